This is an optimization exercise on Yosys and OpenROAD, whose aim is small area, not a production implementation.
Where RTL was checked, it was by simulation tests only, not by an equivalence proof against the original.
Order is by start time. A run may have started before the one above it ended, and the first run may already hold edits.
The series may have gaps, and a smaller design here may also do less where the tests do not look.
The RTL of runs 1 and 5 to 7 was laid out without a check of its function.
Power figures rest on the tool's default switching activity, not on a simulated workload.

<file path="design/flow/run.sh">
#!/bin/bash
# synth_recipe.tcl (not shown) runs the flow's synth.tcl, then flattens the netlist and writes it again
# the make line also repeats each setting of config.mk as NAME=value (left out here)
make -C /OpenROAD-flow-scripts/flow DESIGN_CONFIG=/design/flow/config.mk WORK_HOME=/design/flow/orfs CLKGATE_MAP_FILE= SYNTH_SCRIPT=/design/flow/synth_recipe.tcl finish
</file>
<file path="design/flow/config.mk">
export PLATFORM = sky130hd
export DESIGN_NAME = snake_game
export DESIGN_NICKNAME = snake_game
export VERILOG_FILES = /design/flow/design.v
export SDC_FILE = /design/flow/constraint.sdc
export NUM_CORES = 4
export LEC_CHECK = 0
export CAP_MARGIN = 20
export CORE_MARGIN = 2
export CORE_UTILIZATION = 40
export SLEW_MARGIN = 20
</file>
<file path="design/flow/constraint.sdc">
create_clock -name core_clock -period 25.0 [get_ports {clk}]
set_input_delay 5.0000 -clock core_clock [delete_from_list [all_inputs] [get_ports {clk}]]
set_output_delay 5.0000 -clock core_clock [all_outputs]
set_load 0.01 [all_outputs]
</file>
<file path="design/flow/design.v">
module CLK_1HZ(clk_ht, rst, clk_1hz, tick);
parameter HALF = 27'd559;
input clk_ht;
input rst;
output clk_1hz;
output tick;
reg clk_1hz;
reg [26:0] counter;
assign tick = (counter == HALF) && !clk_1hz;
always @ (posedge clk_ht)
    begin
    if (!rst)
        begin
            counter <= 0;
            clk_1hz <= 0;
        end
    else
        begin
        counter <= counter + 1;
        if (counter == HALF)
            begin
                    counter <= 0;
                    clk_1hz <= ~clk_1hz;
            end
        else
            clk_1hz <= clk_1hz;
        end
    end
endmodule
module CLK_100HZ(clk_ht, rst, clk_1hz, tick);
parameter HALF = 27'd7;
input clk_ht;
input rst;
output clk_1hz;
output tick;
reg clk_1hz;
reg [26:0] counter;
assign tick = (counter == HALF) && !clk_1hz;
always @ (posedge clk_ht)
    begin
    if (!rst)
        begin
            counter <= 0;
            clk_1hz <= 0;
        end
    else
        begin
        counter <= counter + 1;
        if (counter == HALF)
            begin
                    counter <= 0;
                    clk_1hz <= ~clk_1hz;
            end
        else
            clk_1hz <= clk_1hz;
        end
    end
endmodule
module RNG (
    input clock,
    input rst,
    input step,
    output reg [7:0] rnd
);
reg [6:0] random;
wire feedback = random[6] ^ random[5];
always @(posedge clock) begin
    if (!rst) begin
        random <= 7'b1010101;
        rnd <= 8'd40;
    end else if (step) begin
        random <= {random[5:0], feedback};
        rnd <= {1'b0, random} % 80;
    end
end
endmodule
module DISPLAY_7SEG (
    input clk,
    input rst,
    input [13:0] so,
    output reg [6:0] seg,
    output reg [3:0] an
);
reg [7:0] clk_div;
reg [1:0] scan;
reg [3:0] digit;
always @(posedge clk) begin
    if (!rst) clk_div <= 0;
    else clk_div <= clk_div + 1;
end
wire slow_tick = (clk_div == 8'h7f);
wire [3:0] nghin, tram, chuc, dvi;
assign dvi   = so % 10;
assign chuc  = (so / 10) ;
assign tram  = (so / 100) ;
assign nghin = (so / 1000) ;
function [6:0] seg_decode;
    input [3:0] num;
    case (num)
        4'h0: seg_decode = 7'b1000000;
        4'h1: seg_decode = 7'b1001111;
        4'h2: seg_decode = 7'b0100100;
        4'h3: seg_decode = 7'b0000110;
        4'h4: seg_decode = 7'b0001011;
        4'h5: seg_decode = 7'b0010010;
        4'h6: seg_decode = 7'b0010000;
        4'h7: seg_decode = 7'b1000111;
        4'h8: seg_decode = 7'b0000000;
        4'h9: seg_decode = 7'b0000010;
        default: seg_decode = 7'b1111111;
    endcase
endfunction
always @(posedge clk) begin
    if (!rst) begin
        scan <= 0;
        an <= 0;
        digit <= 0;
        seg <= 0;
    end else if (slow_tick) begin
        scan <= scan + 1;
        case (scan)
            2'b00: begin an <= 4'b1110; digit <= chuc; end
            2'b01: begin an <= 4'b1101; digit <= dvi; end
            2'b10: begin an <= 4'b1011; digit <= tram; end
            2'b11: begin an <= 4'b0111; digit <= nghin; end
        endcase
        seg <= seg_decode(digit);
    end
end
endmodule
module sound(
    input clk,
    input rst,
    output beep
);
    reg beep_r;
    reg [7:0] state;
    reg [15:0] count, count_end;
    reg [23:0] count1;
    reg [7:0] state_nx;
    parameter   C4 = 16'd96,
                D4 = 16'd85,
                E4 = 16'd76,
                F4 = 16'd72,
                G4 = 16'd64,
                A4 = 16'd57,
                A4s = 16'd54,
                C5 = 16'd48;
    parameter   TIME = 10000;
    assign beep = beep_r;
    always @(posedge clk) begin
        if (!rst) begin
            count <= 16'h0;
            beep_r <= 1'b0;
        end else begin
            count <= count + 1'b1;
            if (count == count_end) begin
                count <= 16'h0;
                beep_r <= !beep_r;
            end
        end
    end
    always @(*) begin
        if (state == 8'd24)
            state_nx = 8'd0;
        else
            state_nx = state + 1'b1;
    end
    always @(posedge clk) begin
        if (!rst) begin
            count1 <= 24'd0;
            state <= 8'd0;
            count_end <= 16'd0;
        end else if (count1 < TIME) begin
            count1 <= count1 + 1'b1;
        end else begin
            count1 <= 24'd0;
            state <= state_nx;
            case (state_nx)
                8'd0, 8'd1: count_end <= C4;
                8'd2, 8'd3: count_end <= D4;
                8'd4, 8'd5: count_end <= C4;
                8'd6, 8'd7: count_end <= F4;
                8'd8, 8'd9: count_end <= E4;
                8'd10, 8'd11: count_end <= C4;
                8'd12, 8'd13: count_end <= D4;
                8'd14, 8'd15: count_end <= C4;
                8'd16, 8'd17: count_end <= G4;
                8'd18, 8'd19: count_end <= F4;
                8'd20, 8'd21: count_end <= C4;
                8'd22, 8'd23: count_end <= C5;
                8'd24, 8'd25: count_end <= A4;
                8'd26, 8'd27: count_end <= F4;
                8'd28, 8'd29: count_end <= E4;
                8'd30, 8'd31: count_end <= D4;
                8'd32, 8'd33: count_end <= A4s;
                8'd34, 8'd35: count_end <= A4;
                8'd36, 8'd37: count_end <= F4;
                8'd38, 8'd39: count_end <= G4;
                8'd40, 8'd41: count_end <= F4;
                default: count_end <= 16'd0;
            endcase
        end
    end
endmodule
module snake_game(clk, rs, rw, en, dat, rst, up, dwn, lef, rig, led, seg, buz);
    input up, dwn, lef, rig, rst, clk;
    output [7:0] dat;
    output rs, rw, en;
    output [3:0] led;
    output [6:0] seg;
    output buz;
    reg [1:0] dir;
    reg [3:0] wall;
    reg [7:0] pos;
    reg [7:0] x;
    reg [7:0] food;
    wire clk_1hz, tick_1hz;
    reg [7:0] dat;
    reg rs;
    wire clk_100hz, tick_100hz;
    reg [4:0] next;
    wire [7:0] rnd;
    reg [14:0] score;
    reg clk_food;
    reg food_toggle;
    wire food_step;
    reg [7:0] arr1[0:79];
    integer y;
    reg [31:0] n;
    reg [31:0] m;
    integer o;
    reg game_over;
    CLK_1HZ U1 (clk, rst, clk_1hz, tick_1hz);
    DISPLAY_7SEG U2 (clk, rst, score[13:0], seg, led);
    CLK_100HZ U3 (clk, rst, clk_100hz, tick_100hz);
    sound U4 (clk, rst, buz);
    RNG U5 (clk, rst, food_step, rnd);
    function [7:0] arr;
        input [7:0] i;
        begin
            if (i < 20) arr = 8'h80 + i;
            else if (i < 40) arr = 8'hC0 + (i - 20);
            else if (i < 60) arr = 8'h94 + (i - 40);
            else arr = 8'hD4 + (i - 60);
        end
    endfunction
    always @(*) begin
        food_toggle = (pos == food);
        if (!game_over && score > 3) begin
            for (o = 1; o < 79; o = o + 1) begin
                if (arr(o) == food && o < score) food_toggle = 1'b1;
            end
        end
    end
    assign food_step = food_toggle && !clk_food;
    always @(posedge clk) begin
        if (!rst) begin
            food <= 8'd0;
            score <= 15'd0;
        end else if (food_step) begin
            food <= arr(rnd);
            score <= score + 1;
        end
    end
    always @(posedge clk) begin
    if (!rst) begin
        dir <= 0;
        wall <= 0;
        clk_food <= 0;
        game_over <= 0;
    end else begin
    if (rig == 0 && dir != 1) dir <= 0;
    else if (lef == 0 && dir != 0) dir <= 1;
    else if (up == 0 && dir != 3) dir <= 2;
    else if (dwn == 0 && dir != 2) dir <= 3;
        if (x > 0 && x < 19)
            wall <= 0;
        else if (x == 39 || x == 59)
            wall <= 1;
        else if (x > 60 && x < 79)
            wall <= 2;
        else if (x == 20 || x == 40)
            wall <= 3;
        else if (x == 0)
            wall <= 4;
        else if (x == 19)
            wall <= 5;
        else if (x == 60)
            wall <= 6;
        else if (x == 79)
            wall <= 7;
        else
            wall <= 8;
        if (food_toggle)
            clk_food <= ~clk_food;
        if (!game_over && score > 3) begin
            for (o = 1; o < 79; o = o + 1) begin
                if (arr1[o] == pos && o < score) game_over <= 1;
            end
        end
    end
    end
    always @(posedge clk) begin
    if (!rst) begin
        x <= 0;
        pos <= 0;
        for (y = 0; y < 80; y = y + 1)
            arr1[y] <= 8'hff;
    end else if (tick_1hz) begin
        case (wall)
            0: begin
                case (dir)
                    2'd0: x <= x + 1;
                    2'd1: x <= x - 1;
                    2'd2: x <= x + 60;
                    2'd3: x <= x + 20;
                endcase
            end
            1: begin
                case (dir)
                    2'd0: x <= x - 19;
                    2'd1: x <= x - 1;
                    2'd2: x <= x - 20;
                    2'd3: x <= x + 20;
                endcase
            end
            2: begin
                case (dir)
                    2'd0: x <= x + 1;
                    2'd1: x <= x - 1;
                    2'd2: x <= x - 20;
                    2'd3: x <= x - 60;
                endcase
            end
            3: begin
                case (dir)
                    2'd0: x <= x + 1;
                    2'd1: x <= x + 19;
                    2'd2: x <= x - 20;
                    2'd3: x <= x + 20;
                endcase
            end
            4: begin
                case (dir)
                    2'd0: x <= x + 1;
                    2'd1: x <= x + 19;
                    2'd2: x <= x + 60;
                    2'd3: x <= x + 20;
                endcase
            end
            5: begin
                case (dir)
                    2'd0: x <= x - 19;
                    2'd1: x <= x - 1;
                    2'd2: x <= x + 60;
                    2'd3: x <= x + 20;
                endcase
            end
            6: begin
                case (dir)
                    2'd0: x <= x + 1;
                    2'd1: x <= x + 19;
                    2'd2: x <= x - 20;
                    2'd3: x <= x - 60;
                endcase
            end
            7: begin
                case (dir)
                    2'd0: x <= x - 19;
                    2'd1: x <= x - 1;
                    2'd2: x <= x - 20;
                    2'd3: x <= x - 60;
                endcase
            end
            default: begin
                case (dir)
                    2'd0: x <= x + 7'd1;
                    2'd1: x <= x - 7'd1;
                    2'd2: x <= x - 7'd20;
                    2'd3: x <= x + 7'd20;
                endcase
            end
        endcase
        pos <= arr(x);
        arr1[0] <= pos;
        for (y = 79; y > 0; y = y - 1) begin
            arr1[y] <= arr1[y-1];
        end
    end
    end
    always @(posedge clk) begin
    if (!rst) begin
        rs <= 0;
        dat <= 0;
        next <= 0;
        n <= 0;
        m <= 0;
    end else if (tick_100hz) begin
        case (next)
            5'd0:  begin rs <= 0; dat <= 8'h38; next <= 5'd1; end
            5'd1:  begin rs <= 0; dat <= 8'h0C; next <= 5'd2; end
            5'd2:  begin rs <= 0; dat <= 8'h6; next <= 5'd3; end
            5'd3:  begin rs <= 0; dat <= 8'h1; next <= 5'd4; end
            5'd4:  begin rs <= 0; dat <= food; next <= 5'd8; end
            5'd8:  begin rs <= 1; dat <= 8'h6F; next <= 5'd5; end
            5'd5:  begin rs <= 0; dat <= pos; next <= 5'd9; end
            5'd9:  begin rs <= 1; dat <= 8'h4F;
                        if (score != 0) next <= 5'd10;
                        else next <= 5'd0;
                   end
            5'd6:  begin
                        if (n < score) begin
                            n <= n + 1;
                            rs <= 0;
                            dat <= (n < 80) ? arr1[n] : 8'hff;
                            next <= 5'd7;
                        end else begin
                            n <= 0;
                            m <= 0;
                            next <= 5'd13;
                        end
                   end
            5'd7:  begin
                        if (m < score) begin
                            m <= m + 1;
                            rs <= 1;
                            dat <= 8'b11011011;
                            next <= 5'd10;
                        end else begin
                            next <= 5'd13;
                        end
                   end
            5'd10: begin rs <= 1; dat <= 8'h20; next <= 5'd6; end
            5'd13: begin
                        if (game_over) next <= 5'd12;
                        else next <= 5'd0;
                   end
            5'd12: begin rs <= 0; dat <= 8'h1; next <= 5'd14;  end
            5'd14: begin rs <= 0; dat <= arr(5); next <= 5'd15; end
            5'd15: begin rs <= 1; dat <= "G"; next <= 5'd16;  end
            5'd16: begin rs <= 1; dat <= "a"; next <= 5'd17;  end
            5'd17: begin rs <= 1; dat <= "m"; next <= 5'd18;  end
            5'd18: begin rs <= 1; dat <= "e"; next <= 5'd19; end
            5'd19: begin rs <= 1; dat <= " "; next <= 5'd20; end
            5'd20: begin rs <= 1; dat <= "O"; next <= 5'd21; end
            5'd21: begin rs <= 1; dat <= "v"; next <= 5'd22; end
            5'd22: begin rs <= 1; dat <= "e"; next <= 5'd23; end
            5'd23: begin rs <= 1; dat <= "r"; next <= 5'd24; end
            5'd24: begin rs <= 0; end
            default: begin end
        endcase
    end
    end
    assign en = clk_100hz;
    assign rw = 0;
endmodule
</file>
==> results of run 1 <==
-- synth_stat cells, types with 18 or more instances --
cell | instances | area, µm²
a211oi_1 | 46 | 345.3
a21o_1 | 34 | 255.2
a21oi_1 | 253 | 1266
a221oi_1 | 50 | 437.9
a22o_1 | 55 | 481.7
a22oi_1 | 221 | 1659
a31oi_1 | 52 | 325.3
and2_1 | 27 | 168.9
and3_1 | 58 | 362.9
buf_1 | 54 | 202.7
clkbuf_1 | 401 | 1505
dfxtp_1 | 914 | 18300
ha_1 | 149 | 1864
inv_1 | 93 | 349.1
mux2i_1 | 40 | 400.4
nand2_1 | 1609 | 6040
nand2b_1 | 42 | 262.8
nand3_1 | 793 | 3969
nand4_1 | 170 | 1064
nor2_1 | 573 | 2151
nor2b_1 | 32 | 200.2
nor3_1 | 95 | 475.5
nor4_1 | 167 | 1045
o211ai_1 | 41 | 307.8
o21a_1 | 29 | 217.7
o21ai_0 | 185 | 925.9
o22ai_1 | 33 | 206.5
o31ai_1 | 21 | 157.7
or2_2 | 18 | 112.6
or3_1 | 33 | 206.5
xnor2_1 | 407 | 3565
xor2_1 | 456 | 3994
-- worst paths after layout --
kind | cells after the start | endpoint | slack [ns] | from
min reg2reg | 1 | U3.counter[0] | 0.44 | U3.counter[0]
min | 1 | U3.counter[0] | 0.44 | U3.counter[0]
max | 101 | U2.digit[0] | 1.87 | U2.scan[0]
max reg2reg | 101 | U2.digit[0] | 1.87 | U2.scan[0]
-- layout make-up --
class / instances / area, µm² / area share
Multi-Input combinational cell: 6027 / 35790 / 0.5767
Sequential cell: 914 / 18330 / 0.2953
Clock buffer: 157 / 3072 / 0.04950
Tap cell: 1876 / 2347 / 0.03782
Timing Repair Buffer: 208 / 1688 / 0.02720
Clock inverter: 30 / 424.2 / 0.006835
Inverter: 101 / 381.6 / 0.006149
Antenna cell: 11 / 27.53 / 0.0004435
-- per-layer routing --
metal | vias up | share of wire | wire length (µm) | global-route usage
li1 | 26060 | - | - | -
met1 | 28900 | 0.41 | 124900 | 0.5579
met2 | 3950 | 0.38 | 114000 | 0.5392
met3 | 884 | 0.14 | 41360 | 0.1579
met4 | 42 | 0.069 | 20830 | 0.2275
met5 | - | 0.0011 | 341 | 0
-- cells by family (layout without fill, tap and decap cells) --
kind of cell,count (synthesis),after routing,synth area share
and+or+nand+nor,3706,3706,0.2996
AOI/OAI and AO/OA,1241,1241,0.1555
DFF,914,914,0.3260
xor gates and xnor gates,864,864,0.1350
buffers and inverters,578,496,0.03986
adders and majority gates,154,154,0.03415
muxes,51,51,0.009809
other,1,22,0.00006682
-- cells in the final DEF, fill, tap and decap left out, drive strengths merged, types with 20 or more instances in the layout --
cell and instances:
nand2 1610, dfxtp 914, nand3 794, nor2 575, xor2 456, xnor2 408
a21oi 257, a22oi 221, o21ai 197, buf 182, nand4 172, nor4 168
clkbuf 157, ha 149, inv 102, nor3 98, and3 58, a22o 55
a31oi 54, a221oi 52, a211oi 49, nand2b 42, o211ai 42, mux2i 42
a21o 34, o22ai 33, or3 33, nor2b 32, and2 31, o21a 29
clkdlybuf4s50 26, o31ai 23, or2 21, clkinv 20
-- worst max-delay path: cells and delay by family (launching register included) --
family / cells / cell delay [ns]
xor+xnor: 1 / 0.28
compound gates: 41 / 8.56
mux: 3 / 0.96
simple gates: 32 / 6.82
buf+inv: 10 / 1.36
fa+ha+maj: 14 / 4.54
flops: 1 / 0.45
-- sequential cells by signal (all words and copies together), names as in the netlist, 4 cells and up --
signal        flops
U4.state          8
m                32
U2.digit          4
U5.random         5
U2.seg            7
U2.clk_div        8
next              5
score            15
U4.count1        24
pos               8
U1.counter       27
dat               8
n                32
U2.an             4
U4.count         16
food              8
arr1            640
U4.count_end      7
U3.counter       27
wall              4
x                 8
U5.rnd            7
-- stage by stage --
stage               utilization  setup slack (ns)  instance area [µm²]  total power, mW  setup TNS, ns
global placement         0.4194             1.182                58440            1.838              0
finish                   0.4453             1.870                62060            3.425              0
CTS                      0.4445            0.9999                61950            3.423              0
floorplan                     -             3.168                56160            1.739              0
detailed placement       0.4195             1.097                58450            1.840              0
global route             0.4451         -0.008729                62030            3.517      -0.008729
-- where the power goes --
| group | switching, mW | leakage (nW) | internal [mW] |
|---|---|---|---|
| logic | 0.204 | 15.6 | 0.101 |
| clock network | 0.703 | 1.70 | 0.904 |
| registers | 0.0373 | 7.41 | 1.48 |
| total | 0.944 | 24.7 | 2.48 |
-- repair_timing --
item | in CTS | in global routing
gates resized for setup | 0 | 11
setup endpoints to repair | 0 | 1
buffers inserted | 0 | 2
hold buffers | 0 | 0
==> results.yml, run 1 <==
clock_tree:
  cts_made_buffers: 104
  path_clk_slew_ns: 0.07
  htreeDepth: 3
  cts_buffer_depth: 3
  cts.sinks: 914
  cts.root.buffer_cell: "clkbuf_16"
  worstSkewPairLatency_ns: 0.80
  cts_tree: "done"
floorplan:
  io_pins: 29
  fp.dieW_um: 378.6
  die_area_um2: 143300
  core_area_um2: 139400
  rows: 137
  start_util: 0.4027
  die_h_um: 378.6
power_and_ir_drop:
  p_leak_nw: 24.67
  power_density_nw_per_um2: 55.19
  ir_drop_mv: 0.05526
routing:
  routed_wl_um: 301500
  drc_errors: 0
  vias: 59840
  firstDrtPassIters: 8
  postRouteAntennaNets: 0
  drt_iter0_markers: 9428
  vias_per_cell: 6.417
  wl_per_cell_um: 32.33
setup_path:
  critical_path.max_fanout: 9
  cpPeakStageDelay_ns: 0.55
  crit_top_cell: "ha_1"
  critPathKind: "reg -> reg"
  slowest_stage: "or4b_1"
  worst_setup_path_start_kind: "flip-flop"
  critPathArrivalTime_ns: 23.81
  worstPathRequired_ns: 25.68
  worstSetupEndpointType: "flip-flop"
cells_and_area:
  layoutNonFillerInstCount: 9324
  final_net_count: 7511
  syn2layout_area_growth_pct: 10.58
  fill_cells: 14210
  drive_gt1_frac: 0.06683
synth:
  synth_seq_cells: 914
  yosys_warnings: 7
  synth-edff-count: 0
  syn_area_um2: 56120
  synth.distinct_cells: 127
  ys_async_sr_fraction: 0
  ys_seq_area_frac: 0.3260
  synthCells: 7509
  synth_ff_type: "dfxtp_1"
  syn_area_per_cell_um2: 7.474
timing:
  fin_skew_ns: 0.06366
  setup_viol: 0
  period_needed_ns: 23.13
  timing.fmax_mhz: 43.23
  relSlewSlack: 0.08649
  hold_slack_ns: 0.4438
  min_period_over_period: 0.9252
  hold_viol: 0
  worst_pin_slew_ns: 1.370
  slew_violations: 0
grt:
  groute.usage.overall: 0.4083
  overflow: 0
  grt_max_degree: 217
  antenna_found_initial: 41
  grt_pass1_wl_um: 418000
  grt_pass1_vias: 53180
place:
  portBuffers: 27
  place_inst: 9123
  gp_congestion: 1.156
  hpwlAfterDp_um: 225500
flow_run:
  drv_cap: 0
hold_path:
  worstHoldPathType: "reg -> reg"
outcome:
  status: "finished clean"
==> run 2, diff against run 1 <==
==> design/flow/design.v (replaced) <==
module CLK_1HZ(clk, rst, q15, h, tick);
input clk;
input rst;
input q15;
output reg [6:0] h;
output tick;
assign tick = q15 && (h == 7'd69);
always @(posedge clk)
    if (!rst) h <= 7'd35;
    else if (q15) h <= (h == 7'd69) ? 7'd0 : h + 7'd1;
endmodule
module CLK_100HZ(clk, rst, q);
input clk;
input rst;
output reg [3:0] q;
always @(posedge clk)
    if (!rst) q <= 4'd0;
    else q <= q + 4'd1;
endmodule
module RNG (
    input clock,
    input rst,
    input step,
    output reg [6:0] rc
);
reg [6:0] random;
wire feedback = random[6] ^ random[5];
wire [6:0] r80 = (random >= 7'd80) ? random - 7'd80 : random;
wire [1:0] row = (r80 >= 7'd60) ? 2'd3 : (r80 >= 7'd40) ? 2'd2 : (r80 >= 7'd20) ? 2'd1 : 2'd0;
wire [6:0] col = r80 - {row, 4'b0} - {row, 2'b0};
always @(posedge clock) begin
    if (!rst) begin
        random <= 7'b1010101;
        rc <= {2'd2, 5'd0};    
    end else if (step) begin
        random <= {random[5:0], feedback};
        rc <= {row, col[4:0]};
    end
end
endmodule
module DISPLAY_7SEG (
    input clk,
    input rst,
    input q15,
    input inc,
    input wrap,
    output reg [6:0] seg,
    output reg [3:0] an
);
reg [3:0] g;
reg [1:0] scan;
reg [3:0] digit;
reg [3:0] d0, d1, d2, d3;
reg d4;
always @(posedge clk) begin
    if (!rst) g <= 0;
    else if (q15) g <= g + 1;
end
wire slow_tick = q15 && (g == 4'd7);
always @(posedge clk) begin
    if (!rst || (inc && wrap)) begin
        d0 <= 0; d1 <= 0; d2 <= 0; d3 <= 0; d4 <= 0;
    end else if (inc) begin
        if (d0 != 9) d0 <= d0 + 1;
        else begin
            d0 <= 0;
            if (d1 != 9) d1 <= d1 + 1;
            else begin
                d1 <= 0;
                if (d2 != 9) d2 <= d2 + 1;
                else begin
                    d2 <= 0;
                    if (d3 != 9) d3 <= d3 + 1;
                    else begin
                        d3 <= 0;
                        d4 <= 1;
                    end
                end
            end
        end
    end
end
wire [3:0] dvi   = d0;
wire [3:0] e4    = {3'b0, d4};
wire [3:0] chuc  = d1 + 4'd10 * d2 + 4'd4 * d3 + 4'd8 * e4;
wire [3:0] tram  = d2 + 4'd10 * d3 + 4'd4 * e4;
wire [3:0] nghin = d3 + 4'd10 * e4;
function [6:0] seg_decode;
    input [3:0] num;
    case (num)
        4'h0: seg_decode = 7'b1000000;
        4'h1: seg_decode = 7'b1001111;
        4'h2: seg_decode = 7'b0100100;
        4'h3: seg_decode = 7'b0000110;
        4'h4: seg_decode = 7'b0001011;
        4'h5: seg_decode = 7'b0010010;
        4'h6: seg_decode = 7'b0010000;
        4'h7: seg_decode = 7'b1000111;
        4'h8: seg_decode = 7'b0000000;
        4'h9: seg_decode = 7'b0000010;
        default: seg_decode = 7'b1111111;
    endcase
endfunction
always @(posedge clk) begin
    if (!rst) begin
        scan <= 0;
        an <= 0;
        digit <= 0;
        seg <= 0;
    end else if (slow_tick) begin
        scan <= scan + 1;
        case (scan)
            2'b00: begin an <= 4'b1110; digit <= chuc; end
            2'b01: begin an <= 4'b1101; digit <= dvi; end
            2'b10: begin an <= 4'b1011; digit <= tram; end
            2'b11: begin an <= 4'b0111; digit <= nghin; end
        endcase
        seg <= seg_decode(digit);
    end
end
endmodule
module sound(
    input clk,
    input rst,
    output beep
);
    reg beep_r;
    reg [4:0] st;
    reg [15:0] count;
    reg [13:0] count1;
    reg [6:0] count_end;
    parameter   C4 = 7'd96,
                D4 = 7'd85,
                E4 = 7'd76,
                F4 = 7'd72,
                G4 = 7'd64,
                A4 = 7'd57,
                A4s = 7'd54,
                C5 = 7'd48;
    parameter   TIME = 10000;
    assign beep = beep_r;
    always @(*) begin
        case (st)
            5'd0, 5'd1: count_end = C4;
            5'd2, 5'd3: count_end = D4;
            5'd4, 5'd5: count_end = C4;
            5'd6, 5'd7: count_end = F4;
            5'd8, 5'd9: count_end = E4;
            5'd10, 5'd11: count_end = C4;
            5'd12, 5'd13: count_end = D4;
            5'd14, 5'd15: count_end = C4;
            5'd16, 5'd17: count_end = G4;
            5'd18, 5'd19: count_end = F4;
            5'd20, 5'd21: count_end = C4;
            5'd22, 5'd23: count_end = C5;
            5'd24: count_end = A4;
            default: count_end = 7'd0;
        endcase
    end
    always @(posedge clk) begin
        if (!rst) begin
            count <= 16'h0;
            beep_r <= 1'b0;
        end else begin
            count <= count + 1'b1;
            if (count == {9'd0, count_end}) begin
                count <= 16'h0;
                beep_r <= !beep_r;
            end
        end
    end
    always @(posedge clk) begin
        if (!rst) begin
            count1 <= 14'd0;
            st <= 5'd25;
        end else if (count1 != TIME) begin
            count1 <= count1 + 1'b1;
        end else begin
            count1 <= 14'd0;
            st <= (st == 5'd24) ? 5'd0 : (st == 5'd25) ? 5'd1 : st + 5'd1;
        end
    end
endmodule
module snake_game(clk, rs, rw, en, dat, rst, up, dwn, lef, rig, led, seg, buz);
    input up, dwn, lef, rig, rst, clk;
    output [7:0] dat;
    output rs, rw, en;
    output [3:0] led;
    output [6:0] seg;
    output buz;
    localparam [6:0] CELL_Z  = 7'b0011111;   
    localparam [6:0] CELL_19 = 7'b0010011;   
    reg [7:0] dat;
    reg rs;
    reg [4:0] next;
    reg [14:0] n;
    reg [14:0] m;
    reg [14:0] score;
    reg [1:0] dir;
    reg [1:0] ld;           
    reg [6:0] x;            
    reg [6:0] pos;          
    reg [6:0] food;
    reg clk_food;
    reg game_over;
    reg [6:0] cnt;
    reg [1:0] D [0:79];
    reg [6:0] W;            
    reg [6:0] S;            
    reg [6:0] cj;           
    reg fnd;
    reg [6:0] ci;           
    reg cif;
    integer k;
    wire [3:0] q;
    wire [6:0] h;
    wire tick;
    wire q15 = (q == 4'd15);
    wire lcd_step = (q == 4'd7);
    wire [6:0] rc;
    wire food_step;
    CLK_100HZ U3 (clk, rst, q);
    CLK_1HZ U1 (clk, rst, q15, h, tick);
    DISPLAY_7SEG U2 (clk, rst, q15, food_step, score[13:0] == 14'h3fff, seg, led);
    sound U4 (clk, rst, buz);
    RNG U5 (clk, rst, food_step, rc);
    function [6:0] mv;
        input [6:0] c;
        input [1:0] d;
        begin
            mv = c;
            case (d)
                2'd0: mv[4:0] = (c[4:0] == 5'd19) ? 5'd0 : c[4:0] + 5'd1;
                2'd1: mv[4:0] = (c[4:0] == 5'd0) ? 5'd19 : c[4:0] - 5'd1;
                2'd2: begin mv[5] = ~c[5]; mv[6] = c[6] ^ ~c[5]; end
                2'd3: begin mv[5] = ~c[5]; mv[6] = c[6] ^ c[5]; end
            endcase
        end
    endfunction
    function [7:0] conv;
        input [6:0] c;
        reg [5:0] lo;
        begin
            lo = {1'b0, c[4:0]} + (c[6] ? 6'd20 : 6'd0);
            conv = {1'b1, c[5], lo};
        end
    endfunction
    function [6:0] idx;
        input [6:0] c;
        begin
            idx = (c[6] ? 7'd40 : 7'd0) + (c[5] ? 7'd20 : 7'd0) + {2'b0, c[4:0]};
        end
    endfunction
    wire cnt0 = (cnt == 7'd0);
    wire food_z = food[4] & food[3];
    wire eq = cnt0 ? food_z : (food == pos);
    wire [6:0] fi = idx(food);
    wire live = !game_over && (score > 15'd3);
    wire forb = live && (fi != 7'd0) && (fi <= 7'd78) && ({8'd0, fi} < score);
    wire food_toggle = eq | forb;
    assign food_step = food_toggle && !clk_food;
    wire hit = live && cif && ({8'd0, ci} + 15'd1 < score);
    always @(posedge clk) begin
        if (!rst) begin
            food <= CELL_Z;
            score <= 15'd0;
        end else if (food_step) begin
            food <= rc;
            score <= score + 15'd1;
        end
    end
    always @(posedge clk) begin
        if (!rst) begin
            dir <= 0;
            clk_food <= 0;
            game_over <= 0;
        end else begin
            if (rig == 0 && dir != 1) dir <= 0;
            else if (lef == 0 && dir != 0) dir <= 1;
            else if (up == 0 && dir != 3) dir <= 2;
            else if (dwn == 0 && dir != 2) dir <= 3;
            if (food_toggle)
                clk_food <= ~clk_food;
            if (hit)
                game_over <= 1;
        end
    end
    wire [6:0] di = q[2] ? n[6:0] : {h[5:0], q[3]};
    wire [1:0] dv = D[di];
    always @(posedge clk) begin
        if (tick) begin
            D[0] <= ld;
            for (k = 79; k > 0; k = k - 1)
                D[k] <= D[k-1];
        end
    end
    wire [6:0] sj = {h[5:0], q[3]};
    wire scan_step = (q[2:0] == 3'b001) && (h <= 7'd38);
    wire [6:0] sn = mv(S, dv ^ 2'd1);
    wire sv = ({1'b0, sj} + 8'd1 < {1'b0, cnt});
    always @(posedge clk) begin
        if (!rst) begin
            x <= 7'd0;
            pos <= CELL_19;
            ld <= 2'd0;
            cnt <= 7'd0;
            fnd <= 1'b0;
            cif <= 1'b0;
        end else if (tick) begin
            x <= mv(x, dir);
            pos <= x;
            ld <= dir;
            if (cnt != 7'd81) cnt <= cnt + 7'd1;
            ci <= cj;
            cif <= fnd;
            fnd <= 1'b0;
            S <= x;
        end else if (scan_step) begin
            S <= sn;
            if (!fnd && sv && sn == x) begin
                fnd <= 1'b1;
                cj <= sj;
            end
        end
    end
    wire [6:0] base = (n == 15'd0) ? pos : W;
    wire [6:0] wv = mv(base, dv ^ {1'b0, q[0]});
    wire lcd_read = lcd_step && (next == 5'd6) && (n < score);
    wire adjust = (q == 4'd6) && (h == 7'd0) && (n != 15'd0);
    always @(posedge clk) begin
        if (lcd_read || adjust)
            W <= wv;
    end
    wire [7:0] body = (n >= 15'd80) ? 8'hff :
                      ({1'b0, n[6:0]} + 8'd1 < {1'b0, cnt}) ? conv(wv) :
                      ({1'b0, n[6:0]} + 8'd1 == {1'b0, cnt}) ? 8'h00 : 8'hff;
    always @(posedge clk) begin
    if (!rst) begin
        rs <= 0;
        dat <= 0;
        next <= 0;
        n <= 0;
        m <= 0;
    end else if (lcd_step) begin
        case (next)
            5'd0:  begin rs <= 0; dat <= 8'h38; next <= 5'd1; end
            5'd1:  begin rs <= 0; dat <= 8'h0C; next <= 5'd2; end
            5'd2:  begin rs <= 0; dat <= 8'h6; next <= 5'd3; end
            5'd3:  begin rs <= 0; dat <= 8'h1; next <= 5'd4; end
            5'd4:  begin rs <= 0; dat <= conv(food); next <= 5'd8; end
            5'd8:  begin rs <= 1; dat <= 8'h6F; next <= 5'd5; end
            5'd5:  begin rs <= 0; dat <= cnt0 ? 8'h00 : conv(pos); next <= 5'd9; end
            5'd9:  begin rs <= 1; dat <= 8'h4F;
                        if (score != 0) next <= 5'd10;
                        else next <= 5'd0;
                   end
            5'd6:  begin
                        if (n < score) begin
                            n <= n + 1;
                            rs <= 0;
                            dat <= body;
                            next <= 5'd7;
                        end else begin
                            n <= 0;
                            m <= 0;
                            next <= 5'd13;
                        end
                   end
            5'd7:  begin
                        if (m < score) begin
                            m <= m + 1;
                            rs <= 1;
                            dat <= 8'b11011011;
                            next <= 5'd10;
                        end else begin
                            next <= 5'd13;
                        end
                   end
            5'd10: begin rs <= 1; dat <= 8'h20; next <= 5'd6; end
            5'd13: begin
                        if (game_over) next <= 5'd12;
                        else next <= 5'd0;
                   end
            5'd12: begin rs <= 0; dat <= 8'h1; next <= 5'd14;  end
            5'd14: begin rs <= 0; dat <= 8'h85; next <= 5'd15; end
            5'd15: begin rs <= 1; dat <= "G"; next <= 5'd16;  end
            5'd16: begin rs <= 1; dat <= "a"; next <= 5'd17;  end
            5'd17: begin rs <= 1; dat <= "m"; next <= 5'd18;  end
            5'd18: begin rs <= 1; dat <= "e"; next <= 5'd19; end
            5'd19: begin rs <= 1; dat <= " "; next <= 5'd20; end
            5'd20: begin rs <= 1; dat <= "O"; next <= 5'd21; end
            5'd21: begin rs <= 1; dat <= "v"; next <= 5'd22; end
            5'd22: begin rs <= 1; dat <= "e"; next <= 5'd23; end
            5'd23: begin rs <= 1; dat <= "r"; next <= 5'd24; end
            5'd24: begin rs <= 0; end
            default: begin end
        endcase
    end
    end
    assign en = q[3];
    assign rw = 0;
endmodule
==> run 2 against run 1 <==
Compared with the run above: still clean on timing, DRC and antenna; cell area fell by 62%; worst hold slack got worse by 0.028 ns; register-to-register slack improved by 17 ns; clock power fell by 57%; first-iteration DRC count fell by 82%; wire length fell by 82%; via count fell by 72%; global-route usage fell by 21 points; combinational power fell by 8.5%; power fell by 51%; non-clock buffer count fell by 159; fmax rose to 3.3 times the previous value; largest cell class unchanged.
==> results.yml, run 2 <==
cells_and_area:
  syn2layout_area_growth_pct: 10.76
  fill_cells: 4982
  layout_common_cells: "222 x nor2_1, 200 x dfxtp_1, 193 x nand2_1"
  final_area_um2: 23640
  drive_gt1_frac: 0.06219
  final_common_cell: "nor2_1"
  final_net_count: 2332
  layoutNonFillerInstCount: 2923
  top_register: "D"
  largest_register_ffs: 160
  antenna_cells: 0
  fin_util: 0.4490
  biggestRegsByFlops: "D (160), U4.count (16)"
place:
  place_inst: 2843
  gp_congestion: 0.9115
  portBuffers: 27
  hpwlAfterDp_um: 38710
  place_ws_ns: 17.63
  place_area_um2: 22090
setup_path:
  worstSetupEndpointType: "output pin"
  critPathKind: "reg -> out"
  critPathArrivalTime_ns: 2.05
  crit_chain: "clkdlybuf4s50_1"
  worst_setup_path_start_kind: "flip-flop"
  critical_path.max_fanout: 20
  worst-path-buf-inv: 1
  slowest_stage: "dfxtp_1"
  cpPeakStageDelay_ns: 0.77
  worstPathRequired_ns: 20.00
  cpLargestDelayFamily: "flip-flops"
synth:
  synth-xor-area-share: 0.05909
  synth.most_common_cell: "nor2_1"
  ys_async_sr_fraction: 0
  ys_seq_area_frac: 0.4521
  synth_top_family_by_area: "simple AND/OR/NAND/NOR gates"
  synth-simple-area-share: 0.1957
  netlist_top_cells_area: "edfxtp_1 26%, dfxtp_1 19%, ha_1 7.2%"
  syn_area_um2: 21340
  yosys_warnings: 7
  synth_ff_type: "dfxtp_1"
  synth_top_area_frac: 0.2645
  synth_top_cell_by_area: "edfxtp_1"
  synthTopCellsByCount: "222 x nor2_1, 200 x dfxtp_1, 193 x nand2_1, 188 x edfxtp_1, 130 x a21oi_1"
  syn_area_per_cell_um2: 9.579
  synth_adder_area_share: 0.07480
  synthCells: 2228
  synth.distinct_cells: 102
  synth_compound_area_frac: 0.1545
  synth_seq_cells: 388
  synth-edff-count: 188
  synth.area.mux_share: 0.02374
routing:
  drc_errors: 0
  drt_iter0_markers: 1669
  vias: 16920
  firstDrtPassIters: 8
  vias_per_cell: 5.789
  wl_per_cell_um: 18.98
  routed_wl_um: 55480
  postRouteAntennaNets: 0
timing:
  tns_ns: 0
  fin_ws_ns: 17.95
  timing.fmax_mhz: 141.8
  hold_viol: 0
  hold_slack_ns: 0.4161
  slew_violations: 0
  worst_pin_slew_ns: 1.100
  fin_skew_ns: 0.05546
  rsz0062_at_grt: "false"
  relSlewSlack: 0.2652
  period_needed_ns: 7.052
  min_period_over_period: 0.2821
  setup_viol: 0
power_and_ir_drop:
  pwr-share-clk: 0.410
  sw_frac_of_total: 0.2770
  power.switching_mw: 0.4658
  pwr-share-comb: 0.166
  p_leak_nw: 8.051
  p_int_mw: 1.216
  power_mw: 1.682
  seqPwrFrac: 0.423
  ir_drop_mv: 0.05052
  power_density_nw_per_um2: 71.14
floorplan:
  core_area_um2: 52660
  rows: 84
  start_util: 0.4053
  die_h_um: 235.0
  fp.dieW_um: 235.0
  die_area_um2: 55220
  io_pins: 29
clock_tree:
  cts_setup_buffers: 0
  cts_hold_buf: 0
  worstSkewPairLatency_ns: 0.60
  cts_tree: "done"
  cts_resized: 0
  cts.root.buffer_cell: "clkbuf_16"
  htreeDepth: 2
  path_clk_slew_ns: 0.07
  cts.sinks: 388
  cts_made_buffers: 44
  cts_buffer_depth: 3
grt:
  grt_pass1_vias: 16060
  groute.usage.overall: 0.1949
  overflow: 0
  antenna_found_initial: 0
  grt_pass1_wl_um: 88060
  grt_max_degree: 120
flow_run:
  drv_cap: 0
outcome:
  status: "finished clean"
hold_path:
  worstHoldPathType: "reg -> reg"
## run 2: cell types whose count changed in the layout (fill, tap and decap cells not counted), sizes merged, moves of 316 or more
| cell | before | now |
|---|---|---|
| nand3 | 794 | 82 |
| xnor2 | 408 | 92 |
| dfxtp | 914 | 200 |
| nor2 | 575 | 223 |
| nand2 | 1610 | 193 |
| xor2 | 456 | 49 |
## run 2: logic make-up after synthesis
kind of cell / Yosys count
AO/OA/AOI/OAI: 504
AND/OR/NAND/NOR: 821
multiplexers: 49
adder cells (fa/ha/maj): 126
buffers and inverters: 198
XOR/XNOR: 141
other: 1
flip-flops: 388
## run 2: final timing paths
kind | startpoint | endpoint | slack (ns) | depth (start not counted)
max reg2reg | U3.q[2] | dat[4] | 18.47 | 21
max | U3.q[3] | en | 17.95 | 1
min | cj[2] | ci[2] | 0.42 | 0
min reg2reg | cj[2] | ci[2] | 0.42 | 0
## run 2: routing by layer
layer | track usage | vias to the layer above | routed length [µm]
met5 | 0 | - | 0
met3 | 0.04112 | 80 | 3580
met2 | 0.3008 | 509 | 24620
met4 | 0.05811 | 0 | 1241
li1 | - | 8147 | -
met1 | 0.2742 | 8186 | 26030
## run 2: final cells by class
class                           instances  area (µm²)  area share
Clock buffer                           52        1162     0.04917
Clock inverter                         28       377.9     0.01598
Inverter                               76       291.5     0.01233
Multi-Input combinational cell       1642       10870      0.4597
Sequential cell                       388        9649      0.4082
Tap cell                              688       860.8     0.03641
Timing Repair Buffer                   49       430.4     0.01821
## run 2: power groups by stage
| stage | sequential [mW] | clock [mW] | combinational [mW] |
|---|---|---|---|
| 2_1_floorplan | 0.713 | 0 | 0.226 |
| 6_report | 0.711 | 0.690 | 0.280 |
| 5_1_grt | 0.715 | 0.729 | 0.314 |
| 4_1_cts | 0.711 | 0.705 | 0.280 |
| 3_3_place_gp | 0.724 | 0 | 0.272 |
| 3_5_place_dp | 0.725 | 0 | 0.278 |
==> run 3, diff against run 2 <==
--- a/design/flow/design.v
+++ b/design/flow/design.v
@@ -195,5 +195,5 @@
     reg [4:0] next;
     reg [14:0] n;
-    reg [14:0] m;
+    reg dl;                 
     reg [14:0] score;
     reg [1:0] dir;
@@ -204,8 +204,12 @@
     reg clk_food;
     reg game_over;
-    reg [6:0] cnt;
-    reg [1:0] D [0:79];
-    reg [6:0] W;            
+    reg z;                  
+    reg [6:0] cr;           
+    reg [1:0] R [0:79];
+    reg [6:0] p;
     reg [6:0] S;            
+    reg [6:0] P, A, B;      
+    reg sa;
+    reg [1:0] d0r;
     reg [6:0] cj;           
     reg fnd;
@@ -252,13 +256,13 @@
         end
     endfunction
-    wire cnt0 = (cnt == 7'd0);
     wire food_z = food[4] & food[3];
-    wire eq = cnt0 ? food_z : (food == pos);
+    wire eq = z ? food_z : (food == pos);
     wire [6:0] fi = idx(food);
-    wire live = !game_over && (score > 15'd3);
-    wire forb = live && (fi != 7'd0) && (fi <= 7'd78) && ({8'd0, fi} < score);
+    wire shi = |score[14:7];
+    wire live = !game_over && (shi || score[6:2] != 5'd0);
+    wire forb = live && (fi != 7'd0) && (fi <= 7'd78) && (shi || fi < score[6:0]);
     wire food_toggle = eq | forb;
     assign food_step = food_toggle && !clk_food;
-    wire hit = live && cif && ({8'd0, ci} + 15'd1 < score);
+    wire hit = live && cif && (shi || ci < score[6:0]);
     always @(posedge clk) begin
         if (!rst) begin
@@ -286,17 +290,19 @@
         end
     end
-    wire [6:0] di = q[2] ? n[6:0] : {h[5:0], q[3]};
-    wire [1:0] dv = D[di];
+    wire [1:0] tv = (p == 7'd0) ? d0r : R[79];
     always @(posedge clk) begin
-        if (tick) begin
-            D[0] <= ld;
-            for (k = 79; k > 0; k = k - 1)
-                D[k] <= D[k-1];
-        end
+        R[0] <= tv;
+        for (k = 1; k < 80; k = k + 1)
+            R[k] <= R[k-1];
+    end
+    always @(posedge clk) begin
+        if (!rst) p <= 7'd0;
+        else if (tick) p <= (p == 7'd78) ? 7'd0 : (p == 7'd79) ? 7'd1 : p + 7'd2;
+        else p <= (p == 7'd79) ? 7'd0 : p + 7'd1;
     end
-    wire [6:0] sj = {h[5:0], q[3]};
-    wire scan_step = (q[2:0] == 3'b001) && (h <= 7'd38);
-    wire [6:0] sn = mv(S, dv ^ 2'd1);
-    wire sv = ({1'b0, sj} + 8'd1 < {1'b0, cnt});
+    wire [6:0] sb = (p == 7'd0) ? pos : S;
+    wire [6:0] sn = mv(sb, tv ^ 2'd1);
+    always @(posedge clk) S <= (tick && p == 7'd79) ? pos : sn;
+    wire sreal = (p <= cr) && !z;
     always @(posedge clk) begin
         if (!rst) begin
@@ -304,6 +310,8 @@
             pos <= CELL_19;
             ld <= 2'd0;
-            cnt <= 7'd0;
+            z <= 1'b1;
+            cr <= 7'd0;
             fnd <= 1'b0;
+            sa <= 1'b0;
             cif <= 1'b0;
         end else if (tick) begin
@@ -311,28 +319,39 @@
             pos <= x;
             ld <= dir;
-            if (cnt != 7'd81) cnt <= cnt + 7'd1;
+            d0r <= ld;
+            z <= 1'b0;
+            if (!z && cr != 7'd80) cr <= cr + 7'd1;
             ci <= cj;
             cif <= fnd;
             fnd <= 1'b0;
-            S <= x;
-        end else if (scan_step) begin
-            S <= sn;
-            if (!fnd && sv && sn == x) begin
+            sa <= 1'b0;
+        end else begin
+            if (p == 7'd0) sa <= 1'b1;
+            if (sa && !fnd && sreal && p != 7'd0 && p <= 7'd78 && S == x) begin
                 fnd <= 1'b1;
-                cj <= sj;
+                cj <= p;
             end
         end
     end
-    wire [6:0] base = (n == 15'd0) ? pos : W;
-    wire [6:0] wv = mv(base, dv ^ {1'b0, q[0]});
-    wire lcd_read = lcd_step && (next == 5'd6) && (n < score);
-    wire adjust = (q == 4'd6) && (h == 7'd0) && (n != 15'd0);
-    always @(posedge clk) begin
-        if (lcd_read || adjust)
-            W <= wv;
-    end
-    wire [7:0] body = (n >= 15'd80) ? 8'hff :
-                      ({1'b0, n[6:0]} + 8'd1 < {1'b0, cnt}) ? conv(wv) :
-                      ({1'b0, n[6:0]} + 8'd1 == {1'b0, cnt}) ? 8'h00 : 8'hff;
+    wire st7 = (next == 5'd7);
+    wire [15:0] cs = {1'b0, n} + {1'b0, ~score} + {15'd0, !(st7 && dl)};
+    wire lt = !cs[15];
+    wire lcd_read = lcd_step && (next == 5'd6) && lt;
+    wire [6:0] b = n[6:0] + (st7 ? 7'd0 : 7'h7f) + (lcd_read ? 7'd1 : 7'd0) + (tick ? 7'h7f : 7'd0);
+    wire [6:0] pd = p - b;
+    wire n0 = (n == 15'd0) && !st7;
+    always @(posedge clk) begin
+        if (pd == 7'd0) P <= sn;
+        else if (n0 && !lcd_read) P <= pos;
+        else if (lcd_read) P <= A;
+        if (pd == 7'd1) A <= sn;
+        else if (lcd_read) A <= B;
+        else if (tick) A <= P;
+        if (pd == 7'd2) B <= sn;
+        else if (tick) B <= A;
+    end
+    wire [7:0] body = (n[14:7] != 8'd0 || n[6:0] >= 7'd80) ? 8'hff :
+                      (n[6:0] < cr) ? conv(A) :
+                      (n[6:0] == cr && !z) ? 8'h00 : 8'hff;
     always @(posedge clk) begin
     if (!rst) begin
@@ -341,5 +360,5 @@
         next <= 0;
         n <= 0;
-        m <= 0;
+        dl <= 0;
     end else if (lcd_step) begin
         case (next)
@@ -350,5 +369,5 @@
             5'd4:  begin rs <= 0; dat <= conv(food); next <= 5'd8; end
             5'd8:  begin rs <= 1; dat <= 8'h6F; next <= 5'd5; end
-            5'd5:  begin rs <= 0; dat <= cnt0 ? 8'h00 : conv(pos); next <= 5'd9; end
+            5'd5:  begin rs <= 0; dat <= z ? 8'h00 : conv(pos); next <= 5'd9; end
             5'd9:  begin rs <= 1; dat <= 8'h4F;
                         if (score != 0) next <= 5'd10;
@@ -356,6 +375,5 @@
                    end
             5'd6:  begin
-                        if (n < score) begin
-                            n <= n + 1;
+                        if (lt) begin
                             rs <= 0;
                             dat <= body;
@@ -363,15 +381,16 @@
                         end else begin
                             n <= 0;
-                            m <= 0;
+                            dl <= 0;
                             next <= 5'd13;
                         end
                    end
             5'd7:  begin
-                        if (m < score) begin
-                            m <= m + 1;
+                        n <= n + 1;
+                        if (lt) begin
                             rs <= 1;
                             dat <= 8'b11011011;
                             next <= 5'd10;
                         end else begin
+                            dl <= 1;
                             next <= 5'd13;
                         end
==> run 3 against run 2 <==
Compared with the run above: wire length fell by 31%; register-to-register slack worse by 0.65 ns; flip-flop and latch count is 11 higher; synthesized cell count decreased by 17%; fmax decreased by 1.8%; cell count fell by 15%; power fell by 0.40%; clock power is 9.4% lower; cell area fell by 16%; die area is 17% lower; clock skew decreased by 0.011 ns; critical path type is now reg -> reg; critical endpoint is now A[3]; largest power group unchanged.
==> results.yml, run 3 <==
hold_path:
  worstHoldPathType: "reg -> reg"
  hold_depth: 0
floorplan:
  die_h_um: 214.7
  start_util: 0.4033
  io_pins: 29
  rows: 77
  fp.dieW_um: 214.7
  core_area_um2: 44030
  die_area_um2: 46100
synth:
  syn_area_per_cell_um2: 9.620
  synth_ff_type: "dfxtp_1"
  synth_top_area_frac: 0.4081
  synth_top_family_by_area: "simple AND/OR/NAND/NOR gates"
  synth-xor-area-share: 0.05651
  synth.area.mux_share: 0.02952
  synth_adder_area_share: 0.09723
  ys_async_sr_fraction: 0
  yosys_warnings: 7
  synth-edff-count: 37
  synth.most_common_cell: "dfxtp_1"
  ys_seq_area_frac: 0.4707
  synth_compound_area_frac: 0.1467
  synth_top_cell_by_area: "dfxtp_1"
  synth.distinct_cells: 88
  syn_area_um2: 17760
  synth-simple-area-share: 0.1620
  netlist_top_cells_area: "dfxtp_1 41%, ha_1 8.3%, edfxtp_1 6.3%"
  synthCells: 1846
  synth_seq_cells: 399
  synthTopCellsByCount: "362 x dfxtp_1, 178 x nor2_1, 159 x nand2_1, 130 x a21oi_1, 118 x ha_1"
clock_tree:
  cts_hold_buf: 0
  htreeDepth: 2
  cts_buffer_depth: 3
  cts_setup_buffers: 0
  cts.root.buffer_cell: "clkbuf_16"
  cts_made_buffers: 43
  worstSkewPairLatency_ns: 0.59
  path_clk_slew_ns: 0.06
  cts_tree: "done"
  cts.sinks: 399
  cts_resized: 0
cells_and_area:
  syn2layout_area_growth_pct: 12.38
  layoutNonFillerInstCount: 2479
  layout_common_cells: "362 x dfxtp_1, 178 x nor2_1, 159 x nand2_1"
  final_common_cell: "dfxtp_1"
  fin_util: 0.4533
  drive_gt1_frac: 0.06677
  top_register: "R"
  largest_register_ffs: 160
  fill_cells: 4161
  final_area_um2: 19960
  antenna_cells: 0
  final_net_count: 1991
  biggestRegsByFlops: "R (160), U4.count (16)"
timing:
  rsz0062_at_grt: "false"
  timing.fmax_mhz: 139.2
  hold_viol: 0
  slew_violations: 0
  setup_viol: 0
  tns_ns: 0
  min_period_over_period: 0.2873
  fin_ws_ns: 17.82
  worst_pin_slew_ns: 1.023
  period_needed_ns: 7.184
  fin_skew_ns: 0.04413
  hold_slack_ns: 0.3238
  relSlewSlack: 0.3131
routing:
  vias_per_cell: 5.282
  drt_iter0_markers: 766
  drc_errors: 0
  wl_per_cell_um: 15.49
  routed_wl_um: 38390
  firstDrtPassIters: 5
  vias: 13100
  postRouteAntennaNets: 0
setup_path:
  reg2regPathDepth: 20
  worstSetupEndpointType: "flip-flop"
  crit_end: "A[3]"
  worstPathRequired_ns: 25.27
  critPathArrivalTime_ns: 7.45
  critPathKind: "reg -> reg"
  r2r_slack_ns: 17.82
  crit_chain: "nor2b_1 -> nand2_1 -> nor2_1 -> o2111ai_1 -> nor2_1 -> buf_4 -> fa_1 -> inv_1 -> fa_1 -> inv_1 -> fa_1 -> ha_1 -> or2_2 -> fa_1 -> o21ai_0 -> o21ai_0 -> a311oi_1 -> o211ai_1 -> nor3_2 -> or3_1"
  cpLargestDelayFamily: "simple AND/OR/NAND/NOR gates"
  worstReg2RegStart: "next[2]"
  cp.depth: 20
  r2r-end: "A[3]"
  cp-startpoint: "next[2]"
  critical_path.max_fanout: 26
  crit_top_cell: "fa_1"
  worst-path-buf-inv: 3
  worst_setup_path_start_kind: "flip-flop"
  slowest_stage: "dfxtp_1"
  cpPeakStageDelay_ns: 0.89
place:
  place_ws_ns: 17.74
  portBuffers: 27
  place_area_um2: 18540
  place_inst: 2402
  hpwlAfterDp_um: 25990
  gp_congestion: 0.8580
grt:
  overflow: 0
  grt_max_degree: 75
  grt_pass1_wl_um: 64370
  groute.usage.overall: 0.1678
  antenna_found_initial: 0
  grt_pass1_vias: 12760
power_and_ir_drop:
  ir_drop_mv: 0.05158
  p_leak_nw: 7.717
  power_mw: 1.675
  power_density_nw_per_um2: 83.93
flow_run:
  drv_cap: 0
outcome:
  status: "finished clean"
[run 3: changes by cell type in the layout (fill, tap and decap cells not counted), sizes merged, moves of 16 or more]
cell / previous run / this run
dfxtp: 200 / 362
edfxtp: 188 / 37
o21ai: 129 / 77
nor2: 223 / 178
nand2: 193 / 160
nand4: 55 / 23
xnor2: 92 / 66
nand3: 82 / 58
inv: 76 / 99
nor3: 44 / 24
a22oi: 24 / 8
[run 3: worst min path at each step]
stage	startpoint	to	slack [ns]
6_report	R[12][0]	R[13][0]	0.32
5_1_grt	R[20][0]	R[21][0]	0.33
4_1_cts	R[13][1]	R[14][1]	0.33
3_5_place_dp	R[31][1]	R[32][1]	0.31
3_3_place_gp	R[32][1]	R[33][1]	0.31
2_1_floorplan	R[9][0]	R[10][0]	0.31
[run 3: metal layers]
layer	wire, µm	vias to the layer above	GRT usage
li1	-	6553	-
met1	17990	6202	0.2228
met2	17350	268	0.2732
met3	1950	72	0.02703
met4	1095	0	0.06667
met5	0	-	0
[run 3: report_power, final]
part,internal [mW],total (mW),switching [mW]
clock network,0.360,0.625,0.265
registers,0.693,0.740,0.0475
logic,0.131,0.310,0.179
total,1.18,1.67,0.491
[run 3: cells by family (layout without fill, tap and decap cells)]
logic type | count (synthesis) | in the layout
and+or+nand+nor | 594 | 594
AOI/OAI and AO/OA | 388 | 388
xor gates and xnor gates | 113 | 113
other | 1 | 1
buffers and inverters | 168 | 209
adders and majority gates | 131 | 131
DFF | 399 | 399
muxes | 52 | 52
[run 3: layout make-up]
class	count	area [µm²]	area share
repair buffers	36	332.8	0.01668
clock buffers	57	1229	0.06157
clock inverters	20	188.9	0.009467
flip-flops and latches	399	8358	0.4188
inverters	96	360.3	0.01806
multi-input cells	1279	8747	0.4383
well taps	592	740.7	0.03712
[run 3: worst register-to-register path, stage by stage, from the launching register on]
cell	delay, ns
dfxtp_1	0.89
nor2b_1	0.38
nand2_1	0.14
nor2_1	0.43
o2111ai_1	0.29
nor2_1	0.15
buf_4	0.24
fa_1	0.44
inv_1	0.08
fa_1	0.41
inv_1	0.08
fa_1	0.52
ha_1	0.24
or2_2	0.28
fa_1	0.41
o21ai_0	0.21
o21ai_0	0.10
a311oi_1	0.26
o211ai_1	0.26
nor3_2	0.66
or3_1	0.38
==> run 4, diff against run 3 <==
--- a/design/flow/config.mk
+++ b/design/flow/config.mk
@@ -9,3 +9,5 @@
 export CORE_MARGIN = 2
 export CORE_UTILIZATION = 40
+export CTS_BUF_LIST = sky130_fd_sc_hd__clkbuf_4
+export CTS_CLUSTER_SIZE = 30
 export SLEW_MARGIN = 20
==> run 4 against run 3 <==
Compared with the run above: still clean on timing, DRC and antenna; area after synthesis is the same; register-to-register slack is essentially flat; fmax down 0.12%; non-clock buffer count is the same; worst hold slack got worse by 0.0097 ns; power down 4.5%; via count grew 2.9%; combinational power is essentially flat; critical endpoint unchanged.
==> results.yml, run 4 <==
outcome:
  status: "finished clean"
power_and_ir_drop:
  power_mw: 1.600
  p_leak_nw: 7.795
  power.switching_mw: 0.4947
  pwr-share-clk: 0.343
  p_int_mw: 1.106
  power_density_nw_per_um2: 80.63
  pwr-share-comb: 0.194
  seqPwrFrac: 0.463
  ir_drop_mv: 0.04630
  sw_frac_of_total: 0.3091
setup_path:
  crit_top_cell: "fa_1"
  worst-path-buf-inv: 4
  critPathKind: "reg -> reg"
  worstPathRequired_ns: 25.49
  slowest_stage: "dfxtp_1"
  crit_chain: "nor3b_1 -> a31oi_1 -> o211ai_1 -> a211oi_2 -> nor2_1 -> buf_4 -> fa_1 -> inv_1 -> fa_1 -> inv_1 -> fa_1 -> inv_1 -> ha_1 -> or2_2 -> fa_1 -> o21ai_0 -> o21ai_0 -> a311oi_1 -> o211ai_1 -> nor3_2 -> or3_1"
  cp.depth: 21
  cpPeakStageDelay_ns: 0.89
  cpLargestDelayFamily: "adder cells"
  worstReg2RegStart: "next[4]"
  cp-startpoint: "next[4]"
  critical_path.max_fanout: 27
  worstSetupEndpointType: "flip-flop"
  worst_setup_path_start_kind: "flip-flop"
  reg2regPathDepth: 21
  critPathArrivalTime_ns: 7.69
hold_path:
  worstHoldPathType: "reg -> reg"
  holdCritStartpoint: "R[48][1]"
  hold_depth: 0
synth:
  synth.most_common_cell: "dfxtp_1"
  netlist_top_cells_area: "dfxtp_1 41%, ha_1 8.3%, edfxtp_1 6.3%"
  synthCells: 1846
  synth_top_cell_by_area: "dfxtp_1"
  synth-edff-count: 37
  syn_area_um2: 17760
  ys_async_sr_fraction: 0
  synth_seq_cells: 399
  synth.distinct_cells: 88
  yosys_warnings: 7
  synth_ff_type: "dfxtp_1"
  ys_seq_area_frac: 0.4707
  synthTopCellsByCount: "362 x dfxtp_1, 178 x nor2_1, 159 x nand2_1, 130 x a21oi_1, 118 x ha_1"
  synth_top_area_frac: 0.4081
  syn_area_per_cell_um2: 9.620
floorplan:
  io_pins: 29
  start_util: 0.4033
  die_h_um: 214.7
  rows: 77
  die_area_um2: 46100
  core_area_um2: 44030
  fp.dieW_um: 214.7
timing:
  rsz0062_at_grt: "false"
  setup_viol: 0
  tns_ns: 0
  min_period_over_period: 0.2877
  relSlewSlack: 0.3202
  timing.fmax_mhz: 139.0
  worst_pin_slew_ns: 1.015
  fin_skew_ns: 0.07215
  fin_ws_ns: 17.81
  hold_viol: 0
  period_needed_ns: 7.193
  hold_slack_ns: 0.3141
  slew_violations: 0
flow_run:
  drv_cap: 0
cells_and_area:
  layoutNonFillerInstCount: 2588
  fin_util: 0.4508
  top_register: "R"
  final_net_count: 2050
  regArea_um2: 8358
  multi_input_area_um2: 8747
  final_area_um2: 19850
  drive_gt1_frac: 0.1104
  final_common_cell: "dfxtp_1"
  fill_cells: 4246
  largest_register_ffs: 160
  biggestRegsByFlops: "R (160), U4.count (16)"
  syn2layout_area_growth_pct: 11.77
  layout_common_cells: "362 x dfxtp_1, 178 x nor2_1, 159 x nand2_1"
grt:
  grt_pass1_vias: 13240
  overflow: 0
  grt_pass1_wl_um: 65610
  groute.usage.overall: 0.1714
  grt_max_degree: 75
  antenna_found_initial: 2
routing:
  vias: 13480
  routed_wl_um: 39040
  postRouteAntennaNets: 0
  firstDrtPassIters: 5
  drc_errors: 0
  drt_iter0_markers: 713
  wl_per_cell_um: 15.08
  vias_per_cell: 5.209
clock_tree:
  cts_tree: "done"
  cts_resized: 0
  cts_made_buffers: 102
  worstSkewPairLatency_ns: 0.87
  cts.sinks: 399
  cts_setup_buffers: 0
  htreeDepth: 3
  cts.root.buffer_cell: "clkbuf_4"
  path_clk_slew_ns: 0.07
  cts_buffer_depth: 3
  cts_hold_buf: 0
place:
  portBuffers: 27
  hpwlAfterDp_um: 25990
  place_inst: 2402
  gp_congestion: 0.8580
  place_ws_ns: 17.74
  place_area_um2: 18540
run 4: cell counts after synthesis:
No cell type changed its count.
run 4: kinds of logic after synthesis:
group,after synthesis,share of synthesized area
simple gates,594,0.1620
flops,399,0.4707
compound gates,388,0.1467
buf+inv,168,0.03720
fa+ha+maj,131,0.09723
xor+xnor,113,0.05651
mux,52,0.02952
other cells,1,0.0002112
run 4: area by class of cell:
class	count	area share
multi-input combinational	1279	0.4407
sequential	399	0.4211
clock buffer	153	0.05787
tap	592	0.03732
inverter	96	0.01816
timing repair buffer	36	0.01677
clock inverter	29	0.007565
antenna	4	0.0005043
run 4: worst reg2reg max path: stages, from the launching register on:
cell and delay (ns):
dfxtp_1 0.89, nor3b_1 0.17, a31oi_1 0.23, o211ai_1 0.11
a211oi_2 0.53, nor2_1 0.11, buf_4 0.23, fa_1 0.49
inv_1 0.05, fa_1 0.48, inv_1 0.05, fa_1 0.62
inv_1 0.08, ha_1 0.19, or2_2 0.30, fa_1 0.41
o21ai_0 0.21, o21ai_0 0.10, a311oi_1 0.25, o211ai_1 0.26
nor3_2 0.68, or3_1 0.38
run 4: metal layers:
| metal | GRT usage | part of all wire | vias to the layer above |
|---|---|---|---|
| li1 | - | - | 6732 |
| met1 | 0.2221 | 0.47 | 6360 |
| met2 | 0.2748 | 0.45 | 300 |
| met3 | 0.04147 | 0.053 | 88 |
| met4 | 0.06921 | 0.028 | 0 |
| met5 | 0 | 0 | - |
run 4: worst paths after layout:
| kind | endpoint | slack, ns |
|---|---|---|
| setup / recovery | A[3] | 17.81 |
| hold / removal | R[49][1] | 0.31 |
| setup reg to reg | A[3] | 17.81 |
| hold reg to reg | R[49][1] | 0.31 |
run 4: power groups by stage:
| stage | Sequential [mW] | Combinational, mW | Clock (mW) |
|---|---|---|---|
| final | 0.740 | 0.311 | 0.549 |
| after global routing | 0.747 | 0.354 | 0.604 |
| after CTS | 0.740 | 0.313 | 0.570 |
| after detailed placement | 0.754 | 0.310 | 0 |
| after floorplan | 0.732 | 0.261 | 0 |
| after global placement | 0.753 | 0.302 | 0 |
==> run 5, diff against run 4 <==
--- a/design/flow/design.v
+++ b/design/flow/design.v
@@ -22,18 +22,24 @@
     input rst,
     input step,
-    output reg [6:0] rc
+    output f0,
+    output [6:0] fi
 );
 reg [6:0] random;
+reg f0r, f1r;
 wire feedback = random[6] ^ random[5];
-wire [6:0] r80 = (random >= 7'd80) ? random - 7'd80 : random;
-wire [1:0] row = (r80 >= 7'd60) ? 2'd3 : (r80 >= 7'd40) ? 2'd2 : (r80 >= 7'd20) ? 2'd1 : 2'd0;
-wire [6:0] col = r80 - {row, 4'b0} - {row, 2'b0};
+wire [6:0] r1 = {random[0] ^ random[6], random[6:1]};
+wire [6:0] r2 = {r1[0] ^ r1[6], r1[6:1]};
+wire [6:0] r80 = (r2 >= 7'd80) ? r2 - 7'd80 : r2;
+assign f0 = f0r;
+assign fi = f1r ? 7'd40 : r80;
 always @(posedge clock) begin
     if (!rst) begin
         random <= 7'b1010101;
-        rc <= {2'd2, 5'd0};    
+        f0r <= 1'b1;
+        f1r <= 1'b0;
     end else if (step) begin
         random <= {random[5:0], feedback};
-        rc <= {row, col[4:0]};
+        f0r <= 1'b0;
+        f1r <= f0r;
     end
 end
@@ -45,10 +51,12 @@
     input inc,
     input wrap,
-    output reg [6:0] seg,
-    output reg [3:0] an
+    output [6:0] seg,
+    output [3:0] an
 );
 reg [3:0] g;
 reg [1:0] scan;
 reg [3:0] digit;
+reg [3:0] dp;           
+reg on;                 
 reg [3:0] d0, d1, d2, d3;
 reg d4;
@@ -102,19 +110,25 @@
     endcase
 endfunction
+assign seg = seg_decode(dp);
+assign an = !on ? 4'b0000 :
+            (scan == 2'b01) ? 4'b1110 :
+            (scan == 2'b10) ? 4'b1101 :
+            (scan == 2'b11) ? 4'b1011 : 4'b0111;
 always @(posedge clk) begin
     if (!rst) begin
         scan <= 0;
-        an <= 0;
+        on <= 0;
         digit <= 0;
-        seg <= 0;
+        dp <= 4'd8;
     end else if (slow_tick) begin
         scan <= scan + 1;
+        on <= 1;
         case (scan)
-            2'b00: begin an <= 4'b1110; digit <= chuc; end
-            2'b01: begin an <= 4'b1101; digit <= dvi; end
-            2'b10: begin an <= 4'b1011; digit <= tram; end
-            2'b11: begin an <= 4'b0111; digit <= nghin; end
+            2'b00: digit <= chuc;
+            2'b01: digit <= dvi;
+            2'b10: digit <= tram;
+            2'b11: digit <= nghin;
         endcase
-        seg <= seg_decode(digit);
+        dp <= digit;
     end
 end
@@ -129,4 +143,5 @@
     reg [15:0] count;
     reg [13:0] count1;
+    wire [13:0] count1_nx = {count1[12:0], count1[13] ^ count1[12] ^ count1[11] ^ count1[1]};
     reg [6:0] count_end;
     parameter   C4 = 7'd96,
@@ -172,10 +187,10 @@
     always @(posedge clk) begin
         if (!rst) begin
-            count1 <= 14'd0;
+            count1 <= 14'd1;
             st <= 5'd25;
-        end else if (count1 != TIME) begin
-            count1 <= count1 + 1'b1;
+        end else if (count1 != 14'd1470) begin
+            count1 <= count1_nx;
         end else begin
-            count1 <= 14'd0;
+            count1 <= 14'd1;
             st <= (st == 5'd24) ? 5'd0 : (st == 5'd25) ? 5'd1 : st + 5'd1;
         end
@@ -199,7 +214,5 @@
     reg [1:0] dir;
     reg [1:0] ld;           
-    reg [6:0] x;            
     reg [6:0] pos;          
-    reg [6:0] food;
     reg clk_food;
     reg game_over;
@@ -222,5 +235,6 @@
     wire q15 = (q == 4'd15);
     wire lcd_step = (q == 4'd7);
-    wire [6:0] rc;
+    wire f0;
+    wire [6:0] fi;
     wire food_step;
     CLK_100HZ U3 (clk, rst, q);
@@ -228,5 +242,5 @@
     DISPLAY_7SEG U2 (clk, rst, q15, food_step, score[13:0] == 14'h3fff, seg, led);
     sound U4 (clk, rst, buz);
-    RNG U5 (clk, rst, food_step, rc);
+    RNG U5 (clk, rst, food_step, f0, fi);
     function [6:0] mv;
         input [6:0] c;
@@ -256,7 +270,9 @@
         end
     endfunction
-    wire food_z = food[4] & food[3];
-    wire eq = z ? food_z : (food == pos);
-    wire [6:0] fi = idx(food);
+    wire [1:0] frow = (fi >= 7'd60) ? 2'd3 : (fi >= 7'd40) ? 2'd2 : (fi >= 7'd20) ? 2'd1 : 2'd0;
+    wire [6:0] fcol = fi - {frow, 4'b0} - {frow, 2'b0};
+    wire [6:0] food = {frow, fcol[4:0]};
+    wire [6:0] x = mv(pos, ld);    
+    wire eq = f0 ? z : (!z && food == pos);
     wire shi = |score[14:7];
     wire live = !game_over && (shi || score[6:2] != 5'd0);
@@ -266,11 +282,8 @@
     wire hit = live && cif && (shi || ci < score[6:0]);
     always @(posedge clk) begin
-        if (!rst) begin
-            food <= CELL_Z;
+        if (!rst)
             score <= 15'd0;
-        end else if (food_step) begin
-            food <= rc;
+        else if (food_step)
             score <= score + 15'd1;
-        end
     end
     always @(posedge clk) begin
@@ -307,5 +320,4 @@
     always @(posedge clk) begin
         if (!rst) begin
-            x <= 7'd0;
             pos <= CELL_19;
             ld <= 2'd0;
@@ -316,5 +328,4 @@
             cif <= 1'b0;
         end else if (tick) begin
-            x <= mv(x, dir);
             pos <= x;
             ld <= dir;
@@ -351,6 +362,7 @@
         else if (tick) B <= A;
     end
+    wire [6:0] cv = (next == 5'd4) ? food : (next == 5'd5) ? pos : A;
     wire [7:0] body = (n[14:7] != 8'd0 || n[6:0] >= 7'd80) ? 8'hff :
-                      (n[6:0] < cr) ? conv(A) :
+                      (n[6:0] < cr) ? conv(cv) :
                       (n[6:0] == cr && !z) ? 8'h00 : 8'hff;
     always @(posedge clk) begin
@@ -367,7 +379,7 @@
             5'd2:  begin rs <= 0; dat <= 8'h6; next <= 5'd3; end
             5'd3:  begin rs <= 0; dat <= 8'h1; next <= 5'd4; end
-            5'd4:  begin rs <= 0; dat <= conv(food); next <= 5'd8; end
+            5'd4:  begin rs <= 0; dat <= conv(cv); next <= 5'd8; end
             5'd8:  begin rs <= 1; dat <= 8'h6F; next <= 5'd5; end
-            5'd5:  begin rs <= 0; dat <= z ? 8'h00 : conv(pos); next <= 5'd9; end
+            5'd5:  begin rs <= 0; dat <= z ? 8'h00 : conv(cv); next <= 5'd9; end
             5'd9:  begin rs <= 1; dat <= 8'h4F;
                         if (score != 0) next <= 5'd10;
--- a/design/flow/config.mk
+++ b/design/flow/config.mk
@@ -10,4 +10,5 @@
 export CORE_UTILIZATION = 40
 export CTS_BUF_LIST = sky130_fd_sc_hd__clkbuf_4
-export CTS_CLUSTER_SIZE = 30
+export CTS_CLUSTER_DIAMETER = 40
+export CTS_CLUSTER_SIZE = 10
 export SLEW_MARGIN = 20
==> run 5 against run 4 <==
Compared with the run above: critical path type unchanged; flip-flop and latch count shrank 18; non-clock buffer count is 1 lower; clock-buffer cell count fell by 77; register-to-register slack lost 1.3 ns.
==> results.yml, run 5 <==
synth:
  synth.distinct_cells: 83
  synth_top_cell_by_area: "dfxtp_1"
  ys_seq_area_frac: 0.4755
  synthCells: 1769
  synth_ff_type: "dfxtp_1"
  ys_async_sr_fraction: 0
  syn_area_per_cell_um2: 9.509
  synth_top_area_frac: 0.4094
  yosys_warnings: 7
  syn_area_um2: 16820
  synth.most_common_cell: "dfxtp_1"
  netlist_top_cells_area: "dfxtp_1 41%, ha_1 7.8%, edfxtp_1 6.6%"
  synth_seq_cells: 381
  synthTopCellsByCount: "344 x dfxtp_1, 161 x nor2_1, 142 x nand2_1, 129 x a21oi_1, 105 x ha_1"
  synth-edff-count: 37
clock_tree:
  cts_hold_buf: 0
  cts_resized: 0
  htreeDepth: 3
  cts.root.buffer_cell: "clkbuf_4"
  cts_tree: "done"
  cts_buffer_depth: 3
  cts.sinks: 381
  worstSkewPairLatency_ns: 0.78
  cts_made_buffers: 68
  path_clk_slew_ns: 0.09
  cts_setup_buffers: 0
routing:
  vias: 12740
  wl_per_cell_um: 16.06
  firstDrtPassIters: 5
  drc_errors: 0
  routed_wl_um: 38420
  vias_per_cell: 5.327
  drt_iter0_markers: 847
  postRouteAntennaNets: 0
floorplan:
  io_pins: 29
  die_h_um: 209.1
  fp.dieW_um: 209.1
  start_util: 0.4028
  core_area_um2: 41760
  die_area_um2: 43710
  rows: 75
grt:
  antenna_found_initial: 3
  grt_pass1_wl_um: 63090
  overflow: 0
  grt_max_degree: 55
  groute.usage.overall: 0.1777
  grt_pass1_vias: 12440
timing:
  relSlewSlack: 0.2519
  fin_skew_ns: 0.03937
  worst_pin_slew_ns: 1.122
  rsz0062_at_grt: "false"
  hold_viol: 0
  timing.fmax_mhz: 117.7
  period_needed_ns: 8.496
  setup_viol: 0
  slew_violations: 0
  tns_ns: 0
  min_period_over_period: 0.3398
  fin_ws_ns: 16.50
setup_path:
  worst-path-buf-inv: 2
  crit_chain: "nor3b_2 -> a31oi_1 -> o21ai_0 -> a211o_1 -> a21oi_1 -> o31ai_1 -> nand2_1 -> inv_1 -> fa_1 -> fa_1 -> fa_1 -> inv_1 -> ha_1 -> or2_2 -> fa_1 -> o21a_1 -> nor3_1 -> a21oi_1 -> o32a_1 -> o21ai_0 -> nand4_1 -> nor3_2 -> or3_1"
  cpLargestDelayFamily: "simple AND/OR/NAND/NOR gates"
  worst_setup_path_start_kind: "flip-flop"
  worstSetupEndpointType: "flip-flop"
  worstReg2RegStart: "next[2]"
  reg2regPathDepth: 23
  r2r_slack_ns: 16.50
  critPathArrivalTime_ns: 8.93
  critPathKind: "reg -> reg"
  worstPathRequired_ns: 25.44
  cp.depth: 23
  crit_top_cell: "fa_1"
  slowest_stage: "dfxtp_1"
  r2r-end: "A[6]"
  cpPeakStageDelay_ns: 0.78
  critical_path.max_fanout: 21
cells_and_area:
  final_net_count: 1921
  syn2layout_area_growth_pct: 10.58
  biggestRegsByFlops: "R (160), U4.count (16)"
  final_common_cell: "dfxtp_1"
  largest_register_ffs: 160
  top_register: "R"
  drive_gt1_frac: 0.08004
  layout_common_cells: "344 x dfxtp_1, 161 x nor2_1, 142 x nand2_1"
place:
  portBuffers: 27
  gp_congestion: 0.8710
  place_ws_ns: 16.29
  hpwlAfterDp_um: 25860
power_and_ir_drop:
  power_density_nw_per_um2: 74.12
  p_leak_nw: 7.427
  ir_drop_mv: 0.06213
flow_run:
  drv_cap: 0
hold_path:
  holdCritStartpoint: "R[19][0]"
  worstHoldPathType: "reg -> reg"
  hold_depth: 0
  hold_end: "R[20][0]"
outcome:
  status: "finished clean"
## run 5: through the flow
step           power (mW)  cell area (µm²)  hold slack [ns]  cells  utilization
2_1_floorplan      0.8257            16820           0.3096   1769            -
3_3_place_gp       0.8788            17530           0.3116   2268       0.4197
3_5_place_dp       0.8849            17530           0.3121   2268       0.4198
4_1_cts             1.398            18590           0.3186   2388       0.4451
5_1_grt             1.452            18600           0.3321   2392       0.4455
6_report            1.379            18600           0.3263   2392       0.4455
## run 5: final cells by class
cell class	instances	area [µm²]
antenna	4	10.01
clock buffer	76	570.5
clock inverter	44	485.5
fill	3912	23160
inverter	97	364.1
multi-input combinational	1216	8174
sequential	381	7998
tap	539	674.4
timing repair buffer	35	325.3
## run 5: routing by layer
metal	vias to the layer above	routed length (µm)	global-route usage
met1	6003	17550	0.2304
met5	-	0	0
li1	6340	-	-
met3	76	2223	0.04388
met4	0	1137	0.07094
met2	323	17520	0.2846
## run 5: how the worst max path moves through the flow
stage	start	endpoint	slack, ns
floorplan	next[3]	A[0]	17.83
global placement	next[2]	A[1]	16.50
detailed placement	next[2]	A[4]	16.29
CTS	next[2]	A[6]	16.26
global route	next[2]	A[5]	16.01
finish	next[2]	A[6]	16.50
## run 5: cell families (layout without fill, tap and decap cells)
family	Yosys count	count (layout)	synth area share
AOI/OAI and AO/OA	385	385	0.1441
adders and majority gates	116	116	0.09119
DFF	381	381	0.4755
buffers and inverters	172	252	0.03913
muxes	63	63	0.03801
and+or+nand+nor	554	554	0.1606
other	1	5	0.0002229
xor gates and xnor gates	97	97	0.05132
## run 5: report_power, final
part           switching (mW)  total [mW]  internal (mW)
logic                   0.124       0.203         0.0788
clock network           0.247       0.505          0.258
registers              0.0215       0.671          0.649
total                   0.392        1.38          0.986
## run 5: worst reg2reg max path, delay by kind of cell (launching register included)
family | cells | cell delay (ns)
AOI/OAI and AO/OA | 9 | 1.97
buffers and inverters | 2 | 0.34
adders and majority gates | 5 | 2.08
DFF | 1 | 0.78
and+or+nand+nor | 7 | 3.00
==> run 6, diff against run 5 <==
--- a/design/flow/config.mk
+++ b/design/flow/config.mk
@@ -9,6 +9,6 @@
 export CORE_MARGIN = 2
 export CORE_UTILIZATION = 40
-export CTS_BUF_LIST = sky130_fd_sc_hd__clkbuf_4
-export CTS_CLUSTER_DIAMETER = 40
-export CTS_CLUSTER_SIZE = 10
+export CTS_BUF_LIST = sky130_fd_sc_hd__clkbuf_8
+export CTS_CLUSTER_DIAMETER = 50
+export CTS_CLUSTER_SIZE = 20
 export SLEW_MARGIN = 20
==> run 6 against run 5 <==
Compared with the run above: setup slack got worse by 0.055 ns; sequential share of layout area increased by 0.41 points; sequential power about the same; combinational power about the same; synthesized cell count unchanged; non-clock buffer count unchanged; cell count decreased by 2.3%; power decreased by 4.6%; critical endpoint is now A[5]; largest cell class unchanged; largest power group unchanged.
==> results.yml, run 6 <==
place:
  gp_congestion: 0.8710
  hpwlAfterDp_um: 25860
  place_area_um2: 17530
  place_ws_ns: 16.29
  portBuffers: 27
synth:
  yosys_warnings: 7
  synth.most_common_cell: "dfxtp_1"
  netlist_top_cells_area: "dfxtp_1 41%, ha_1 7.8%, edfxtp_1 6.6%"
  syn_area_um2: 16820
  synth-edff-count: 37
  synthTopCellsByCount: "344 x dfxtp_1, 161 x nor2_1, 142 x nand2_1, 129 x a21oi_1, 105 x ha_1"
  synth_top_cell_by_area: "dfxtp_1"
  ys_seq_area_frac: 0.4755
  synth_ff_type: "dfxtp_1"
  synth_top_area_frac: 0.4094
  ys_async_sr_fraction: 0
  synth.distinct_cells: 83
  syn_area_per_cell_um2: 9.509
  synth_seq_cells: 381
  synthCells: 1769
cells_and_area:
  top_register: "R"
  antenna_cells: 0
  final_common_cell: "dfxtp_1"
  fin_util: 0.4413
  syn2layout_area_growth_pct: 9.543
  final_area_um2: 18430
  final_net_count: 1894
  biggestRegsByFlops: "R (160), U4.count (16)"
  layout_common_cells: "344 x dfxtp_1, 161 x nor2_1, 142 x nand2_1"
  largest_register_ffs: 160
  drive_gt1_frac: 0.05670
timing:
  tns_ns: 0
  rsz0062_at_grt: "false"
  hold_viol: 0
  fin_ws_ns: 16.45
  period_needed_ns: 8.551
  fin_skew_ns: 0.03472
  relSlewSlack: 0.2132
  worst_pin_slew_ns: 1.180
  setup_viol: 0
  timing.fmax_mhz: 116.9
  slew_violations: 0
  min_period_over_period: 0.3420
clock_tree:
  cts_tree: "done"
  path_clk_slew_ns: 0.10
  worstSkewPairLatency_ns: 0.62
  cts_buffer_depth: 3
  htreeDepth: 2
  cts_setup_buffers: 0
  cts_made_buffers: 41
  cts.sinks: 381
  cts_hold_buf: 0
  cts.root.buffer_cell: "clkbuf_8"
  cts_resized: 0
routing:
  vias_per_cell: 5.388
  firstDrtPassIters: 5
  vias: 12600
  postRouteAntennaNets: 0
  drt_iter0_markers: 976
  drc_errors: 0
  routed_wl_um: 38000
  wl_per_cell_um: 16.25
setup_path:
  worstReg2RegStart: "next[2]"
  worstPathRequired_ns: 25.26
  worst-path-buf-inv: 2
  worstSetupEndpointType: "flip-flop"
  cp-startpoint: "next[2]"
  critical_path.max_fanout: 21
  crit_chain: "nor3b_2 -> a31oi_1 -> o21ai_0 -> a211o_1 -> a21oi_1 -> o31ai_1 -> nand2_1 -> inv_1 -> fa_1 -> fa_1 -> fa_1 -> inv_1 -> ha_1 -> or2_2 -> fa_1 -> o21a_1 -> nor3_1 -> a21oi_1 -> o32a_1 -> o21ai_0 -> nand4_1 -> nor3_2 -> or3_1"
  critPathArrivalTime_ns: 8.82
  slowest_stage: "dfxtp_1"
  cpPeakStageDelay_ns: 0.78
  crit_top_cell: "fa_1"
  critPathKind: "reg -> reg"
  worst_setup_path_start_kind: "flip-flop"
  cpLargestDelayFamily: "simple AND/OR/NAND/NOR gates"
power_and_ir_drop:
  ir_drop_mv: 0.03546
  power_mw: 1.316
  power_density_nw_per_um2: 71.40
  p_leak_nw: 7.288
floorplan:
  rows: 75
  io_pins: 29
  die_area_um2: 43710
  die_h_um: 209.1
  start_util: 0.4028
  core_area_um2: 41760
  fp.dieW_um: 209.1
hold_path:
  holdCritStartpoint: "R[47][1]"
  worstHoldPathType: "reg -> reg"
flow_run:
  drv_cap: 0
grt:
  grt_pass1_wl_um: 61950
  overflow: 0
  groute.usage.overall: 0.1741
  grt_pass1_vias: 12090
  grt_max_degree: 55
  antenna_found_initial: 0
outcome:
  status: "finished clean"
-- run 6: layer usage --
| metal | GRT usage | wire length (µm) | part of all wire |
|---|---|---|---|
| met3 | 0.04028 | 2277 | 0.060 |
| met5 | 0 | 0 | 0 |
| met2 | 0.2799 | 17210 | 0.45 |
| met1 | 0.2304 | 17420 | 0.46 |
| met4 | 0.05985 | 1091 | 0.029 |
-- run 6: cell families after synthesis --
family	Yosys count	synth area share
AOI/OAI and AO/OA	385	0.1441
xor gates and xnor gates	97	0.05132
adders and majority gates	116	0.09119
buffers and inverters	172	0.03913
DFF	381	0.4755
muxes	63	0.03801
other	1	0.0002229
and+or+nand+nor	554	0.1606
-- run 6: per-stage QoR --
| stage | instances | hold WS, ns |
|---|---|---|
| 2_1_floorplan | 1769 | 0.3096 |
| 6_report | 2338 | 0.3245 |
| 5_1_grt | 2338 | 0.3181 |
| 3_3_place_gp | 2268 | 0.3116 |
| 3_5_place_dp | 2268 | 0.3121 |
| 4_1_cts | 2338 | 0.3264 |
-- run 6: final timing paths --
| path | end | cells after the start | slack (ns) |
|---|---|---|---|
| worst max-delay path | A[5] | 23 | 16.45 |
| worst min-delay path | R[48][1] | 0 | 0.32 |
| worst max register to register | A[5] | 23 | 16.45 |
| worst min register to register | R[48][1] | 0 | 0.32 |
-- run 6: area by class of cell --
cell class / instances / area, µm²
multi-input cells: 1216 / 8174
well taps: 539 / 674.4
repair buffers: 35 / 325.3
inverters: 97 / 364.1
clock inverters: 28 / 312.8
fillers: 3893 / 23330
flip-flops and latches: 381 / 7998
clock buffers: 42 / 578.1
-- run 6: where the power goes --
part	leakage, nW	total (mW)	internal [mW]	switching, mW
clock	0.452	0.442	0.194	0.248
sequential	3.16	0.671	0.649	0.0214
combinational	3.68	0.203	0.0786	0.124
==> run 7, diff against run 6 <==
--- a/design/flow/config.mk
+++ b/design/flow/config.mk
@@ -6,9 +6,9 @@
 export NUM_CORES = 4
 export LEC_CHECK = 0
-export CAP_MARGIN = 20
+export CAP_MARGIN = 0
 export CORE_MARGIN = 2
 export CORE_UTILIZATION = 40
-export CTS_BUF_LIST = sky130_fd_sc_hd__clkbuf_8
+export CTS_BUF_LIST = sky130_fd_sc_hd__clkbuf_4 sky130_fd_sc_hd__clkbuf_8
 export CTS_CLUSTER_DIAMETER = 50
 export CTS_CLUSTER_SIZE = 20
-export SLEW_MARGIN = 20
+export SLEW_MARGIN = 0
==> run 7 against run 6 <==
Compared with the run above: largest power group unchanged; cell area increased by 0.51%; core utilization increased by 0.22 points; sequential share of layout area decreased by 0.22 points; cell count increased by 0.30%; fmax decreased by 2.7%; register-to-register slack got worse by 0.23 ns; still clean on timing, DRC and antenna.
==> results.yml, run 7 <==
timing:
  tns_ns: 0
  hold_viol: 0
  rsz0062_at_grt: "false"
  fin_skew_ns: 0.03346
  slew_violations: 0
  relSlewSlack: 0.1630
  period_needed_ns: 8.785
  setup_viol: 0
  worst_pin_slew_ns: 1.247
  min_period_over_period: 0.3514
  timing.fmax_mhz: 113.8
routing:
  firstDrtPassIters: 7
  routed_wl_um: 37860
  vias: 12540
  postRouteAntennaNets: 0
  drt_iter0_markers: 839
  drc_errors: 0
  vias_per_cell: 5.346
  wl_per_cell_um: 16.15
clock_tree:
  cts.sinks: 381
  cts_setup_buffers: 0
  cts.root.buffer_cell: "clkbuf_8"
  cts_buffer_depth: 3
  cts_tree: "done"
  path_clk_slew_ns: 0.10
  cts_made_buffers: 43
  cts_resized: 0
  worstSkewPairLatency_ns: 0.62
  cts_hold_buf: 0
  htreeDepth: 2
synth:
  synth_top_area_frac: 0.4094
  synth_ff_type: "dfxtp_1"
  synth_top_cell_by_area: "dfxtp_1"
  synth-simple-area-share: 0.1606
  synth.most_common_cell: "dfxtp_1"
  synth_compound_area_frac: 0.1441
  syn_area_um2: 16820
  synth-xor-area-share: 0.05132
  synth_top_family_by_area: "simple AND/OR/NAND/NOR gates"
  ys_async_sr_fraction: 0
  syn_area_per_cell_um2: 9.509
  ys_seq_area_frac: 0.4755
  synthTopCellsByCount: "344 x dfxtp_1, 161 x nor2_1, 142 x nand2_1, 129 x a21oi_1, 105 x ha_1"
  synth_seq_cells: 381
  synth.distinct_cells: 83
  synth-edff-count: 37
  synthCells: 1769
  yosys_warnings: 7
  netlist_top_cells_area: "dfxtp_1 41%, ha_1 7.8%, edfxtp_1 6.6%"
  synth_adder_area_share: 0.09119
  synth.area.mux_share: 0.03801
hold_path:
  worstHoldPathType: "reg -> reg"
cells_and_area:
  largest_register_ffs: 160
  biggestRegsByFlops: "R (160), U4.count (16)"
  final_area_um2: 18520
  top_register: "R"
  layout_common_cells: "344 x dfxtp_1, 161 x nor2_1, 142 x nand2_1"
  antenna_cells: 0
  final_common_cell: "dfxtp_1"
  fill_cells: 3968
  final_net_count: 1896
  drive_gt1_frac: 0.06146
  syn2layout_area_growth_pct: 10.10
setup_path:
  critical_path.max_fanout: 21
  critPathArrivalTime_ns: 9.05
  worst_setup_path_start_kind: "flip-flop"
  crit_top_cell: "fa_1"
  cpPeakStageDelay_ns: 1.03
  crit_chain: "nor3b_2 -> a31oi_1 -> o21ai_0 -> a211o_1 -> a21oi_1 -> o31ai_1 -> nand2_1 -> inv_1 -> fa_1 -> fa_1 -> fa_1 -> inv_1 -> ha_1 -> or2_2 -> fa_1 -> o21a_1 -> nor3_1 -> a21oi_1 -> o32a_1 -> o21ai_0 -> nand4_1 -> nor3_1 -> or3_1"
  critPathKind: "reg -> reg"
  worstSetupEndpointType: "flip-flop"
  worst-path-buf-inv: 2
  worstPathRequired_ns: 25.27
  cpLargestDelayFamily: "simple AND/OR/NAND/NOR gates"
  slowest_stage: "nor3_1"
grt:
  grt_pass1_wl_um: 62400
  grt_pass1_vias: 12170
  grt_max_degree: 55
  overflow: 0
  groute.usage.overall: 0.1754
  antenna_found_initial: 0
power_and_ir_drop:
  power_density_nw_per_um2: 72.69
  ir_drop_mv: 0.03748
  p_leak_nw: 7.330
  sw_frac_of_total: 0.3012
  pwr-share-comb: 0.149
  power.switching_mw: 0.4055
  pwr-share-clk: 0.353
  seqPwrFrac: 0.498
  power_mw: 1.346
  p_int_mw: 0.9407
place:
  gp_congestion: 0.8710
  place_area_um2: 17530
  portBuffers: 27
  hpwlAfterDp_um: 25920
floorplan:
  fp.dieW_um: 209.1
  io_pins: 29
  start_util: 0.4028
  core_area_um2: 41760
  die_h_um: 209.1
  die_area_um2: 43710
  rows: 75
outcome:
  status: "finished clean"
flow_run:
  drv_cap: 0
## run 7: cell counts after synthesis
Identical to the previous run, type by type.
## run 7: final timing paths
check	from	endpoint	slack (ns)	depth (start not counted)
worst max-delay path	next[2]	A[5]	16.22	23
worst min-delay path	R[77][1]	R[78][1]	0.33	0
worst min register to register	R[77][1]	R[78][1]	0.33	0
worst max register to register	next[2]	A[5]	16.22	23
## run 7: cell type report
class / instances / area (µm²) / area share
Clock buffer: 48 / 641.9 / 0.03466
Sequential cell: 381 / 7998 / 0.4318
Timing Repair Buffer: 35 / 325.3 / 0.01757
Multi-Input combinational cell: 1216 / 8165 / 0.4409
Inverter: 97 / 364.1 / 0.01966
Clock inverter: 29 / 351.6 / 0.01898
Tap cell: 539 / 674.4 / 0.03641
## run 7: power by group through the flow
stage | clock network, mW | logic, mW | registers (mW)
floorplan | 0 | 0.151 | 0.674
global placement | 0 | 0.195 | 0.684
detailed placement | 0 | 0.199 | 0.685
CTS | 0.491 | 0.200 | 0.671
global route | 0.514 | 0.225 | 0.675
finish | 0.475 | 0.201 | 0.671
## run 7: routing by layer
| metal | vias up | GRT usage | share of wire |
|---|---|---|---|
| met1 | 5912 | 0.2361 | 0.47 |
| li1 | 6249 | - | - |
| met5 | - | 0 | 0 |
| met2 | 297 | 0.2799 | 0.45 |
| met4 | 0 | 0.06281 | 0.029 |
| met3 | 79 | 0.03547 | 0.055 |
## run 7: worst register-to-register path, stage by stage, from the launching register on
cell and delay [ns]:
dfxtp_1 0.77, nor3b_2 0.63, a31oi_1 0.17, o21ai_0 0.20
a211o_1 0.15, a21oi_1 0.08, o31ai_1 0.71, nand2_1 0.54
inv_1 0.27, fa_1 0.46, fa_1 0.45, fa_1 0.57
inv_1 0.07, ha_1 0.17, or2_2 0.31, fa_1 0.42
o21a_1 0.23, nor3_1 0.16, a21oi_1 0.06, o32a_1 0.18
o21ai_0 0.15, nand4_1 0.28, nor3_1 1.03, or3_1 0.41
## run 7: cell families (layout without fill, tap and decap cells)
| kind of cell | Yosys count | after routing |
|---|---|---|
| other cells | 1 | 1 |
| xor+xnor | 97 | 97 |
| mux | 63 | 63 |
| flops | 381 | 381 |
| simple gates | 554 | 554 |
| compound gates | 385 | 385 |
| buf+inv | 172 | 209 |
| fa+ha+maj | 116 | 116 |
## run 7: metrics by stage
step	util	cells	setup slack, ns	hold WS, ns
after floorplan	-	1769	17.83	0.3096
after global placement	0.4197	2268	16.50	0.3116
after detailed placement	0.4197	2268	16.37	0.3121
after CTS	0.4435	2345	16.32	0.3275
after global routing	0.4435	2345	15.63	0.3272
final	0.4435	2345	16.22	0.3311
==> run 8, diff against run 7 <==
--- a/design/flow/design.v
+++ b/design/flow/design.v
@@ -222,5 +222,6 @@
     reg [6:0] p;
     reg [6:0] S;            
-    reg [6:0] P, A, B;      
+    reg [6:0] A;            
+    reg [1:0] dA, dB, dC;   
     reg sa;
     reg [1:0] d0r;
@@ -349,16 +350,19 @@
     wire lt = !cs[15];
     wire lcd_read = lcd_step && (next == 5'd6) && lt;
-    wire [6:0] b = n[6:0] + (st7 ? 7'd0 : 7'h7f) + (lcd_read ? 7'd1 : 7'd0) + (tick ? 7'h7f : 7'd0);
-    wire [6:0] pd = p - b;
+    wire [6:0] base = n[6:0] + (st7 ? 7'd1 : 7'd0) + (lcd_read ? 7'd1 : 7'd0) + (tick ? 7'h7f : 7'd0);
+    wire [6:0] pd = p - base;
     wire n0 = (n == 15'd0) && !st7;
+    wire [6:0] am = mv(A, lcd_read ? (dB ^ 2'd1) : dA);
     always @(posedge clk) begin
-        if (pd == 7'd0) P <= sn;
-        else if (n0 && !lcd_read) P <= pos;
-        else if (lcd_read) P <= A;
-        if (pd == 7'd1) A <= sn;
-        else if (lcd_read) A <= B;
-        else if (tick) A <= P;
-        if (pd == 7'd2) B <= sn;
-        else if (tick) B <= A;
+        if (pd == 7'd0) A <= sn;
+        else if (tick) A <= n0 ? pos : am;
+        else if (lcd_read) A <= am;
+        if (pd == 7'd0) dA <= tv;
+        else if (lcd_read) dA <= dB;
+        if (pd == 7'd1) dB <= tv;
+        else if (lcd_read) dB <= dC;
+        else if (tick) dB <= dA;
+        if (pd == 7'd2) dC <= tv;
+        else if (tick) dC <= dB;
     end
     wire [6:0] cv = (next == 5'd4) ? food : (next == 5'd5) ? pos : A;
==> design/flow/config.mk (replaced) <==
export PLATFORM = sky130hd
export DESIGN_NAME = snake_game
export DESIGN_NICKNAME = snake_game
export VERILOG_FILES = /design/flow/design.v
export SDC_FILE = /design/flow/constraint.sdc
export NUM_CORES = 4
export LEC_CHECK = 0
export CAP_MARGIN = 20
export CORE_MARGIN = 2
export CORE_UTILIZATION = 40
export CTS_BUF_LIST = sky130_fd_sc_hd__clkbuf_8
export CTS_CLUSTER_DIAMETER = 50
export CTS_CLUSTER_SIZE = 20
export SLEW_MARGIN = 20
==> run 8 against run 7 <==
Compared with the run above: area after synthesis fell by 0.68%; clock power fell by 4.4%; cell area shrank 0.84%; core utilization rose by 0.42 points; clock skew down 0.0067 ns; still clean on timing, DRC and antenna; combinational power increased by 17%.
==> results.yml, run 8 <==
synth:
  netlist_top_cells_area: "dfxtp_1 41%, ha_1 7.7%, edfxtp_1 5.2%"
  synth_top_area_frac: 0.4122
  ys_seq_area_frac: 0.4643
  yosys_warnings: 7
  synth.most_common_cell: "dfxtp_1"
  synth.distinct_cells: 80
  synth_ff_type: "dfxtp_1"
  synthCells: 1793
  ys_async_sr_fraction: 0
  synthTopCellsByCount: "344 x dfxtp_1, 152 x nor2_1, 151 x nand2_1, 111 x a21oi_1, 109 x inv_1"
  syn_area_um2: 16710
  synth_top_cell_by_area: "dfxtp_1"
  synth_seq_cells: 373
  synth-edff-count: 29
  syn_area_per_cell_um2: 9.318
setup_path:
  r2r-end: "A[3]"
  crit_top_cell: "fa_1"
  cpLargestDelayFamily: "simple AND/OR/NAND/NOR gates"
  cpPeakStageDelay_ns: 0.58
  critPathArrivalTime_ns: 7.55
  worstReg2RegStart: "score[12]"
  worst-path-buf-inv: 4
  slowest_stage: "fa_1"
  cp.depth: 24
  critical_path.max_fanout: 20
  worstPathRequired_ns: 25.27
  reg2regPathDepth: 24
  r2r_slack_ns: 17.72
  worst_setup_path_start_kind: "flip-flop"
  worstSetupEndpointType: "flip-flop"
  critPathKind: "reg -> reg"
  crit_chain: "inv_1 -> ha_1 -> a21o_1 -> a21o_1 -> a221oi_1 -> and3_1 -> and2_1 -> inv_2 -> fa_1 -> inv_1 -> fa_1 -> fa_1 -> inv_1 -> ha_1 -> or2_2 -> fa_1 -> nand2_1 -> nand2_1 -> a21oi_1 -> o31ai_1 -> o2bb2ai_1 -> and4_1 -> nand3b_1 -> nand3_1"
power_and_ir_drop:
  p_leak_nw: 7.065
  power_mw: 1.356
  ir_drop_mv: 0.05952
  power_density_nw_per_um2: 73.84
grt:
  overflow: 0
  grt_max_degree: 59
  grt_pass1_wl_um: 60360
  antenna_found_initial: 0
  grt_pass1_vias: 11990
  groute.usage.overall: 0.1677
routing:
  wl_met3_um: 1783
  wl_met2_um: 16270
  top_layer_used: "met4"
  routed_wl_um: 36060
  drc_errors: 0
  drt_iter0_markers: 804
  drt-met1-wl_um: 17100
  wl_per_cell_um: 15.31
  postRouteAntennaNets: 0
  vias_per_cell: 5.298
  vias: 12480
  firstDrtPassIters: 5
floorplan:
  io_pins: 29
  start_util: 0.4073
  fp.dieW_um: 208.4
  die_area_um2: 43420
  die_h_um: 208.4
  core_area_um2: 41020
  rows: 74
cells_and_area:
  syn2layout_area_growth_pct: 9.923
  multi_input_area_um2: 8232
  largest_register_ffs: 160
  antenna_cells: 0
  final_area_um2: 18370
  layout_common_cells: "344 x dfxtp_1, 151 x nor2_1, 151 x nand2_1"
  drive_gt1_frac: 0.05921
  final_net_count: 1919
  top_register: "R"
  fill_cells: 3967
  final_common_cell: "dfxtp_1"
  regArea_um2: 7757
  biggestRegsByFlops: "R (160), U4.count (16)"
place:
  gp_congestion: 0.9029
  hpwlAfterDp_um: 25130
  portBuffers: 27
  place_ws_ns: 17.36
  place_area_um2: 17430
timing:
  setup_viol: 0
  fin_skew_ns: 0.02678
  worst_pin_slew_ns: 0.9857
  slew_violations: 0
  fin_ws_ns: 17.72
  rsz0062_at_grt: "false"
  hold_viol: 0
  relSlewSlack: 0.3413
  timing.fmax_mhz: 137.4
  period_needed_ns: 7.279
  tns_ns: 0
  min_period_over_period: 0.2912
clock_tree:
  cts_resized: 0
  cts.root.buffer_cell: "clkbuf_8"
  cts_buffer_depth: 3
  cts_tree: "done"
  cts_made_buffers: 40
  worstSkewPairLatency_ns: 0.62
  cts_hold_buf: 0
  path_clk_slew_ns: 0.11
  htreeDepth: 2
  cts_setup_buffers: 0
  cts.sinks: 373
hold_path:
  worstHoldPathType: "reg -> reg"
  hold_depth: 0
  hold_end: "R[76][0]"
  holdCritStartpoint: "R[75][0]"
flow_run:
  drv_cap: 0
outcome:
  status: "finished clean"
-- run 8: through the flow --
step,hold slack [ns],util,instances
finish,0.3239,0.4477,2356
detailed placement,0.3121,0.4249,2288
global route,0.3241,0.4477,2356
CTS,0.3306,0.4475,2355
global placement,0.3116,0.4249,2288
floorplan,0.3096,-,1793
-- run 8: cell families after synthesis --
logic type	share of synthesized area
and+or+nand+nor	0.1684
AOI/OAI and AO/OA	0.1481
DFF	0.4643
buffers and inverters	0.04336
adders and majority gates	0.09032
xor gates and xnor gates	0.05662
muxes	0.02861
other	0.0002245
-- run 8: worst register-to-register path, delay by kind of cell, from the launching register on --
family                   cells  cell delay, ns
AO/OA/AOI/OAI                6            1.29
AND/OR/NAND/NOR              8            2.49
buffers and inverters        4            0.37
adder cells (fa/ha/maj)      6            2.39
flip-flops                   1            0.40
-- run 8: layout make-up --
cell class	instances	area share
multi-input combinational	1232	0.4482
sequential	373	0.4224
tap	532	0.03624
clock buffer	43	0.03223
inverter	111	0.02269
timing repair buffer	41	0.02003
clock inverter	24	0.01819
-- run 8: power breakdown --
group          switching (mW)  internal (mW)  total, mW
registers              0.0310          0.636      0.667
logic                   0.136         0.0984      0.235
clock network           0.246          0.208      0.454
-- run 8: worst max-delay path by stage --
stage	to	slack, ns	start
detailed placement	p[4]	17.36	rst
global route	A[4]	17.22	next[4]
floorplan	p[4]	18.53	rst
CTS	A[3]	17.79	score[12]
global placement	p[4]	17.39	rst
finish	A[3]	17.72	score[12]
-- run 8: layer usage --
layer | vias to the layer above | track usage
met2 | 268 | 0.2755
met3 | 55 | 0.03245
met5 | - | 0
met4 | 0 | 0.05284
li1 | 6290 | -
met1 | 5869 | 0.2222
==> run 9, diff against run 8 <==
--- a/design/flow/config.mk
+++ b/design/flow/config.mk
@@ -6,9 +6,9 @@
 export NUM_CORES = 4
 export LEC_CHECK = 0
-export CAP_MARGIN = 20
+export CAP_MARGIN = 0
 export CORE_MARGIN = 2
-export CORE_UTILIZATION = 40
+export CORE_UTILIZATION = 60
 export CTS_BUF_LIST = sky130_fd_sc_hd__clkbuf_8
 export CTS_CLUSTER_DIAMETER = 50
 export CTS_CLUSTER_SIZE = 20
-export SLEW_MARGIN = 20
+export SLEW_MARGIN = 0
==> run 9 against run 8 <==
Compared with the run above: still clean on timing, DRC and antenna; non-clock buffer count fell by 2; synthesized cell count did not move; clock-buffer cell count fell by 7; clock skew grew 0.010 ns; power fell by 4.1%; first-iteration DRC count is 20% higher; register-to-register slack worse by 0.19 ns; die area decreased by 33%; fmax down 2.6%; largest power group unchanged.
==> results.yml, run 9 <==
grt:
  grt_pass1_wl_um: 58360
  antenna_found_initial: 0
  groute.usage.overall: 0.2444
  grt_max_degree: 66
  overflow: 0
  grt_pass1_vias: 11610
power_and_ir_drop:
  pwr-share-comb: 0.180
  power.switching_mw: 0.4014
  power_density_nw_per_um2: 72.15
  ir_drop_mv: 0.06562
  sw_frac_of_total: 0.3087
  p_int_mw: 0.8988
  p_leak_nw: 6.991
  seqPwrFrac: 0.513
  pwr-share-clk: 0.308
synth:
  synth_top_cell_by_area: "dfxtp_1"
  synth_compound_area_frac: 0.1481
  synth_top_family_by_area: "simple AND/OR/NAND/NOR gates"
  synth.distinct_cells: 80
  synth_seq_cells: 373
  ys_async_sr_fraction: 0
  syn_area_um2: 16710
  synthTopCellsByCount: "344 x dfxtp_1, 152 x nor2_1, 151 x nand2_1, 111 x a21oi_1, 109 x inv_1"
  synth-edff-count: 29
  synth_ff_type: "dfxtp_1"
  synth.area.mux_share: 0.02861
  netlist_top_cells_area: "dfxtp_1 41%, ha_1 7.7%, edfxtp_1 5.2%"
  synth.most_common_cell: "dfxtp_1"
  synth-xor-area-share: 0.05662
  syn_area_per_cell_um2: 9.318
  synth_adder_area_share: 0.09032
  synthCells: 1793
  synth_top_area_frac: 0.4122
  yosys_warnings: 7
  synth-simple-area-share: 0.1684
  ys_seq_area_frac: 0.4643
cells_and_area:
  fill_cells: 2384
  largest_register_ffs: 160
  multi_input_area_um2: 8225
  regArea_um2: 7757
  final_net_count: 1913
  final_common_cell: "dfxtp_1"
  antenna_cells: 0
  top_register: "R"
  drive_gt1_frac: 0.05446
  final_area_um2: 18020
  syn2layout_area_growth_pct: 7.856
  biggestRegsByFlops: "R (160), U4.count (16)"
  layout_common_cells: "344 x dfxtp_1, 152 x nor2_1, 151 x nand2_1"
setup_path:
  crit_top_cell: "fa_1"
  critPathKind: "reg -> reg"
  cpLargestDelayFamily: "simple AND/OR/NAND/NOR gates"
  critPathArrivalTime_ns: 7.70
  worst_setup_path_start_kind: "flip-flop"
  worstReg2RegStart: "score[12]"
  worstPathRequired_ns: 25.22
  worstSetupEndpointType: "flip-flop"
  crit_chain: "inv_1 -> ha_1 -> a21o_1 -> a21o_1 -> a221oi_1 -> and3_1 -> and2_1 -> inv_2 -> fa_1 -> inv_1 -> fa_1 -> fa_1 -> inv_1 -> ha_1 -> or2_2 -> fa_1 -> nand2_1 -> nand2_1 -> a21oi_1 -> o31ai_1 -> o2bb2ai_1 -> and4_1 -> nand3b_1 -> nand3_1"
  worst-path-buf-inv: 4
  r2r_slack_ns: 17.53
  slowest_stage: "a221oi_1"
  r2r-end: "A[1]"
  reg2regPathDepth: 24
  critical_path.max_fanout: 20
  cpPeakStageDelay_ns: 0.65
floorplan:
  start_util: 0.6047
  rows: 61
  io_pins: 29
  die_area_um2: 29200
  core_area_um2: 27630
  fp.dieW_um: 170.9
  die_h_um: 170.9
timing:
  setup_viol: 0
  hold_viol: 0
  tns_ns: 0
  relSlewSlack: 0.2401
  timing.fmax_mhz: 133.9
  worst_pin_slew_ns: 1.132
  period_needed_ns: 7.471
  min_period_over_period: 0.2988
  rsz0062_at_grt: "false"
  slew_violations: 0
  fin_skew_ns: 0.03723
clock_tree:
  cts_buffer_depth: 3
  cts_hold_buf: 0
  cts.root.buffer_cell: "clkbuf_8"
  cts_made_buffers: 36
  cts_resized: 0
  cts.sinks: 373
  htreeDepth: 2
  cts_setup_buffers: 0
  cts_tree: "done"
  worstSkewPairLatency_ns: 0.58
  path_clk_slew_ns: 0.10
place:
  portBuffers: 27
  gp_congestion: 0.8510
  place_area_um2: 17230
  hpwlAfterDp_um: 24190
hold_path:
  hold_end: "R[1][0]"
  worstHoldPathType: "reg -> reg"
  hold_depth: 0
  holdCritStartpoint: "R[0][0]"
routing:
  routed_wl_um: 35110
  vias: 12480
  firstDrtPassIters: 5
  drt_iter0_markers: 964
  postRouteAntennaNets: 0
  drc_errors: 0
  wl_per_cell_um: 15.99
  vias_per_cell: 5.683
flow_run:
  drv_cap: 0
outcome:
  status: "finished clean"
[run 9: through the flow]
step	setup slack, ns	util	std cells	power (mW)	hold WS, ns
final	17.53	0.6522	2196	1.300	0.3191
after global routing	17.07	0.6522	2196	1.366	0.3140
after floorplan	18.53	-	1793	0.8529	0.3096
after CTS	17.58	0.6522	2196	1.310	0.3140
after global placement	17.47	0.6235	2133	0.9052	0.3107
after detailed placement	17.35	0.6235	2133	0.9102	0.3121
[run 9: power groups by stage]
stage	Sequential, mW	Combinational (mW)	Clock, mW
3_3_place_gp	0.679	0.227	0
2_1_floorplan	0.665	0.188	0
6_report	0.666	0.233	0.400
4_1_cts	0.666	0.232	0.411
3_5_place_dp	0.680	0.231	0
5_1_grt	0.671	0.261	0.435
[run 9: final cells by class]
cell class,count,share of cell area
Inverter,111,0.02312
Clock buffer,36,0.02750
Multi-Input combinational cell,1232,0.4565
Timing Repair Buffer,39,0.01972
Tap cell,378,0.02625
Clock inverter,27,0.01646
Sequential cell,373,0.4305
[run 9: worst max-delay path by stage]
stage	from	endpoint	slack (ns)	depth (start not counted)
detailed placement	rst	U4.count_end[4]	17.35	9
global placement	rst	U4.count_end[4]	17.47	9
finish	score[12]	A[1]	17.53	24
global route	score[12]	A[6]	17.07	24
floorplan	rst	p[4]	18.53	7
CTS	score[12]	A[6]	17.58	24
[run 9: worst register-to-register path: cells and delay by family (launching register included)]
kind            cells  cell delay (ns)
compound gates      6             1.41
fa+ha+maj           6             2.42
simple gates        8             2.53
buf+inv             4             0.39
flops               1             0.40
[run 9: routing by layer]
layer	vias up	GRT usage	part of all wire
li1	6293	-	-
met1	5836	0.3352	0.47
met2	283	0.3961	0.45
met3	68	0.03447	0.046
met4	0	0.08696	0.030
met5	-	0	0
[run 9: kinds of logic after synthesis]
family | Yosys count
buffers and inverters | 188
AO/OA/AOI/OAI | 387
AND/OR/NAND/NOR | 575
multiplexers | 47
other | 1
flip-flops | 373
XOR/XNOR | 108
adder cells (fa/ha/maj) | 114
==> run 10, diff against run 9 <==
==> design/flow/flow/run.sh (new file) <==
#!/bin/bash
# Own flow: the standard synthesis, then the combinational logic between
# the registers re-mapped by ABC for area (flow/remap.tcl; every register keeps
# its instance, cell type and nets), then the standard layout from there.
set -euo pipefail
R="$PWD/orfs/results/$FLOW_PLATFORM/snake_game/base"
YOSYS="$FLOW_HOME/../tools/install/yosys/bin/yosys"
[[ -x "$YOSYS" ]] || YOSYS=yosys

bash standard.sh synth > synth.log 2>&1

cp "$R/1_2_yosys.v" standard_1_2_yosys.v
REMAP_LIB="$FLOW_HOME/platforms/$FLOW_PLATFORM/lib/sky130_fd_sc_hd__tt_025C_1v80.lib" \
REMAP_NETLIST="$PWD/standard_1_2_yosys.v" \
REMAP_OUT="$R/1_2_yosys.v" \
    "$YOSYS" -c flow/remap.tcl > remap.log 2>&1

bash standard.sh > layout.log 2>&1
==> design/flow/flow/remap.tcl (new file) <==
# Re-map the combinational logic of the standard synthesis netlist for area.
# Every sequential cell and tie cell is kept as it is (same instance, cell
# type and nets); only the logic between them is re-optimised by ABC.
yosys -import
set lib $::env(REMAP_LIB)
set net $::env(REMAP_NETLIST)
set top $::env(FLOW_TOP)
read_liberty -ignore_miss_func $lib
read_verilog $net
hierarchy -top $top
tee -o remap_before.txt stat -liberty $lib
setattr -mod -set keep_hierarchy 1 sky130_fd_sc_hd__*df* sky130_fd_sc_hd__*dl* sky130_fd_sc_hd__conb_1
flatten
yosys rename -hide w:_*_.*
opt_clean -purge
select -module $top
set dont_use {sky130_fd_sc_hd__probe_p_8 sky130_fd_sc_hd__probec_p_8 sky130_fd_sc_hd__lpflow_bleeder_1 sky130_fd_sc_hd__lpflow_clkbufkapwr_1 sky130_fd_sc_hd__lpflow_clkbufkapwr_16 sky130_fd_sc_hd__lpflow_clkbufkapwr_2 sky130_fd_sc_hd__lpflow_clkbufkapwr_4 sky130_fd_sc_hd__lpflow_clkbufkapwr_8 sky130_fd_sc_hd__lpflow_clkinvkapwr_1 sky130_fd_sc_hd__lpflow_clkinvkapwr_16 sky130_fd_sc_hd__lpflow_clkinvkapwr_2 sky130_fd_sc_hd__lpflow_clkinvkapwr_4 sky130_fd_sc_hd__lpflow_clkinvkapwr_8 sky130_fd_sc_hd__lpflow_decapkapwr_12 sky130_fd_sc_hd__lpflow_decapkapwr_3 sky130_fd_sc_hd__lpflow_decapkapwr_4 sky130_fd_sc_hd__lpflow_decapkapwr_6 sky130_fd_sc_hd__lpflow_decapkapwr_8 sky130_fd_sc_hd__lpflow_inputiso0n_1 sky130_fd_sc_hd__lpflow_inputiso0p_1 sky130_fd_sc_hd__lpflow_inputiso1n_1 sky130_fd_sc_hd__lpflow_inputiso1p_1 sky130_fd_sc_hd__lpflow_inputisolatch_1 sky130_fd_sc_hd__lpflow_isobufsrc_1 sky130_fd_sc_hd__lpflow_isobufsrc_16 sky130_fd_sc_hd__lpflow_isobufsrc_2 sky130_fd_sc_hd__lpflow_isobufsrc_4 sky130_fd_sc_hd__lpflow_isobufsrc_8 sky130_fd_sc_hd__lpflow_isobufsrckapwr_16 sky130_fd_sc_hd__lpflow_lsbuf_lh_hl_isowell_tap_1 sky130_fd_sc_hd__lpflow_lsbuf_lh_hl_isowell_tap_2 sky130_fd_sc_hd__lpflow_lsbuf_lh_hl_isowell_tap_4 sky130_fd_sc_hd__lpflow_lsbuf_lh_isowell_4 sky130_fd_sc_hd__lpflow_lsbuf_lh_isowell_tap_1 sky130_fd_sc_hd__lpflow_lsbuf_lh_isowell_tap_2 sky130_fd_sc_hd__lpflow_lsbuf_lh_isowell_tap_4 sky130_fd_sc_hd__fill_1 sky130_fd_sc_hd__fill_2 sky130_fd_sc_hd__fill_4 sky130_fd_sc_hd__fill_8 }
set du {}
foreach c $dont_use { lappend du -dont_use $c }
abc -liberty $lib {*}$du -script "+strash;ifraig;dc2;strash;dch,-f;map,-a"
opt_clean -purge
select -clear
hilomap -singleton -hicell sky130_fd_sc_hd__conb_1 HI -locell sky130_fd_sc_hd__conb_1 LO
insbuf -buf sky130_fd_sc_hd__buf_1 A X
opt_clean -purge

tee -o remap_after.txt stat -liberty $lib
select $top
write_verilog -noattr -nohex -nodec -selected $::env(REMAP_OUT)
==> design/flow/standard.sh (new file) <==
#!/bin/bash
# synth_recipe.tcl (not shown) runs the flow's synth.tcl, then flattens the netlist and writes it again
# the make line also repeats each setting of config.mk as NAME=value (left out here)
make -C /OpenROAD-flow-scripts/flow DESIGN_CONFIG=/design/flow/config.mk WORK_HOME=/design/flow/orfs CLKGATE_MAP_FILE= SYNTH_SCRIPT=/design/flow/synth_recipe.tcl "${@:-finish}"
--- a/design/flow/config.mk
+++ b/design/flow/config.mk
@@ -6,9 +6,9 @@
 export NUM_CORES = 4
 export LEC_CHECK = 0
-export CAP_MARGIN = 0
+export CAP_MARGIN = 20
 export CORE_MARGIN = 2
-export CORE_UTILIZATION = 60
+export CORE_UTILIZATION = 40
 export CTS_BUF_LIST = sky130_fd_sc_hd__clkbuf_8
 export CTS_CLUSTER_DIAMETER = 50
 export CTS_CLUSTER_SIZE = 20
-export SLEW_MARGIN = 0
+export SLEW_MARGIN = 20
removed: design/flow/run.sh
==> run 10 against run 9 <==
Compared with the run above: first-iteration DRC count rose by 4.9%; global-route usage fell by 6.2 points; non-clock buffer count fell by 6; core utilization fell by 19 points; combinational power fell by 43%; sequential share of layout area rose by 4.5 points; clock-buffer cell count rose by 3; fmax rose by 0.66%; sequential power fell by 3%; critical endpoint is now p[6].
==> results.yml, run 10 <==
power_and_ir_drop:
  pwr-share-comb: 0.109
  power_density_nw_per_um2: 74.90
  power.switching_mw: 0.3511
  p_leak_nw: 6.014
  pwr-share-clk: 0.361
  sw_frac_of_total: 0.2875
  ir_drop_mv: 0.03853
  seqPwrFrac: 0.530
  p_int_mw: 0.8701
floorplan:
  start_util: 0.4073
  fp.dieW_um: 194.6
  io_pins: 29
  core_area_um2: 35660
  rows: 69
  die_area_um2: 37850
  die_h_um: 194.6
setup_path:
  worstPathRequired_ns: 25.48
  critPathArrivalTime_ns: 7.90
  slowest_stage: "nor2_1"
  crit_top_cell: "clkinv_1"
  cpPeakStageDelay_ns: 0.72
  crit_chain: "buf_2 -> buf_4 -> clkinv_1 -> nor2_1 -> clkinv_1 -> o31ai_1 -> nand3_1 -> o41ai_1"
  worstSetupEndpointType: "flip-flop"
  worst_setup_path_start_kind: "input port"
  critPathKind: "in -> reg"
  critical_path.max_fanout: 34
  reg2regPathDepth: 31
clock_tree:
  cts_setup_buffers: 0
  cts.sinks: 373
  path_clk_slew_ns: 0.11
  cts.root.buffer_cell: "clkbuf_8"
  htreeDepth: 2
  cts_made_buffers: 38
  cts_hold_buf: 0
  worstSkewPairLatency_ns: 0.58
  cts_tree: "done"
  cts_resized: 0
  cts_buffer_depth: 3
cells_and_area:
  fill_cells: 3542
  final_net_count: 1881
  syn2layout_area_growth_pct: 12.27
  drive_gt1_frac: 0.04097
  layout_common_cells: "344 x dfxtp_1, 322 x nor2_1, 269 x clkinv_1"
  final_common_cell: "dfxtp_1"
  biggestRegsByFlops: "R (160), U4.count (16)"
  largest_register_ffs: 160
  multi_input_area_um2: 5757
  antenna_cells: 0
  top_register: "R"
  regArea_um2: 7757
routing:
  postRouteAntennaNets: 0
  vias: 12270
  drt_iter0_markers: 1011
  vias_per_cell: 5.187
  wl_per_cell_um: 14.52
  firstDrtPassIters: 5
  drc_errors: 0
  routed_wl_um: 34330
timing:
  setup_viol: 0
  hold_slack_ns: 0.3132
  relSlewSlack: 0.4709
  slew_violations: 0
  rsz0062_at_grt: "false"
  min_period_over_period: 0.2969
  period_needed_ns: 7.422
  hold_viol: 0
  timing.fmax_mhz: 134.7
  worst_pin_slew_ns: 0.7908
  tns_ns: 0
  fin_skew_ns: 0.03594
grt:
  grt_pass1_wl_um: 57640
  antenna_found_initial: 0
  grt_pass1_vias: 11700
  overflow: 0
  groute.usage.overall: 0.1823
  grt_max_degree: 35
flow_run:
  drv_cap: 0
place:
  portBuffers: 27
  gp_congestion: 0.8866
  hpwlAfterDp_um: 24620
hold_path:
  worstHoldPathType: "reg -> reg"
  hold_depth: 0
synth:
  syn_area_per_cell_um2: 8.060
  synthCells: 1802
  yosys_warnings: 7
  syn_area_um2: 14520
outcome:
  status: "finished clean"
## run 10: path summary, 6_finish.rpt
check          startpoint       end  slack (ns)
max                   rst      p[6]       17.58
min              R[19][0]  R[20][0]        0.31
max reg2reg  U5.random[1]  U2.d3[3]       18.62
min reg2reg      R[19][0]  R[20][0]        0.31
## run 10: cell type report
cell class / count / area share
Clock buffer: 39 / 0.03292
Clock inverter: 30 / 0.02195
Inverter: 269 / 0.06192
Multi-Input combinational cell: 1160 / 0.3531
Sequential cell: 373 / 0.4758
Tap cell: 461 / 0.03537
Timing Repair Buffer: 33 / 0.01903
## run 10: metrics by stage
step           setup slack, ns  area [µm²]  cells  total power, mW  utilization
2_1_floorplan            17.86       14520   1802           0.7510            -
3_3_place_gp             17.07       15410   2296           0.7894       0.4322
3_5_place_dp             16.95       15410   2296           0.7914       0.4322
4_1_cts                  17.56       16310   2365            1.233       0.4573
5_1_grt                  17.16       16310   2365            1.280       0.4573
6_report                 17.58       16310   2365            1.221       0.4573
## run 10: metal layers
layer | GRT usage | share of wire
met1 | 0.2507 | 0.48
met2 | 0.2930 | 0.44
met3 | 0.03037 | 0.057
met4 | 0.05726 | 0.025
met5 | 0 | 0
## run 10: critical path: cells and delay by family
kind | cells | cell delay (ns)
buf+inv | 4 | 1.47
compound gates | 2 | 0.55
simple gates | 2 | 0.85
## run 10: power by group through the flow
| stage | Combinational (mW) | Clock [mW] | Sequential [mW] |
|---|---|---|---|
| after floorplan | 0.0952 | 0 | 0.656 |
| after global placement | 0.128 | 0 | 0.661 |
| after detailed placement | 0.130 | 0 | 0.661 |
| after CTS | 0.131 | 0.454 | 0.648 |
| after global routing | 0.151 | 0.478 | 0.651 |
| final | 0.133 | 0.441 | 0.647 |
==> run 11, diff against run 10 <==
--- a/design/flow/flow/run.sh
+++ b/design/flow/flow/run.sh
@@ -16,3 +16,4 @@
     "$YOSYS" -c flow/remap.tcl > remap.log 2>&1
 
+export BUFFER_PORTS_ARGS="-buffer_cell sky130_fd_sc_hd__buf_1"
 bash standard.sh > layout.log 2>&1
--- a/design/flow/flow/remap.tcl
+++ b/design/flow/flow/remap.tcl
@@ -18,5 +18,5 @@
 set du {}
 foreach c $dont_use { lappend du -dont_use $c }
-abc -liberty $lib {*}$du -script "+strash;ifraig;dc2;strash;dch,-f;map,-a"
+abc -liberty $lib {*}$du -script "+strash;dc2;dc2;dch,-f;amap;strash;dc2;dch,-f;amap"
 opt_clean -purge
 select -clear
--- a/design/flow/config.mk
+++ b/design/flow/config.mk
@@ -6,9 +6,9 @@
 export NUM_CORES = 4
 export LEC_CHECK = 0
-export CAP_MARGIN = 20
+export CAP_MARGIN = 0
 export CORE_MARGIN = 2
-export CORE_UTILIZATION = 40
+export CORE_UTILIZATION = 60
 export CTS_BUF_LIST = sky130_fd_sc_hd__clkbuf_8
 export CTS_CLUSTER_DIAMETER = 50
 export CTS_CLUSTER_SIZE = 20
-export SLEW_MARGIN = 20
+export SLEW_MARGIN = 0
==> run 11 against run 10 <==
Compared with the run above: clock power shrank 15%; combinational power shrank 8%; critical path depth grew 27; via count shrank 5.5%; clock skew grew 0.0078 ns; clock-buffer cell count shrank 2; flip-flop and latch count is the same; largest power group unchanged.
==> results.yml, run 11 <==
outcome:
  status: "finished clean"
clock_tree:
  cts_setup_buffers: 0
  cts_resized: 0
  htreeDepth: 2
  cts_made_buffers: 35
  cts.sinks: 373
  cts_buffer_depth: 3
  worstSkewPairLatency_ns: 0.56
  path_clk_slew_ns: 0.10
  cts_hold_buf: 0
  cts.root.buffer_cell: "clkbuf_8"
  cts_tree: "done"
power_and_ir_drop:
  pwr-share-clk: 0.324
  power.switching_mw: 0.3241
  power_density_nw_per_um2: 76.14
  sw_frac_of_total: 0.2796
  p_leak_nw: 5.337
  ir_drop_mv: 0.09967
  power_mw: 1.159
  pwr-share-comb: 0.106
  p_int_mw: 0.8349
  seqPwrFrac: 0.570
place:
  hpwlAfterDp_um: 22310
  portBuffers: 27
  gp_congestion: 0.8882
  place_inst: 1908
setup_path:
  r2r_slack_ns: 17.58
  r2r-end: "A[3]"
  worstReg2RegStart: "next[2]"
  slowest_stage: "dfxtp_1"
  cpPeakStageDelay_ns: 0.50
  critPathKind: "reg -> reg"
  crit_end: "A[3]"
  critPathArrivalTime_ns: 7.79
  worstSetupEndpointType: "flip-flop"
  cp-startpoint: "next[2]"
  critical_path.max_fanout: 11
  worst_setup_path_start_kind: "flip-flop"
  reg2regPathDepth: 35
  worstPathRequired_ns: 25.38
  crit_top_cell: "nor2_1"
floorplan:
  die_area_um2: 24480
  io_pins: 29
  rows: 55
  core_area_um2: 22710
  die_h_um: 156.5
  fp.dieW_um: 156.5
  start_util: 0.6142
timing:
  min_period_over_period: 0.2967
  timing.fmax_mhz: 134.8
  rsz0062_at_grt: "false"
  fin_skew_ns: 0.04372
  hold_viol: 0
  hold_slack_ns: 0.3149
  worst_pin_slew_ns: 1.073
  relSlewSlack: 0.2819
  tns_ns: 0
  setup_viol: 0
  period_needed_ns: 7.417
  slew_violations: 0
flow_run:
  drv_cap: 0
routing:
  drc_errors: 0
  firstDrtPassIters: 6
  vias: 11600
  wl_per_cell_um: 15.92
  vias_per_cell: 5.890
  routed_wl_um: 31340
  postRouteAntennaNets: 0
  drt_iter0_markers: 1116
grt:
  antenna_found_initial: 0
  grt_pass1_wl_um: 50850
  groute.usage.overall: 0.2553
  overflow: 0
  grt_max_degree: 50
  grt_pass1_vias: 10390
synth:
  syn_area_um2: 13950
  synthCells: 1587
  syn_area_per_cell_um2: 8.788
  yosys_warnings: 7
cells_and_area:
  multi_input_area_um2: 5454
  layout_common_cells: "344 x dfxtp_1, 283 x nor2_1, 197 x clkinv_1"
  drive_gt1_frac: 0.04276
  fill_cells: 1872
  final_common_cell: "dfxtp_1"
  syn2layout_area_growth_pct: 9.151
  regArea_um2: 7757
  antenna_cells: 0
  layoutNonFillerInstCount: 1969
  biggestRegsByFlops: "R (160), U4.count (16)"
  top_register: "R"
  largest_register_ffs: 160
  fin_util: 0.6704
  final_net_count: 1666
hold_path:
  worstHoldPathType: "reg -> reg"
run 11: power groups by stage:
stage | Sequential (mW) | Combinational (mW) | Clock [mW]
floorplan | 0.666 | 0.0908 | 0
finish | 0.661 | 0.122 | 0.376
global route | 0.665 | 0.136 | 0.407
CTS | 0.661 | 0.120 | 0.384
detailed placement | 0.675 | 0.119 | 0
global placement | 0.674 | 0.116 | 0
run 11: worst max-delay path: cells and delay by family, from the launching register on:
family,cells,cell delay (ns)
AOI/OAI and AO/OA,17,2.13
buffers and inverters,4,1.20
and+or+nand+nor,14,3.39
DFF,1,0.50
run 11: worst min-delay path by stage:
| stage | to | cells after the start | slack [ns] | startpoint |
|---|---|---|---|---|
| finish | R[3][1] | 0 | 0.31 | R[2][1] |
| global route | R[3][1] | 0 | 0.31 | R[2][1] |
| detailed placement | R[30][1] | 0 | 0.31 | R[29][1] |
| floorplan | R[10][0] | 0 | 0.31 | R[9][0] |
| CTS | R[3][1] | 0 | 0.31 | R[2][1] |
| global placement | R[52][0] | 0 | 0.31 | R[51][0] |
run 11: cell type report:
class                           count  share of cell area
Clock buffer                       37             0.03345
Clock inverter                     24             0.01529
Inverter                          198             0.04882
Multi-Input combinational cell   1016              0.3583
Sequential cell                   373              0.5096
Tap cell                          285             0.02342
Timing Repair Buffer               36             0.01118
run 11: per-stage QoR:
step	setup slack (ns)	instance area, µm²
floorplan	16.29	13950
global placement	17.18	14480
detailed placement	17.14	14480
CTS	17.69	15220
global route	16.82	15220
finish	17.58	15220
run 11: routing by layer:
metal  GRT usage  share of wire  vias to the layer above
met4     0.08606          0.025                        0
met5           0              0                        -
met3     0.03905          0.070                       56
met1      0.3534           0.46                     5261
li1            -              -                     5870
met2      0.4107           0.45                      411
==> run 12, diff against run 11 <==
--- a/design/flow/config.mk
+++ b/design/flow/config.mk
@@ -6,5 +6,5 @@
 export NUM_CORES = 4
 export LEC_CHECK = 0
-export CAP_MARGIN = 0
+export CAP_MARGIN = 20
 export CORE_MARGIN = 2
 export CORE_UTILIZATION = 60
@@ -12,3 +12,3 @@
 export CTS_CLUSTER_DIAMETER = 50
 export CTS_CLUSTER_SIZE = 20
-export SLEW_MARGIN = 0
+export SLEW_MARGIN = 20
==> run 12 against run 11 <==
Compared with the run above: clock skew decreased by 0.00071 ns; global-route usage unchanged; power about the same; largest cell class unchanged; highest routed layer unchanged.
==> results.yml, run 12 <==
cells_and_area:
  drive_gt1_frac: 0.04335
  final_common_cell: "dfxtp_1"
  syn2layout_area_growth_pct: 9.169
  fin_util: 0.6705
  final_area_um2: 15230
  biggestRegsByFlops: "R (160), U4.count (16)"
  final_net_count: 1666
  layout_common_cells: "344 x dfxtp_1, 282 x nor2_1, 197 x clkinv_1"
  top_register: "R"
  largest_register_ffs: 160
  antenna_cells: 0
flow_run:
  drv_cap: 0
clock_tree:
  worstSkewPairLatency_ns: 0.56
  path_clk_slew_ns: 0.10
  cts_hold_buf: 0
  cts.sinks: 373
  cts_resized: 0
  htreeDepth: 2
  cts_tree: "done"
  cts_made_buffers: 35
  cts_setup_buffers: 0
  cts_buffer_depth: 3
  cts.root.buffer_cell: "clkbuf_8"
setup_path:
  crit_end: "A[3]"
  worstReg2RegStart: "next[2]"
  worstPathRequired_ns: 25.37
  critical_path.max_fanout: 11
  critPathArrivalTime_ns: 7.81
  worst_setup_path_start_kind: "flip-flop"
  cp-startpoint: "next[2]"
  reg2regPathDepth: 35
  cpPeakStageDelay_ns: 0.50
  critPathKind: "reg -> reg"
  worstSetupEndpointType: "flip-flop"
  slowest_stage: "dfxtp_1"
  crit_top_cell: "nor2_1"
  r2r-end: "A[3]"
  r2r_slack_ns: 17.56
power_and_ir_drop:
  p_leak_nw: 5.336
  ir_drop_mv: 0.09968
  power_density_nw_per_um2: 76.13
place:
  place_ws_ns: 17.14
  hpwlAfterDp_um: 22310
  place_area_um2: 14480
  portBuffers: 27
  gp_congestion: 0.8882
routing:
  postRouteAntennaNets: 0
  vias: 11640
  routed_wl_um: 31390
  drc_errors: 0
  wl_per_cell_um: 15.94
  vias_per_cell: 5.913
  firstDrtPassIters: 5
  drt_iter0_markers: 1095
hold_path:
  worstHoldPathType: "reg -> reg"
grt:
  groute.usage.overall: 0.2553
  grt_pass1_wl_um: 50850
  antenna_found_initial: 0
  overflow: 0
  grt_pass1_vias: 10390
  grt_max_degree: 50
timing:
  rsz0062_at_grt: "false"
  period_needed_ns: 7.440
  relSlewSlack: 0.4006
  hold_slack_ns: 0.3144
  slew_violations: 0
  min_period_over_period: 0.2976
  worst_pin_slew_ns: 0.8991
  fin_ws_ns: 17.56
  fin_skew_ns: 0.04301
  timing.fmax_mhz: 134.4
  setup_viol: 0
  tns_ns: 0
  hold_viol: 0
floorplan:
  io_pins: 29
  core_area_um2: 22710
  fp.dieW_um: 156.5
  start_util: 0.6142
  die_area_um2: 24480
  rows: 55
  die_h_um: 156.5
synth:
  synthCells: 1587
  syn_area_per_cell_um2: 8.788
  yosys_warnings: 7
  syn_area_um2: 13950
outcome:
  status: "finished clean"
run 12: cell types whose count changed in the layout (fill, tap and decap cells not counted):
cell / previous run / this run
nor2_1: 283 / 282
nor2_2: 0 / 1
run 12: worst max-delay path, delay by kind of cell, from the launching register on:
family                 cells  cell delay (ns)
and+or+nand+nor           14             3.41
buffers and inverters      4             1.20
AOI/OAI and AO/OA         17             2.14
DFF                        1             0.50
run 12: per-stage QoR:
step	power (mW)	std cells
2_1_floorplan	0.7572	1587
3_3_place_gp	0.7902	1908
3_5_place_dp	0.7939	1908
4_1_cts	1.165	1969
5_1_grt	1.208	1969
6_report	1.159	1969
run 12: report_power, final:
| part | total, mW | internal [mW] | switching (mW) |
|---|---|---|---|
| Sequential | 0.661 | 0.640 | 0.0209 |
| Clock | 0.376 | 0.153 | 0.223 |
| Combinational | 0.122 | 0.0416 | 0.0808 |
| Total | 1.16 | 0.835 | 0.324 |
run 12: metal layers:
metal  global-route usage  vias up  wire (µm)
li1                     -     5873          -
met1               0.3534     5287      14430
met2               0.4107      422      14050
met3              0.03905       60       2098
met4              0.08606        0        811
met5                    0        -          0
run 12: how the worst min path moves through the flow:
stage               slack, ns  depth (start not counted)  startpoint       end
global placement         0.31                          0    R[51][0]  R[52][0]
CTS                      0.31                          0     R[2][1]   R[3][1]
finish                   0.31                          0     R[2][1]   R[3][1]
floorplan                0.31                          0     R[9][0]  R[10][0]
detailed placement       0.31                          0    R[29][1]  R[30][1]
global route             0.31                          0     R[2][1]   R[3][1]
run 12: final cells by class:
class	instances	area, µm²
well taps	285	356.6
multi-input cells	1016	5456
clock inverters	24	232.7
clock buffers	37	509.2
inverters	198	743.2
flip-flops and latches	373	7757
repair buffers	36	170.2
fillers	1871	7483
==> run 13, diff against run 12 <==
--- a/design/flow/config.mk
+++ b/design/flow/config.mk
@@ -9,6 +9,6 @@
 export CORE_MARGIN = 2
 export CORE_UTILIZATION = 60
-export CTS_BUF_LIST = sky130_fd_sc_hd__clkbuf_8
-export CTS_CLUSTER_DIAMETER = 50
-export CTS_CLUSTER_SIZE = 20
+export CTS_BUF_LIST = sky130_fd_sc_hd__clkbuf_16
+export CTS_CLUSTER_DIAMETER = 60
+export CTS_CLUSTER_SIZE = 30
 export SLEW_MARGIN = 20
==> run 13 against run 12 <==
Compared with the run above: critical path depth did not move; largest cell class unchanged; fmax fell by 0.17%; flip-flop and latch count did not move; wire length rose by 0.79%; still clean; clock power rose by 14%; power rose by 4.5%; combinational power barely moved; clock skew fell by 0.013 ns.
==> results.yml, run 13 <==
outcome:
  status: "finished clean"
timing:
  fin_skew_ns: 0.03040
  timing.fmax_mhz: 134.2
  slew_violations: 0
  min_period_over_period: 0.2981
  setup_viol: 0
  period_needed_ns: 7.453
  hold_viol: 0
  rsz0062_at_grt: "false"
  tns_ns: 0
  fin_ws_ns: 17.55
  worst_pin_slew_ns: 0.9082
  relSlewSlack: 0.3946
clock_tree:
  cts_made_buffers: 23
  cts_setup_buffers: 0
  cts_buffer_depth: 3
  worstSkewPairLatency_ns: 0.55
  cts_resized: 0
  htreeDepth: 1
  cts_hold_buf: 0
  cts.sinks: 373
  path_clk_slew_ns: 0.10
  cts_tree: "done"
  cts.root.buffer_cell: "clkbuf_16"
routing:
  wl_per_cell_um: 16.24
  vias_per_cell: 5.944
  drc_errors: 0
  routed_wl_um: 31640
  postRouteAntennaNets: 0
  firstDrtPassIters: 5
  drt_iter0_markers: 980
  vias: 11580
grt:
  grt_max_degree: 50
  overflow: 0
  groute.usage.overall: 0.2560
  grt_pass1_wl_um: 51260
  grt_pass1_vias: 10410
  antenna_found_initial: 0
power_and_ir_drop:
  power.switching_mw: 0.3307
  sw_frac_of_total: 0.2731
  power_density_nw_per_um2: 79.00
  seqPwrFrac: 0.546
  pwr-share-clk: 0.353
  pwr-share-comb: 0.101
  ir_drop_mv: 0.08083
  p_leak_nw: 5.378
  p_int_mw: 0.8804
setup_path:
  slowest_stage: "dfxtp_1"
  critical_path.max_fanout: 11
  worstPathRequired_ns: 25.38
  r2r_slack_ns: 17.55
  cpLargestDelayFamily: "simple AND/OR/NAND/NOR gates"
  cpPeakStageDelay_ns: 0.51
  critPathKind: "reg -> reg"
  worst_setup_path_start_kind: "flip-flop"
  crit_top_cell: "nor2_1"
  worstSetupEndpointType: "flip-flop"
  worst-path-buf-inv: 4
  critPathArrivalTime_ns: 7.83
cells_and_area:
  biggestRegsByFlops: "R (160), U4.count (16)"
  final_common_cell: "dfxtp_1"
  syn2layout_area_growth_pct: 9.922
  largest_register_ffs: 160
  top_register: "R"
  multi_input_area_um2: 5456
  regArea_um2: 7757
  layout_common_cells: "344 x dfxtp_1, 282 x nor2_1, 197 x clkinv_1"
  antenna_cells: 0
  final_net_count: 1654
  drive_gt1_frac: 0.03187
  fill_cells: 1848
place:
  portBuffers: 27
  place_ws_ns: 17.14
  gp_congestion: 0.8882
  hpwlAfterDp_um: 22310
flow_run:
  drv_cap: 0
floorplan:
  start_util: 0.6142
  die_area_um2: 24480
  fp.dieW_um: 156.5
  core_area_um2: 22710
  io_pins: 29
  rows: 55
  die_h_um: 156.5
hold_path:
  worstHoldPathType: "reg -> reg"
synth:
  syn_area_um2: 13950
  synthCells: 1587
  yosys_warnings: 7
  syn_area_per_cell_um2: 8.788
run 13: through the flow:
step                      power [mW]  area, µm²  hold WS, ns  instances  utilization
after floorplan               0.7572      13950       0.3096       1587            -
after global placement        0.7902      14480       0.3100       1908       0.6377
after detailed placement      0.7939      14480       0.3121       1908       0.6377
after CTS                      1.217      15330       0.3230       1948       0.6750
after global routing           1.258      15330       0.3273       1948       0.6751
final                          1.211      15330       0.3250       1948       0.6751
run 13: area by class of cell:
| cell class | count | area share |
|---|---|---|
| flip-flops and latches | 373 | 0.5060 |
| multi-input cells | 1016 | 0.3559 |
| inverters | 198 | 0.04848 |
| clock buffers | 23 | 0.03754 |
| well taps | 285 | 0.02326 |
| clock inverters | 17 | 0.01771 |
| repair buffers | 36 | 0.01110 |
run 13: worst paths after layout:
kind                   end      from  cells after the start
setup reg to reg      A[3]   next[2]                     35
hold reg to reg   R[44][1]  R[43][1]                      0
setup / recovery      A[3]   next[2]                     35
hold / removal    R[44][1]  R[43][1]                      0
run 13: power groups by stage:
stage / registers (mW) / logic, mW / clock network, mW
2_1_floorplan: 0.666 / 0.0908 / 0
3_3_place_gp: 0.674 / 0.116 / 0
3_5_place_dp: 0.675 / 0.119 / 0
4_1_cts: 0.662 / 0.120 / 0.436
5_1_grt: 0.665 / 0.136 / 0.457
6_report: 0.661 / 0.123 / 0.427
run 13: routing by layer:
layer  GRT usage  wire length [µm]
met1      0.3545             14410
met5           0                 0
met4     0.07514               791
met3     0.02963              2014
met2      0.4246             14420
==> run 14, diff against run 13 <==
--- a/design/flow/config.mk
+++ b/design/flow/config.mk
@@ -9,5 +9,5 @@
 export CORE_MARGIN = 2
 export CORE_UTILIZATION = 60
-export CTS_BUF_LIST = sky130_fd_sc_hd__clkbuf_16
+export CTS_BUF_LIST = sky130_fd_sc_hd__clkbuf_8 sky130_fd_sc_hd__clkbuf_16
 export CTS_CLUSTER_DIAMETER = 60
 export CTS_CLUSTER_SIZE = 30
==> run 14 against run 13 <==
Compared with the run above: non-clock buffer count unchanged; core utilization unchanged; cell count is the same; cell area did not move; power unchanged; combinational power about the same; first-iteration DRC count unchanged; register-to-register slack hardly changed; sequential power is essentially flat; die area did not move; largest cell class unchanged; highest routed layer unchanged.
==> results.yml, run 14 <==
setup_path:
  crit_top_cell: "nor2_1"
  slowest_stage: "dfxtp_1"
  cpPeakStageDelay_ns: 0.51
  worstPathRequired_ns: 25.38
  critPathKind: "reg -> reg"
  worstSetupEndpointType: "flip-flop"
  critPathArrivalTime_ns: 7.83
  critical_path.max_fanout: 11
  cpLargestDelayFamily: "simple AND/OR/NAND/NOR gates"
  worst-path-buf-inv: 4
  r2r_slack_ns: 17.55
  worst_setup_path_start_kind: "flip-flop"
timing:
  min_period_over_period: 0.2981
  hold_viol: 0
  setup_viol: 0
  relSlewSlack: 0.3946
  fin_ws_ns: 17.55
  rsz0062_at_grt: "false"
  slew_violations: 0
  period_needed_ns: 7.453
  fin_skew_ns: 0.03040
  tns_ns: 0
  worst_pin_slew_ns: 0.9082
  timing.fmax_mhz: 134.2
routing:
  wl_per_cell_um: 16.24
  firstDrtPassIters: 5
  postRouteAntennaNets: 0
  drt_iter0_markers: 980
  routed_wl_um: 31640
  vias_per_cell: 5.944
  drc_errors: 0
  vias: 11580
grt:
  grt_use_met1: 0.3545
  top_usage_layer: "met2"
  met3_usage: 0.02963
  grt_use_met2: 0.4246
  groute.usage.overall: 0.2560
  grt_pass1_vias: 10410
  grt_pass1_wl_um: 51260
  overflow: 0
  grt_max_degree: 50
  antenna_found_initial: 0
clock_tree:
  cts.root.buffer_cell: "clkbuf_16"
  path_clk_slew_ns: 0.10
  cts_setup_buffers: 0
  cts_tree: "done"
  cts_made_buffers: 23
  cts_resized: 0
  htreeDepth: 1
  cts.sinks: 373
  worstSkewPairLatency_ns: 0.55
  cts_buffer_depth: 3
  cts_hold_buf: 0
flow_run:
  drv_cap: 0
power_and_ir_drop:
  p_leak_nw: 5.378
  power_mw: 1.211
  ir_drop_mv: 0.08083
  power_density_nw_per_um2: 79.00
cells_and_area:
  fill_cells: 1848
  final_common_cell: "dfxtp_1"
  biggestRegsByFlops: "R (160), U4.count (16)"
  layout_common_cells: "344 x dfxtp_1, 282 x nor2_1, 197 x clkinv_1"
  antenna_cells: 0
  drive_gt1_frac: 0.03187
  largest_register_ffs: 160
  top_register: "R"
  layoutNonFillerInstCount: 1948
  final_net_count: 1654
  syn2layout_area_growth_pct: 9.922
synth:
  yosys_warnings: 7
  synthCells: 1587
  syn_area_per_cell_um2: 8.788
  syn_area_um2: 13950
floorplan:
  die_area_um2: 24480
  rows: 55
  core_area_um2: 22710
  start_util: 0.6142
  die_h_um: 156.5
  fp.dieW_um: 156.5
  io_pins: 29
place:
  gp_congestion: 0.8882
  hpwlAfterDp_um: 22310
  place_inst: 1908
  portBuffers: 27
  place_ws_ns: 17.14
outcome:
  status: "finished clean"
hold_path:
  worstHoldPathType: "reg -> reg"
-- run 14: where the power goes --
group | internal (mW) | switching, mW
clock | 0.199 | 0.229
sequential | 0.640 | 0.0211
combinational | 0.0416 | 0.0811
total | 0.880 | 0.331
-- run 14: routing by layer --
| layer | vias up | part of all wire |
|---|---|---|
| met4 | 0 | 0.025 |
| met2 | 389 | 0.46 |
| met1 | 5298 | 0.46 |
| met5 | - | 0 |
| li1 | 5830 | - |
| met3 | 61 | 0.064 |
-- run 14: final cells by class --
class	instances	area, µm²	share of cell area
clock buffer	23	575.6	0.03754
clock inverter	17	271.5	0.01771
inverter	198	743.2	0.04848
multi-input combinational	1016	5456	0.3559
sequential	373	7757	0.5060
tap	285	356.6	0.02326
timing repair buffer	36	170.2	0.01110
-- run 14: path summary, 6_finish.rpt --
kind / startpoint / to / depth (start not counted)
worst max register to register: next[2] / A[3] / 35
worst max-delay path: next[2] / A[3] / 35
worst min-delay path: R[43][1] / R[44][1] / 0
worst min register to register: R[43][1] / R[44][1] / 0
-- run 14: per-stage QoR --
stage	hold slack, ns	instance area, µm²	utilization
6_report	0.3250	15330	0.6751
5_1_grt	0.3273	15330	0.6751
2_1_floorplan	0.3096	13950	-
3_5_place_dp	0.3121	14480	0.6377
3_3_place_gp	0.3100	14480	0.6377
4_1_cts	0.3230	15330	0.6750
==> run 15, diff against run 14 <==
==> design/flow/flow/run.sh (replaced) <==
#!/bin/bash
# Own flow: the standard synthesis, then the combinational logic between
# the registers re-mapped by ABC for area (flow/remap.tcl; every register keeps
# its instance, cell type and nets), proved equivalent to the standard netlist
# (flow/equiv.tcl), then the standard layout from there, with the smallest
# buffer on the ports.
set -euo pipefail
R="$PWD/orfs/results/$FLOW_PLATFORM/snake_game/base"
YOSYS="$FLOW_HOME/../tools/install/yosys/bin/yosys"
[[ -x "$YOSYS" ]] || YOSYS=yosys
export REMAP_LIB="$FLOW_HOME/platforms/$FLOW_PLATFORM/lib/sky130_fd_sc_hd__tt_025C_1v80.lib"

bash standard.sh synth > synth.log 2>&1
cp "$R/1_2_yosys.v" standard_1_2_yosys.v

# ABC scripts, most aggressive first; the first whose result is proved
# equivalent is used, else the standard netlist stays
SCRIPTS=(
  "strash;dc2;dc2;dch,-f;amap;strash;dc2;dch,-f;amap;mfs3,-a"
  "strash;dc2;dc2;dch,-f;amap;strash;dc2;dch,-f;amap"
  "strash;ifraig;dc2;strash;dch,-f;map,-a"
)
i=0
for s in "${SCRIPTS[@]}"; do
  i=$((i+1))
  if REMAP_SCRIPT="$s" REMAP_NETLIST="$PWD/standard_1_2_yosys.v" REMAP_OUT="$PWD/remap_$i.v" \
       "$YOSYS" -c flow/remap.tcl > remap_$i.log 2>&1 &&
     EQUIV_GOLD="$PWD/standard_1_2_yosys.v" EQUIV_GATE="$PWD/remap_$i.v" \
       timeout 1200 "$YOSYS" -c flow/equiv.tcl > equiv_$i.log 2>&1; then
    cp "remap_$i.v" "$R/1_2_yosys.v"
    echo "using remap script $i: $s" > remap_choice.txt
    break
  fi
done

export BUFFER_PORTS_ARGS="-buffer_cell sky130_fd_sc_hd__buf_1"
bash standard.sh > layout.log 2>&1
==> design/flow/flow/equiv.tcl (new file) <==
# Prove that the re-mapped netlist does what the standard synthesis netlist
# does: both have the same registers (same names), so the logic between them
# is checked cone by cone.
yosys -import
set lib $::env(REMAP_LIB)
read_liberty -ignore_miss_func $lib
read_verilog $::env(EQUIV_GOLD)
hierarchy -top $::env(FLOW_TOP)
flatten
yosys rename $::env(FLOW_TOP) gold
design -stash gold
read_liberty -ignore_miss_func $lib
read_verilog $::env(EQUIV_GATE)
hierarchy -top $::env(FLOW_TOP)
flatten
yosys rename $::env(FLOW_TOP) gate
design -stash gate
design -copy-from gold -as gold gold
design -copy-from gate -as gate gate
equiv_make gold gate equiv
hierarchy -top equiv
equiv_simple -seq 2
equiv_status -assert
--- a/design/flow/flow/remap.tcl
+++ b/design/flow/flow/remap.tcl
@@ -9,5 +9,5 @@
 read_verilog $net
 hierarchy -top $top
-tee -o remap_before.txt stat -liberty $lib
+tee -q -o remap_before.txt stat -liberty $lib
 setattr -mod -set keep_hierarchy 1 sky130_fd_sc_hd__*df* sky130_fd_sc_hd__*dl* sky130_fd_sc_hd__conb_1
 flatten
@@ -18,5 +18,5 @@
 set du {}
 foreach c $dont_use { lappend du -dont_use $c }
-abc -liberty $lib {*}$du -script "+strash;dc2;dc2;dch,-f;amap;strash;dc2;dch,-f;amap"
+abc -liberty $lib {*}$du -script "+$::env(REMAP_SCRIPT)"
 opt_clean -purge
 select -clear
@@ -25,5 +25,5 @@
 opt_clean -purge
 
-tee -o remap_after.txt stat -liberty $lib
+tee -q -o remap_after.txt stat -liberty $lib
 select $top
 write_verilog -noattr -nohex -nodec -selected $::env(REMAP_OUT)
--- a/design/flow/config.mk
+++ b/design/flow/config.mk
@@ -9,6 +9,6 @@
 export CORE_MARGIN = 2
 export CORE_UTILIZATION = 60
-export CTS_BUF_LIST = sky130_fd_sc_hd__clkbuf_8 sky130_fd_sc_hd__clkbuf_16
-export CTS_CLUSTER_DIAMETER = 60
-export CTS_CLUSTER_SIZE = 30
+export CTS_BUF_LIST = sky130_fd_sc_hd__clkbuf_8
+export CTS_CLUSTER_DIAMETER = 50
+export CTS_CLUSTER_SIZE = 20
 export SLEW_MARGIN = 20
==> run 15 against run 14 <==
Compared with the run above: still clean; register-to-register slack worse by 0.17 ns; combinational power hardly changed; clock power shrank 11%; power decreased by 3.7%; cell area is 1.4% lower; clock-buffer cell count increased by 14.
==> results.yml, run 15 <==
grt:
  grt_pass1_wl_um: 50300
  grt_use_met2: 0.3972
  top_usage_layer: "met2"
  grt_use_met1: 0.3586
  antenna_found_initial: 0
  grt_max_degree: 55
  groute.usage.overall: 0.2530
  grt_pass1_vias: 10140
  overflow: 0
  met3_usage: 0.03722
timing:
  timing.fmax_mhz: 131.2
  min_period_over_period: 0.3049
  rsz0062_at_grt: "false"
  relSlewSlack: 0.3071
  hold_slack_ns: 0.3255
  fin_skew_ns: 0.03457
  setup_viol: 0
  period_needed_ns: 7.622
  slew_violations: 0
  hold_viol: 0
  tns_ns: 0
  fin_ws_ns: 17.38
  worst_pin_slew_ns: 1.030
power_and_ir_drop:
  power.switching_mw: 0.3218
  seqPwrFrac: 0.566
  pwr-share-clk: 0.326
  p_int_mw: 0.8444
  p_leak_nw: 5.311
  power_density_nw_per_um2: 77.17
  ir_drop_mv: 0.06970
  power_mw: 1.166
  sw_frac_of_total: 0.2759
  pwr-share-comb: 0.108
place:
  portBuffers: 27
  hpwlAfterDp_um: 21780
  gp_congestion: 0.9381
  place_ws_ns: 17.57
routing:
  routed_wl_um: 30810
  postRouteAntennaNets: 0
  vias: 11300
  wl_per_cell_um: 15.96
  firstDrtPassIters: 6
  drt_iter0_markers: 1152
  drc_errors: 0
  vias_per_cell: 5.852
cells_and_area:
  fill_cells: 1870
  drive_gt1_frac: 0.04377
  regArea_um2: 7757
  syn2layout_area_growth_pct: 9.254
  biggestRegsByFlops: "R (160), U4.count (16)"
  largest_register_ffs: 160
  final_common_cell: "dfxtp_1"
  top_register: "R"
  fin_util: 0.6675
  layout_common_cells: "344 x dfxtp_1, 260 x nor2_1, 181 x clkinv_1"
  multi_input_area_um2: 5401
  antenna_cells: 0
  final_net_count: 1629
setup_path:
  worstReg2RegStart: "next[2]"
  worstPathRequired_ns: 25.38
  r2r_slack_ns: 17.38
  slowest_stage: "nor4_1"
  reg2regPathDepth: 34
  critPathArrivalTime_ns: 8.01
  cp-startpoint: "next[2]"
  crit_top_cell: "nor2_1"
  critical_path.max_fanout: 11
  worst_setup_path_start_kind: "flip-flop"
  r2r-end: "A[3]"
  critPathKind: "reg -> reg"
  crit_end: "A[3]"
  worstSetupEndpointType: "flip-flop"
  cpPeakStageDelay_ns: 0.88
floorplan:
  start_util: 0.6109
  fp.dieW_um: 155.8
  die_h_um: 155.8
  core_area_um2: 22640
  io_pins: 29
  die_area_um2: 24280
  rows: 55
clock_tree:
  path_clk_slew_ns: 0.11
  cts_buffer_depth: 3
  cts_made_buffers: 35
  worstSkewPairLatency_ns: 0.57
  cts_hold_buf: 0
  cts_resized: 0
  cts.sinks: 373
  cts.root.buffer_cell: "clkbuf_8"
  cts_tree: "done"
  htreeDepth: 2
  cts_setup_buffers: 0
synth:
  synthCells: 1550
  yosys_warnings: 7
  syn_area_per_cell_um2: 8.924
  syn_area_um2: 13830
hold_path:
  worstHoldPathType: "reg -> reg"
  holdCritStartpoint: "R[76][0]"
flow_run:
  drv_cap: 0
outcome:
  status: "finished clean"
## run 15: per-layer routing
layer,routed length [µm],vias to the layer above
li1,-,5718
met1,14540,5128
met2,13530,378
met3,1941,71
met4,801,0
met5,0,-
## run 15: worst max-delay path: cells and delay by family, from the launching register on
| kind | cells | cell delay (ns) |
|---|---|---|
| AOI/OAI and AO/OA | 14 | 1.76 |
| buffers and inverters | 4 | 1.00 |
| and+or+nand+nor | 16 | 4.19 |
| DFF | 1 | 0.51 |
## run 15: layout make-up
cell class | instances | share of cell area
multi-input combinational | 995 | 0.3574
tap | 285 | 0.02360
sequential | 373 | 0.5133
inverter | 182 | 0.04521
timing repair buffer | 36 | 0.01126
clock inverter | 22 | 0.01548
clock buffer | 37 | 0.03370
## run 15: how the worst min path moves through the flow
stage               endpoint  slack, ns  cells after the start
CTS                 R[77][0]       0.33                      0
global placement    R[61][1]       0.31                      0
detailed placement  R[61][0]       0.31                      0
global route        R[77][0]       0.32                      0
floorplan           R[10][0]       0.31                      0
finish              R[77][0]       0.33                      0
## run 15: power groups by stage
stage / registers (mW) / clock network, mW / logic [mW]
after floorplan: 0.666 / 0 / 0.0934
after global placement: 0.673 / 0 / 0.122
after detailed placement: 0.673 / 0 / 0.123
after CTS: 0.660 / 0.388 / 0.124
after global routing: 0.664 / 0.411 / 0.141
final: 0.660 / 0.380 / 0.126
## run 15: stage by stage
| step | cell area (µm²) | instances |
|---|---|---|
| global route | 15110 | 1930 |
| global placement | 14370 | 1871 |
| floorplan | 13830 | 1550 |
| detailed placement | 14370 | 1871 |
| finish | 15110 | 1930 |
| CTS | 15110 | 1930 |
==> run 16, diff against run 15 <==
--- a/design/flow/config.mk
+++ b/design/flow/config.mk
@@ -10,5 +10,5 @@
 export CORE_UTILIZATION = 60
 export CTS_BUF_LIST = sky130_fd_sc_hd__clkbuf_8
-export CTS_CLUSTER_DIAMETER = 50
+export CTS_CLUSTER_DIAMETER = 70
 export CTS_CLUSTER_SIZE = 20
 export SLEW_MARGIN = 20
==> run 16 against run 15 <==
Compared with the run above: register-to-register slack improved by 0.05 ns; cell area decreased by 1.8%; area after synthesis unchanged; via count decreased by 0.59%; non-clock buffer count unchanged; global-route usage decreased by 0.36 points; setup slack improved by 0.050 ns; critical path type unchanged; critical endpoint unchanged; largest power group unchanged; highest routed layer unchanged.
==> results.yml, run 16 <==
clock_tree:
  cts_tree: "done"
  cts_made_buffers: 24
  cts_hold_buf: 0
  cts.root.buffer_cell: "clkbuf_8"
  cts_buffer_depth: 3
  cts_resized: 0
  htreeDepth: 1
  worstSkewPairLatency_ns: 0.61
  cts_setup_buffers: 0
  cts.sinks: 373
  path_clk_slew_ns: 0.11
synth:
  syn_area_um2: 13830
  synthCells: 1550
  syn_area_per_cell_um2: 8.924
  yosys_warnings: 7
routing:
  drt_iter0_markers: 1065
  postRouteAntennaNets: 0
  firstDrtPassIters: 5
  wl_per_cell_um: 16.03
  routed_wl_um: 30530
  vias_per_cell: 5.894
  drc_errors: 0
  vias: 11230
cells_and_area:
  fin_util: 0.6552
  final_net_count: 1618
  syn2layout_area_growth_pct: 7.245
  drive_gt1_frac: 0.02778
  biggestRegsByFlops: "R (160), U4.count (16)"
  final_common_cell: "dfxtp_1"
  antenna_cells: 0
  layout_common_cells: "344 x dfxtp_1, 260 x nor2_1, 181 x clkinv_1"
  top_register: "R"
  largest_register_ffs: 160
place:
  portBuffers: 27
  gp_congestion: 0.9381
  place_ws_ns: 17.57
  hpwlAfterDp_um: 21780
setup_path:
  worstSetupEndpointType: "flip-flop"
  critPathKind: "reg -> reg"
  cpLargestDelayFamily: "simple AND/OR/NAND/NOR gates"
  slowest_stage: "nor4_1"
  worst-path-buf-inv: 4
  worstPathRequired_ns: 25.42
  cpPeakStageDelay_ns: 0.85
  critical_path.max_fanout: 11
  crit_top_cell: "nor2_1"
  critPathArrivalTime_ns: 7.99
  worst_setup_path_start_kind: "flip-flop"
timing:
  setup_viol: 0
  timing.fmax_mhz: 132.1
  period_needed_ns: 7.572
  slew_violations: 0
  tns_ns: 0
  hold_viol: 0
  worst_pin_slew_ns: 0.9929
  fin_skew_ns: 0.04974
  fin_ws_ns: 17.43
  relSlewSlack: 0.3320
  min_period_over_period: 0.3029
  rsz0062_at_grt: "false"
power_and_ir_drop:
  pwr-share-clk: 0.275
  p_int_mw: 0.7975
  ir_drop_mv: 0.07095
  power_density_nw_per_um2: 73.15
  sw_frac_of_total: 0.2650
  p_leak_nw: 5.187
  pwr-share-comb: 0.116
  power.switching_mw: 0.2876
  seqPwrFrac: 0.608
grt:
  grt_pass1_wl_um: 49860
  grt_pass1_vias: 10020
  grt_max_degree: 55
  groute.usage.overall: 0.2495
  antenna_found_initial: 0
  overflow: 0
floorplan:
  start_util: 0.6109
  io_pins: 29
  rows: 55
  core_area_um2: 22640
  die_h_um: 155.8
  die_area_um2: 24280
  fp.dieW_um: 155.8
outcome:
  status: "finished clean"
hold_path:
  worstHoldPathType: "reg -> reg"
flow_run:
  drv_cap: 0
[run 16: power groups by stage]
stage | combinational, mW | clock, mW | sequential, mW
floorplan | 0.0934 | 0 | 0.666
global placement | 0.122 | 0 | 0.673
detailed placement | 0.123 | 0 | 0.673
CTS | 0.124 | 0.307 | 0.660
global route | 0.141 | 0.328 | 0.664
finish | 0.126 | 0.299 | 0.660
[run 16: layer usage]
layer / track usage / share of wire / vias to the layer above
met5: 0 / 0 / -
li1: - / - / 5684
met3: 0.02806 / 0.063 / 62
met1: 0.3597 / 0.47 / 5094
met2: 0.3953 / 0.44 / 388
met4: 0.07995 / 0.024 / 0
[run 16: path summary, 6_finish.rpt]
check	slack, ns	start	endpoint	cells past startpoint
min reg2reg	0.32	R[4][1]	R[5][1]	0
max	17.43	next[2]	A[3]	34
max reg2reg	17.43	next[2]	A[3]	34
min	0.32	R[4][1]	R[5][1]	0
[run 16: through the flow]
step	hold slack, ns	power (mW)	std cells	cell area (µm²)
after floorplan	0.3096	0.7595	1550	13830
after global placement	0.3095	0.7944	1871	14370
after detailed placement	0.3121	0.7964	1871	14370
after CTS	0.3177	1.092	1905	14830
after global routing	0.3248	1.133	1905	14830
final	0.3191	1.085	1905	14830
[run 16: cell type report]
cell class / instances / area (µm²)
Clock buffer: 24 / 330.3
Sequential cell: 373 / 7757
Tap cell: 285 / 356.6
Fill cell: 1903 / 7806
Clock inverter: 10 / 135.1
Inverter: 182 / 683.2
Multi-Input combinational cell: 995 / 5401
Timing Repair Buffer: 36 / 170.2
==> run 17, diff against run 16 <==
--- a/design/flow/flow/run.sh
+++ b/design/flow/flow/run.sh
@@ -4,5 +4,5 @@
 # its instance, cell type and nets), proved equivalent to the standard netlist
 # (flow/equiv.tcl), then the standard layout from there, with the smallest
-# buffer on the ports.
+# buffer on the ports and a clock tree without dummy loads.
 set -euo pipefail
 R="$PWD/orfs/results/$FLOW_PLATFORM/snake_game/base"
@@ -35,3 +35,5 @@
 
 export BUFFER_PORTS_ARGS="-buffer_cell sky130_fd_sc_hd__buf_1"
+# clock tree: clusters of up to 20 registers on clkbuf_8, no dummy loads
+export CTS_ARGS="-sink_clustering_enable -repair_clock_nets -sink_clustering_size 20 -sink_clustering_max_diameter 50 -buf_list sky130_fd_sc_hd__clkbuf_8 -dont_use_dummy_load"
 bash standard.sh > layout.log 2>&1
--- a/design/flow/config.mk
+++ b/design/flow/config.mk
@@ -9,6 +9,3 @@
 export CORE_MARGIN = 2
 export CORE_UTILIZATION = 60
-export CTS_BUF_LIST = sky130_fd_sc_hd__clkbuf_8
-export CTS_CLUSTER_DIAMETER = 70
-export CTS_CLUSTER_SIZE = 20
 export SLEW_MARGIN = 20
==> run 17 against run 16 <==
Compared with the run above: global-route usage rose by 0.23 points; worst hold slack got worse by 0.047 ns; core utilization rose by 0.072 points; sequential power barely moved; critical path depth did not move; first-iteration DRC count fell by 5.3%; fmax fell by 0.22%; clock power rose by 2%; clock-buffer cell count rose by 11; non-clock buffer count did not move; register-to-register slack got worse by 0.02 ns; still clean on timing, DRC and antenna; power rose by 0.43%.
==> results.yml, run 17 <==
grt:
  grt_max_degree: 55
  overflow: 0
  grt_pass1_vias: 10070
  groute.usage.overall: 0.2518
  antenna_found_initial: 0
  grt_pass1_wl_um: 50050
clock_tree:
  cts.sinks: 373
  cts_hold_buf: 0
  cts_made_buffers: 35
  cts.root.buffer_cell: "clkbuf_8"
  cts_setup_buffers: 0
  worstSkewPairLatency_ns: 0.55
  cts_buffer_depth: 3
  cts_tree: "done"
  cts_resized: 0
  htreeDepth: 2
  path_clk_slew_ns: 0.11
place:
  place_area_um2: 14370
  gp_congestion: 0.9381
  place_ws_ns: 17.57
  hpwlAfterDp_um: 21780
  portBuffers: 27
  place_inst: 1871
synth:
  syn_area_um2: 13830
  synthCells: 1550
  yosys_warnings: 7
  syn_area_per_cell_um2: 8.924
timing:
  hold_slack_ns: 0.2722
  period_needed_ns: 7.589
  fin_skew_ns: 0.06777
  slew_violations: 0
  worst_pin_slew_ns: 1.003
  relSlewSlack: 0.3255
  fin_ws_ns: 17.41
  hold_viol: 0
  timing.fmax_mhz: 131.8
  tns_ns: 0
  min_period_over_period: 0.3035
  setup_viol: 0
  rsz0062_at_grt: "false"
routing:
  postRouteAntennaNets: 0
  drc_errors: 0
  routed_wl_um: 30620
  firstDrtPassIters: 6
  drt_iter0_markers: 1009
  vias: 11240
  vias_per_cell: 5.895
  wl_per_cell_um: 16.07
floorplan:
  core_area_um2: 22640
  fp.dieW_um: 155.8
  die_h_um: 155.8
  die_area_um2: 24280
  rows: 55
  start_util: 0.6109
  io_pins: 29
cells_and_area:
  antenna_cells: 0
  final_net_count: 1629
  final_area_um2: 14850
  drive_gt1_frac: 0.02961
  biggestRegsByFlops: "R (160), U4.count (16)"
  syn2layout_area_growth_pct: 7.363
  fill_cells: 1901
  layoutNonFillerInstCount: 1906
  final_common_cell: "dfxtp_1"
  largest_register_ffs: 160
  layout_common_cells: "344 x dfxtp_1, 260 x nor2_1, 181 x clkinv_1"
  top_register: "R"
  fin_util: 0.6559
hold_path:
  hold_depth: 0
  worstHoldPathType: "reg -> reg"
  holdCritStartpoint: "R[76][0]"
power_and_ir_drop:
  p_leak_nw: 5.198
  sw_frac_of_total: 0.2572
  ir_drop_mv: 0.06970
  power_mw: 1.090
  power.switching_mw: 0.2803
  seqPwrFrac: 0.606
  pwr-share-clk: 0.279
  pwr-share-comb: 0.116
  p_int_mw: 0.8095
  power_density_nw_per_um2: 73.38
setup_path:
  critical_path.max_fanout: 11
  cp-startpoint: "next[2]"
  worstReg2RegStart: "next[2]"
  worst_setup_path_start_kind: "flip-flop"
  crit_top_cell: "nor2_1"
  cpPeakStageDelay_ns: 0.86
  worstPathRequired_ns: 25.35
  r2r_slack_ns: 17.41
  reg2regPathDepth: 34
  worstSetupEndpointType: "flip-flop"
  critPathArrivalTime_ns: 7.94
  slowest_stage: "nor4_1"
  critPathKind: "reg -> reg"
outcome:
  status: "finished clean"
flow_run:
  drv_cap: 0
[run 17: power groups by stage]
stage	Clock [mW]	Sequential (mW)	Combinational, mW
final	0.304	0.660	0.126
after global routing	0.334	0.664	0.141
after CTS	0.313	0.661	0.124
after detailed placement	0	0.673	0.123
after global placement	0	0.673	0.122
after floorplan	0	0.666	0.0934
[run 17: worst paths after layout]
path | to
max | A[3]
min | R[77][0]
max reg2reg | A[3]
min reg2reg | R[77][0]
[run 17: critical path, delay by kind of cell (launching register included)]
kind,cells,cell delay [ns]
flip-flops,1,0.49
AND/OR/NAND/NOR,16,4.19
buffers and inverters,4,1.01
AO/OA/AOI/OAI,14,1.73
[run 17: cell type report]
cell class,instances,area [µm²],area share
sequential,373,7757,0.5224
multi-input combinational,995,5401,0.3637
inverter,182,683.2,0.04600
clock buffer,35,481.7,0.03244
tap,285,356.6,0.02401
timing repair buffer,36,170.2,0.01146
[run 17: metal layers]
layer	global-route usage	part of all wire
met1	0.3579	0.47
met2	0.3944	0.44
met3	0.03639	0.065
met4	0.08956	0.026
met5	0	0
==> run 18, diff against run 17 <==
--- a/design/flow/flow/run.sh
+++ b/design/flow/flow/run.sh
@@ -36,4 +36,4 @@
 export BUFFER_PORTS_ARGS="-buffer_cell sky130_fd_sc_hd__buf_1"
 # clock tree: clusters of up to 20 registers on clkbuf_8, no dummy loads
-export CTS_ARGS="-sink_clustering_enable -repair_clock_nets -sink_clustering_size 20 -sink_clustering_max_diameter 50 -buf_list sky130_fd_sc_hd__clkbuf_8 -dont_use_dummy_load"
+export CTS_ARGS="-sink_clustering_enable -repair_clock_nets -sink_clustering_size 20 -sink_clustering_max_diameter 60 -buf_list sky130_fd_sc_hd__clkbuf_8 -dont_use_dummy_load"
 bash standard.sh > layout.log 2>&1
==> run 18 against run 17 <==
Compared with the run above: still clean; combinational power hardly changed; register-to-register slack gained 0.09 ns; cell area decreased by 0.56%; worst hold slack improved by 0.012 ns; synthesized cell count unchanged; core utilization shrank 0.36 points; clock power down 8.9%; sequential power barely moved; highest routed layer unchanged.
==> results.yml, run 18 <==
routing:
  vias: 11270
  drc_errors: 0
  vias_per_cell: 5.929
  routed_wl_um: 30570
  postRouteAntennaNets: 0
  firstDrtPassIters: 6
  drt_iter0_markers: 1176
  wl_per_cell_um: 16.09
synth:
  syn_area_um2: 13830
  syn_area_per_cell_um2: 8.924
  yosys_warnings: 7
  synthCells: 1550
setup_path:
  worstSetupEndpointType: "flip-flop"
  critPathArrivalTime_ns: 7.92
  worstReg2RegStart: "next[2]"
  reg2regPathDepth: 34
  crit_top_cell: "nor2_1"
  slowest_stage: "nor4_1"
  critPathKind: "reg -> reg"
  cpPeakStageDelay_ns: 0.83
  worst_setup_path_start_kind: "flip-flop"
  r2r-end: "A[3]"
  cpLargestDelayFamily: "simple AND/OR/NAND/NOR gates"
  r2r_slack_ns: 17.50
  worst-path-buf-inv: 4
  worstPathRequired_ns: 25.42
  critical_path.max_fanout: 11
grt:
  grt_pass1_wl_um: 50240
  groute.usage.overall: 0.2519
  antenna_found_initial: 0
  overflow: 0
  grt_max_degree: 55
  grt_pass1_vias: 10100
clock_tree:
  path_clk_slew_ns: 0.11
  cts.sinks: 373
  cts_setup_buffers: 0
  cts_buffer_depth: 3
  cts_resized: 0
  cts.root.buffer_cell: "clkbuf_8"
  htreeDepth: 1
  cts_hold_buf: 0
  cts_tree: "done"
  cts_made_buffers: 29
  worstSkewPairLatency_ns: 0.61
place:
  gp_congestion: 0.9381
  place_area_um2: 14370
  hpwlAfterDp_um: 21780
  portBuffers: 27
timing:
  timing.fmax_mhz: 133.4
  worst_pin_slew_ns: 0.9681
  fin_skew_ns: 0.09653
  slew_violations: 0
  min_period_over_period: 0.2998
  rsz0062_at_grt: "false"
  tns_ns: 0
  setup_viol: 0
  relSlewSlack: 0.3487
  hold_viol: 0
  period_needed_ns: 7.496
cells_and_area:
  final_area_um2: 14770
  regArea_um2: 7757
  fill_cells: 1910
  multi_input_area_um2: 5401
  largest_register_ffs: 160
  syn2layout_area_growth_pct: 6.766
  drive_gt1_frac: 0.02601
  final_net_count: 1623
  antenna_cells: 0
  layout_common_cells: "344 x dfxtp_1, 260 x nor2_1, 181 x clkinv_1"
  top_register: "R"
  final_common_cell: "dfxtp_1"
  biggestRegsByFlops: "R (160), U4.count (16)"
floorplan:
  io_pins: 29
  die_area_um2: 24280
  die_h_um: 155.8
  core_area_um2: 22640
  rows: 55
  fp.dieW_um: 155.8
  start_util: 0.6109
hold_path:
  hold_end: "R[7][0]"
  holdCritStartpoint: "R[6][0]"
  worstHoldPathType: "reg -> reg"
  hold_depth: 0
power_and_ir_drop:
  p_int_mw: 0.7873
  seqPwrFrac: 0.621
  pwr-share-clk: 0.261
  power_density_nw_per_um2: 72.00
  power.switching_mw: 0.2759
  p_leak_nw: 5.155
  ir_drop_mv: 0.06252
  sw_frac_of_total: 0.2595
  pwr-share-comb: 0.118
flow_run:
  drv_cap: 0
outcome:
  status: "finished clean"
[run 18: layout make-up]
type / count / area share
tap: 285 / 0.02415
timing repair buffer: 36 / 0.01152
inverter: 182 / 0.04626
multi-input combinational: 995 / 0.3658
sequential: 373 / 0.5253
clock buffer: 29 / 0.02703
[run 18: how the worst max path moves through the flow]
stage | startpoint | end | slack, ns | cells after the start
after floorplan | rst | cj[0] | 16.34 | 8
after global placement | rst | p[4] | 17.82 | 8
after detailed placement | next[2] | A[3] | 17.57 | 34
after CTS | next[2] | A[3] | 17.60 | 34
after global routing | next[2] | A[3] | 16.64 | 34
final | next[2] | A[3] | 17.50 | 34
[run 18: metrics by stage]
stage | instances | hold slack [ns] | total power [mW] | util | worst slack, ns
final | 1900 | 0.2840 | 1.063 | 0.6523 | 17.50
after global routing | 1900 | 0.2943 | 1.113 | 0.6523 | 16.64
after CTS | 1900 | 0.2684 | 1.071 | 0.6522 | 17.60
after detailed placement | 1871 | 0.3121 | 0.7964 | 0.6345 | 17.57
after global placement | 1871 | 0.3095 | 0.7944 | 0.6345 | 17.82
after floorplan | 1550 | 0.3096 | 0.7595 | - | 16.34
[run 18: metal layers]
layer | track usage | vias up | share of wire
met5 | 0 | - | 0
met4 | 0.08082 | 0 | 0.025
met3 | 0.03306 | 71 | 0.073
met2 | 0.4012 | 423 | 0.44
met1 | 0.3584 | 5095 | 0.46
li1 | - | 5677 | -
[run 18: power by group through the flow]
stage,sequential (mW),combinational (mW),clock (mW)
2_1_floorplan,0.666,0.0934,0
3_3_place_gp,0.673,0.122,0
3_5_place_dp,0.673,0.123,0
4_1_cts,0.661,0.124,0.286
5_1_grt,0.664,0.141,0.307
6_report,0.660,0.126,0.277
==> run 19, diff against run 18 <==
--- a/design/flow/design.v
+++ b/design/flow/design.v
@@ -311,6 +311,5 @@
     end
     always @(posedge clk) begin
-        if (!rst) p <= 7'd0;
-        else if (tick) p <= (p == 7'd78) ? 7'd0 : (p == 7'd79) ? 7'd1 : p + 7'd2;
+        if (tick) p <= (p == 7'd78) ? 7'd0 : (p == 7'd79) ? 7'd1 : p + 7'd2;
         else p <= (p == 7'd79) ? 7'd0 : p + 7'd1;
     end
==> run 19 against run 18 <==
Compared with the run above: critical path depth is 5 higher; sequential share of layout area is 0.41 points higher; synthesized cell count hardly changed; cell count is 0.32% lower; cell area is 0.65% lower; wire length is 1.5% lower; die area is 0.33% lower.
==> results.yml, run 19 <==
synth:
  synthCells: 1549
  syn_area_um2: 13790
  syn_area_per_cell_um2: 8.900
  yosys_warnings: 7
setup_path:
  critPathArrivalTime_ns: 8.85
  cpPeakStageDelay_ns: 0.66
  worstSetupEndpointType: "flip-flop"
  worst_setup_path_start_kind: "flip-flop"
  critical_path.max_fanout: 14
  slowest_stage: "nor2_1"
  worstPathRequired_ns: 25.19
  worst-path-buf-inv: 6
  cpLargestDelayFamily: "simple AND/OR/NAND/NOR gates"
  critPathKind: "reg -> reg"
clock_tree:
  worstSkewPairLatency_ns: 0.60
  cts_hold_buf: 0
  cts_tree: "done"
  path_clk_slew_ns: 0.11
  htreeDepth: 1
  cts_setup_buffers: 0
  cts_made_buffers: 27
  cts.sinks: 373
  cts.root.buffer_cell: "clkbuf_8"
  cts_buffer_depth: 3
  cts_resized: 0
power_and_ir_drop:
  p_leak_nw: 5.144
  power_density_nw_per_um2: 62.87
  pwr-share-clk: 0.292
  power_mw: 0.9225
  pwr-share-comb: 0.048
  sw_frac_of_total: 0.2246
  p_int_mw: 0.7153
  seqPwrFrac: 0.661
  ir_drop_mv: 0.06333
  power.switching_mw: 0.2072
cells_and_area:
  antenna_cells: 0
  fill_cells: 1930
  final_net_count: 1617
  drive_gt1_frac: 0.02237
  final_common_cell: "dfxtp_1"
  largest_register_ffs: 160
  syn2layout_area_growth_pct: 6.426
  top_register: "R"
  biggestRegsByFlops: "R (160), U4.count (16)"
  final_area_um2: 14670
  layout_common_cells: "343 x dfxtp_1, 269 x nor2_1, 178 x clkinv_1"
routing:
  vias: 11080
  postRouteAntennaNets: 0
  vias_per_cell: 5.847
  drt_iter0_markers: 1069
  wl_per_cell_um: 15.90
  drc_errors: 0
  routed_wl_um: 30120
  firstDrtPassIters: 8
grt:
  grt_pass1_vias: 9960
  overflow: 0
  groute.usage.overall: 0.2478
  grt_pass1_wl_um: 49630
  grt_max_degree: 53
  antenna_found_initial: 0
place:
  portBuffers: 27
  place_area_um2: 14300
  hpwlAfterDp_um: 21360
  gp_congestion: 0.9195
floorplan:
  io_pins: 29
  fp.dieW_um: 155.6
  die_area_um2: 24210
  core_area_um2: 22570
  rows: 55
  die_h_um: 155.6
  start_util: 0.6108
timing:
  fin_skew_ns: 0.08431
  period_needed_ns: 8.656
  setup_viol: 0
  tns_ns: 0
  hold_viol: 0
  worst_pin_slew_ns: 0.9221
  slew_violations: 0
  rsz0062_at_grt: "false"
  timing.fmax_mhz: 115.5
  relSlewSlack: 0.3805
  min_period_over_period: 0.3462
flow_run:
  drv_cap: 0
hold_path:
  worstHoldPathType: "reg -> reg"
outcome:
  status: "finished clean"
-- run 19: changes by cell type in the layout (fill, tap and decap cells not counted), sizes merged, moves of 7 or more --
cell | before | now
nor3 | 57 | 44
nand2 | 120 | 110
nor2 | 261 | 269
o21ai | 103 | 116
o221ai | 30 | 17
a21oi | 83 | 101
a211oi | 43 | 36
-- run 19: power by group through the flow --
| stage | Clock [mW] | Sequential, mW | Combinational, mW |
|---|---|---|---|
| final | 0.269 | 0.610 | 0.0438 |
| after global routing | 0.299 | 0.611 | 0.0489 |
| after CTS | 0.276 | 0.610 | 0.0432 |
| after detailed placement | 0 | 0.623 | 0.0432 |
| after global placement | 0 | 0.623 | 0.0423 |
| after floorplan | 0 | 0.622 | 0.0298 |
-- run 19: path summary, 6_finish.rpt --
check	start	endpoint	slack, ns	depth (start not counted)
worst max-delay path	next[2]	A[0]	16.34	39
worst min-delay path	R[1][1]	R[2][1]	0.25	0
worst max register to register	next[2]	A[0]	16.34	39
worst min register to register	R[1][1]	R[2][1]	0.25	0
-- run 19: through the flow --
| stage | instances | setup slack, ns | hold slack (ns) | utilization |
|---|---|---|---|---|
| 2_1_floorplan | 1549 | 17.09 | 0.3096 | - |
| 3_3_place_gp | 1867 | 16.89 | 0.3104 | 0.6334 |
| 3_5_place_dp | 1867 | 16.65 | 0.3121 | 0.6335 |
| 4_1_cts | 1894 | 16.54 | 0.2422 | 0.6500 |
| 5_1_grt | 1894 | 15.42 | 0.2382 | 0.6500 |
| 6_report | 1894 | 16.34 | 0.2546 | 0.6500 |
-- run 19: area by class of cell --
type / count / area [µm²] / share of cell area
clock buffers: 27 / 371.6 / 0.02533
inverters: 178 / 668.1 / 0.04554
multi-input cells: 998 / 5360 / 0.3653
flip-flops and latches: 373 / 7767 / 0.5294
well taps: 285 / 356.6 / 0.02430
repair buffers: 33 / 147.6 / 0.01006
-- run 19: per-layer routing --
metal,vias up,global-route usage,part of all wire
li1,5666,-,-
met1,5086,0.3662,0.49
met2,286,0.3932,0.44
met3,37,0.03000,0.055
met4,0,0.05417,0.014
met5,-,0,0
==> run 20, diff against run 19 <==
--- a/design/flow/flow/run.sh
+++ b/design/flow/flow/run.sh
@@ -36,4 +36,4 @@
 export BUFFER_PORTS_ARGS="-buffer_cell sky130_fd_sc_hd__buf_1"
 # clock tree: clusters of up to 20 registers on clkbuf_8, no dummy loads
-export CTS_ARGS="-sink_clustering_enable -repair_clock_nets -sink_clustering_size 20 -sink_clustering_max_diameter 60 -buf_list sky130_fd_sc_hd__clkbuf_8 -dont_use_dummy_load"
+export CTS_ARGS="-sink_clustering_enable -repair_clock_nets -sink_clustering_size 20 -sink_clustering_max_diameter 60 -buf_list sky130_fd_sc_hd__clkbuf_8 -root_buf sky130_fd_sc_hd__clkbuf_4 -tree_buf sky130_fd_sc_hd__clkbuf_4 -dont_use_dummy_load"
 bash standard.sh > layout.log 2>&1
==> run 20 against run 19 <==
Compared with the run above: still clean on timing, DRC and antenna; die area stayed put; cell count hardly changed; flip-flop and latch count stayed put; power is 0.78% lower; setup slack worse by 0.040 ns; sequential share of layout area is 0.059 points higher; register-to-register slack worse by 0.04 ns; non-clock buffer count stayed put; fmax is 0.46% lower.
==> results.yml, run 20 <==
grt:
  grt_pass1_wl_um: 49650
  grt_pass1_vias: 9970
  antenna_found_initial: 1
  groute.usage.overall: 0.2481
  overflow: 0
  grt_max_degree: 53
cells_and_area:
  largest_register_ffs: 160
  fill_cells: 1934
  layout_common_cells: "343 x dfxtp_1, 269 x nor2_1, 178 x clkinv_1"
  top_register: "R"
  drive_gt1_frac: 0.02237
  syn2layout_area_growth_pct: 6.308
  biggestRegsByFlops: "R (160), U4.count (16)"
  final_net_count: 1617
  final_common_cell: "dfxtp_1"
routing:
  firstDrtPassIters: 10
  wl_per_cell_um: 15.89
  vias_per_cell: 5.848
  vias: 11080
  drt_iter0_markers: 1007
  postRouteAntennaNets: 0
  routed_wl_um: 30120
  drc_errors: 0
clock_tree:
  cts_buffer_depth: 3
  cts_tree: "done"
  worstSkewPairLatency_ns: 0.77
  htreeDepth: 1
  cts.sinks: 373
  cts_setup_buffers: 0
  cts.root.buffer_cell: "clkbuf_4"
  cts_made_buffers: 27
  cts_hold_buf: 0
  cts_resized: 0
  path_clk_slew_ns: 0.11
setup_path:
  critPathKind: "reg -> reg"
  critical_path.max_fanout: 14
  slowest_stage: "nor2_1"
  worstSetupEndpointType: "flip-flop"
  critPathArrivalTime_ns: 9.01
  worst_setup_path_start_kind: "flip-flop"
  cpPeakStageDelay_ns: 0.66
  worstPathRequired_ns: 25.31
place:
  portBuffers: 27
  place_ws_ns: 16.65
  hpwlAfterDp_um: 21360
  gp_congestion: 0.9195
floorplan:
  rows: 55
  fp.dieW_um: 155.6
  die_h_um: 155.6
  die_area_um2: 24210
  io_pins: 29
  start_util: 0.6108
  core_area_um2: 22570
synth:
  syn_area_um2: 13790
  syn_area_per_cell_um2: 8.900
  synthCells: 1549
  yosys_warnings: 7
flow_run:
  drv_cap: 0
power_and_ir_drop:
  p_leak_nw: 5.136
  power_density_nw_per_um2: 62.45
  ir_drop_mv: 0.06321
  power_mw: 0.9152
timing:
  worst_pin_slew_ns: 0.9362
  fin_ws_ns: 16.30
  setup_viol: 0
  slew_violations: 0
  hold_slack_ns: 0.2123
  tns_ns: 0
  fin_skew_ns: 0.1245
  timing.fmax_mhz: 115.0
  hold_viol: 0
  min_period_over_period: 0.3478
  rsz0062_at_grt: "false"
  period_needed_ns: 8.696
  relSlewSlack: 0.3710
hold_path:
  worstHoldPathType: "reg -> reg"
outcome:
  status: "finished clean"
==> run 20: final cells by class <==
class	count	area, µm²	share of cell area
Multi-Input combinational cell	998	5360	0.3657
Inverter	178	668.1	0.04559
Clock buffer	27	352.8	0.02408
Tap cell	285	356.6	0.02433
Sequential cell	373	7767	0.5300
Antenna cell	1	2.502	0.0001708
Timing Repair Buffer	33	147.6	0.01007
==> run 20: layer usage <==
metal | part of all wire | track usage | vias up
li1 | - | - | 5667
met1 | 0.49 | 0.3662 | 5088
met2 | 0.44 | 0.3932 | 286
met3 | 0.051 | 0.02750 | 41
met4 | 0.018 | 0.05985 | 0
met5 | 0 | 0 | -
==> run 20: path summary, 6_finish.rpt <==
path | startpoint | endpoint | slack, ns | cells after the start
min | R[1][1] | R[2][1] | 0.21 | 0
max reg2reg | next[2] | A[0] | 16.30 | 39
min reg2reg | R[1][1] | R[2][1] | 0.21 | 0
max | next[2] | A[0] | 16.30 | 39
==> run 20: per-stage QoR <==
stage | area [µm²] | std cells | utilization
3_3_place_gp | 14300 | 1867 | 0.6334
6_report | 14660 | 1895 | 0.6493
5_1_grt | 14660 | 1895 | 0.6493
4_1_cts | 14650 | 1894 | 0.6492
3_5_place_dp | 14300 | 1867 | 0.6335
2_1_floorplan | 13790 | 1549 | -
==> run 20: report_power, final <==
part           internal, mW  switching, mW
registers             0.606        0.00417
logic                0.0132         0.0309
clock network        0.0902          0.171
total                 0.709          0.206
==> run 20: worst max-delay path: cells and delay by family (launching register included) <==
family                 cells  cell delay, ns
DFF                        1            0.49
buffers and inverters      6            1.60
AOI/OAI and AO/OA         16            2.22
and+or+nand+nor           17            3.99
==> run 21, diff against run 20 <==
--- a/design/flow/design.v
+++ b/design/flow/design.v
@@ -311,5 +311,6 @@
     end
     always @(posedge clk) begin
-        if (tick) p <= (p == 7'd78) ? 7'd0 : (p == 7'd79) ? 7'd1 : p + 7'd2;
+        if (!rst) p <= 7'd0;
+        else if (tick) p <= (p == 7'd78) ? 7'd0 : (p == 7'd79) ? 7'd1 : p + 7'd2;
         else p <= (p == 7'd79) ? 7'd0 : p + 7'd1;
     end
==> run 21 against run 20 <==
Compared with the run above: largest power group unchanged; cell count grew 0.37%; power rose by 15%; non-clock buffer count is 3 higher; critical path depth is 5 lower; highest routed layer unchanged; still clean on timing, DRC and antenna; area after synthesis is 0.34% higher.
==> results.yml, run 21 <==
floorplan:
  rows: 55
  start_util: 0.6109
  io_pins: 29
  die_h_um: 155.8
  fp.dieW_um: 155.8
  die_area_um2: 24280
  core_area_um2: 22640
grt:
  antenna_found_initial: 1
  grt_pass1_vias: 10130
  groute.usage.overall: 0.2514
  overflow: 0
  grt_pass1_wl_um: 50230
  grt_max_degree: 55
power_and_ir_drop:
  ir_drop_mv: 0.06242
  seqPwrFrac: 0.625
  p_int_mw: 0.7810
  power_mw: 1.056
  pwr-share-clk: 0.256
  p_leak_nw: 5.148
  power.switching_mw: 0.2751
  power_density_nw_per_um2: 71.58
  sw_frac_of_total: 0.2605
  pwr-share-comb: 0.119
outcome:
  status: "finished clean"
place:
  gp_congestion: 0.9381
  portBuffers: 27
  place_inst: 1871
  hpwlAfterDp_um: 21780
  place_ws_ns: 17.57
cells_and_area:
  syn2layout_area_growth_pct: 6.667
  layoutNonFillerInstCount: 1902
  top_register: "R"
  drive_gt1_frac: 0.02601
  biggestRegsByFlops: "R (160), U4.count (16)"
  largest_register_ffs: 160
  layout_common_cells: "344 x dfxtp_1, 260 x nor2_1, 181 x clkinv_1"
  final_common_cell: "dfxtp_1"
  final_net_count: 1623
  fill_cells: 1911
routing:
  postRouteAntennaNets: 0
  drt_iter0_markers: 1132
  vias: 11260
  wl_per_cell_um: 16.10
  drc_errors: 0
  firstDrtPassIters: 7
  vias_per_cell: 5.921
  routed_wl_um: 30630
clock_tree:
  cts_buffer_depth: 3
  cts_hold_buf: 0
  cts.root.buffer_cell: "clkbuf_4"
  cts_tree: "done"
  htreeDepth: 1
  cts.sinks: 373
  worstSkewPairLatency_ns: 0.77
  cts_made_buffers: 29
  path_clk_slew_ns: 0.12
  cts_resized: 0
  cts_setup_buffers: 0
hold_path:
  worstHoldPathType: "reg -> reg"
  holdCritStartpoint: "R[6][0]"
synth:
  syn_area_um2: 13830
  syn_area_per_cell_um2: 8.924
  yosys_warnings: 7
  synthCells: 1550
timing:
  period_needed_ns: 7.529
  slew_violations: 0
  setup_viol: 0
  hold_viol: 0
  rsz0062_at_grt: "false"
  worst_pin_slew_ns: 0.9979
  min_period_over_period: 0.3012
  fin_skew_ns: 0.1111
  timing.fmax_mhz: 132.8
  tns_ns: 0
  fin_ws_ns: 17.47
  relSlewSlack: 0.3286
setup_path:
  crit_top_cell: "nor2_1"
  critical_path.max_fanout: 11
  cp-startpoint: "next[2]"
  worstPathRequired_ns: 25.57
  worstSetupEndpointType: "flip-flop"
  slowest_stage: "nor4_1"
  critPathArrivalTime_ns: 8.10
  critPathKind: "reg -> reg"
  worstReg2RegStart: "next[2]"
  worst_setup_path_start_kind: "flip-flop"
  cpPeakStageDelay_ns: 0.85
flow_run:
  drv_cap: 0
-- run 21: metal layers --
metal,GRT usage,up-vias,part of all wire,wire length [µm]
met2,0.4005,396,0.44,13520
li1,-,5688,-,-
met5,0,-,0,0
met1,0.3582,5109,0.47,14250
met3,0.03028,68,0.066,2012
met4,0.08301,0,0.028,852
-- run 21: power by group through the flow --
stage	combinational [mW]	sequential, mW	clock [mW]
3_5_place_dp	0.123	0.673	0
2_1_floorplan	0.0934	0.666	0
4_1_cts	0.124	0.661	0.280
3_3_place_gp	0.122	0.673	0
5_1_grt	0.141	0.664	0.300
6_report	0.126	0.660	0.270
-- run 21: final cells by class --
| type | instances | area (µm²) | share of cell area |
|---|---|---|---|
| multi-input combinational | 995 | 5401 | 0.3661 |
| sequential | 373 | 7757 | 0.5258 |
| inverter | 182 | 683.2 | 0.04630 |
| clock buffer | 29 | 380.4 | 0.02578 |
| timing repair buffer | 36 | 170.2 | 0.01153 |
| tap | 285 | 356.6 | 0.02417 |
| antenna | 2 | 5.005 | 0.0003392 |
-- run 21: final timing paths --
path / endpoint / slack (ns) / depth (start not counted)
worst max-delay path: A[3] / 17.47 / 34
worst min register to register: R[7][0] / 0.27 / 0
worst min-delay path: R[7][0] / 0.27 / 0
worst max register to register: A[3] / 17.47 / 34
-- run 21: critical path, delay by kind of cell, from the launching register on --
kind            cells  cell delay (ns)
compound gates     14             1.72
buf+inv             4             0.99
flops               1             0.49
simple gates       16             4.19
-- run 21: through the flow --
stage | hold WS [ns] | util | area (µm²)
floorplan | 0.3096 | - | 13830
global placement | 0.3095 | 0.6345 | 14370
detailed placement | 0.3121 | 0.6345 | 14370
CTS | 0.2377 | 0.6513 | 14750
global route | 0.2784 | 0.6517 | 14750
finish | 0.2708 | 0.6517 | 14750
==> run 22, diff against run 21 <==
--- a/design/flow/flow/run.sh
+++ b/design/flow/flow/run.sh
@@ -36,4 +36,4 @@
 export BUFFER_PORTS_ARGS="-buffer_cell sky130_fd_sc_hd__buf_1"
 # clock tree: clusters of up to 20 registers on clkbuf_8, no dummy loads
-export CTS_ARGS="-sink_clustering_enable -repair_clock_nets -sink_clustering_size 20 -sink_clustering_max_diameter 60 -buf_list sky130_fd_sc_hd__clkbuf_8 -root_buf sky130_fd_sc_hd__clkbuf_4 -tree_buf sky130_fd_sc_hd__clkbuf_4 -dont_use_dummy_load"
+export CTS_ARGS="-sink_clustering_enable -repair_clock_nets -sink_clustering_size 20 -sink_clustering_max_diameter 50 -buf_list sky130_fd_sc_hd__clkbuf_8 -root_buf sky130_fd_sc_hd__clkbuf_4 -tree_buf sky130_fd_sc_hd__clkbuf_4 -dont_use_dummy_load"
 bash standard.sh > layout.log 2>&1
--- a/design/flow/config.mk
+++ b/design/flow/config.mk
@@ -8,4 +8,4 @@
 export CAP_MARGIN = 20
 export CORE_MARGIN = 2
-export CORE_UTILIZATION = 60
+export CORE_UTILIZATION = 70
 export SLEW_MARGIN = 20
==> run 22 against run 21 <==
Compared with the run above: still clean; sequential power about the same; area after synthesis stayed put; register-to-register slack better by 0.24 ns; die area shrank 14%; cell area decreased by 0.23%; cell count decreased by 1.1%; non-clock buffer count is the same; critical path depth increased by 3; worst hold slack improved by 0.025 ns; sequential share of layout area rose by 0.12 points; clock-buffer cell count unchanged; critical path type unchanged; critical endpoint unchanged; largest power group unchanged.
==> results.yml, run 22 <==
power_and_ir_drop:
  p_leak_nw: 5.147
  power_density_nw_per_um2: 71.86
  ir_drop_mv: 0.08029
clock_tree:
  cts_tree: "done"
  cts_made_buffers: 29
  htreeDepth: 1
  cts_setup_buffers: 0
  cts.root.buffer_cell: "clkbuf_4"
  worstSkewPairLatency_ns: 0.78
  cts_hold_buf: 0
  cts.sinks: 373
  cts_buffer_depth: 3
  path_clk_slew_ns: 0.12
  cts_resized: 0
grt:
  grt_pass1_wl_um: 51020
  grt_pass1_vias: 10620
  overflow: 0
  grt_max_degree: 54
  groute.usage.overall: 0.3020
  antenna_found_initial: 1
cells_and_area:
  drive_gt1_frac: 0.02539
  layout_common_cells: "344 x dfxtp_1, 260 x nor2_1, 181 x clkinv_1"
  largest_register_ffs: 160
  final_net_count: 1623
  top_register: "R"
  fin_util: 0.7588
  final_common_cell: "dfxtp_1"
  syn2layout_area_growth_pct: 6.423
  final_area_um2: 14720
  biggestRegsByFlops: "R (160), U4.count (16)"
setup_path:
  slowest_stage: "dfxtp_1"
  r2r-end: "A[3]"
  worstPathRequired_ns: 25.59
  critical_path.max_fanout: 11
  critPathKind: "reg -> reg"
  critPathArrivalTime_ns: 7.87
  crit_top_cell: "nor2_1"
  reg2regPathDepth: 37
  r2r_slack_ns: 17.71
  worstSetupEndpointType: "flip-flop"
  cpPeakStageDelay_ns: 0.51
  worstReg2RegStart: "next[2]"
  worst_setup_path_start_kind: "flip-flop"
timing:
  worst_pin_slew_ns: 1.075
  tns_ns: 0
  slew_violations: 0
  setup_viol: 0
  min_period_over_period: 0.2915
  fin_skew_ns: 0.1165
  hold_viol: 0
  period_needed_ns: 7.289
  hold_slack_ns: 0.2959
  fin_ws_ns: 17.71
  timing.fmax_mhz: 137.2
  relSlewSlack: 0.2800
  rsz0062_at_grt: "false"
floorplan:
  core_area_um2: 19400
  io_pins: 29
  die_h_um: 144.6
  fp.dieW_um: 144.6
  rows: 51
  die_area_um2: 20900
  start_util: 0.7130
routing:
  vias: 11720
  drt_iter0_markers: 1261
  wl_per_cell_um: 16.79
  routed_wl_um: 31580
  drc_errors: 0
  firstDrtPassIters: 6
  postRouteAntennaNets: 0
  vias_per_cell: 6.230
synth:
  yosys_warnings: 7
  syn_area_um2: 13830
  synthCells: 1550
  syn_area_per_cell_um2: 8.924
place:
  portBuffers: 27
  place_ws_ns: 17.34
  gp_congestion: 0.9389
  place_area_um2: 14340
  hpwlAfterDp_um: 22610
hold_path:
  worstHoldPathType: "reg -> reg"
  hold_depth: 0
  hold_end: "R[4][0]"
  holdCritStartpoint: "R[3][0]"
outcome:
  status: "finished clean"
flow_run:
  drv_cap: 0
[run 22: cell types whose count changed in the layout (fill, tap and decap cells not counted)]
cell	previous run	this run
nor4_2	1	0
diode_2	2	1
nor4_1	11	12
[run 22: how the worst max path moves through the flow]
stage | from | endpoint | slack [ns] | cells after the start
floorplan | rst | cj[0] | 16.34 | 8
detailed placement | rst | p[4] | 17.34 | 9
finish | next[2] | A[3] | 17.71 | 37
global route | next[3] | A[3] | 16.97 | 35
global placement | rst | cj[0] | 17.55 | 11
CTS | next[2] | A[3] | 17.90 | 35
[run 22: routing by layer]
layer	global-route usage	routed length [µm]
met1	0.4061	13440
met2	0.4974	14720
met3	0.04205	2240
met4	0.1175	1172
met5	0	0
[run 22: cell type report]
class / instances / area [µm²]
Timing Repair Buffer: 36 / 170.2
Antenna cell: 1 / 2.502
Inverter: 182 / 683.2
Multi-Input combinational cell: 995 / 5395
Tap cell: 265 / 331.6
Clock buffer: 29 / 380.4
Fill cell: 1450 / 4678
Sequential cell: 373 / 7757
[run 22: where the power goes]
part / switching [mW] / total, mW / internal [mW]
registers: 0.0214 / 0.662 / 0.640
clock network: 0.174 / 0.271 / 0.0970
logic: 0.0818 / 0.126 / 0.0437
[run 22: worst max-delay path, delay by kind of cell (launching register included)]
kind,cells,cell delay (ns)
AO/OA/AOI/OAI,17,1.97
AND/OR/NAND/NOR,16,3.52
flip-flops,1,0.51
buffers and inverters,4,1.16
[run 22: through the flow]
| step | std cells | power, mW |
|---|---|---|
| 5_1_grt | 1881 | 1.101 |
| 2_1_floorplan | 1550 | 0.7595 |
| 3_3_place_gp | 1851 | 0.7911 |
| 3_5_place_dp | 1851 | 0.7960 |
| 6_report | 1881 | 1.058 |
| 4_1_cts | 1880 | 1.058 |
==> run 23, diff against run 22 <==
--- a/design/flow/flow/run.sh
+++ b/design/flow/flow/run.sh
@@ -36,4 +36,4 @@
 export BUFFER_PORTS_ARGS="-buffer_cell sky130_fd_sc_hd__buf_1"
 # clock tree: clusters of up to 20 registers on clkbuf_8, no dummy loads
-export CTS_ARGS="-sink_clustering_enable -repair_clock_nets -sink_clustering_size 20 -sink_clustering_max_diameter 50 -buf_list sky130_fd_sc_hd__clkbuf_8 -root_buf sky130_fd_sc_hd__clkbuf_4 -tree_buf sky130_fd_sc_hd__clkbuf_4 -dont_use_dummy_load"
+export CTS_ARGS="-sink_clustering_enable -repair_clock_nets -sink_clustering_size 20 -sink_clustering_max_diameter 60 -buf_list sky130_fd_sc_hd__clkbuf_8 -root_buf sky130_fd_sc_hd__clkbuf_4 -tree_buf sky130_fd_sc_hd__clkbuf_4 -dont_use_dummy_load"
 bash standard.sh > layout.log 2>&1
--- a/design/flow/config.mk
+++ b/design/flow/config.mk
@@ -8,4 +8,6 @@
 export CAP_MARGIN = 20
 export CORE_MARGIN = 2
-export CORE_UTILIZATION = 70
+export CORE_UTILIZATION = 60
+export GPL_ROUTABILITY_DRIVEN = 0
+export GPL_TIMING_DRIVEN = 0
 export SLEW_MARGIN = 20
==> run 23 against run 22 <==
Compared with the run above: via count fell by 4.7%; global-route usage fell by 5.7 points; clock-buffer cell count did not move; highest routed layer unchanged; synthesized cell count did not move; cell count rose by 0.80%.
==> results.yml, run 23 <==
cells_and_area:
  regArea_um2: 7757
  largest_register_ffs: 160
  top_register: "R"
  final_area_um2: 14750
  syn2layout_area_growth_pct: 6.648
  biggestRegsByFlops: "R (160), U4.count (16)"
  layout_common_cells: "344 x dfxtp_1, 260 x nor2_1, 181 x clkinv_1"
  multi_input_area_um2: 5418
  fill_cells: 1951
  final_common_cell: "dfxtp_1"
  final_net_count: 1618
  drive_gt1_frac: 0.02484
routing:
  vias_per_cell: 5.892
  drt_iter0_markers: 1152
  drc_errors: 0
  wl_per_cell_um: 15.63
  firstDrtPassIters: 6
  vias: 11170
  postRouteAntennaNets: 0
  routed_wl_um: 29640
setup_path:
  worstSetupEndpointType: "flip-flop"
  cp.depth: 34
  reg2regPathDepth: 34
  worstPathRequired_ns: 25.58
  crit_top_cell: "nor2_1"
  slowest_stage: "nor4_2"
  cpLargestDelayFamily: "simple AND/OR/NAND/NOR gates"
  worst_setup_path_start_kind: "flip-flop"
  critical_path.max_fanout: 11
  critPathArrivalTime_ns: 8.69
  worst-path-buf-inv: 4
  cpPeakStageDelay_ns: 0.85
  critPathKind: "reg -> reg"
power_and_ir_drop:
  p_leak_nw: 5.135
  power_density_nw_per_um2: 71.57
  seqPwrFrac: 0.625
  ir_drop_mv: 0.06444
  pwr-share-comb: 0.120
  sw_frac_of_total: 0.2606
  p_int_mw: 0.7807
  power.switching_mw: 0.2751
  pwr-share-clk: 0.255
grt:
  grt_use_met2: 0.3814
  groute.usage.overall: 0.2445
  overflow: 0
  grt_max_degree: 40
  met3_usage: 0.03722
  top_usage_layer: "met2"
  antenna_found_initial: 1
  grt_pass1_wl_um: 49250
  grt_pass1_vias: 10020
  grt_use_met1: 0.3565
hold_path:
  worstHoldPathType: "reg -> reg"
  hold_depth: 0
timing:
  fin_skew_ns: 0.08691
  worst_pin_slew_ns: 1.051
  hold_viol: 0
  tns_ns: 0
  period_needed_ns: 8.117
  setup_viol: 0
  relSlewSlack: 0.2964
  min_period_over_period: 0.3247
  fin_ws_ns: 16.88
  timing.fmax_mhz: 123.2
  rsz0062_at_grt: "false"
  slew_violations: 0
place:
  place_ws_ns: 17.13
  hpwlAfterDp_um: 21450
  portBuffers: 27
  place_area_um2: 14370
floorplan:
  core_area_um2: 22640
  fp.dieW_um: 155.8
  io_pins: 29
  start_util: 0.6109
  rows: 55
  die_area_um2: 24280
  die_h_um: 155.8
clock_tree:
  cts.sinks: 373
  path_clk_slew_ns: 0.11
  cts.root.buffer_cell: "clkbuf_4"
  cts_buffer_depth: 3
  cts_made_buffers: 29
  cts_resized: 0
  cts_hold_buf: 0
  cts_setup_buffers: 0
  htreeDepth: 1
  worstSkewPairLatency_ns: 0.76
  cts_tree: "done"
synth:
  synthCells: 1550
  syn_area_per_cell_um2: 8.924
  syn_area_um2: 13830
  yosys_warnings: 7
flow_run:
  drv_cap: 0
outcome:
  status: "finished clean"
run 23: routing by layer:
layer  wire, µm  up-vias
met1      14100     5101
met4        810        0
met3       1712       56
li1           -     5678
met5          0        -
met2      13020      336
run 23: power groups by stage:
stage          Combinational [mW]  Clock (mW)  Sequential (mW)
3_5_place_dp                0.123           0            0.673
2_1_floorplan              0.0934           0            0.666
6_report                    0.127       0.269            0.660
4_1_cts                     0.123       0.278            0.660
5_1_grt                     0.141       0.299            0.665
3_3_place_gp                0.119           0            0.672
run 23: stage by stage:
step	power, mW	hold slack (ns)	utilization	std cells
4_1_cts	1.062	0.3085	0.6513	1895
5_1_grt	1.105	0.3223	0.6516	1896
2_1_floorplan	0.7595	0.3096	-	1550
3_5_place_dp	0.7962	0.3121	0.6345	1866
3_3_place_gp	0.7913	0.3113	0.6312	1862
6_report	1.056	0.3017	0.6516	1896
run 23: area by class of cell:
type,count,area share
flip-flops and latches,373,0.5259
inverters,182,0.04640
multi-input cells,995,0.3673
repair buffers,31,0.01035
well taps,285,0.02417
clock buffers,29,0.02578
diodes,1,0.0001696
run 23: path summary, 6_finish.rpt:
path,startpoint,to,slack [ns]
hold / removal,R[41][1],R[42][1],0.30
setup reg to reg,next[2],A[3],16.88
hold reg to reg,R[41][1],R[42][1],0.30
setup / recovery,next[2],A[3],16.88
==> run 24, diff against run 23 <==
--- a/design/flow/design.v
+++ b/design/flow/design.v
@@ -22,24 +22,21 @@
     input rst,
     input step,
-    output f0,
+    input f0,
     output [6:0] fi
 );
 reg [6:0] random;
-reg f0r, f1r;
+reg f1r;
 wire feedback = random[6] ^ random[5];
 wire [6:0] r1 = {random[0] ^ random[6], random[6:1]};
 wire [6:0] r2 = {r1[0] ^ r1[6], r1[6:1]};
 wire [6:0] r80 = (r2 >= 7'd80) ? r2 - 7'd80 : r2;
-assign f0 = f0r;
 assign fi = f1r ? 7'd40 : r80;
 always @(posedge clock) begin
     if (!rst) begin
         random <= 7'b1010101;
-        f0r <= 1'b1;
         f1r <= 1'b0;
     end else if (step) begin
         random <= {random[5:0], feedback};
-        f0r <= 1'b0;
-        f1r <= f0r;
+        f1r <= f0;
     end
 end
@@ -236,6 +233,6 @@
     wire q15 = (q == 4'd15);
     wire lcd_step = (q == 4'd7);
-    wire f0;
     wire [6:0] fi;
+    wire f0 = z && (score == 15'd0);
     wire food_step;
     CLK_100HZ U3 (clk, rst, q);
@@ -275,5 +272,5 @@
     wire [6:0] food = {frow, fcol[4:0]};
     wire [6:0] x = mv(pos, ld);    
-    wire eq = f0 ? z : (!z && food == pos);
+    wire eq = f0 || (!z && food == pos);
     wire shi = |score[14:7];
     wire live = !game_over && (shi || score[6:2] != 5'd0);
--- a/design/flow/flow/run.sh
+++ b/design/flow/flow/run.sh
@@ -36,4 +36,4 @@
 export BUFFER_PORTS_ARGS="-buffer_cell sky130_fd_sc_hd__buf_1"
 # clock tree: clusters of up to 20 registers on clkbuf_8, no dummy loads
-export CTS_ARGS="-sink_clustering_enable -repair_clock_nets -sink_clustering_size 20 -sink_clustering_max_diameter 60 -buf_list sky130_fd_sc_hd__clkbuf_8 -root_buf sky130_fd_sc_hd__clkbuf_4 -tree_buf sky130_fd_sc_hd__clkbuf_4 -dont_use_dummy_load"
+export CTS_ARGS="-sink_clustering_enable -repair_clock_nets -sink_clustering_size 30 -sink_clustering_max_diameter 45 -buf_list sky130_fd_sc_hd__clkbuf_16 -root_buf sky130_fd_sc_hd__clkbuf_4 -tree_buf sky130_fd_sc_hd__clkbuf_4 -dont_use_dummy_load"
 bash standard.sh > layout.log 2>&1
--- a/design/flow/config.mk
+++ b/design/flow/config.mk
@@ -9,5 +9,3 @@
 export CORE_MARGIN = 2
 export CORE_UTILIZATION = 60
-export GPL_ROUTABILITY_DRIVEN = 0
-export GPL_TIMING_DRIVEN = 0
 export SLEW_MARGIN = 20
==> run 24 against run 23 <==
Compared with the run above: critical path type unchanged; die area down 0.21%; critical endpoint is now A[2]; register-to-register slack better by 0.21 ns; largest power group unchanged; power grew 20%; combinational power up 57%.
==> results.yml, run 24 <==
outcome:
  status: "finished clean"
floorplan:
  start_util: 0.6096
  die_h_um: 155.7
  core_area_um2: 22640
  io_pins: 29
  rows: 55
  fp.dieW_um: 155.7
  die_area_um2: 24230
routing:
  drt_iter0_markers: 964
  drc_errors: 0
  wl_met2_um: 14020
  postRouteAntennaNets: 0
  firstDrtPassIters: 6
  vias_per_cell: 5.904
  wl_per_cell_um: 16.32
  drt-met1-wl_um: 14550
  vias: 11400
  top_layer_used: "met4"
  wl_met3_um: 1787
  routed_wl_um: 31490
cells_and_area:
  biggestRegsByFlops: "R (160), U4.count (16)"
  final_net_count: 1651
  top_register: "R"
  drive_gt1_frac: 0.02739
  syn2layout_area_growth_pct: 9.238
  fin_util: 0.6659
  final_area_um2: 15080
  largest_register_ffs: 160
  layout_common_cells: "343 x dfxtp_1, 292 x nor2_1, 168 x clkinv_1"
  final_common_cell: "dfxtp_1"
  layoutNonFillerInstCount: 1930
power_and_ir_drop:
  p_leak_nw: 5.411
  p_int_mw: 0.9163
  sw_frac_of_total: 0.2762
  pwr-share-comb: 0.157
  seqPwrFrac: 0.537
  power.switching_mw: 0.3497
  ir_drop_mv: 0.08899
  power_mw: 1.266
  pwr-share-clk: 0.306
  power_density_nw_per_um2: 83.97
timing:
  fin_skew_ns: 0.04115
  tns_ns: 0
  min_period_over_period: 0.3162
  hold_slack_ns: 0.3087
  hold_viol: 0
  timing.fmax_mhz: 126.5
  worst_pin_slew_ns: 0.9385
  fin_ws_ns: 17.10
  setup_viol: 0
  slew_violations: 0
  rsz0062_at_grt: "false"
  relSlewSlack: 0.3743
  period_needed_ns: 7.904
synth:
  yosys_warnings: 7
  synthCells: 1574
  syn_area_um2: 13800
  syn_area_per_cell_um2: 8.769
clock_tree:
  cts.root.buffer_cell: "clkbuf_4"
  cts_resized: 0
  cts_setup_buffers: 0
  htreeDepth: 1
  worstSkewPairLatency_ns: 0.90
  cts_made_buffers: 31
  cts_tree: "done"
  cts_buffer_depth: 3
  cts_hold_buf: 0
  path_clk_slew_ns: 0.10
  cts.sinks: 372
grt:
  grt_pass1_wl_um: 52160
  groute.usage.overall: 0.2603
  antenna_found_initial: 1
  grt_max_degree: 48
  grt_pass1_vias: 10790
  overflow: 0
place:
  place_inst: 1897
  portBuffers: 27
  gp_congestion: 0.9486
  place_ws_ns: 16.58
  hpwlAfterDp_um: 22300
  place_area_um2: 14340
setup_path:
  worstPathRequired_ns: 25.55
  cpPeakStageDelay_ns: 0.56
  worstSetupEndpointType: "flip-flop"
  critPathArrivalTime_ns: 8.45
  critical_path.max_fanout: 11
  critPathKind: "reg -> reg"
  worst_setup_path_start_kind: "flip-flop"
  slowest_stage: "nor3_1"
hold_path:
  worstHoldPathType: "reg -> reg"
flow_run:
  drv_cap: 0
## run 24: cell types whose count changed in the layout (fill, tap and decap cells not counted), sizes merged, moves of 5 or more
cell    previous run  this run
nor2             261       292
a21oi             83       103
clkinv           182       168
a22oi             19         9
o22ai             52        62
and2              11        20
nand2b            11         3
o221ai            30        22
or2                3        11
nor3              57        64
buf               31        37
o221a              8         3
## run 24: worst paths after layout
| kind | start | cells past startpoint | slack, ns | end |
|---|---|---|---|---|
| worst max register to register | next[0] | 33 | 17.10 | A[2] |
| worst max-delay path | next[0] | 33 | 17.10 | A[2] |
| worst min register to register | R[40][0] | 0 | 0.31 | R[41][0] |
| worst min-delay path | R[40][0] | 0 | 0.31 | R[41][0] |
## run 24: metal layers
layer | track usage | up-vias
met5 | 0 | -
met4 | 0.09436 | 0
met3 | 0.03028 | 96
met2 | 0.4267 | 381
met1 | 0.3581 | 5188
li1 | - | 5730
## run 24: cell type report
cell class	instances	area [µm²]
Fill cell	1861	7564
Antenna cell	2	5.005
Inverter	169	634.4
Timing Repair Buffer	38	185.2
Multi-Input combinational cell	1033	5435
Sequential cell	372	7737
Tap cell	285	356.6
Clock buffer	31	723.2
## run 24: critical path, delay by kind of cell (launching register included)
family	cells	cell delay, ns
AO/OA/AOI/OAI	17	2.83
buffers and inverters	5	1.55
flip-flops	1	0.54
AND/OR/NAND/NOR	11	2.63
## run 24: power by group through the flow
stage	clock network, mW	registers, mW	logic, mW
floorplan	0	0.681	0.146
global placement	0	0.691	0.191
detailed placement	0	0.692	0.193
CTS	0.396	0.680	0.195
global route	0.417	0.685	0.221
finish	0.388	0.679	0.199
==> run 25, diff against run 24 <==
--- a/design/flow/flow/run.sh
+++ b/design/flow/flow/run.sh
@@ -36,4 +36,4 @@
 export BUFFER_PORTS_ARGS="-buffer_cell sky130_fd_sc_hd__buf_1"
 # clock tree: clusters of up to 20 registers on clkbuf_8, no dummy loads
-export CTS_ARGS="-sink_clustering_enable -repair_clock_nets -sink_clustering_size 30 -sink_clustering_max_diameter 45 -buf_list sky130_fd_sc_hd__clkbuf_16 -root_buf sky130_fd_sc_hd__clkbuf_4 -tree_buf sky130_fd_sc_hd__clkbuf_4 -dont_use_dummy_load"
+export CTS_ARGS="-sink_clustering_enable -repair_clock_nets -sink_clustering_size 40 -sink_clustering_max_diameter 50 -buf_list sky130_fd_sc_hd__clkbuf_16 -root_buf sky130_fd_sc_hd__clkbuf_4 -tree_buf sky130_fd_sc_hd__clkbuf_4 -dont_use_dummy_load"
 bash standard.sh > layout.log 2>&1
==> run 25 against run 24 <==
Compared with the run above: clock power down 2%; cell count about the same; clock skew up 0.068 ns; critical path depth unchanged.
==> results.yml, run 25 <==
power_and_ir_drop:
  sw_frac_of_total: 0.2765
  power_mw: 1.257
  seqPwrFrac: 0.540
  pwr-share-comb: 0.158
  power.switching_mw: 0.3475
  p_int_mw: 0.9095
  power_density_nw_per_um2: 83.52
  p_leak_nw: 5.398
  ir_drop_mv: 0.08946
  pwr-share-clk: 0.302
setup_path:
  critPathKind: "reg -> reg"
  worstReg2RegStart: "next[0]"
  slowest_stage: "nor3_1"
  critPathArrivalTime_ns: 8.38
  worst_setup_path_start_kind: "flip-flop"
  cp-startpoint: "next[0]"
  critical_path.max_fanout: 11
  worstPathRequired_ns: 25.55
  cpPeakStageDelay_ns: 0.57
  worstSetupEndpointType: "flip-flop"
place:
  place_area_um2: 14340
  hpwlAfterDp_um: 22300
  gp_congestion: 0.9486
  portBuffers: 27
timing:
  setup_viol: 0
  slew_violations: 0
  period_needed_ns: 7.833
  timing.fmax_mhz: 127.7
  tns_ns: 0
  relSlewSlack: 0.3691
  min_period_over_period: 0.3133
  hold_viol: 0
  fin_skew_ns: 0.1089
  rsz0062_at_grt: "false"
  worst_pin_slew_ns: 0.9463
floorplan:
  die_area_um2: 24230
  fp.dieW_um: 155.7
  core_area_um2: 22640
  start_util: 0.6096
  rows: 55
  die_h_um: 155.7
  io_pins: 29
clock_tree:
  cts.sinks: 372
  path_clk_slew_ns: 0.09
  cts_setup_buffers: 0
  htreeDepth: 1
  cts.root.buffer_cell: "clkbuf_4"
  cts_hold_buf: 0
  cts_buffer_depth: 3
  worstSkewPairLatency_ns: 0.91
  cts_tree: "done"
  cts_resized: 0
  cts_made_buffers: 30
cells_and_area:
  drive_gt1_frac: 0.02680
  largest_register_ffs: 160
  final_net_count: 1650
  top_register: "R"
  layout_common_cells: "343 x dfxtp_1, 292 x nor2_1, 168 x clkinv_1"
  syn2layout_area_growth_pct: 9.056
  final_common_cell: "dfxtp_1"
  final_area_um2: 15050
  biggestRegsByFlops: "R (160), U4.count (16)"
synth:
  yosys_warnings: 7
  syn_area_um2: 13800
  synthCells: 1574
  syn_area_per_cell_um2: 8.769
outcome:
  status: "finished clean"
grt:
  antenna_found_initial: 1
  grt_pass1_vias: 10740
  grt_max_degree: 48
  overflow: 0
  groute.usage.overall: 0.2593
  grt_pass1_wl_um: 51980
routing:
  drc_errors: 0
  firstDrtPassIters: 8
  routed_wl_um: 31530
  vias: 11460
  postRouteAntennaNets: 0
  wl_per_cell_um: 16.34
  vias_per_cell: 5.943
  drt_iter0_markers: 1021
flow_run:
  drv_cap: 0
hold_path:
  worstHoldPathType: "reg -> reg"
  holdCritStartpoint: "R[28][1]"
[run 25: critical path: cells and delay by family, from the launching register on]
kind,cells,cell delay (ns)
compound gates,17,2.87
flops,1,0.54
buf+inv,5,1.53
simple gates,11,2.62
[run 25: stage by stage]
step / setup slack [ns] / instances / hold WS [ns] / utilization
finish: 17.17 / 1929 / 0.2682 / 0.6648
global route: 16.40 / 1929 / 0.2890 / 0.6648
CTS: 17.34 / 1927 / 0.2824 / 0.6644
detailed placement: 16.58 / 1897 / 0.3121 / 0.6335
global placement: 16.66 / 1897 / 0.3105 / 0.6335
floorplan: 16.87 / 1574 / 0.3096 / -
[run 25: area by class of cell]
type / instances / area, µm²
diodes: 2 / 5.005
flip-flops and latches: 372 / 7737
clock buffers: 30 / 698.2
well taps: 285 / 356.6
inverters: 169 / 634.4
multi-input cells: 1033 / 5435
fillers: 1876 / 7589
repair buffers: 38 / 185.2
[run 25: per-layer routing]
metal,wire [µm],GRT usage
met1,14460,0.3584
met2,13970,0.4231
met4,1109,0.09000
met3,1983,0.03250
met5,0,0
[run 25: worst paths after layout]
check	end	slack [ns]	depth (start not counted)
max	A[6]	17.17	33
min	R[29][1]	0.27	0
max reg2reg	A[6]	17.17	33
min reg2reg	R[29][1]	0.27	0
[run 25: power by group through the flow]
stage               combinational, mW  clock [mW]  sequential (mW)
floorplan                       0.146           0            0.681
global placement                0.191           0            0.691
detailed placement              0.193           0            0.692
CTS                             0.194       0.388            0.679
global route                    0.221       0.409            0.684
finish                          0.199       0.379            0.679
==> run 26, diff against run 25 <==
--- a/design/flow/flow/run.sh
+++ b/design/flow/flow/run.sh
@@ -36,4 +36,4 @@
 export BUFFER_PORTS_ARGS="-buffer_cell sky130_fd_sc_hd__buf_1"
 # clock tree: clusters of up to 20 registers on clkbuf_8, no dummy loads
-export CTS_ARGS="-sink_clustering_enable -repair_clock_nets -sink_clustering_size 40 -sink_clustering_max_diameter 50 -buf_list sky130_fd_sc_hd__clkbuf_16 -root_buf sky130_fd_sc_hd__clkbuf_4 -tree_buf sky130_fd_sc_hd__clkbuf_4 -dont_use_dummy_load"
+export CTS_ARGS="-sink_clustering_enable -repair_clock_nets -sink_clustering_size 20 -sink_clustering_max_diameter 60 -buf_list sky130_fd_sc_hd__clkbuf_8 -root_buf sky130_fd_sc_hd__clkbuf_4 -tree_buf sky130_fd_sc_hd__clkbuf_4 -dont_use_dummy_load"
 bash standard.sh > layout.log 2>&1
==> run 26 against run 25 <==
Compared with the run above: first-iteration DRC count decreased by 3.4%; clock power decreased by 32%; largest cell class unchanged; worst hold slack improved by 0.052 ns; non-clock buffer count unchanged; flip-flop and latch count unchanged; sequential power about the same; clock skew decreased by 0.037 ns; combinational power about the same; global-route usage decreased by 0.33 points; critical path depth unchanged; fmax increased by 0.31%; largest power group unchanged.
==> results.yml, run 26 <==
clock_tree:
  htreeDepth: 1
  cts_hold_buf: 0
  cts.sinks: 372
  worstSkewPairLatency_ns: 0.76
  cts_resized: 0
  path_clk_slew_ns: 0.11
  cts_buffer_depth: 3
  cts_tree: "done"
  cts_setup_buffers: 0
  cts_made_buffers: 26
  cts.root.buffer_cell: "clkbuf_4"
synth:
  synthCells: 1574
  yosys_warnings: 7
  syn_area_um2: 13800
  syn_area_per_cell_um2: 8.769
routing:
  drt_iter0_markers: 986
  vias: 11320
  wl_per_cell_um: 16.19
  drc_errors: 0
  firstDrtPassIters: 5
  routed_wl_um: 31160
  vias_per_cell: 5.886
  postRouteAntennaNets: 0
cells_and_area:
  final_common_cell: "dfxtp_1"
  biggestRegsByFlops: "R (160), U4.count (16)"
  drive_gt1_frac: 0.02442
  layout_common_cells: "343 x dfxtp_1, 292 x nor2_1, 168 x clkinv_1"
  fin_util: 0.6489
  syn2layout_area_growth_pct: 6.436
  top_register: "R"
  final_net_count: 1646
  largest_register_ffs: 160
setup_path:
  cpPeakStageDelay_ns: 0.55
  slowest_stage: "nor3_1"
  critical_path.max_fanout: 11
  critPathArrivalTime_ns: 8.23
  worst_setup_path_start_kind: "flip-flop"
  worstSetupEndpointType: "flip-flop"
  worstPathRequired_ns: 25.42
  critPathKind: "reg -> reg"
timing:
  relSlewSlack: 0.3712
  min_period_over_period: 0.3124
  tns_ns: 0
  period_needed_ns: 7.809
  setup_viol: 0
  timing.fmax_mhz: 128.1
  rsz0062_at_grt: "false"
  worst_pin_slew_ns: 0.9431
  hold_viol: 0
  slew_violations: 0
  fin_skew_ns: 0.07225
place:
  gp_congestion: 0.9486
  hpwlAfterDp_um: 22300
  portBuffers: 27
grt:
  groute.usage.overall: 0.2560
  grt_max_degree: 48
  grt_use_met1: 0.3567
  top_usage_layer: "met2"
  overflow: 0
  met3_usage: 0.03139
  grt_use_met2: 0.4172
  grt_pass1_wl_um: 51240
  antenna_found_initial: 1
  grt_pass1_vias: 10540
power_and_ir_drop:
  p_leak_nw: 5.231
  power.switching_mw: 0.3300
  power_density_nw_per_um2: 77.28
  ir_drop_mv: 0.08178
  sw_frac_of_total: 0.2907
  seqPwrFrac: 0.598
  pwr-share-clk: 0.227
  p_int_mw: 0.8052
  pwr-share-comb: 0.175
floorplan:
  start_util: 0.6096
  die_area_um2: 24230
  core_area_um2: 22640
  rows: 55
  fp.dieW_um: 155.7
  io_pins: 29
  die_h_um: 155.7
flow_run:
  drv_cap: 0
hold_path:
  worstHoldPathType: "reg -> reg"
outcome:
  status: "finished clean"
## run 26: cell count changes in the layout (fill, tap and decap cells not counted), sizes merged
cell    before  now
diode        2    1
clkbuf      31   27
## run 26: metrics by stage
| step | instances | power, mW | hold WS [ns] | setup WS (ns) | cell area, µm² |
|---|---|---|---|---|---|
| floorplan | 1574 | 0.8273 | 0.3096 | 16.87 | 13800 |
| global placement | 1897 | 0.8812 | 0.3105 | 16.66 | 14340 |
| detailed placement | 1897 | 0.8857 | 0.3121 | 16.58 | 14340 |
| CTS | 1923 | 1.140 | 0.3233 | 17.33 | 14680 |
| global route | 1924 | 1.192 | 0.3147 | 16.36 | 14690 |
| finish | 1924 | 1.135 | 0.3197 | 17.19 | 14690 |
## run 26: per-layer routing
layer / vias to the layer above / wire, µm
li1: 5713 / -
met1: 5175 / 14470
met2: 362 / 13910
met4: 0 / 934
met5: - / 0
met3: 74 / 1844
## run 26: power by group through the flow
stage	Clock (mW)	Combinational, mW	Sequential (mW)
3_3_place_gp	0	0.191	0.691
6_report	0.258	0.199	0.678
5_1_grt	0.288	0.221	0.684
2_1_floorplan	0	0.146	0.681
3_5_place_dp	0	0.193	0.692
4_1_cts	0.267	0.194	0.679
## run 26: worst max-delay path, delay by kind of cell, from the launching register on
kind	cells	cell delay, ns
AOI/OAI and AO/OA	17	2.86
and+or+nand+nor	11	2.58
buffers and inverters	5	1.53
DFF	1	0.54
## run 26: worst paths after layout
path                            slack, ns        to  cells past startpoint     start
worst max-delay path                17.19      A[2]                     33   next[0]
worst min-delay path                 0.32  R[29][1]                      0  R[28][1]
worst max register to register      17.19      A[2]                     33   next[0]
worst min register to register       0.32  R[29][1]                      0  R[28][1]
## run 26: layout make-up
cell class / instances / area [µm²]
diodes: 1 / 2.502
clock buffers: 26 / 339.1
fillers: 1926 / 7950
inverters: 169 / 634.4
multi-input cells: 1033 / 5435
flip-flops and latches: 372 / 7737
well taps: 285 / 356.6
repair buffers: 38 / 185.2
==> run 27, diff against run 26 <==
--- a/design/flow/config.mk
+++ b/design/flow/config.mk
@@ -8,4 +8,5 @@
 export CAP_MARGIN = 20
 export CORE_MARGIN = 2
-export CORE_UTILIZATION = 60
+export CORE_UTILIZATION = 65
+export PLACE_DENSITY = 0.8
 export SLEW_MARGIN = 20
==> run 27 against run 26 <==
Compared with the run above: still clean on timing, DRC and antenna; wire length is 2.6% lower; combinational power hardly changed; synthesized cell count stayed put; largest power group unchanged.
==> results.yml, run 27 <==
timing:
  hold_slack_ns: 0.2887
  period_needed_ns: 7.759
  worst_pin_slew_ns: 1.095
  hold_viol: 0
  setup_viol: 0
  min_period_over_period: 0.3104
  timing.fmax_mhz: 128.9
  rsz0062_at_grt: "false"
  fin_skew_ns: 0.04733
  slew_violations: 0
  tns_ns: 0
  relSlewSlack: 0.2676
grt:
  grt_max_degree: 58
  overflow: 0
  antenna_found_initial: 1
  groute.usage.overall: 0.2715
  grt_pass1_vias: 10360
  grt_pass1_wl_um: 49550
floorplan:
  core_area_um2: 20960
  start_util: 0.6586
  rows: 53
  die_area_um2: 22420
  die_h_um: 149.7
  fp.dieW_um: 149.7
  io_pins: 29
power_and_ir_drop:
  pwr-share-clk: 0.226
  seqPwrFrac: 0.598
  pwr-share-comb: 0.176
  power_density_nw_per_um2: 77.34
  p_int_mw: 0.8052
  p_leak_nw: 5.215
  sw_frac_of_total: 0.2895
  power.switching_mw: 0.3282
  ir_drop_mv: 0.06664
cells_and_area:
  largest_register_ffs: 160
  syn2layout_area_growth_pct: 6.183
  top_register: "R"
  layout_common_cells: "343 x dfxtp_1, 292 x nor2_1, 168 x clkinv_1"
  drive_gt1_frac: 0.02263
  final_common_cell: "dfxtp_1"
  final_net_count: 1643
  biggestRegsByFlops: "R (160), U4.count (16)"
  fin_util: 0.6994
clock_tree:
  cts_made_buffers: 26
  worstSkewPairLatency_ns: 0.73
  cts_hold_buf: 0
  cts.sinks: 372
  path_clk_slew_ns: 0.11
  cts_resized: 0
  cts_setup_buffers: 0
  cts.root.buffer_cell: "clkbuf_4"
  htreeDepth: 1
  cts_tree: "done"
  cts_buffer_depth: 3
routing:
  top_layer_used: "met4"
  drc_errors: 0
  wl_per_cell_um: 15.88
  firstDrtPassIters: 9
  postRouteAntennaNets: 0
  routed_wl_um: 30350
  wl_met2_um: 14020
  drt-met1-wl_um: 13530
  drt_iter0_markers: 769
  vias_per_cell: 5.917
  vias: 11310
  wl_met3_um: 1907
synth:
  syn_area_per_cell_um2: 8.769
  synthCells: 1574
  yosys_warnings: 7
  syn_area_um2: 13800
setup_path:
  worstReg2RegStart: "next[0]"
  reg2regPathDepth: 33
  worstSetupEndpointType: "flip-flop"
  worst_setup_path_start_kind: "flip-flop"
  r2r-end: "A[4]"
  cp-startpoint: "next[0]"
  r2r_slack_ns: 17.24
  cp.depth: 33
  slowest_stage: "dfxtp_1"
  crit_end: "A[4]"
  critical_path.max_fanout: 11
  worst-path-buf-inv: 5
  cpLargestDelayFamily: "compound AO/OA/AOI/OAI gates"
  worstPathRequired_ns: 25.38
  cpPeakStageDelay_ns: 0.54
  critPathArrivalTime_ns: 8.13
  critPathKind: "reg -> reg"
place:
  portBuffers: 27
  gp_congestion: 0.9613
  hpwlAfterDp_um: 21790
outcome:
  status: "finished clean"
flow_run:
  drv_cap: 0
hold_path:
  holdCritStartpoint: "R[1][1]"
  worstHoldPathType: "reg -> reg"
==> run 27: layout make-up <==
| class | instances | area [µm²] |
|---|---|---|
| sequential | 372 | 7737 |
| fill | 1676 | 6300 |
| multi-input combinational | 1033 | 5435 |
| inverter | 169 | 634.4 |
| tap | 275 | 344.1 |
| clock buffer | 26 | 339.1 |
| timing repair buffer | 35 | 162.7 |
| antenna | 1 | 2.502 |
==> run 27: metal layers <==
metal,global-route usage,vias up
li1,-,5702
met1,0.3598,5201
met2,0.4567,335
met3,0.04848,70
met4,0.08255,0
met5,0,-
==> run 27: worst min path at each step <==
stage / endpoint / depth (start not counted)
global route: R[2][1] / 0
floorplan: R[10][0] / 0
finish: R[2][1] / 0
detailed placement: R[67][1] / 0
CTS: R[2][1] / 0
global placement: R[71][0] / 0
==> run 27: power by group through the flow <==
stage / logic [mW] / clock network (mW) / registers, mW
CTS: 0.195 / 0.265 / 0.678
detailed placement: 0.194 / 0 / 0.691
global placement: 0.189 / 0 / 0.689
floorplan: 0.146 / 0 / 0.681
finish: 0.200 / 0.256 / 0.678
global route: 0.222 / 0.284 / 0.683
==> run 27: per-stage QoR <==
stage	total power, mW	cells	area [µm²]	setup WS, ns
3_3_place_gp	0.8784	1884	14310	16.97
2_1_floorplan	0.8273	1574	13800	16.87
5_1_grt	1.190	1911	14660	16.26
4_1_cts	1.138	1910	14650	17.38
6_report	1.133	1911	14660	17.24
3_5_place_dp	0.8852	1884	14310	16.92
==> run 27: worst register-to-register path, delay by kind of cell, from the launching register on <==
family                 cells  cell delay (ns)
AOI/OAI and AO/OA         17             2.80
buffers and inverters      5             1.52
and+or+nand+nor           11             2.58
DFF                        1             0.54
==> run 28, diff against run 27 <==
--- a/design/flow/config.mk
+++ b/design/flow/config.mk
@@ -8,5 +8,5 @@
 export CAP_MARGIN = 20
 export CORE_MARGIN = 2
-export CORE_UTILIZATION = 65
-export PLACE_DENSITY = 0.8
+export CORE_UTILIZATION = 60
+export PLACE_DENSITY = 0.85
 export SLEW_MARGIN = 20
==> run 28 against run 27 <==
Compared with the run above: combinational power about the same; clock skew increased by 0.015 ns; worst hold slack improved by 0.019 ns; sequential power about the same; wire length increased by 1.4%; sequential share of layout area about the same; fmax decreased by 0.47%; synthesized cell count unchanged; global-route usage decreased by 2.0 points; critical path depth unchanged; register-to-register slack got worse by 0.04 ns; largest power group unchanged; highest routed layer unchanged.
==> results.yml, run 28 <==
outcome:
  status: "finished clean"
setup_path:
  cpPeakStageDelay_ns: 0.57
  worst_setup_path_start_kind: "flip-flop"
  worstSetupEndpointType: "flip-flop"
  cp-startpoint: "next[1]"
  critPathArrivalTime_ns: 8.16
  reg2regPathDepth: 33
  critPathKind: "reg -> reg"
  critical_path.max_fanout: 11
  r2r_slack_ns: 17.20
  slowest_stage: "dfxtp_1"
  worstPathRequired_ns: 25.37
  r2r-end: "A[4]"
  worstReg2RegStart: "next[1]"
floorplan:
  fp.dieW_um: 155.7
  die_h_um: 155.7
  die_area_um2: 24230
  core_area_um2: 22640
  rows: 55
  start_util: 0.6096
  io_pins: 29
routing:
  postRouteAntennaNets: 0
  drc_errors: 0
  wl_per_cell_um: 16.02
  vias: 11460
  vias_per_cell: 5.965
  routed_wl_um: 30770
  drt_iter0_markers: 904
  firstDrtPassIters: 8
timing:
  slew_violations: 0
  worst_pin_slew_ns: 1.144
  setup_viol: 0
  min_period_over_period: 0.3118
  period_needed_ns: 7.796
  rsz0062_at_grt: "false"
  timing.fmax_mhz: 128.3
  relSlewSlack: 0.2317
  fin_skew_ns: 0.06272
  tns_ns: 0
  hold_viol: 0
cells_and_area:
  largest_register_ffs: 160
  final_common_cell: "dfxtp_1"
  top_register: "R"
  biggestRegsByFlops: "R (160), U4.count (16)"
  drive_gt1_frac: 0.02202
  final_net_count: 1643
  layout_common_cells: "343 x dfxtp_1, 292 x nor2_1, 169 x clkinv_1"
  fin_util: 0.6479
  syn2layout_area_growth_pct: 6.273
hold_path:
  worstHoldPathType: "reg -> reg"
  holdCritStartpoint: "R[5][1]"
  hold_depth: 0
  hold_end: "R[6][1]"
grt:
  overflow: 0
  grt_pass1_vias: 10710
  grt_max_degree: 58
  antenna_found_initial: 1
  grt_pass1_wl_um: 50770
  groute.usage.overall: 0.2516
clock_tree:
  cts_made_buffers: 26
  cts_resized: 0
  cts_buffer_depth: 3
  cts_setup_buffers: 0
  cts.sinks: 372
  worstSkewPairLatency_ns: 0.73
  htreeDepth: 1
  cts.root.buffer_cell: "clkbuf_4"
  path_clk_slew_ns: 0.12
  cts_hold_buf: 0
  cts_tree: "done"
place:
  gp_congestion: 0.9847
  portBuffers: 27
  hpwlAfterDp_um: 22100
synth:
  synthCells: 1574
  syn_area_um2: 13800
  yosys_warnings: 7
  syn_area_per_cell_um2: 8.769
power_and_ir_drop:
  power_density_nw_per_um2: 77.26
  p_leak_nw: 5.213
  ir_drop_mv: 0.05501
flow_run:
  drv_cap: 0
==> run 28: area by class of cell <==
type | count | area [µm²]
Antenna cell | 1 | 2.502
Fill cell | 1829 | 7973
Inverter | 169 | 634.4
Sequential cell | 372 | 7737
Timing Repair Buffer | 35 | 162.7
Tap cell | 285 | 356.6
Multi-Input combinational cell | 1033 | 5435
Clock buffer | 26 | 339.1
==> run 28: worst max-delay path by stage <==
stage | endpoint | slack [ns] | depth (start not counted)
6_report | A[4] | 17.20 | 33
5_1_grt | A[4] | 16.39 | 33
4_1_cts | A[4] | 17.29 | 33
3_5_place_dp | cj[6] | 16.71 | 9
3_3_place_gp | cj[0] | 16.91 | 9
2_1_floorplan | cj[0] | 16.87 | 7
==> run 28: metrics by stage <==
step	total power [mW]	hold slack (ns)	instances	instance area [µm²]	worst slack [ns]
detailed placement	0.8847	0.3121	1893	14320	16.71
CTS	1.138	0.3115	1919	14660	17.29
finish	1.133	0.3073	1921	14670	17.20
global route	1.190	0.3148	1921	14670	16.39
global placement	0.8765	0.3105	1893	14310	16.91
floorplan	0.8273	0.3096	1574	13800	16.87
==> run 28: per-layer routing <==
| metal | track usage | routed length (µm) | vias to the layer above |
|---|---|---|---|
| met1 | 0.3375 | 13590 | 5228 |
| met4 | 0.09349 | 1104 | 0 |
| met5 | 0 | 0 | - |
| li1 | - | - | 5696 |
| met3 | 0.03917 | 2154 | 95 |
| met2 | 0.4140 | 13920 | 439 |
==> run 28: worst max-delay path, delay by kind of cell, from the launching register on <==
family | cells | cell delay, ns
compound gates | 17 | 2.82
buf+inv | 5 | 1.49
flops | 1 | 0.57
simple gates | 11 | 2.56
==> run 28: report_power, final <==
| group | total (mW) | switching (mW) | internal (mW) |
|---|---|---|---|
| logic | 0.197 | 0.129 | 0.0683 |
| registers | 0.677 | 0.0272 | 0.650 |
| clock network | 0.258 | 0.172 | 0.0868 |
| total | 1.13 | 0.328 | 0.805 |
==> run 29, diff against run 28 <==
--- a/design/flow/design.v
+++ b/design/flow/design.v
@@ -87,8 +87,16 @@
 end
 wire [3:0] dvi   = d0;
-wire [3:0] e4    = {3'b0, d4};
-wire [3:0] chuc  = d1 + 4'd10 * d2 + 4'd4 * d3 + 4'd8 * e4;
-wire [3:0] tram  = d2 + 4'd10 * d3 + 4'd4 * e4;
-wire [3:0] nghin = d3 + 4'd10 * e4;
+reg [3:0] oa, ob;
+reg [1:0] oc;
+reg oe;
+always @(*) begin
+    case (scan)
+        2'b00: begin oa = d1; ob = d2; oc = d3[1:0]; oe = d4; end
+        2'b01: begin oa = d0; ob = 4'd0; oc = 2'd0; oe = 1'b0; end
+        2'b10: begin oa = d2; ob = d3; oc = {1'b0, d4}; oe = 1'b0; end
+        default: begin oa = d3; ob = {3'b0, d4}; oc = 2'd0; oe = 1'b0; end
+    endcase
+end
+wire [3:0] dval = oa + {ob[2:0], 1'b0} + {ob[0], 3'b0} + {oc, 2'b0} + {oe, 3'b0};
 function [6:0] seg_decode;
     input [3:0] num;
@@ -121,10 +129,5 @@
         scan <= scan + 1;
         on <= 1;
-        case (scan)
-            2'b00: digit <= chuc;
-            2'b01: digit <= dvi;
-            2'b10: digit <= tram;
-            2'b11: digit <= nghin;
-        endcase
+        digit <= dval;
         dp <= digit;
     end
@@ -347,6 +350,6 @@
     wire lt = !cs[15];
     wire lcd_read = lcd_step && (next == 5'd6) && lt;
-    wire [6:0] base = n[6:0] + (st7 ? 7'd1 : 7'd0) + (lcd_read ? 7'd1 : 7'd0) + (tick ? 7'h7f : 7'd0);
-    wire [6:0] pd = p - base;
+    wire [6:0] pn = p - n[6:0];
+    wire [6:0] pd = pn - {6'd0, st7} - {6'd0, lcd_read} + {6'd0, tick};
     wire n0 = (n == 15'd0) && !st7;
     wire [6:0] am = mv(A, lcd_read ? (dB ^ 2'd1) : dA);
--- a/design/flow/flow/run.sh
+++ b/design/flow/flow/run.sh
@@ -14,23 +14,37 @@
 cp "$R/1_2_yosys.v" standard_1_2_yosys.v
 
-# ABC scripts, most aggressive first; the first whose result is proved
-# equivalent is used, else the standard netlist stays
+# ABC scripts; every result proved equivalent to the standard netlist is a
+# candidate and the smallest is used (if none is, the standard netlist stays)
 SCRIPTS=(
   "strash;dc2;dc2;dch,-f;amap;strash;dc2;dch,-f;amap;mfs3,-a"
+  "strash;dc2;dc2;dch,-f;amap;strash;dc2;dch,-f;amap;mfs3,-a,-e"
   "strash;dc2;dc2;dch,-f;amap;strash;dc2;dch,-f;amap"
   "strash;ifraig;dc2;strash;dch,-f;map,-a"
 )
+best=""
+best_area=""
 i=0
 for s in "${SCRIPTS[@]}"; do
   i=$((i+1))
   if REMAP_SCRIPT="$s" REMAP_NETLIST="$PWD/standard_1_2_yosys.v" REMAP_OUT="$PWD/remap_$i.v" \
-       "$YOSYS" -c flow/remap.tcl > remap_$i.log 2>&1 &&
+       REMAP_STAT="$PWD/remap_$i.stat" "$YOSYS" -c flow/remap.tcl > remap_$i.log 2>&1 &&
      EQUIV_GOLD="$PWD/standard_1_2_yosys.v" EQUIV_GATE="$PWD/remap_$i.v" \
        timeout 1200 "$YOSYS" -c flow/equiv.tcl > equiv_$i.log 2>&1; then
-    cp "remap_$i.v" "$R/1_2_yosys.v"
-    echo "using remap script $i: $s" > remap_choice.txt
-    break
+    area=$(awk '/Chip area for top module/ {print $NF}' "remap_$i.stat")
+    echo "script $i: area $area: $s" >> remap_choice.txt
+    if [[ -n "$area" ]] && { [[ -z "$best_area" ]] || awk -v a="$area" -v b="$best_area" 'BEGIN {exit !(a < b)}'; }; then
+      best=$i
+      best_area=$area
+    fi
+  else
+    echo "script $i: failed or not proved: $s" >> remap_choice.txt
   fi
 done
+if [[ -n "$best" ]]; then
+  cp "remap_$best.v" "$R/1_2_yosys.v"
+  echo "using script $best" >> remap_choice.txt
+else
+  echo "using the standard netlist" >> remap_choice.txt
+fi
 
 export BUFFER_PORTS_ARGS="-buffer_cell sky130_fd_sc_hd__buf_1"
--- a/design/flow/flow/remap.tcl
+++ b/design/flow/flow/remap.tcl
@@ -25,5 +25,5 @@
 opt_clean -purge
 
-tee -q -o remap_after.txt stat -liberty $lib
+tee -q -o $::env(REMAP_STAT) stat -liberty $lib
 select $top
 write_verilog -noattr -nohex -nodec -selected $::env(REMAP_OUT)
==> run 29 against run 28 <==
Compared with the run above: global-route usage down 0.18 points; highest routed layer unchanged; clock-buffer cell count up 2; synthesized cell count down 3.7%; clock power up 3%; critical endpoint is now A[2]; still clean; setup slack better by 0.26 ns; wire length down 1.8%.
==> results.yml, run 29 <==
outcome:
  status: "finished clean"
setup_path:
  r2r-end: "A[2]"
  slowest_stage: "dfxtp_1"
  cp-startpoint: "next[0]"
  cpPeakStageDelay_ns: 0.58
  cpLargestDelayFamily: "compound AO/OA/AOI/OAI gates"
  worst_setup_path_start_kind: "flip-flop"
  worst-path-buf-inv: 3
  r2r_slack_ns: 17.47
  critPathArrivalTime_ns: 8.13
  crit_end: "A[2]"
  worstPathRequired_ns: 25.60
  critical_path.max_fanout: 12
  reg2regPathDepth: 36
  cp.depth: 36
  worstSetupEndpointType: "flip-flop"
  worstReg2RegStart: "next[0]"
  critPathKind: "reg -> reg"
cells_and_area:
  top_register: "R"
  layout_common_cells: "343 x dfxtp_1, 257 x nor2_1, 175 x clkinv_1"
  biggestRegsByFlops: "R (160), U4.count (16)"
  largest_register_ffs: 160
  syn2layout_area_growth_pct: 6.460
  layoutNonFillerInstCount: 1863
  final_common_cell: "dfxtp_1"
  final_area_um2: 14540
  drive_gt1_frac: 0.02346
  final_net_count: 1585
synth:
  syn_area_per_cell_um2: 9.014
  yosys_warnings: 7
  synthCells: 1515
  syn_area_um2: 13660
timing:
  fin_skew_ns: 0.1273
  hold_viol: 0
  relSlewSlack: 0.3101
  fin_ws_ns: 17.47
  rsz0062_at_grt: "false"
  period_needed_ns: 7.533
  hold_slack_ns: 0.2898
  worst_pin_slew_ns: 1.035
  setup_viol: 0
  min_period_over_period: 0.3013
  timing.fmax_mhz: 132.7
  tns_ns: 0
  slew_violations: 0
routing:
  firstDrtPassIters: 8
  vias_per_cell: 6.055
  vias: 11280
  wl_per_cell_um: 16.22
  routed_wl_um: 30230
  postRouteAntennaNets: 0
  drc_errors: 0
  drt_iter0_markers: 1098
clock_tree:
  cts_hold_buf: 0
  cts.root.buffer_cell: "clkbuf_4"
  cts_tree: "done"
  cts_buffer_depth: 3
  cts.sinks: 372
  cts_resized: 0
  cts_setup_buffers: 0
  path_clk_slew_ns: 0.11
  worstSkewPairLatency_ns: 0.77
  cts_made_buffers: 28
  htreeDepth: 1
place:
  place_area_um2: 14160
  hpwlAfterDp_um: 21390
  portBuffers: 27
  gp_congestion: 0.9268
  place_ws_ns: 17.09
  place_inst: 1833
grt:
  grt_max_degree: 54
  grt_pass1_vias: 10460
  antenna_found_initial: 1
  overflow: 0
  groute.usage.overall: 0.2498
  grt_pass1_wl_um: 50040
power_and_ir_drop:
  p_int_mw: 0.7988
  sw_frac_of_total: 0.2865
  seqPwrFrac: 0.598
  power_density_nw_per_um2: 77.00
  power.switching_mw: 0.3207
  pwr-share-clk: 0.237
  pwr-share-comb: 0.165
  ir_drop_mv: 0.06110
  p_leak_nw: 5.037
floorplan:
  die_h_um: 154.9
  fp.dieW_um: 154.9
  die_area_um2: 23980
  rows: 55
  start_util: 0.6068
  io_pins: 29
  core_area_um2: 22500
flow_run:
  drv_cap: 0
hold_path:
  worstHoldPathType: "reg -> reg"
-- run 29: cell types whose count changed in the layout (fill, tap and decap cells not counted), moves of 10 or more --
cell | before | now
a21oi_1 | 103 | 70
a221oi_1 | 14 | 27
a22oi_1 | 9 | 19
nand2_1 | 122 | 110
nor2_1 | 292 | 257
o22ai_1 | 62 | 52
-- run 29: metrics by stage --
stage                     total power, mW  utilization
final                               1.119       0.6460
after global routing                1.173       0.6460
after CTS                           1.121       0.6457
after detailed placement           0.8609       0.6294
after global placement             0.8539       0.6292
after floorplan                    0.8113            -
-- run 29: worst min path at each step --
stage          startpoint       end  cells past startpoint
5_1_grt          R[53][0]  R[54][0]                      0
2_1_floorplan     R[9][0]  R[10][0]                      0
6_report         R[45][0]  R[46][0]                      0
3_5_place_dp     R[29][0]  R[30][0]                      0
3_3_place_gp     R[66][0]  R[67][0]                      0
4_1_cts          R[53][0]  R[54][0]                      0
-- run 29: layout make-up --
type                            count  area [µm²]
Antenna cell                        1       2.502
Tap cell                          285       356.6
Timing Repair Buffer               34       152.6
Sequential cell                   372        7737
Clock buffer                       28       366.6
Fill cell                        1840        7965
Multi-Input combinational cell    968        5265
Inverter                          175       656.9
-- run 29: power groups by stage --
stage                     Combinational, mW  Sequential [mW]  Clock (mW)
after floorplan                       0.139            0.673           0
after global placement                0.173            0.680           0
after detailed placement              0.179            0.682           0
after CTS                             0.180            0.669       0.272
after global routing                  0.204            0.674       0.295
final                                 0.185            0.669       0.265
-- run 29: routing by layer --
layer	vias to the layer above	GRT usage	routed length, µm
met5	-	0	0
met4	0	0.07937	850
met3	76	0.03343	2118
met2	471	0.4205	14090
met1	5199	0.3364	13170
li1	5535	-	-
==> run 30, diff against run 29 <==
--- a/design/flow/design.v
+++ b/design/flow/design.v
@@ -101,17 +101,14 @@
 function [6:0] seg_decode;
     input [3:0] num;
-    case (num)
-        4'h0: seg_decode = 7'b1000000;
-        4'h1: seg_decode = 7'b1001111;
-        4'h2: seg_decode = 7'b0100100;
-        4'h3: seg_decode = 7'b0000110;
-        4'h4: seg_decode = 7'b0001011;
-        4'h5: seg_decode = 7'b0010010;
-        4'h6: seg_decode = 7'b0010000;
-        4'h7: seg_decode = 7'b1000111;
-        4'h8: seg_decode = 7'b0000000;
-        4'h9: seg_decode = 7'b0000010;
-        default: seg_decode = 7'b1111111;
-    endcase
+    seg_decode = (num == 4'h0) ? 7'b1000000 :
+                 (num == 4'h1) ? 7'b1001111 :
+                 (num == 4'h2) ? 7'b0100100 :
+                 (num == 4'h3) ? 7'b0000110 :
+                 (num == 4'h4) ? 7'b0001011 :
+                 (num == 4'h5) ? 7'b0010010 :
+                 (num == 4'h6) ? 7'b0010000 :
+                 (num == 4'h7) ? 7'b1000111 :
+                 (num == 4'h8) ? 7'b0000000 :
+                 (num == 4'h9) ? 7'b0000010 : 7'b1111111;
 endfunction
 assign seg = seg_decode(dp);
@@ -156,20 +153,19 @@
     assign beep = beep_r;
     always @(*) begin
-        case (st)
-            5'd0, 5'd1: count_end = C4;
-            5'd2, 5'd3: count_end = D4;
-            5'd4, 5'd5: count_end = C4;
-            5'd6, 5'd7: count_end = F4;
-            5'd8, 5'd9: count_end = E4;
-            5'd10, 5'd11: count_end = C4;
-            5'd12, 5'd13: count_end = D4;
-            5'd14, 5'd15: count_end = C4;
-            5'd16, 5'd17: count_end = G4;
-            5'd18, 5'd19: count_end = F4;
-            5'd20, 5'd21: count_end = C4;
-            5'd22, 5'd23: count_end = C5;
-            5'd24: count_end = A4;
-            default: count_end = 7'd0;
-        endcase
+        count_end =
+            (st[4:1] == 4'd0) ? C4 :    
+            (st[4:1] == 4'd1) ? D4 :    
+            (st[4:1] == 4'd2) ? C4 :    
+            (st[4:1] == 4'd3) ? F4 :    
+            (st[4:1] == 4'd4) ? E4 :    
+            (st[4:1] == 4'd5) ? C4 :    
+            (st[4:1] == 4'd6) ? D4 :    
+            (st[4:1] == 4'd7) ? C4 :    
+            (st[4:1] == 4'd8) ? G4 :    
+            (st[4:1] == 4'd9) ? F4 :    
+            (st[4:1] == 4'd10) ? C4 :    
+            (st[4:1] == 4'd11) ? C5 :    
+            (st == 5'd24) ? A4 :
+            7'd0;               
     end
     always @(posedge clk) begin
==> run 30 against run 29 <==
Compared with the run above: cell area is 1.6% lower; combinational power grew 5%; clock-buffer cell count shrank 2; worst hold slack got worse by 0.019 ns; setup slack lost 1.5 ns; sequential power down 3%; critical path depth fell by 1; first-iteration DRC count rose by 14%; synthesized cell count up 1.7%; flip-flop and latch count down 13; die area decreased by 1.3%; wire length is 2.5% higher; critical path type unchanged.
==> results.yml, run 30 <==
floorplan:
  start_util: 0.6137
  die_area_um2: 23670
  die_h_um: 153.9
  rows: 54
  core_area_um2: 21960
  fp.dieW_um: 153.9
  io_pins: 29
setup_path:
  slowest_stage: "a21oi_1"
  worstPathRequired_ns: 25.39
  worst_setup_path_start_kind: "flip-flop"
  critPathArrivalTime_ns: 9.42
  worstSetupEndpointType: "flip-flop"
  critical_path.max_fanout: 12
  cpPeakStageDelay_ns: 0.68
  critPathKind: "reg -> reg"
  crit_top_cell: "nor2_1"
timing:
  rsz0062_at_grt: "false"
  period_needed_ns: 9.035
  setup_viol: 0
  worst_pin_slew_ns: 1.026
  fin_ws_ns: 15.96
  relSlewSlack: 0.3133
  hold_slack_ns: 0.2704
  slew_violations: 0
  hold_viol: 0
  fin_skew_ns: 0.1155
  min_period_over_period: 0.3614
  tns_ns: 0
  timing.fmax_mhz: 110.7
routing:
  vias: 11480
  wl_per_cell_um: 16.49
  postRouteAntennaNets: 0
  firstDrtPassIters: 6
  vias_per_cell: 6.109
  routed_wl_um: 30990
  drt_iter0_markers: 1257
  drc_errors: 0
clock_tree:
  cts_made_buffers: 26
  cts.sinks: 359
  cts_buffer_depth: 3
  cts_resized: 0
  cts_hold_buf: 0
  cts.root.buffer_cell: "clkbuf_4"
  path_clk_slew_ns: 0.11
  worstSkewPairLatency_ns: 0.76
  cts_tree: "done"
  cts_setup_buffers: 0
  htreeDepth: 1
power_and_ir_drop:
  pwr-share-clk: 0.230
  pwr-share-comb: 0.177
  sw_frac_of_total: 0.2931
  ir_drop_mv: 0.05826
  p_leak_nw: 4.918
  power_density_nw_per_um2: 76.81
  power.switching_mw: 0.3219
  seqPwrFrac: 0.593
  power_mw: 1.098
  p_int_mw: 0.7764
synth:
  synthCells: 1541
  syn_area_per_cell_um2: 8.745
  yosys_warnings: 7
  syn_area_um2: 13480
cells_and_area:
  top_register: "R"
  fill_cells: 1712
  multi_input_area_um2: 5270
  drive_gt1_frac: 0.02003
  syn2layout_area_growth_pct: 6.119
  fin_util: 0.6512
  regArea_um2: 7477
  largest_register_ffs: 160
  final_common_cell: "dfxtp_1"
  final_net_count: 1606
  layout_common_cells: "330 x dfxtp_1, 288 x nor2_1, 193 x clkinv_1"
  biggestRegsByFlops: "R (160), U4.count (16)"
hold_path:
  worstHoldPathType: "reg -> reg"
grt:
  met3_usage: 0.03636
  grt_max_degree: 59
  grt_use_met2: 0.4264
  grt_use_met1: 0.3530
  grt_pass1_vias: 10690
  overflow: 0
  antenna_found_initial: 1
  groute.usage.overall: 0.2588
  grt_pass1_wl_um: 51490
  top_usage_layer: "met2"
place:
  place_ws_ns: 16.14
  portBuffers: 27
  hpwlAfterDp_um: 22160
  gp_congestion: 0.9564
outcome:
  status: "finished clean"
flow_run:
  drv_cap: 0
-- run 30: cell count changes in the layout (fill, tap and decap cells not counted), sizes merged, moves of 8 or more --
cell,change
a211oi,+9
o21a,+10
clkinv,+18
dfxtp,-13
nand3,-13
and2,-14
nor4,+9
nor2,+31
o221a,-8
a21oi,+11
nor2b,-13
nor3,-8
-- run 30: path summary, 6_finish.rpt --
check / start / endpoint / slack (ns) / cells after the start
max reg2reg: next[1] / A[1] / 15.96 / 35
min: R[35][0] / R[36][0] / 0.27 / 0
min reg2reg: R[35][0] / R[36][0] / 0.27 / 0
max: next[1] / A[1] / 15.96 / 35
-- run 30: power by group through the flow --
stage	clock [mW]	combinational, mW	sequential [mW]
3_3_place_gp	0	0.184	0.662
3_5_place_dp	0	0.190	0.664
6_report	0.253	0.194	0.651
4_1_cts	0.259	0.191	0.652
5_1_grt	0.278	0.216	0.658
2_1_floorplan	0	0.144	0.656
-- run 30: cell type report --
cell class / count / area share
well taps: 280 / 0.02450
inverters: 194 / 0.05092
multi-input cells: 988 / 0.3685
diodes: 1 / 0.0001750
repair buffers: 31 / 0.009275
clock buffers: 26 / 0.02371
flip-flops and latches: 359 / 0.5229
-- run 30: metal layers --
| layer | vias up | share of wire |
|---|---|---|
| li1 | 5647 | - |
| met1 | 5259 | 0.44 |
| met2 | 492 | 0.45 |
| met3 | 80 | 0.078 |
| met4 | 0 | 0.034 |
| met5 | - | 0 |
-- run 30: per-stage QoR --
stage / cells / cell area [µm²]
floorplan: 1541 / 13480
global placement: 1852 / 13960
detailed placement: 1852 / 13960
CTS: 1878 / 14300
global route: 1879 / 14300
finish: 1879 / 14300
-- run 30: critical path: cells and delay by family (launching register included) --
family          cells  cell delay (ns)
compound gates     19             3.89
buf+inv             4             1.43
flops               1             0.43
simple gates       12             3.04
==> run 31, diff against run 30 <==
--- a/design/flow/flow/run.sh
+++ b/design/flow/flow/run.sh
@@ -50,4 +50,4 @@
 export BUFFER_PORTS_ARGS="-buffer_cell sky130_fd_sc_hd__buf_1"
 # clock tree: clusters of up to 20 registers on clkbuf_8, no dummy loads
-export CTS_ARGS="-sink_clustering_enable -repair_clock_nets -sink_clustering_size 20 -sink_clustering_max_diameter 60 -buf_list sky130_fd_sc_hd__clkbuf_8 -root_buf sky130_fd_sc_hd__clkbuf_4 -tree_buf sky130_fd_sc_hd__clkbuf_4 -dont_use_dummy_load"
+export CTS_ARGS="-sink_clustering_enable -repair_clock_nets -sink_clustering_size 20 -sink_clustering_max_diameter 55 -buf_list sky130_fd_sc_hd__clkbuf_8 -root_buf sky130_fd_sc_hd__clkbuf_4 -tree_buf sky130_fd_sc_hd__clkbuf_4 -dont_use_dummy_load"
 bash standard.sh > layout.log 2>&1
==> run 31 against run 30 <==
Compared with the run above: first-iteration DRC count shrank 1.6%; clock skew grew 0.038 ns; fmax shrank 0.97%; sequential share of layout area fell by 0.10 points; die area unchanged; worst hold slack better by 0.019 ns; register-to-register slack worse by 0.09 ns; critical path depth rose by 2; combinational power about the same; global-route usage down 0.099 points; highest routed layer unchanged.
==> results.yml, run 31 <==
timing:
  slew_violations: 0
  setup_viol: 0
  tns_ns: 0
  period_needed_ns: 9.124
  min_period_over_period: 0.3650
  relSlewSlack: 0.3223
  hold_viol: 0
  timing.fmax_mhz: 109.6
  worst_pin_slew_ns: 1.013
  fin_ws_ns: 15.88
  rsz0062_at_grt: "false"
  fin_skew_ns: 0.1538
setup_path:
  critPathKind: "reg -> reg"
  worst_setup_path_start_kind: "flip-flop"
  worstSetupEndpointType: "flip-flop"
  slowest_stage: "a21oi_1"
  critPathArrivalTime_ns: 9.44
  worstPathRequired_ns: 25.32
  crit_top_cell: "nor2_1"
  critical_path.max_fanout: 12
  cpPeakStageDelay_ns: 0.65
routing:
  wl_per_cell_um: 16.40
  vias_per_cell: 6.077
  drt_iter0_markers: 1237
  routed_wl_um: 30850
  postRouteAntennaNets: 0
  firstDrtPassIters: 8
  drc_errors: 0
  vias: 11430
hold_path:
  worstHoldPathType: "reg -> reg"
grt:
  grt_pass1_wl_um: 51360
  overflow: 0
  antenna_found_initial: 1
  groute.usage.overall: 0.2578
  grt_pass1_vias: 10710
  grt_max_degree: 59
power_and_ir_drop:
  power.switching_mw: 0.3240
  pwr-share-comb: 0.175
  p_int_mw: 0.7830
  ir_drop_mv: 0.06738
  seqPwrFrac: 0.588
  sw_frac_of_total: 0.2927
  power_density_nw_per_um2: 77.26
  pwr-share-clk: 0.236
  p_leak_nw: 4.932
  power_mw: 1.107
clock_tree:
  cts_tree: "done"
  cts_resized: 0
  worstSkewPairLatency_ns: 0.78
  cts_buffer_depth: 3
  cts.root.buffer_cell: "clkbuf_4"
  path_clk_slew_ns: 0.10
  cts_made_buffers: 28
  htreeDepth: 1
  cts.sinks: 359
  cts_hold_buf: 0
  cts_setup_buffers: 0
place:
  gp_congestion: 0.9564
  place_ws_ns: 16.14
  hpwlAfterDp_um: 22160
  place_area_um2: 13960
  place_inst: 1852
  portBuffers: 27
floorplan:
  rows: 54
  fp.dieW_um: 153.9
  io_pins: 29
  start_util: 0.6137
  die_h_um: 153.9
  core_area_um2: 21960
  die_area_um2: 23670
synth:
  syn_area_um2: 13480
  syn_area_per_cell_um2: 8.745
  yosys_warnings: 7
  synthCells: 1541
cells_and_area:
  final_net_count: 1608
  top_register: "R"
  final_common_cell: "dfxtp_1"
  layoutNonFillerInstCount: 1881
  largest_register_ffs: 160
  biggestRegsByFlops: "R (160), U4.count (16)"
  final_area_um2: 14330
  drive_gt1_frac: 0.02125
  layout_common_cells: "330 x dfxtp_1, 288 x nor2_1, 193 x clkinv_1"
  syn2layout_area_growth_pct: 6.323
  fill_cells: 1707
flow_run:
  drv_cap: 0
outcome:
  status: "finished clean"
==> run 31: worst max-delay path: cells and delay by family, from the launching register on <==
kind	cells	cell delay, ns
AO/OA/AOI/OAI	18	3.56
AND/OR/NAND/NOR	15	3.36
buffers and inverters	4	1.43
flip-flops	1	0.42
==> run 31: worst paths after layout <==
path | depth (start not counted) | startpoint | slack, ns | end
worst max-delay path | 37 | next[1] | 15.88 | A[1]
worst min-delay path | 0 | R[0][0] | 0.29 | R[1][0]
worst max register to register | 37 | next[1] | 15.88 | A[1]
worst min register to register | 0 | R[0][0] | 0.29 | R[1][0]
==> run 31: power by group through the flow <==
stage / clock, mW / combinational (mW) / sequential (mW)
after floorplan: 0 / 0.144 / 0.656
after global placement: 0 / 0.184 / 0.662
after detailed placement: 0 / 0.190 / 0.664
after CTS: 0.267 / 0.191 / 0.652
after global routing: 0.287 / 0.216 / 0.657
final: 0.262 / 0.194 / 0.651
==> run 31: metal layers <==
layer | part of all wire | wire length [µm] | track usage
met5 | 0 | 0 | 0
met4 | 0.029 | 888 | 0.08901
met3 | 0.074 | 2271 | 0.03720
met2 | 0.45 | 14010 | 0.4228
met1 | 0.44 | 13680 | 0.3524
==> run 31: layout make-up <==
class                      instances  area (µm²)  share of cell area
antenna                            1       2.502           0.0001747
multi-input combinational        988        5270              0.3678
timing repair buffer              31       132.6            0.009257
sequential                       359        7477              0.5219
clock buffer                      28       366.6             0.02559
inverter                         194       728.2             0.05083
tap                              280       350.3             0.02445
==> run 31: metrics by stage <==
step	utilization	hold WS, ns
floorplan	-	0.3096
global placement	0.6357	0.3110
detailed placement	0.6357	0.3121
CTS	0.6524	0.2719
global route	0.6525	0.2801
finish	0.6525	0.2893

## afterwards: timing with drivers on the ports
How much do the figures lean on ideal ports? The routed layouts below were timed once more, with nothing changed but the port constraints. Step 1 assumes that a clkbuf_16 drives the clock port and a buf_2 every other input. Step 2, shift: input delay + t, output delay - t, t = (earliest + latest rising clock arrival at the registers) / 2. This alone moves slack from input paths to output paths. a / b / c = ideal / step 1 / step 2; a / b = the first two.
run | shift t [ns] | setup slack, ns | hold WS [ns] | latest minus earliest clock arrival (ns) | worst data-port slew with drivers (ns)
run 1 | 0.844 | 1.870 / 1.870 / 1.870 | 0.444 / 0.444 / 0.444 | 0.076 / 0.077 | 0.13
run 2 | 0.635 | 17.948 / 17.889 / 17.633 | 0.416 / 0.416 / 0.416 | 0.061 / 0.061 | 0.03
run 3 | 0.623 | 17.816 / 17.816 / 17.751 | 0.324 / 0.324 / 0.324 | 0.044 / 0.044 | 0.03
run 4 | 0.880 | 17.807 / 17.807 / 17.724 | 0.314 / 0.314 / 0.314 | 0.073 / 0.072 | 0.03
run 5 | 0.807 | 16.504 / 16.504 / 16.504 | 0.326 / 0.326 / 0.326 | 0.039 / 0.039 | 0.03
run 6 | 0.651 | 16.449 / 16.449 / 16.449 | 0.325 / 0.325 / 0.325 | 0.046 / 0.046 | 0.03
run 7 | 0.655 | 16.215 / 16.215 / 16.215 | 0.331 / 0.331 / 0.331 | 0.034 / 0.034 | 0.03
run 8 | 0.649 | 17.721 / 17.721 / 17.410 | 0.324 / 0.324 / 0.324 | 0.029 / 0.029 | 0.04
run 9 | 0.614 | 17.529 / 17.529 / 17.354 | 0.319 / 0.319 / 0.319 | 0.043 / 0.044 | 0.04
run 10 | 0.605 | 17.578 / 17.603 / 16.998 | 0.313 / 0.313 / 0.313 | 0.038 / 0.038 | 0.03
run 11 | 0.588 | 17.583 / 17.583 / 17.127 | 0.315 / 0.315 / 0.315 | 0.046 / 0.046 | 0.03
run 12 | 0.587 | 17.560 / 17.560 / 17.192 | 0.314 / 0.314 / 0.314 | 0.045 / 0.045 | 0.03
run 13 | 0.589 | 17.547 / 17.547 / 17.177 | 0.325 / 0.325 / 0.325 | 0.031 / 0.031 | 0.03
run 14 | 0.589 | 17.547 / 17.547 / 17.177 | 0.325 / 0.325 / 0.325 | 0.031 / 0.031 | 0.03
run 15 | 0.595 | 17.379 / 17.379 / 17.379 | 0.326 / 0.326 / 0.326 | 0.036 / 0.035 | 0.03
run 16 | 0.631 | 17.428 / 17.428 / 17.428 | 0.319 / 0.319 / 0.319 | 0.051 / 0.050 | 0.03
run 17 | 0.569 | 17.411 / 17.411 / 17.411 | 0.272 / 0.272 / 0.272 | 0.070 / 0.070 | 0.03
run 18 | 0.615 | 17.504 / 17.504 / 17.504 | 0.284 / 0.284 / 0.284 | 0.097 / 0.097 | 0.03
run 19 | 0.605 | 16.344 / 16.344 / 16.344 | 0.255 / 0.255 / 0.255 | 0.085 / 0.085 | 0.03
run 20 | 0.750 | 16.304 / 16.304 / 16.304 | 0.212 / 0.212 / 0.212 | 0.125 / 0.125 | 0.03
run 21 | 0.758 | 17.471 / 17.471 / 17.471 | 0.271 / 0.271 / 0.271 | 0.111 / 0.112 | 0.03
run 22 | 0.769 | 17.711 / 17.711 / 17.315 | 0.296 / 0.296 / 0.296 | 0.117 / 0.117 | 0.03
run 23 | 0.756 | 16.883 / 16.883 / 16.883 | 0.302 / 0.302 / 0.302 | 0.087 / 0.087 | 0.04
run 24 | 0.928 | 17.096 / 17.096 / 16.810 | 0.309 / 0.309 / 0.309 | 0.051 / 0.050 | 0.03
run 25 | 0.905 | 17.167 / 17.167 / 16.846 | 0.268 / 0.268 / 0.268 | 0.120 / 0.120 | 0.03
run 26 | 0.763 | 17.191 / 17.191 / 16.816 | 0.320 / 0.320 / 0.320 | 0.073 / 0.072 | 0.03
run 27 | 0.750 | 17.241 / 17.241 / 16.826 | 0.289 / 0.289 / 0.289 | 0.048 / 0.049 | 0.03
run 28 | 0.739 | 17.204 / 17.204 / 16.698 | 0.307 / 0.307 / 0.307 | 0.066 / 0.066 | 0.05
run 29 | 0.749 | 17.467 / 17.467 / 17.266 | 0.290 / 0.290 / 0.290 | 0.128 / 0.128 | 0.03
run 30 | 0.755 | 15.965 / 15.965 / 15.965 | 0.270 / 0.270 / 0.270 | 0.116 / 0.116 | 0.03
run 31 | 0.753 | 15.876 / 15.876 / 15.876 | 0.289 / 0.289 / 0.289 | 0.156 / 0.156 | 0.03
After both steps setup and hold are still met in every run listed. For run 10, which loses most, drivers alone change the setup slack by +0.025 ns; drivers and shift together by -0.580 ns.
